What follows belongs to an exercise in optimizing a design on an open flow for small area and a short achievable clock period; a production flow would make more cautious choices.
At most, simulation tests tie the RTL to the original design; equivalence was not proved.
The runs stand in the order in which they began. Some may have run side by side, so a run need not build on the results above it, and the first need not be the original design.
Some runs may be left out. An edit can pass the tests and still lose a function that they never use.
The RTL of run 1 was laid out without a check of its function.
Power and IR drop assume default switching activity.

[design/flow/design.v]
module APB_master (
    input PCLK,
    input PRESETn,
    input [31:0] paddr,
    input psel1,
    input [3:0] pstrb,
    input Transfer,
    input pwrite,
    input [31:0] pwdata,
    output reg [31:0] hi,
    output reg [31:0] lo,
    output reg [31:0] nhi,
    output reg [31:0] nlo,
    output reg wv,              
    output reg nwv,             
    output rd_en,               
    output reg [31:0] wd        
    );
    reg s_setup, s_access, s_hung;
    wire s_idle = ~(s_setup | s_access | s_hung);
    always @(posedge PCLK or negedge PRESETn) begin
        if (!PRESETn) begin
            s_setup  <= 1'b0;
            s_access <= 1'b0;
            s_hung   <= 1'b0;
        end else begin
            s_setup  <= (s_idle | s_access) & Transfer;
            s_access <= s_setup & psel1;
            s_hung   <= s_hung | (s_setup & ~psel1);
        end
    end
    wire in_range = ~|paddr[31:10];
    wire [31:0] dhi = {31'd0, in_range} << paddr[9:5];
    wire [31:0] dlo = 32'd1 << paddr[4:0];
    reg wr;
    always @(posedge PCLK) begin
        if (s_setup) begin
            hi  <= dhi;
            lo  <= dlo;
            nhi <= ~dhi;
            nlo <= ~dlo;
            wr  <= pwrite;
        end
    end
    function [31:0] encode(input [31:0] d, input [3:0] s);
        case (s)
            4'b0001: encode = {{24{d[7]}}, d[7:0]};
            4'b0010: encode = {{16{d[15]}}, d[15:8], 8'h00};
            4'b0011: encode = {{16{d[15]}}, d[15:0]};
            4'b0100: encode = {{16{d[23]}}, d[23:16], 8'h00};
            4'b0101: encode = {{8{d[23]}}, d[23:16], 8'h00, d[7:0]};
            4'b0110: encode = {{8{d[23]}}, d[23:8], 8'h00};
            4'b0111: encode = {{8{d[23]}}, d[23:0]};
            4'b1000: encode = {d[31:24], 24'h000000};
            4'b1001: encode = {d[31:24], 16'h0000, d[7:0]};
            4'b1010: encode = {d[30:23], 8'h00, d[15:8], 8'h00};
            4'b1011: encode = {d[30:23], 8'h00, d[15:0]};
            4'b1100: encode = {d[31:16], 16'h0000};
            4'b1101: encode = {d[31:16], 8'h00, d[7:0]};
            4'b1110: encode = {d[31:8], 8'h00};
            4'b1111: encode = d;
            default: encode = 32'h00000000;
        endcase
    endfunction
    always @(posedge PCLK) begin
        if (s_setup)
            wd <= pwdata;
        else if (s_access)
            wd <= encode(wd, pstrb);
    end
    always @(posedge PCLK) begin
        wv  <= s_access & wr;
        nwv <= ~(s_access & wr);
    end
    assign rd_en = s_access & ~wr & (pstrb == 4'b0000);
endmodule
module APB_Slave (
    input PCLK,
    input PRESETn,
    input [31:0] hi,
    input [31:0] lo,
    input [31:0] nhi,
    input [31:0] nlo,
    input wv,
    input nwv,
    input rd_en,
    input [31:0] wd,
    output reg [31:0] PRDATA
    );
    wire [32*1024-1:0] q;
    genvar i;
    generate
        for (i = 0; i < 1024; i = i + 1) begin : w
            wire we   = wv & hi[i/32] & lo[i%32];
            wire keep = nwv | nhi[i/32] | nlo[i%32];
            reg [31:0] d;
            always @(posedge PCLK)
                d <= (d & {32{keep}}) | (wd & {32{we}});
            assign q[i*32 +: 32] = d & {32{hi[i/32] & lo[i%32]}};
        end
    endgenerate
    wire [32*2047-1:0] t;
    assign t[32*1023 +: 32*1024] = q;
    generate
        for (i = 1022; i >= 0; i = i - 1) begin : o
            assign t[32*i +: 32] = t[32*(2*i+1) +: 32] | t[32*(2*i+2) +: 32];
        end
    endgenerate
    wire [31:0] rd = t[31:0];
    always @(posedge PCLK or negedge PRESETn) begin
        if (!PRESETn)
            PRDATA <= 32'h00000000;
        else if (rd_en)
            PRDATA <= rd;
    end
endmodule
module APB_top #(
        parameter ADDR_WIDTH = 32,
        parameter DATA_WIDTH = 32
    ) (
    input PCLK,
    input PRESETn,
    input [ADDR_WIDTH-1:0] paddr,
    input psel1,
    input [(DATA_WIDTH/8)-1:0] pstrb,
    input Transfer,
    input pwrite,
    input [DATA_WIDTH-1:0] pwdata,
    output [31:0] PRDATA
    );
    wire [31:0] hi, lo, nhi, nlo;
    wire        wv, nwv;
    wire        rd_en;
    wire [31:0] wd;
    APB_master Master (
        .PCLK(PCLK), .PRESETn(PRESETn),
        .paddr(paddr), .psel1(psel1), .pstrb(pstrb), .Transfer(Transfer),
        .pwrite(pwrite), .pwdata(pwdata),
        .hi(hi), .lo(lo), .nhi(nhi), .nlo(nlo), .wv(wv), .nwv(nwv),
        .rd_en(rd_en), .wd(wd)
    );
    APB_Slave Slave (
        .PCLK(PCLK), .PRESETn(PRESETn),
        .hi(hi), .lo(lo), .nhi(nhi), .nlo(nlo), .wv(wv), .nwv(nwv),
        .rd_en(rd_en), .wd(wd),
        .PRDATA(PRDATA)
    );
endmodule
[design/flow/run.sh]
#!/bin/bash
# synth_recipe.tcl (not shown) runs the flow's synth.tcl, then flattens the netlist and writes it again
# the make line also repeats each setting of config.mk as NAME=value (left out here)
make -C /OpenROAD-flow-scripts/flow DESIGN_CONFIG=/design/flow/config.mk WORK_HOME=/design/flow/orfs CLKGATE_MAP_FILE= SYNTH_SCRIPT=/design/flow/synth_recipe.tcl finish
[design/flow/config.mk]
export PLATFORM = sky130hd
export DESIGN_NAME = APB_top
export DESIGN_NICKNAME = APB_top
export VERILOG_FILES = /design/flow/design.v
export SDC_FILE = /design/flow/constraint.sdc
export NUM_CORES = 8
export LEC_CHECK = 0
export CAP_MARGIN = 35
export CORE_MARGIN = 2
export CORE_UTILIZATION = 40
export SETUP_SLACK_MARGIN = 0.7
export SLEW_MARGIN = 35
export SYNTH_MEMORY_MAX_BITS = 65536
[design/flow/constraint.sdc]
create_clock -name core_clock -period 7.0 [get_ports {PCLK}]
set_input_delay 1.4000 -clock core_clock [delete_from_list [all_inputs] [get_ports {PCLK}]]
set_output_delay 1.4000 -clock core_clock [all_outputs]
set_load 0.01 [all_outputs]
==> out/qor.csv, run 1 <==
stage;metric;value;unit
run_status;Failed at;5_1_grt;
run_status;status;did not finish;
clock_network;deepest level of the CTS H-tree;8;
placement;PortBufs;104;
run_status;Run Error;[ERROR GRT-0116] Global routing finished with congestion. Check the congestion regions in the DRC Viewer.;
logic_synthesis;Post-synth top cells;a22o_1 (34932), dfxtp_1 (32770), clkbuf_1 (15623), a22oi_1 (8123), nand3_1 (5522);
placement;RePlAce Congestion;1.531;
logic_synthesis;#FFs+latches synth;32966;
placement;HPWL Detailed;14630000;um
die;Rows;641;
die;Die H;1751;um
clock_network;CTS sink count;32966;
die;Die W;1751;um
global_route;Congestion Overflow GR;667282;
placement;placement-stage cell area;1391000;sq um
global_route;largest net degree at the start of global routing;158;
clock_network;Max clock buf depth;6;
logic_synthesis;mean post-synth cell area;10.77;sq um
logic_synthesis;Synth top area share;53.75;%
global_route;GRT Util Overall;128.2;%
logic_synthesis;Yosys Warn Count;2;
global_route;first-pass GRT wire length;25040000;um
global_route;number of global-route vias before repair;1612828;
placement;DP Worst Slack;-330.2;ps
logic_synthesis;sequential area share after synthesis;54.22;%
logic_synthesis;top cells by area, synth;dfxtp_1 (54%), a22o_1 (25%), a22oi_1 (5.0%);
logic_synthesis;syn_nets;113372;
logic_synthesis;number of library cell types mapped by synthesis;76;
logic_synthesis;Cells after Synth;113299;
logic_synthesis;Post-synth EDFFs;161;
logic_synthesis;most instantiated library cell after synthesis;a22o_1;
logic_synthesis;mapped cell area;1220000;sq um
clock_network;Clock Tree Root;clkbuf_16;
logic_synthesis;leading area contributor after synthesis;dfxtp_1;
die;# IOs;105;
clock_network;CTS Buf Count;3514;
die;Starting Density;40.09;%
logic_synthesis;Most used DFF post-synth;dfxtp_1;
logic_synthesis;Async SR Flop Fraction;0.1062;%
==> per-stage QoR <==
step,hold WS (ps),cells
after floorplan,428.7,113299
after global placement,448.2,149264
after detailed placement,447.1,151135
after CTS,54.87,157660
==> layer usage <==
layer	track usage, %	overflow
met1	122.1	175586
met4	119.3	65880
met5	108.7	8189
met2	150.4	327512
met3	116.8	90115
==> repair_timing <==
| action | in CTS |
|---|---|
| endpoints found under the setup margin | 28 |
| gates resized for setup | 180 |
| cloned | 2 |
| pin swaps | 79 |
| hold buffers | 4 |
| buffers inserted | 76 |
| endpoints found under the hold margin | 22 |
==> power by group through the flow <==
stage	Clock (W)	Combinational, W	Sequential [W]
after CTS	0.197	0.160	0.266
after detailed placement	0	0.159	0.269
after global placement	0	0.154	0.270
after floorplan	0	0.0619	0.253
==> worst max-delay path by stage <==
stage	startpoint	to	slack, ps	depth (start not counted)
after floorplan	Master.s_setup	Master.wd[14]	2960	5
after global placement	Master.hi[9]	Slave.PRDATA[3]	-6890	11
after detailed placement	Master.hi[7]	Slave.PRDATA[6]	-330	17
after CTS	Master.hi[23]	Slave.PRDATA[6]	560	16
==> cell families after synthesis <==
family / synth area share, %
AO/OA/AOI/OAI: 33.18
buffers and inverters: 5.464
flip-flops: 54.22
AND/OR/NAND/NOR: 7.131
==> inputs of run 2 (changes only) <==
==> design/flow/design.v (replaced) <==
module APB_master (
    input PCLK,
    input PRESETn,
    input psel1,
    input [3:0] pstrb,
    input Transfer,
    input pwrite,
    input [31:0] pwdata,
    output ld,                  
    output reg wv,              
    output rd_en,               
    output reg [31:0] wd        
    );
    reg s_setup, s_access, s_hung;
    wire s_idle = ~(s_setup | s_access | s_hung);
    always @(posedge PCLK or negedge PRESETn) begin
        if (!PRESETn) begin
            s_setup  <= 1'b0;
            s_access <= 1'b0;
            s_hung   <= 1'b0;
        end else begin
            s_setup  <= (s_idle | s_access) & Transfer;
            s_access <= s_setup & psel1;
            s_hung   <= s_hung | (s_setup & ~psel1);
        end
    end
    assign ld = s_setup;
    reg wr;
    always @(posedge PCLK)
        if (s_setup)
            wr <= pwrite;
    function [31:0] encode(input [31:0] d, input [3:0] s);
        case (s)
            4'b0001: encode = {{24{d[7]}}, d[7:0]};
            4'b0010: encode = {{16{d[15]}}, d[15:8], 8'h00};
            4'b0011: encode = {{16{d[15]}}, d[15:0]};
            4'b0100: encode = {{16{d[23]}}, d[23:16], 8'h00};
            4'b0101: encode = {{8{d[23]}}, d[23:16], 8'h00, d[7:0]};
            4'b0110: encode = {{8{d[23]}}, d[23:8], 8'h00};
            4'b0111: encode = {{8{d[23]}}, d[23:0]};
            4'b1000: encode = {d[31:24], 24'h000000};
            4'b1001: encode = {d[31:24], 16'h0000, d[7:0]};
            4'b1010: encode = {d[30:23], 8'h00, d[15:8], 8'h00};
            4'b1011: encode = {d[30:23], 8'h00, d[15:0]};
            4'b1100: encode = {d[31:16], 16'h0000};
            4'b1101: encode = {d[31:16], 8'h00, d[7:0]};
            4'b1110: encode = {d[31:8], 8'h00};
            4'b1111: encode = d;
            default: encode = 32'h00000000;
        endcase
    endfunction
    always @(posedge PCLK) begin
        if (s_setup)
            wd <= pwdata;
        else if (s_access)
            wd <= encode(wd, pstrb);
    end
    always @(posedge PCLK)
        wv <= s_access & wr;
    assign rd_en = s_access & ~wr & (pstrb == 4'b0000);
endmodule
module APB_Slave (
    input PCLK,
    input PRESETn,
    input [31:0] paddr,
    input ld,                   
    input wv,                   
    input rd_en,                
    input [31:0] wd,
    output reg [31:0] PRDATA
    );
    wire in_range = ~|paddr[31:10];
    wire [8*32-1:0] qrd;
    genvar j;
    generate
        for (j = 0; j < 8; j = j + 1) begin : q
            APB_memquad quad (
                .PCLK(PCLK), .ld(ld),
                .sel_in(in_range & (paddr[9:7] == j)), .a_in(paddr[6:0]),
                .wv(wv), .wd(wd), .rd(qrd[32*j +: 32])
            );
        end
    endgenerate
    wire [31:0] n0, n1, n2, n3, p0, p1, rd_n;
    APB_nor2 o0 (.a(qrd[0 +: 32]),   .b(qrd[32 +: 32]),  .y(n0));
    APB_nor2 o1 (.a(qrd[64 +: 32]),  .b(qrd[96 +: 32]),  .y(n1));
    APB_nor2 o2 (.a(qrd[128 +: 32]), .b(qrd[160 +: 32]), .y(n2));
    APB_nor2 o3 (.a(qrd[192 +: 32]), .b(qrd[224 +: 32]), .y(n3));
    APB_nand2 a0 (.a(n0), .b(n1), .y(p0));
    APB_nand2 a1 (.a(n2), .b(n3), .y(p1));
    APB_nor2 o4 (.a(p0), .b(p1), .y(rd_n));
    always @(posedge PCLK or negedge PRESETn) begin
        if (!PRESETn)
            PRDATA <= 32'h00000000;
        else if (rd_en)
            PRDATA <= ~rd_n;
    end
endmodule
module APB_memquad (
    input PCLK,
    input ld,
    input sel_in,
    input [6:0] a_in,
    input wv,
    input [31:0] wd,
    output [31:0] rd
    );
    wire [4*32-1:0] grd;
    genvar j;
    generate
        for (j = 0; j < 4; j = j + 1) begin : g
            APB_memgroup grp (
                .PCLK(PCLK), .ld(ld),
                .sel_in(sel_in & (a_in[6:5] == j)), .a_in(a_in[4:0]),
                .wv(wv), .wd(wd), .rd(grd[32*j +: 32])
            );
        end
    endgenerate
    wire [31:0] n0, n1;
    APB_nor2 o0 (.a(grd[0 +: 32]),  .b(grd[32 +: 32]), .y(n0));
    APB_nor2 o1 (.a(grd[64 +: 32]), .b(grd[96 +: 32]), .y(n1));
    APB_nand2 a0 (.a(n0), .b(n1), .y(rd));
endmodule
module APB_memgroup (
    input PCLK,
    input ld,
    input sel_in,
    input [4:0] a_in,
    input wv,
    input [31:0] wd,
    output [31:0] rd
    );
    reg [3:0] h;
    reg [7:0] l;
    always @(posedge PCLK)
        if (ld) begin
            h <= {3'd0, sel_in} << a_in[4:3];
            l <= 8'd1 << a_in[2:0];
        end
    wire [31:0] s;
    wire [31:0] we;
    wire [32*32-1:0] q;
    genvar k;
    generate
        for (k = 0; k < 32; k = k + 1) begin : w
            assign s[k]  = h[k/8] & l[k%8];
            assign we[k] = s[k] & wv;
            APB_memword word (.PCLK(PCLK), .we(we[k]), .keep(~we[k]), .wd(wd),
                              .q(q[32*k +: 32]));
        end
    endgenerate
    wire [4*32-1:0] r8;
    generate
        for (k = 0; k < 4; k = k + 1) begin : m
            APB_rdmux8 mux (.s(s[8*k +: 8]), .q(q[256*k +: 256]), .rd(r8[32*k +: 32]));
        end
    endgenerate
    wire [31:0] n0, n1;
    APB_nor2 o0 (.a(r8[0 +: 32]),  .b(r8[32 +: 32]), .y(n0));
    APB_nor2 o1 (.a(r8[64 +: 32]), .b(r8[96 +: 32]), .y(n1));
    APB_nand2 a0 (.a(n0), .b(n1), .y(rd));
endmodule
module APB_rdmux8 (
    input [7:0] s,
    input [8*32-1:0] q,
    output [31:0] rd
    );
    assign rd = (q[0 +: 32]   & {32{s[0]}}) | (q[32 +: 32]  & {32{s[1]}}) |
                (q[64 +: 32]  & {32{s[2]}}) | (q[96 +: 32]  & {32{s[3]}}) |
                (q[128 +: 32] & {32{s[4]}}) | (q[160 +: 32] & {32{s[5]}}) |
                (q[192 +: 32] & {32{s[6]}}) | (q[224 +: 32] & {32{s[7]}});
endmodule
module APB_memword (
    input PCLK,
    input we,
    input keep,
    input [31:0] wd,
    output reg [31:0] q
    );
    always @(posedge PCLK)
        q <= (q & {32{keep}}) | (wd & {32{we}});
endmodule
module APB_nor2 (
    input [31:0] a,
    input [31:0] b,
    output [31:0] y
    );
    assign y = ~(a | b);
endmodule
module APB_nand2 (
    input [31:0] a,
    input [31:0] b,
    output [31:0] y
    );
    assign y = ~(a & b);
endmodule
module APB_top #(
        parameter ADDR_WIDTH = 32,
        parameter DATA_WIDTH = 32
    ) (
    input PCLK,
    input PRESETn,
    input [ADDR_WIDTH-1:0] paddr,
    input psel1,
    input [(DATA_WIDTH/8)-1:0] pstrb,
    input Transfer,
    input pwrite,
    input [DATA_WIDTH-1:0] pwdata,
    output [31:0] PRDATA
    );
    wire        ld;
    wire        wv;
    wire        rd_en;
    wire [31:0] wd;
    APB_master Master (
        .PCLK(PCLK), .PRESETn(PRESETn),
        .psel1(psel1), .pstrb(pstrb), .Transfer(Transfer),
        .pwrite(pwrite), .pwdata(pwdata),
        .ld(ld), .wv(wv), .rd_en(rd_en), .wd(wd)
    );
    APB_Slave Slave (
        .PCLK(PCLK), .PRESETn(PRESETn),
        .paddr(paddr), .ld(ld), .wv(wv), .rd_en(rd_en), .wd(wd),
        .PRDATA(PRDATA)
    );
endmodule
==> design/flow/config.mk (replaced) <==
export PLATFORM = sky130hd
export DESIGN_NAME = APB_top
export DESIGN_NICKNAME = APB_top
export VERILOG_FILES = /design/flow/design.v
export SDC_FILE = /design/flow/constraint.sdc
export NUM_CORES = 8
export LEC_CHECK = 0
export CAP_MARGIN = 20
export CORE_MARGIN = 2
export CORE_UTILIZATION = 55
export CTS_CLUSTER_DIAMETER = 60
export CTS_CLUSTER_SIZE = 20
export PLACE_DENSITY = 0.65
export SETUP_SLACK_MARGIN = 3.0
export SLEW_MARGIN = 20
export SYNTH_HIERARCHICAL = 1
export SYNTH_MEMORY_MAX_BITS = 65536
==> out/qor.csv, run 2 <==
stage;metric;value;unit;change
worst_setup_path;Critical path origin;Slave.q[1].quad.g[3].grp.h[3];;
sta;Fin Setup TNS;0;ps;
pwr;Pwr Density;387.6;nW/um^2;
logic_synthesis;Cells after Synth;104185;;was 113299
die;Die W;1505;um;was 1751 um
finish;most common cell after layout, fill and taps aside;dfxtp_1;;
global_route;initial antenna violation count;186;;
worst_setup_path;startpoint class of the critical path;flop;;
logic_synthesis;mean post-synth cell area;11.90;sq um;was 10.77 sq um
drt;antenna viol nets, final;0;;
global_route;Congestion Overflow GR;0;;
finish;top flop regs;Slave.q.quad.g.grp.w.word.q (32768), Slave.q.quad.g.grp.l (256), Slave.q.quad.g.grp.h (128);;
sta;Rel. slew slack;3.205;%;
logic_synthesis;top cells by area, synth;dfxtp_1 (53%), a22o_1 (22%), a22oi_1 (9.9%);;was dfxtp_1 (54%), a22o_1 (25%), a22oi_1 (5.0%)
die;Die H;1505;um;was 1751 um
logic_synthesis;Post-Synth XOR/XNOR Area;0.0007065;%;was 0%
placement;RePlAce Congestion;0.8822;;was 1.531
worst_setup_path;crit end category;flop;;
sta;Slew @ Worst Pin;1452;ps;
worst_setup_path;Critical Path RT;8540;ps;
logic_synthesis;Synth top area share;52.92;%;was 53.75%
drt;Vias/cell;7.312;;
clock_network;CTS sink count;33221;;was 32966
sta;endpoints failing setup;0;;
pwr;Peak VDD IR;0.0003264;V;
finish;ratio of cells with drive above 1 in the final layout;10.96;%;
worst_setup_path;RR Startpoint;Slave.q[1].quad.g[3].grp.h[3];;
logic_synthesis;most instantiated library cell after synthesis;dfxtp_1;;was a22o_1
finish;final std cells w/o fill;131389;;
placement;# placed instances;127139;;was 151135
logic_synthesis;mux contribution to synthesized area;0.02503;%;was 0%
finish;register area;669500;sq um;
clock_network;Max clock buf depth;6;;unchanged
global_route;number of global-route vias before repair;911028;;
die;Starting Density;55.11;%;was 40.09%
logic_synthesis;Post-synth EDFFs;417;;was 161
global_route;first-pass GRT wire length;6472000;um;
logic_synthesis;main combinational cell family by area after synthesis;compound AO/OA/AOI/OAI gates;;unchanged
run_status;status;no timing/DRC/antenna violations;;was did not finish
worst_setup_path;CP Data Arrival Time;5790;ps;
clock_network;CTS Buf Count;2224;;was 3514
logic_synthesis;Yosys Warn Count;10;;was 2
logic_synthesis;Most used DFF post-synth;dfxtp_1;;unchanged
sta;minimum clock period;4244;ps;
logic_synthesis;syn_nets;104258;;was 113372
finish;max FFs per register;32768;;
logic_synthesis;#FFs+latches synth;33221;;was 32966
worst_setup_path;kind of critical path;flop to flop;;
worst_setup_path;worst reg2reg path endpoint;Slave.PRDATA[9];;
drt;drc violations;0;;
drt;initial DRC count;121902;;
run;# Max-Cap Violations;0;;
clock_network;clk slew on worst S/H paths;80;ps;
logic_synthesis;number of library cell types mapped by synthesis;48;;was 76
finish;Reg with most FFs;Slave.q.quad.g.grp.w.word.q;;
finish;Nets;99979;;
finish;Multi-input gate area;482500;sq um;
clock_network;clk latency of the worst-skew pair;1690;ps;
clock_network;CTS tree;done;;
placement;PortBufs;104;;unchanged
placement;HPWL Detailed;2583000;um;was 14630000 um
finish;most frequent cells in the layout;dfxtp_1 (32768), a22o_1 (30721), a22oi_1 (16376);;
placement;placement-stage cell area;1212000;sq um;was 1391000 sq um
worst_setup_path;CP max FO;32;;
die;core region area;2250000;sq um;
worst_setup_path;Reg2Reg Depth;13;;
pwr;Leak;488.2;nW;
global_route;GRT Util Overall;37.40;%;
finish;Finished Cell Area;1293000;sq um;
finish;Area Growth Syn to Fin;4.300;%;
logic_synthesis;sequential area share after synthesis;54.00;%;was 54.22%
logic_synthesis;post-synthesis compound-gate area fraction;33.30;%;was 33.18%
drt;routed len/inst;34.34;um;
die;total die area;2266000;sq um;
finish;Layout fillers;187910;;
sta;RSZ-0062 raised after global routing;yes;;
drt;drt first pass iters;8;;
die;Rows;551;;was 641
placement;DP Worst Slack;895.6;ps;was -330.2 ps
global_route;largest net degree at the start of global routing;150;;
logic_synthesis;post-synthesis adder-cell area fraction;0;%;unchanged
worst_hold_path;Hold Path Class;input pin to flop;;
drt;Post-Route WL;4512000;um;
sta;clk_skew;82.53;ps;
die;# IOs;105;;unchanged
sta;FMAX;235.6;MHz;
clock_network;Clock Tree Root;clkbuf_16;;unchanged
sta;Max Slew Vio Count;0;;
drt;via count;960728;;
logic_synthesis;mapped cell area;1240000;sq um;was 1220000 sq um
worst_setup_path;flop-to-flop setup slack;2760;ps;
worst_setup_path;Worst setup endpoint;Slave.PRDATA[9];;
logic_synthesis;Async SR Flop Fraction;0.1054;%;was 0.1062%
sta;Final Hold Fails;0;;
logic_synthesis;leading area contributor after synthesis;dfxtp_1;;unchanged
sta;final period utilization;60.63;%;
clock_network;deepest level of the CTS H-tree;8;;unchanged
logic_synthesis;simple-gate share of the synthesized area;5.045;%;was 7.131%
logic_synthesis;Post-synth top cells;dfxtp_1 (32769), a22o_1 (30721), a22oi_1 (16384), buf_6 (7043), nand4_1 (4097);;was a22o_1 (34932), dfxtp_1 (32770), clkbuf_1 (15623), a22oi_1 (8123), nand3_1 (5522)
sta;final worst slack;2756;ps;
## run 2: cell types whose count changed after synthesis, moves of 780 or more
cell      previous run  this run
clkbuf_1         15623         7
a22oi_1           8123     16384
buf_6                8      7043
nand3_1           5522      1026
a22o_1           34932     30721
nor2_1             293      2724
a22o_2               0      2048
nand4_1           2552      4097
buf_2              912      2434
a221oi_1          1504         0
and3_1            2590      1089
or3_1             1056         1
o22ai_1            854         0
nand2_1            605      1385
## run 2: how the worst min path moves through the flow
| stage | depth (start not counted) | from | slack (ps) | to |
|---|---|---|---|---|
| 2_1_floorplan | 1 | Master.s_hung | 430 | Master.s_hung |
| 3_3_place_gp | 1 | Master.s_hung | 450 | Master.s_hung |
| 3_5_place_dp | 1 | Master.wr | 460 | Master.wv |
| 4_1_cts | 2 | Transfer | 210 | Master.s_setup |
| 5_1_grt | 2 | Transfer | 300 | Master.s_setup |
| 6_report | 2 | Transfer | 300 | Master.s_setup |
## run 2: report_power, final
group | internal [W] | leakage, nW | switching, W | total [W]
sequential | 0.231 | 273 | 0.0226 | 0.253
combinational | 0.0468 | 179 | 0.0613 | 0.108
clock | 0.0683 | 35.5 | 0.0714 | 0.140
## run 2: layout make-up
class | count | area share [%]
tap | 29862 | 2.890
sequential | 33221 | 51.78
multi-input combinational | 60961 | 37.32
inverter | 35 | 0.01016
timing repair buffer | 3463 | 2.335
clock buffer | 2658 | 4.675
antenna | 161 | 0.03116
clock inverter | 1028 | 0.9681
## run 2: cell families after synthesis
logic type,Yosys count
mux,31
compound gates,49191
xor+xnor,1
flops,33221
buf+inv,10003
simple gates,11738
## run 2: worst max-delay path: stages (launching register included)
cell and delay, ps:
edfxtp_1 360, buf_4 190, and2_1 160, buf_4 250, a22oi_1 250, nand4_1 290
nor2_2 370, nand2_1 220, nor2_1 580, nand2_2 450, nor2_4 550, nand2_1 190
nor2_1 120, mux2i_1 70
## run 2: modules after synthesis (local to each module, per instance), a selection
module        cells inside  copies in the design
APB_master             155                     1
APB_rdmux8             184                   128
APB_memquad              4                     8
APB_memgroup           143                    32
APB_nor2                32                    85
APB_Slave              126                     1
APB_nand2               32                    42
## run 2: per-layer routing
metal | wire length (um) | vias up | track usage (%) | part of all wire [%]
li1 | - | 407878 | - | -
met1 | 1795000 | 486381 | 49.66 | 40
met2 | 1881000 | 56421 | 54.23 | 42
met3 | 511800 | 9940 | 9.730 | 11
met4 | 324100 | 108 | 23.60 | 7.2
met5 | 720 | - | 0.002085 | 0.016
## run 2: what timing repair did
item                                    4_1_cts  5_1_grt
pin swaps                                    96      124
hold buffers                                  1        0
endpoints found under the setup margin       58       51
endpoints found under the hold margin        19        0
gates resized for setup                    1160      295
buffers inserted                            173      227
## run 2: stage by stage
step	power (W)	util (%)	hold slack (ps)
global placement	0.3549	53.86	447.4
CTS	0.4963	57.34	205.5
finish	0.5012	57.48	302.6
detailed placement	0.3580	53.89	455.8
global route	0.5161	57.47	304.2
floorplan	0.3163	-	428.7
==> inputs of run 3 (changes only) <==
--- a/design/flow/config.mk
+++ b/design/flow/config.mk
@@ -8,8 +8,8 @@
 export CAP_MARGIN = 20
 export CORE_MARGIN = 2
-export CORE_UTILIZATION = 55
+export CORE_UTILIZATION = 65
 export CTS_CLUSTER_DIAMETER = 60
 export CTS_CLUSTER_SIZE = 20
-export PLACE_DENSITY = 0.65
+export PLACE_DENSITY = 0.72
 export SETUP_SLACK_MARGIN = 3.0
 export SLEW_MARGIN = 20
==> out/qor.csv, run 3 <==
stage;metric;value;unit;change
drt;drc violations;0;;unchanged
worst_hold_path;worst hold path cell count;2;;unchanged
worst_setup_path;worst reg2reg path endpoint;Slave.PRDATA[0];;was Slave.PRDATA[9]
finish;Nets;99914;;was 99979
sta;Rel. slew slack;3.994;%;was 3.205%
logic_synthesis;top cells by area, synth;dfxtp_1 (53%), a22o_1 (22%), a22oi_1 (9.9%);;unchanged
placement;RePlAce Congestion;0.9103;;was 0.8822
pwr;Leak;488.9;nW;was 488.2 nW
finish;Reg with most FFs;Slave.q.quad.g.grp.w.word.q;;unchanged
sta;minimum clock period;4260;ps;was 4244 ps
clock_network;Clock Tree Root;clkbuf_16;;unchanged
global_route;first-pass GRT wire length;6308000;um;was 6472000 um
pwr;Peak VDD IR;0.0003265;V;was 0.0003264 V
logic_synthesis;Async SR Flop Fraction;0.1054;%;unchanged
worst_setup_path;startpoint class of the critical path;flop;;unchanged
logic_synthesis;Post-synth EDFFs;417;;unchanged
worst_setup_path;kind of critical path;flop to flop;;unchanged
clock_network;Max clock buf depth;6;;unchanged
worst_hold_path;Hold Path Class;input pin to flop;;unchanged
run;# Max-Cap Violations;0;;unchanged
finish;max FFs per register;32768;;unchanged
finish;top flop regs;Slave.q.quad.g.grp.w.word.q (32768), Slave.q.quad.g.grp.l (256), Slave.q.quad.g.grp.h (128);;unchanged
worst_hold_path;Worst Hold End;Master.s_setup;;unchanged
finish;most frequent cells in the layout;dfxtp_1 (32768), a22o_1 (30721), a22oi_1 (16381);;was dfxtp_1 (32768), a22o_1 (30721), a22oi_1 (16376)
sta;Fin Setup TNS;0;ps;unchanged
logic_synthesis;Post-synth top cells;dfxtp_1 (32769), a22o_1 (30721), a22oi_1 (16384), buf_6 (7043), nand4_1 (4097);;unchanged
global_route;initial antenna violation count;185;;was 186
worst_setup_path;flop-to-flop setup slack;2740;ps;was 2760 ps
die;core region area;1904000;sq um;was 2250000 sq um
run_status;Fail Reasons;antenna violations;;
logic_synthesis;sequential area share after synthesis;54.00;%;unchanged
finish;Layout fillers;143625;;was 187910
logic_synthesis;syn_nets;104258;;unchanged
sta;final period utilization;60.85;%;was 60.63%
logic_synthesis;#FFs+latches synth;33221;;unchanged
clock_network;deepest level of the CTS H-tree;8;;unchanged
drt;via count;967813;;was 960728
logic_synthesis;Yosys Warn Count;10;;unchanged
sta;Slew @ Worst Pin;1440;ps;was 1452 ps
die;# IOs;105;;unchanged
finish;final core utilization;67.72;%;was 57.48%
global_route;Congestion Overflow GR;0;;unchanged
worst_setup_path;WP buf/inv;1;;was 2
die;Rows;507;;was 551
finish;register area;669500;sq um;about the same
die;total die area;1918000;sq um;was 2266000 sq um
drt;Post-Route WL;4375000;um;was 4512000 um
global_route;GRT met2 Usage;61.00;%;was 54.23%
clock_network;CTS tree;done;;unchanged
logic_synthesis;Most used DFF post-synth;dfxtp_1;;unchanged
worst_setup_path;RR Startpoint;Slave.q[4].quad.g[3].grp.l[6];;was Slave.q[1].quad.g[3].grp.h[3]
placement;DP Worst Slack;1126;ps;was 895.6 ps
sta;Final Hold Fails;0;;unchanged
worst_setup_path;CP max FO;32;;unchanged
finish;Multi-input gate area;481700;sq um;was 482500 sq um
placement;# placed instances;122706;;was 127139
worst_setup_path;delay-heaviest family, CP;simple AND/OR/NAND/NOR gates;;unchanged
sta;RSZ-0062 raised after global routing;yes;;unchanged
worst_setup_path;Reg2Reg Depth;12;;was 13
global_route;GRT Util Overall;43.00;%;was 37.40%
pwr;Pwr Density;391.4;nW/um^2;was 387.6 nW/um^2
die;Die H;1385;um;was 1505 um
logic_synthesis;mapped cell area;1240000;sq um;unchanged
logic_synthesis;leading area contributor after synthesis;dfxtp_1;;unchanged
logic_synthesis;mean post-synth cell area;11.90;sq um;unchanged
finish;ratio of cells with drive above 1 in the final layout;10.75;%;was 10.96%
sta;Max Slew Vio Count;0;;unchanged
worst_setup_path;slowest CP cell;edfxtp_1;;was nor2_1
worst_setup_path;crit end category;flop;;unchanged
placement;HPWL Detailed;2493000;um;was 2583000 um
global_route;GR peak layer;met2;;unchanged
die;Die W;1385;um;was 1505 um
sta;endpoints failing setup;0;;unchanged
logic_synthesis;most instantiated library cell after synthesis;dfxtp_1;;unchanged
worst_setup_path;critical-path cell list;and2_1 -> buf_4 -> a22oi_1 -> nand4_1 -> nor2_1 -> nand2_1 -> nor2_1 -> nand2_1 -> nor2_1 -> nand2_1 -> nor2_1 -> mux2i_1;;was buf_4 -> and2_1 -> buf_4 -> a22oi_1 -> nand4_1 -> nor2_2 -> nand2_1 -> nor2_1 -> nand2_2 -> nor2_4 -> nand2_1 -> nor2_1 -> mux2i_1
sta;clk_skew;61.22;ps;was 82.53 ps
sta;final worst slack;2740;ps;was 2756 ps
sta;FMAX;234.8;MHz;was 235.6 MHz
drt;drt first pass iters;7;;was 8
run_status;status;finished with violations;;was no timing/DRC/antenna violations
die;Starting Density;65.12;%;was 55.11%
drt;initial DRC count;134132;;was 121902
finish;final std cells w/o fill;127175;;was 131389
worst_setup_path;Critical Path RT;8380;ps;was 8540 ps
drt;antenna viol nets, final;1;;was 0
clock_network;CTS Buf Count;2262;;was 2224
clock_network;CTS sink count;33221;;unchanged
clock_network;clk latency of the worst-skew pair;1500;ps;was 1690 ps
worst_setup_path;Most Frequent Cell on Critical Path;nor2_1;;
drt;routed len/inst;34.40;um;was 34.34 um
placement;PortBufs;104;;unchanged
global_route;number of global-route vias before repair;917954;;was 911028
drt;Vias/cell;7.610;;was 7.312
logic_synthesis;number of library cell types mapped by synthesis;48;;unchanged
global_route;met3 Use GR;12.21;%;was 9.730%
worst_setup_path;Crit path largest cell delay;610;ps;was 580 ps
clock_network;clk slew on worst S/H paths;80;ps;about the same
finish;Area Growth Syn to Fin;3.988;%;was 4.300%
global_route;met1 usage;55.84;%;was 49.66%
logic_synthesis;Cells after Synth;104185;;unchanged
finish;most common cell after layout, fill and taps aside;dfxtp_1;;unchanged
global_route;largest net degree at the start of global routing;159;;was 150
logic_synthesis;Synth top area share;52.92;%;unchanged
worst_setup_path;CP Data Arrival Time;5640;ps;was 5790 ps
worst_hold_path;Hold Crit Start;Transfer;;unchanged
## run 3: changes by cell type in the layout (fill, tap and decap cells not counted), moves of 31 or more
cell       change
clkbuf_8      +58
buf_4         -97
clkinv_2      +57
clkinv_8      -52
nor2_1        +57
clkbuf_16     +78
and2_2        -76
clkbuf_1      +56
inv_16        -31
bufinv_16     +61
inv_6         -45
and2_1        +71
diode_2      +125
nor2_4        -47
## run 3: power by group
group,internal (W),switching [W]
Clock,0.0728,0.0703
Combinational,0.0466,0.0611
Sequential,0.231,0.0230
Total,0.350,0.154
## run 3: kinds of logic after synthesis
family,count (synthesis),share of synthesized area [%]
flip-flops,33221,54.00
AO/OA/AOI/OAI,49191,33.30
XOR/XNOR,1,0.0007066
buffers and inverters,10003,7.633
AND/OR/NAND/NOR,11738,5.045
multiplexers,31,0.02503
## run 3: what timing repair did
item | 4_1_cts | 5_1_grt
pin swaps | 46 | 89
resized for setup | 975 | 312
buffers inserted | 142 | 177
hold buffers | 1 | 0
setup endpoints to repair | 64 | 32
hold endpoints to repair | 3 | 0
cloned | 0 | 0
## run 3: how the worst max path moves through the flow
stage                                  start          endpoint  slack (ps)  depth (start not counted)
3_3_place_gp   Slave.q[7].quad.g[0].grp.h[0]   Slave.PRDATA[8]         940                         12
3_5_place_dp   Slave.q[7].quad.g[0].grp.h[0]  Slave.PRDATA[13]        1130                         12
4_1_cts        Slave.q[0].quad.g[0].grp.l[2]  Slave.PRDATA[13]        2800                         13
6_report       Slave.q[4].quad.g[3].grp.l[6]   Slave.PRDATA[0]        2740                         12
2_1_floorplan                  Master.wd[15]     Master.wd[30]      -11630                          3
5_1_grt        Slave.q[5].quad.g[0].grp.h[1]  Slave.PRDATA[28]        2960                         13
## run 3: final cells by class
class	count	area share, %
inverters	35	0.01019
repair buffers	3360	2.276
diodes	286	0.05552
clock inverters	1010	0.9697
clock buffers	2852	4.922
multi-input cells	60961	37.37
flip-flops and latches	33221	51.93
well taps	25450	2.470
## run 3: metrics by stage
stage	hold WS, ps	total power [W]	area, sq um
5_1_grt	455.0	0.5182	1289000
6_report	446.8	0.5045	1289000
3_3_place_gp	442.0	0.3534	1206000
2_1_floorplan	428.7	0.3163	1240000
3_5_place_dp	467.0	0.3569	1206000
4_1_cts	365.6	0.4980	1286000
## run 3: per-layer routing
metal	wire length [um]	vias to the layer above
li1	-	407888
met1	1656000	483723
met2	1796000	64363
met3	551800	11737
met4	370200	102
met5	799	-
## run 3: Yosys stat by module, one instance, submodules excluded, a selection
module        copies in the design  cells inside  flip-flops and latches
APB_nor2                        85            32                       0
APB_rdmux8                     128           184                       0
APB_nand2                       42            32                       0
APB_Slave                        1           126                      32
APB_memword                   1024            70                      32
APB_master                       1           155                      37
APB_memquad                      8             4                       0
APB_memgroup                    32           143                      12
==> inputs of run 4 (changes only) <==
--- a/design/flow/design.v
+++ b/design/flow/design.v
@@ -8,5 +8,5 @@
     input [31:0] pwdata,
     output ld,                  
-    output reg wv,              
+    output wc,                  
     output rd_en,               
     output reg [31:0] wd        
@@ -56,6 +56,5 @@
             wd <= encode(wd, pstrb);
     end
-    always @(posedge PCLK)
-        wv <= s_access & wr;
+    assign wc = s_access & wr;
     assign rd_en = s_access & ~wr & (pstrb == 4'b0000);
 endmodule
@@ -65,5 +64,5 @@
     input [31:0] paddr,
     input ld,                   
-    input wv,                   
+    input wc,                   
     input rd_en,                
     input [31:0] wd,
@@ -78,5 +77,5 @@
                 .PCLK(PCLK), .ld(ld),
                 .sel_in(in_range & (paddr[9:7] == j)), .a_in(paddr[6:0]),
-                .wv(wv), .wd(wd), .rd(qrd[32*j +: 32])
+                .wc(wc), .wd(wd), .rd(qrd[32*j +: 32])
             );
         end
@@ -102,5 +101,5 @@
     input sel_in,
     input [6:0] a_in,
-    input wv,
+    input wc,
     input [31:0] wd,
     output [31:0] rd
@@ -113,5 +112,5 @@
                 .PCLK(PCLK), .ld(ld),
                 .sel_in(sel_in & (a_in[6:5] == j)), .a_in(a_in[4:0]),
-                .wv(wv), .wd(wd), .rd(grd[32*j +: 32])
+                .wc(wc), .wd(wd), .rd(grd[32*j +: 32])
             );
         end
@@ -127,8 +126,11 @@
     input sel_in,
     input [4:0] a_in,
-    input wv,
+    input wc,                   
     input [31:0] wd,
     output [31:0] rd
     );
+    reg wv;
+    always @(posedge PCLK)
+        wv <= wc;
     reg [3:0] h;
     reg [7:0] l;
@@ -210,5 +212,5 @@
     );
     wire        ld;
-    wire        wv;
+    wire        wc;
     wire        rd_en;
     wire [31:0] wd;
@@ -217,9 +219,9 @@
         .psel1(psel1), .pstrb(pstrb), .Transfer(Transfer),
         .pwrite(pwrite), .pwdata(pwdata),
-        .ld(ld), .wv(wv), .rd_en(rd_en), .wd(wd)
+        .ld(ld), .wc(wc), .rd_en(rd_en), .wd(wd)
     );
     APB_Slave Slave (
         .PCLK(PCLK), .PRESETn(PRESETn),
-        .paddr(paddr), .ld(ld), .wv(wv), .rd_en(rd_en), .wd(wd),
+        .paddr(paddr), .ld(ld), .wc(wc), .rd_en(rd_en), .wd(wd),
         .PRDATA(PRDATA)
     );
--- a/design/flow/config.mk
+++ b/design/flow/config.mk
@@ -8,9 +8,9 @@
 export CAP_MARGIN = 20
 export CORE_MARGIN = 2
-export CORE_UTILIZATION = 65
-export CTS_CLUSTER_DIAMETER = 60
-export CTS_CLUSTER_SIZE = 20
-export PLACE_DENSITY = 0.72
-export SETUP_SLACK_MARGIN = 3.0
+export CORE_UTILIZATION = 55
+export CTS_CLUSTER_DIAMETER = 80
+export CTS_CLUSTER_SIZE = 25
+export PLACE_DENSITY = 0.65
+export SETUP_SLACK_MARGIN = 3.5
 export SLEW_MARGIN = 20
 export SYNTH_HIERARCHICAL = 1
==> out/qor.csv, run 4 <==
stage;metric;value;unit;change
run_status;status;finished with violations;;unchanged
run_status;Fail Reasons;max-slew violations;;was antenna violations
logic_synthesis;mapped cell area;1240000;sq um;about the same
logic_synthesis;Synth top area share;52.94;%;was 52.92%
finish;ratio of cells with drive above 1 in the final layout;11.59;%;was 10.75%
drt;antenna viol nets, final;0;;was 1
logic_synthesis;leading area contributor after synthesis;dfxtp_1;;unchanged
clock_network;clk slew on worst S/H paths;100;ps;was 80 ps
sta;final period utilization;57.33;%;was 60.85%
die;Starting Density;55.14;%;was 65.12%
finish;most frequent cells in the layout;dfxtp_1 (32770), a22o_1 (30721), a22oi_1 (16148);;was dfxtp_1 (32768), a22o_1 (30721), a22oi_1 (16381)
logic_synthesis;mean post-synth cell area;11.90;sq um;about the same
logic_synthesis;#FFs+latches synth;33252;;was 33221
drt;initial DRC count;124879;;was 134132
placement;PortBufs;104;;unchanged
worst_setup_path;startpoint class of the critical path;flop;;unchanged
sta;RSZ-0062 raised after global routing;yes;;unchanged
clock_network;Clock Tree Root;clkbuf_16;;unchanged
die;# IOs;105;;unchanged
drt;drc violations;0;;unchanged
worst_setup_path;CP max FO;32;;unchanged
drt;Post-Route WL;4531000;um;was 4375000 um
placement;HPWL Detailed;2558000;um;was 2493000 um
sta;endpoints failing setup;0;;unchanged
die;Die W;1506;um;was 1385 um
die;Rows;551;;was 507
logic_synthesis;Cells after Synth;104216;;was 104185
clock_network;CTS sink count;33252;;was 33221
pwr;Leak;484.4;nW;was 488.9 nW
global_route;number of global-route vias before repair;908897;;was 917954
logic_synthesis;Yosys Warn Count;10;;unchanged
finish;most common cell after layout, fill and taps aside;dfxtp_1;;unchanged
drt;Vias/cell;7.332;;was 7.610
sta;Rel. slew slack;-1.106;%;was 3.994%
global_route;largest net degree at the start of global routing;137;;was 159
clock_network;Max clock buf depth;6;;unchanged
sta;Fin Setup TNS;0;ps;unchanged
finish;Area Growth Syn to Fin;3.854;%;was 3.988%
pwr;Peak VDD IR;0.0002547;V;was 0.0003265 V
sta;Slew @ Worst Pin;1517;ps;was 1440 ps
pwr;Pwr Density;371.8;nW/um^2;was 391.4 nW/um^2
sta;FMAX;249.2;MHz;was 234.8 MHz
finish;max FFs per register;32768;;unchanged
worst_hold_path;Hold Path Class;input pin to asynchronous set/reset pin;;was input pin to flop
placement;placement-stage cell area;1213000;sq um;was 1206000 sq um
sta;minimum clock period;4013;ps;was 4260 ps
logic_synthesis;Most used DFF post-synth;dfxtp_1;;unchanged
global_route;initial antenna violation count;148;;was 185
global_route;GRT Util Overall;37.39;%;was 43.00%
worst_setup_path;Critical Path RT;8490;ps;was 8380 ps
global_route;Congestion Overflow GR;0;;unchanged
clock_network;CTS Buf Count;1619;;was 2262
finish;Nets;100443;;was 99914
clock_network;CTS tree;done;;unchanged
global_route;first-pass GRT wire length;6469000;um;was 6308000 um
clock_network;deepest level of the CTS H-tree;7;;was 8
sta;clk_skew;76.71;ps;was 61.22 ps
logic_synthesis;Post-synth EDFFs;417;;unchanged
die;total die area;2267000;sq um;was 1918000 sq um
die;core region area;2250000;sq um;was 1904000 sq um
logic_synthesis;sequential area share after synthesis;54.02;%;was 54.00%
logic_synthesis;most instantiated library cell after synthesis;dfxtp_1;;unchanged
finish;Reg with most FFs;Slave.q.quad.g.grp.w.word.q;;unchanged
logic_synthesis;Async SR Flop Fraction;0.1053;%;was 0.1054%
logic_synthesis;Post-synth top cells;dfxtp_1 (32800), a22o_1 (30721), a22oi_1 (16384), buf_6 (7043), nand4_1 (4097);;was dfxtp_1 (32769), a22o_1 (30721), a22oi_1 (16384), buf_6 (7043), nand4_1 (4097)
die;Die H;1506;um;was 1385 um
run;# Max-Cap Violations;0;;unchanged
finish;Layout fillers;188061;;was 143625
sta;Final Hold Fails;0;;unchanged
worst_setup_path;crit end category;flop;;unchanged
finish;top flop regs;Slave.q.quad.g.grp.w.word.q (32768), Slave.q.quad.g.grp.l (256), Slave.q.quad.g.grp.h (128);;unchanged
drt;via count;962201;;was 967813
logic_synthesis;top cells by area, synth;dfxtp_1 (53%), a22o_1 (22%), a22oi_1 (9.9%);;unchanged
logic_synthesis;syn_nets;104289;;was 104258
drt;drt first pass iters;13;;was 7
logic_synthesis;number of library cell types mapped by synthesis;48;;unchanged
placement;RePlAce Congestion;0.8816;;was 0.9103
worst_setup_path;CP Data Arrival Time;5510;ps;was 5640 ps
drt;routed len/inst;34.53;um;was 34.40 um
worst_setup_path;kind of critical path;flop to flop;;unchanged
sta;Max Slew Vio Count;1;;was 0
finish;Finished Cell Area;1288000;sq um;was 1289000 sq um
clock_network;clk latency of the worst-skew pair;1640;ps;was 1500 ps
run 4: changes by cell type after synthesis, sizes merged:
cell   delta
dfxtp    +31
run 4: cell families (layout without fill, tap and decap cells):
logic type	count (synthesis)	in the layout	share of synthesized area [%]
AO/OA/AOI/OAI	49191	49191	33.28
multiplexers	31	31	0.02502
AND/OR/NAND/NOR	11738	11747	5.043
other	0	233	0
buffers and inverters	10003	6922	7.629
XOR/XNOR	1	1	0.0007063
flip-flops	33252	33252	54.02
run 4: power by group:
group	internal, W	switching (W)
registers	0.231	0.0226
clock network	0.0472	0.0651
logic	0.0490	0.0642
run 4: repair_timing:
action | in CTS | in global routing
cloned | 14 | 69
hold buffers | 1 | 0
hold endpoints to repair | 4 | 0
buffers inserted | 818 | 342
pin swaps | 557 | 798
setup endpoints to repair | 64 | 64
resized for setup | 2751 | 1472
run 4: per-stage QoR:
| step | setup WS, ps | utilization (%) | hold slack (ps) | power, W | cells |
|---|---|---|---|---|---|
| 6_report | 2987 | 57.26 | 230.2 | 0.4790 | 131239 |
| 5_1_grt | 3026 | 57.24 | 181.3 | 0.4935 | 131070 |
| 4_1_cts | 2993 | 56.82 | 114.5 | 0.4720 | 130595 |
| 3_5_place_dp | 1087 | 53.94 | 451.4 | 0.3582 | 127367 |
| 3_3_place_gp | 830.7 | 53.92 | 441.4 | 0.3550 | 127352 |
| 2_1_floorplan | -11630 | - | 428.7 | 0.3165 | 104216 |
run 4: cell type report:
type                    instances  area [sq um]  share of cell area (%)
repair buffers               4492         42080                   3.267
clock buffers                1830         42480                   3.298
flip-flops and latches      33252        670100                   52.02
clock inverters               565          7005                  0.5438
inverters                      35         131.4                 0.01020
multi-input cells           60970        488400                   37.91
well taps                   29862         37360                   2.901
diodes                        233         583.1                 0.04526
run 4: worst paths after layout:
kind                                               startpoint          endpoint  slack (ps)  depth (start not counted)
worst max-delay path            Slave.q[4].quad.g[2].grp.l[7]  Slave.PRDATA[17]        2990                         13
worst min-delay path                                  PRESETn     Master.s_hung         230                          2
worst max register to register  Slave.q[4].quad.g[2].grp.l[7]  Slave.PRDATA[17]        2990                         13
worst min register to register                  Master.s_hung     Master.s_hung         480                          1
max in group asynchronous                             PRESETn  Slave.PRDATA[29]        5450                          3
min in group core_clock                              Transfer    Master.s_setup         310                          2
run 4: critical path, stage by stage (launching register included):
cell and delay (ps):
edfxtp_1 470, buf_4 190, and2_1 130, buf_4 280, a22oi_1 250, nand4_1 220, nor2_2 280, nand2_2 210
nor2_4 320, nand2_4 290, nor2_4 630, nand2_8 210, nor2_1 180, mux2i_1 80
run 4: metal layers:
layer  up-vias  share of wire (%)  routed length (um)  GRT usage, %
met5         -              0.017                 775             0
met4        86                6.5              295900         21.47
met3      9418                 12              527500         9.463
met2     57300                 42             1895000         54.34
met1    487439                 40             1812000         50.54
li1     407958                  -                   -             -
run 4: modules after synthesis (local to each module, per instance), a selection:
module	area (sq um)	times used
APB_nor2	120.1	85
APB_Slave	1425	1
APB_memword	991.0	1024
APB_memgroup	1190	32
APB_memquad	37.54	8
APB_rdmux8	1319	128
APB_master	1760	1
APB_nand2	120.1	42
==> inputs of run 5 (changes only) <==
--- a/design/flow/config.mk
+++ b/design/flow/config.mk
@@ -6,5 +6,5 @@
 export NUM_CORES = 8
 export LEC_CHECK = 0
-export CAP_MARGIN = 20
+export CAP_MARGIN = 35
 export CORE_MARGIN = 2
 export CORE_UTILIZATION = 55
@@ -13,5 +13,5 @@
 export PLACE_DENSITY = 0.65
 export SETUP_SLACK_MARGIN = 3.5
-export SLEW_MARGIN = 20
+export SLEW_MARGIN = 35
 export SYNTH_HIERARCHICAL = 1
 export SYNTH_MEMORY_MAX_BITS = 65536
==> out/qor.csv, run 5 <==
stage;metric;value;unit;change
worst_setup_path;startpoint class of the critical path;flop;;unchanged
placement;placement-stage cell area;1215000;sq um;was 1213000 sq um
logic_synthesis;main combinational cell family by area after synthesis;compound AO/OA/AOI/OAI gates;;unchanged
worst_hold_path;Hold Path Class;input pin to asynchronous set/reset pin;;unchanged
clock_network;clk latency of the worst-skew pair;1710;ps;was 1640 ps
worst_setup_path;critical-path cell list;buf_4 -> and2_4 -> buf_4 -> a22oi_1 -> nand4_1 -> nor2_1 -> nand2_2 -> nor2_2 -> nand2_1 -> nor2_4 -> nand2_2 -> nor2_1 -> mux2i_1;;was buf_4 -> and2_1 -> buf_4 -> a22oi_1 -> nand4_1 -> nor2_2 -> nand2_2 -> nor2_4 -> nand2_4 -> nor2_4 -> nand2_8 -> nor2_1 -> mux2i_1
logic_synthesis;simple-gate share of the synthesized area;5.043;%;unchanged
finish;final std cells w/o fill;131348;;was 131239
clock_network;Clock Tree Root;clkbuf_16;;unchanged
drt;antenna viol nets, final;0;;unchanged
die;Rows;551;;unchanged
logic_synthesis;number of library cell types mapped by synthesis;48;;unchanged
global_route;initial antenna violation count;145;;was 148
die;Die H;1506;um;unchanged
finish;Finished Cell Area;1293000;sq um;was 1288000 sq um
clock_network;deepest level of the CTS H-tree;7;;unchanged
die;Die W;1506;um;unchanged
sta;Fin Setup TNS;0;ps;unchanged
worst_setup_path;CP max FO;17;;was 32
worst_setup_path;Reg2Reg Depth;13;;unchanged
logic_synthesis;Post-synth top cells;dfxtp_1 (32800), a22o_1 (30721), a22oi_1 (16384), buf_6 (7043), nand4_1 (4097);;unchanged
logic_synthesis;Synth top area share;52.94;%;unchanged
logic_synthesis;post-synthesis adder-cell area fraction;0;%;unchanged
worst_setup_path;flop-to-flop setup slack;3020;ps;was 2990 ps
sta;endpoints failing setup;0;;unchanged
logic_synthesis;sequential area share after synthesis;54.02;%;unchanged
drt;Vias/cell;7.325;;was 7.332
worst_setup_path;kind of critical path;flop to flop;;unchanged
logic_synthesis;Most used DFF post-synth;dfxtp_1;;unchanged
sta;Slew @ Worst Pin;1386;ps;was 1517 ps
worst_setup_path;CP Data Arrival Time;5490;ps;was 5510 ps
sta;FMAX;251.5;MHz;was 249.2 MHz
logic_synthesis;most instantiated library cell after synthesis;dfxtp_1;;unchanged
clock_network;CTS tree;done;;unchanged
worst_setup_path;number of cells on the critical path;13;;unchanged
logic_synthesis;#FFs+latches synth;33252;;unchanged
finish;Area Growth Syn to Fin;4.208;%;was 3.854%
placement;PortBufs;104;;unchanged
clock_network;Max clock buf depth;6;;unchanged
worst_setup_path;Critical path origin;Slave.q[5].quad.g[0].grp.h[1];;was Slave.q[4].quad.g[2].grp.l[7]
worst_setup_path;Crit path largest cell delay;500;ps;was 630 ps
finish;most common cell after layout, fill and taps aside;dfxtp_1;;unchanged
drt;via count;962077;;was 962201
sta;RSZ-0062 raised after global routing;yes;;unchanged
worst_setup_path;RR Startpoint;Slave.q[5].quad.g[0].grp.h[1];;was Slave.q[4].quad.g[2].grp.l[7]
logic_synthesis;mapped cell area;1240000;sq um;unchanged
drt;drc violations;0;;unchanged
finish;max FFs per register;32768;;unchanged
global_route;Congestion Overflow GR;0;;unchanged
worst_setup_path;Worst setup endpoint;Slave.PRDATA[6];;was Slave.PRDATA[17]
pwr;Peak VDD IR;0.0002620;V;was 0.0002547 V
sta;clk_skew;101.2;ps;was 76.71 ps
clock_network;clk slew on worst S/H paths;100;ps;about the same
finish;Layout fillers;187577;;was 188061
global_route;number of global-route vias before repair;909800;;was 908897
logic_synthesis;Async SR Flop Fraction;0.1053;%;unchanged
die;Starting Density;55.14;%;unchanged
placement;HPWL Detailed;2567000;um;was 2558000 um
die;# IOs;105;;unchanged
logic_synthesis;post-synthesis compound-gate area fraction;33.28;%;unchanged
finish;Nets;100613;;was 100443
logic_synthesis;Post-Synth XOR/XNOR Area;0.0007061;%;unchanged
worst_setup_path;WP buf/inv;2;;unchanged
worst_setup_path;delay-heaviest family, CP;simple AND/OR/NAND/NOR gates;;unchanged
logic_synthesis;Post-synth EDFFs;417;;unchanged
logic_synthesis;Cells after Synth;104216;;unchanged
sta;Rel. slew slack;7.613;%;was -1.106%
pwr;Pwr Density;371.3;nW/um^2;was 371.8 nW/um^2
worst_setup_path;crit end category;flop;;unchanged
finish;Reg with most FFs;Slave.q.quad.g.grp.w.word.q;;unchanged
clock_network;CTS sink count;33252;;unchanged
finish;ratio of cells with drive above 1 in the final layout;11.82;%;was 11.59%
logic_synthesis;Yosys Warn Count;10;;unchanged
die;total die area;2267000;sq um;unchanged
sta;minimum clock period;3976;ps;was 4013 ps
global_route;GRT Util Overall;37.43;%;was 37.39%
finish;most frequent cells in the layout;dfxtp_1 (32770), a22o_1 (30721), a22oi_1 (16118);;was dfxtp_1 (32770), a22o_1 (30721), a22oi_1 (16148)
drt;initial DRC count;126210;;was 124879
run;# Max-Cap Violations;0;;unchanged
global_route;largest net degree at the start of global routing;137;;unchanged
worst_setup_path;Critical Path RT;8520;ps;was 8490 ps
sta;Final Hold Fails;0;;unchanged
sta;Max Slew Vio Count;0;;was 1
logic_synthesis;top cells by area, synth;dfxtp_1 (53%), a22o_1 (22%), a22oi_1 (9.9%);;unchanged
clock_network;CTS Buf Count;1621;;was 1619
placement;# placed instances;127424;;was 127367
pwr;Leak;486.2;nW;was 484.4 nW
worst_setup_path;worst reg2reg path endpoint;Slave.PRDATA[6];;was Slave.PRDATA[17]
placement;RePlAce Congestion;0.8816;;unchanged
drt;drt first pass iters;9;;was 13
logic_synthesis;syn_nets;104289;;unchanged
logic_synthesis;leading area contributor after synthesis;dfxtp_1;;unchanged
logic_synthesis;mux contribution to synthesized area;0.02502;%;unchanged
sta;final period utilization;56.80;%;was 57.33%
run_status;status;no timing/DRC/antenna violations;;was finished with violations
drt;Post-Route WL;4537000;um;was 4531000 um
die;core region area;2250000;sq um;unchanged
logic_synthesis;mean post-synth cell area;11.90;sq um;unchanged
worst_setup_path;slowest CP cell;nor2_4;;unchanged
finish;top flop regs;Slave.q.quad.g.grp.w.word.q (32768), Slave.q.quad.g.grp.l (256), Slave.q.quad.g.grp.h (128);;unchanged
pwr;Tot Pwr;0.4800;W;was 0.4790 W
drt;routed len/inst;34.54;um;was 34.53 um
global_route;first-pass GRT wire length;6470000;um;was 6469000 um
-- run 5: cell counts after synthesis --
Identical to the previous run, type by type.
-- run 5: power breakdown --
group          internal (W)  total [W]  switching, W
sequential            0.231      0.254        0.0226
combinational        0.0492      0.114        0.0644
clock                0.0475      0.113        0.0654
total                 0.328      0.480         0.152
-- run 5: worst min-delay path by stage --
stage / to / depth (start not counted) / slack (ps)
after floorplan: Master.s_hung / 1 / 430
after detailed placement: Master.s_hung / 1 / 450
after global placement: Master.s_hung / 1 / 440
after global routing: Master.s_hung / 2 / 210
after CTS: Master.s_hung / 2 / 120
final: Master.s_hung / 2 / 240
-- run 5: kinds of logic (layout without fill, tap and decap cells) --
group / after synthesis / after routing
compound gates: 49191 / 49191
flops: 33252 / 33252
simple gates: 11738 / 11748
buf+inv: 10003 / 7113
mux: 31 / 31
xor+xnor: 1 / 1
other cells: 0 / 150
-- run 5: Yosys stat by module (local to each module, per instance), excerpt --
module,cells inside,area [sq um],flip-flops and latches,copies in the design
APB_master,154,1760,36,1
APB_nand2,32,120.1,0,42
APB_rdmux8,184,1319,0,128
APB_memword,70,991.0,32,1024
APB_memquad,4,37.54,0,8
APB_nor2,32,120.1,0,85
APB_memgroup,144,1190,13,32
APB_Slave,126,1425,32,1
-- run 5: timing repair --
item | 4_1_cts | 5_1_grt
setup buffers | 890 | 350
endpoints found under the setup margin | 64 | 64
pin swaps | 638 | 820
gates resized for setup | 2874 | 1346
cloned | 26 | 57
hold endpoints to repair | 4 | 0
hold buffers | 1 | 0
-- run 5: area by class of cell --
| class | count | area [sq um] | share of cell area, % |
|---|---|---|---|
| repair buffers | 4659 | 44980 | 3.480 |
| flip-flops and latches | 33252 | 670100 | 51.85 |
| multi-input cells | 60971 | 489500 | 37.87 |
| clock buffers | 1855 | 42840 | 3.314 |
| well taps | 29862 | 37360 | 2.891 |
| clock inverters | 564 | 7238 | 0.5600 |
| diodes | 150 | 375.4 | 0.02904 |
| inverters | 35 | 131.4 | 0.01016 |
-- run 5: worst reg2reg max path: stages (launching register included) --
cell	delay, ps
edfxtp_1	480
buf_4	200
and2_4	240
buf_4	260
a22oi_1	210
nand4_1	100
nor2_1	380
nand2_2	330
nor2_2	310
nand2_1	260
nor2_4	500
nand2_2	280
nor2_1	200
mux2i_1	90
-- run 5: through the flow --
stage / utilization (%) / hold slack [ps] / worst slack [ps]
after floorplan: - / 428.7 / -11630
after global placement: 53.92 / 441.4 / 830.7
after detailed placement: 54.03 / 449.7 / 1293
after CTS: 57.00 / 121.2 / 2987
after global routing: 57.45 / 206.8 / 3036
final: 57.46 / 235.8 / 3024
-- run 5: metal layers --
layer / wire length (um) / up-vias / part of all wire (%) / GRT usage (%)
li1: - / 408336 / - / -
met1: 1809000 / 487328 / 40 / 50.15
met2: 1900000 / 56909 / 42 / 54.36
met3: 531000 / 9404 / 12 / 10.07
met4: 295800 / 100 / 6.5 / 21.71
met5: 659 / - / 0.015 / 0
==> inputs of run 6 (changes only) <==
--- a/design/flow/design.v
+++ b/design/flow/design.v
@@ -168,8 +168,24 @@
     output [31:0] rd
     );
-    assign rd = (q[0 +: 32]   & {32{s[0]}}) | (q[32 +: 32]  & {32{s[1]}}) |
-                (q[64 +: 32]  & {32{s[2]}}) | (q[96 +: 32]  & {32{s[3]}}) |
-                (q[128 +: 32] & {32{s[4]}}) | (q[160 +: 32] & {32{s[5]}}) |
-                (q[192 +: 32] & {32{s[6]}}) | (q[224 +: 32] & {32{s[7]}});
+    wire [31:0] t0, t1, t2;
+    APB_andor3 m0 (.s(s[2:0]), .q(q[0 +: 96]),  .y_n(t0));
+    APB_andor3 m1 (.s(s[5:3]), .q(q[96 +: 96]), .y_n(t1));
+    APB_andor2 m2 (.s(s[7:6]), .q(q[192 +: 64]), .y_n(t2));
+    assign rd = ~(t0 & t1 & t2);
+endmodule
+module APB_andor3 (
+    input [2:0] s,
+    input [3*32-1:0] q,
+    output [31:0] y_n
+    );
+    assign y_n = ~((q[0 +: 32] & {32{s[0]}}) | (q[32 +: 32] & {32{s[1]}}) |
+                   (q[64 +: 32] & {32{s[2]}}));
+endmodule
+module APB_andor2 (
+    input [1:0] s,
+    input [2*32-1:0] q,
+    output [31:0] y_n
+    );
+    assign y_n = ~((q[0 +: 32] & {32{s[0]}}) | (q[32 +: 32] & {32{s[1]}}));
 endmodule
 module APB_memword (
==> out/qor.csv, run 6 <==
stage;metric;value;unit;change
logic_synthesis;Post-Synth XOR/XNOR Area;0.0007108;%;was 0.0007061%
placement;# placed instances;122899;;was 127424
run_status;status;finished with violations;;was no timing/DRC/antenna violations
sta;minimum clock period;4213;ps;was 3976 ps
logic_synthesis;#FFs+latches synth;33252;;unchanged
die;Starting Density;55.04;%;was 55.14%
worst_setup_path;Crit path largest cell delay;1000;ps;was 500 ps
placement;DP Worst Slack;900.9;ps;was 1293 ps
logic_synthesis;Post-synth top cells;dfxtp_1 (32800), a22o_1 (30721), buf_6 (8195), a222oi_1 (8192), nand3_1 (5122);;was dfxtp_1 (32800), a22o_1 (30721), a22oi_1 (16384), buf_6 (7043), nand4_1 (4097)
worst_setup_path;startpoint class of the critical path;flop;;unchanged
drt;antenna viol nets, final;1;;was 0
logic_synthesis;Async SR Flop Fraction;0.1053;%;unchanged
logic_synthesis;sequential area share after synthesis;54.38;%;was 54.02%
die;total die area;2252000;sq um;was 2267000 sq um
worst_setup_path;CP max FO;11;;was 17
die;Rows;550;;was 551
finish;final std cells w/o fill;126766;;was 131348
logic_synthesis;mapped cell area;1232000;sq um;was 1240000 sq um
clock_network;CTS tree;done;;unchanged
finish;most common cell after layout, fill and taps aside;dfxtp_1;;unchanged
run_status;Fail Reasons;antenna violations;;
pwr;Cell Int Power;0.3274;W;was 0.3276 W
die;# IOs;105;;unchanged
global_route;initial antenna violation count;144;;was 145
sta;final worst slack;2787;ps;was 3024 ps
worst_setup_path;slowest CP cell;a222oi_1;;was nor2_4
pwr;sequential share of power;52.6;%;was 52.8%
global_route;first-pass GRT wire length;6391000;um;was 6470000 um
pwr;clock share of power;23.0;%;was 23.5%
placement;HPWL Detailed;2613000;um;was 2567000 um
sta;Max Slew Vio Count;0;;unchanged
worst_setup_path;crit end category;flop;;unchanged
global_route;Congestion Overflow GR;0;;unchanged
finish;Reg with most FFs;Slave.q.quad.g.grp.w.word.q;;unchanged
logic_synthesis;Synth top area share;53.29;%;was 52.94%
logic_synthesis;top cells by area, synth;dfxtp_1 (53%), a22o_1 (22%), buf_6 (7.5%);;was dfxtp_1 (53%), a22o_1 (22%), a22oi_1 (9.9%)
logic_synthesis;Post-synth EDFFs;417;;unchanged
clock_network;Clock Tree Root;clkbuf_16;;unchanged
sta;FMAX;237.4;MHz;was 251.5 MHz
placement;PortBufs;104;;unchanged
pwr;Tot Pwr;0.4822;W;was 0.4800 W
logic_synthesis;most instantiated library cell after synthesis;dfxtp_1;;unchanged
pwr;Leak;491.1;nW;was 486.2 nW
pwr;Sw Share;32.10;%;was 31.75%
logic_synthesis;mean post-synth cell area;12.31;sq um;was 11.90 sq um
clock_network;Max clock buf depth;6;;unchanged
worst_setup_path;Critical Path RT;8480;ps;was 8520 ps
worst_setup_path;critical-path cell list;buf_4 -> and2_4 -> buf_12 -> a222oi_1 -> nand3_1 -> nor2_2 -> nand2_2 -> nor2_4 -> nand2_4 -> nor2_4 -> buf_6 -> nand2_8 -> nor2_4 -> mux2i_1;;was buf_4 -> and2_4 -> buf_4 -> a22oi_1 -> nand4_1 -> nor2_1 -> nand2_2 -> nor2_2 -> nand2_1 -> nor2_4 -> nand2_2 -> nor2_1 -> mux2i_1
drt;initial DRC count;159171;;was 126210
worst_setup_path;CP Data Arrival Time;5690;ps;was 5490 ps
drt;Vias/cell;7.473;;was 7.325
global_route;number of global-route vias before repair;885577;;was 909800
die;Die H;1501;um;was 1506 um
drt;via count;947289;;was 962077
finish;Area Growth Syn to Fin;3.712;%;was 4.208%
pwr;Pwr Density;377.3;nW/um^2;was 371.3 nW/um^2
finish;ratio of cells with drive above 1 in the final layout;12.97;%;was 11.82%
logic_synthesis;mux contribution to synthesized area;0.02518;%;was 0.02502%
finish;top flop regs;Slave.q.quad.g.grp.w.word.q (32768), Slave.q.quad.g.grp.l (256), Slave.q.quad.g.grp.h (128);;unchanged
pwr;Combinational Power Share;24.4;%;was 23.7%
worst_setup_path;Most Frequent Cell on Critical Path;nor2_4;;
clock_network;deepest level of the CTS H-tree;7;;unchanged
global_route;largest net degree at the start of global routing;128;;was 137
placement;RePlAce Congestion;0.9077;;was 0.8816
logic_synthesis;main combinational cell family by area after synthesis;compound AO/OA/AOI/OAI gates;;unchanged
run;# Max-Cap Violations;0;;unchanged
logic_synthesis;syn_nets;100193;;was 104289
sta;endpoints failing setup;0;;unchanged
finish;most frequent cells in the layout;dfxtp_1 (32768), a22o_1 (30721), a222oi_1 (8192);;was dfxtp_1 (32770), a22o_1 (30721), a22oi_1 (16118)
sta;Rel. slew slack;14.70;%;was 7.613%
die;core region area;2239000;sq um;was 2250000 sq um
pwr;net switching power;0.1548;W;was 0.1524 W
sta;Slew @ Worst Pin;1280;ps;was 1386 ps
clock_network;CTS sink count;33252;;unchanged
drt;routed len/inst;35.29;um;was 34.54 um
drt;drc violations;0;;unchanged
finish;max FFs per register;32768;;unchanged
logic_synthesis;post-synthesis adder-cell area fraction;0;%;unchanged
finish;Nets;96118;;was 100613
logic_synthesis;number of library cell types mapped by synthesis;49;;was 48
sta;RSZ-0062 raised after global routing;yes;;unchanged
worst_hold_path;Hold Path Class;input pin to flop;;was input pin to asynchronous set/reset pin
logic_synthesis;simple-gate share of the synthesized area;4.660;%;was 5.043%
logic_synthesis;Most used DFF post-synth;dfxtp_1;;unchanged
global_route;GRT Util Overall;37.20;%;was 37.43%
clock_network;CTS Buf Count;1598;;was 1621
sta;Fin Setup TNS;0;ps;unchanged
sta;Final Hold Fails;0;;unchanged
sta;clk_skew;109.9;ps;was 101.2 ps
die;Die W;1501;um;was 1506 um
worst_setup_path;kind of critical path;flop to flop;;unchanged
sta;final period utilization;60.19;%;was 56.80%
pwr;Peak VDD IR;0.0002704;V;was 0.0002620 V
drt;Post-Route WL;4474000;um;was 4537000 um
clock_network;clk slew on worst S/H paths;100;ps;about the same
logic_synthesis;leading area contributor after synthesis;dfxtp_1;;unchanged
drt;drt first pass iters;14;;was 9
logic_synthesis;Cells after Synth;100120;;was 104216
logic_synthesis;post-synthesis compound-gate area fraction;32.67;%;was 33.28%
logic_synthesis;Yosys Warn Count;10;;unchanged
clock_network;clk latency of the worst-skew pair;1670;ps;was 1710 ps
run 6: cell types whose count changed after synthesis, sizes merged:
cell / change
nand4: -4096
a222oi: +8192
nand3: +4096
a22oi: -12288
run 6: per-stage QoR:
stage               instance area [sq um]  util, %  hold WS (ps)
floorplan                         1232000        -         428.7
global placement                  1196000    53.45         441.5
detailed placement                1201000    53.63         449.4
CTS                               1270000    56.73         145.7
global route                      1278000    57.07         263.9
finish                            1278000    57.09         251.6
run 6: worst max-delay path, delay by kind of cell, from the launching register on:
| family | cells | cell delay (ps) |
|---|---|---|
| buffers and inverters | 3 | 510 |
| AOI/OAI and AO/OA | 1 | 1000 |
| muxes | 1 | 80 |
| and+or+nand+nor | 9 | 1990 |
| DFF | 1 | 450 |
run 6: power by group through the flow:
stage / combinational, W / clock (W) / sequential (W)
2_1_floorplan: 0.0629 / 0 / 0.254
3_3_place_gp: 0.103 / 0 / 0.256
3_5_place_dp: 0.105 / 0 / 0.257
4_1_cts: 0.112 / 0.111 / 0.253
5_1_grt: 0.121 / 0.118 / 0.258
6_report: 0.118 / 0.111 / 0.254
run 6: Yosys stat by module (local to each module, per instance), excerpt:
module / flops+latches / cells inside
APB_andor3: 0 / 41
APB_memword: 32 / 70
APB_nand2: 0 / 32
APB_andor2: 0 / 38
APB_memquad: 0 / 4
APB_nor2: 0 / 32
APB_master: 36 / 154
APB_rdmux8: 0 / 32
APB_memgroup: 13 / 144
APB_Slave: 32 / 126
run 6: final timing paths:
check / start / endpoint / slack (ps) / cells past startpoint
worst max register to register: Slave.q[0].quad.g[3].grp.l[3] / Slave.PRDATA[25] / 2790 / 14
worst min register to register: Master.s_hung / Master.s_hung / 470 / 1
max in group asynchronous: PRESETn / Slave.PRDATA[29] / 5290 / 3
worst min-delay path: Transfer / Master.s_setup / 250 / 2
worst max-delay path: Slave.q[0].quad.g[3].grp.l[3] / Slave.PRDATA[25] / 2790 / 14
min in group asynchronous: PRESETn / Master.s_setup / 280 / 2
run 6: logic make-up (layout without fill, tap and decap cells):
| group | Yosys count | count (layout) |
|---|---|---|
| compound gates | 45095 | 45095 |
| flops | 33252 | 33252 |
| simple gates | 11738 | 11750 |
| buf+inv | 10003 | 6664 |
| mux | 31 | 31 |
| xor+xnor | 1 | 1 |
| other cells | 0 | 165 |
run 6: per-layer routing:
layer | vias up | GRT usage (%) | share of wire, %
li1 | 399245 | - | -
met1 | 478547 | 50.96 | 40
met2 | 60571 | 52.63 | 41
met3 | 8830 | 10.57 | 13
met4 | 96 | 20.85 | 6.4
met5 | - | 0.09008 | 0.014
run 6: repair_timing:
action,in CTS,in global routing
endpoints found under the hold margin,5,0
gates cloned,42,24
pin swaps,1110,713
gates resized for setup,3581,790
setup endpoints to repair,144,66
hold buffers,1,0
buffers inserted,996,189
run 6: area by class of cell:
class / instances / area, sq um
Multi-Input combinational cell: 56877 / 477900
Inverter: 35 / 131.4
Antenna cell: 165 / 412.9
Clock inverter: 529 / 6599
Sequential cell: 33252 / 670200
Tap cell: 29808 / 37300
Fill cell: 184677 / 960700
Timing Repair Buffer: 4281 / 43430
Clock buffer: 1819 / 41940
==> inputs of run 7 (changes only) <==
--- a/design/flow/design.v
+++ b/design/flow/design.v
@@ -168,24 +168,8 @@
     output [31:0] rd
     );
-    wire [31:0] t0, t1, t2;
-    APB_andor3 m0 (.s(s[2:0]), .q(q[0 +: 96]),  .y_n(t0));
-    APB_andor3 m1 (.s(s[5:3]), .q(q[96 +: 96]), .y_n(t1));
-    APB_andor2 m2 (.s(s[7:6]), .q(q[192 +: 64]), .y_n(t2));
-    assign rd = ~(t0 & t1 & t2);
-endmodule
-module APB_andor3 (
-    input [2:0] s,
-    input [3*32-1:0] q,
-    output [31:0] y_n
-    );
-    assign y_n = ~((q[0 +: 32] & {32{s[0]}}) | (q[32 +: 32] & {32{s[1]}}) |
-                   (q[64 +: 32] & {32{s[2]}}));
-endmodule
-module APB_andor2 (
-    input [1:0] s,
-    input [2*32-1:0] q,
-    output [31:0] y_n
-    );
-    assign y_n = ~((q[0 +: 32] & {32{s[0]}}) | (q[32 +: 32] & {32{s[1]}}));
+    assign rd = (q[0 +: 32]   & {32{s[0]}}) | (q[32 +: 32]  & {32{s[1]}}) |
+                (q[64 +: 32]  & {32{s[2]}}) | (q[96 +: 32]  & {32{s[3]}}) |
+                (q[128 +: 32] & {32{s[4]}}) | (q[160 +: 32] & {32{s[5]}}) |
+                (q[192 +: 32] & {32{s[6]}}) | (q[224 +: 32] & {32{s[7]}});
 endmodule
 module APB_memword (
--- a/design/flow/config.mk
+++ b/design/flow/config.mk
@@ -12,5 +12,5 @@
 export CTS_CLUSTER_SIZE = 25
 export PLACE_DENSITY = 0.65
-export SETUP_SLACK_MARGIN = 3.5
+export SETUP_SLACK_MARGIN = 3.2
 export SLEW_MARGIN = 35
 export SYNTH_HIERARCHICAL = 1
==> out/qor.csv, run 7 <==
stage;metric;value;unit;change
die;Starting Density;55.14;%;was 55.04%
sta;Final Hold Fails;0;;unchanged
clock_network;Max clock buf depth;6;;unchanged
finish;Reg with most FFs;Slave.q.quad.g.grp.w.word.q;;unchanged
logic_synthesis;mapped cell area;1240000;sq um;was 1232000 sq um
logic_synthesis;number of library cell types mapped by synthesis;48;;was 49
finish;max FFs per register;32768;;unchanged
die;Rows;551;;was 550
pwr;clock share of power;23.7;%;was 23.0%
logic_synthesis;simple-gate share of the synthesized area;5.043;%;was 4.660%
global_route;Congestion Overflow GR;0;;unchanged
sta;Slew @ Worst Pin;1377;ps;was 1280 ps
finish;ratio of cells with drive above 1 in the final layout;10.42;%;was 12.97%
logic_synthesis;Synth top area share;52.94;%;was 53.29%
pwr;Sw Share;31.55;%;was 32.10%
run_status;status;finished with violations;;unchanged
global_route;largest net degree at the start of global routing;137;;was 128
logic_synthesis;#FFs+latches synth;33252;;unchanged
sta;clk_skew;99.62;ps;was 109.9 ps
pwr;Cell Int Power;0.3259;W;was 0.3274 W
clock_network;CTS Buf Count;1621;;was 1598
die;Die H;1506;um;was 1501 um
pwr;sequential share of power;53.2;%;was 52.6%
sta;Fin Setup TNS;0;ps;unchanged
die;core region area;2250000;sq um;was 2239000 sq um
sta;FMAX;253.5;MHz;was 237.4 MHz
global_route;GRT Util Overall;37.22;%;was 37.20%
run_status;Fail Reasons;antenna violations;;unchanged
drt;drt first pass iters;9;;was 14
clock_network;clk latency of the worst-skew pair;1700;ps;was 1670 ps
pwr;Combinational Power Share;23.1;%;was 24.4%
sta;minimum clock period;3945;ps;was 4213 ps
logic_synthesis;main combinational cell family by area after synthesis;compound AO/OA/AOI/OAI gates;;unchanged
clock_network;CTS sink count;33252;;unchanged
finish;top flop regs;Slave.q.quad.g.grp.w.word.q (32768), Slave.q.quad.g.grp.l (256), Slave.q.quad.g.grp.h (128);;unchanged
logic_synthesis;Async SR Flop Fraction;0.1053;%;unchanged
drt;Vias/cell;7.315;;was 7.473
logic_synthesis;most instantiated library cell after synthesis;dfxtp_1;;unchanged
finish;most frequent cells in the layout;dfxtp_1 (32770), a22o_1 (30721), a22oi_1 (16361);;was dfxtp_1 (32768), a22o_1 (30721), a222oi_1 (8192)
worst_hold_path;Hold Path Class;input pin to asynchronous set/reset pin;;was input pin to flop
logic_synthesis;post-synthesis adder-cell area fraction;0;%;unchanged
die;Die W;1506;um;was 1501 um
global_route;initial antenna violation count;160;;was 144
pwr;Peak VDD IR;0.0002599;V;was 0.0002704 V
logic_synthesis;Post-synth EDFFs;417;;unchanged
logic_synthesis;Most used DFF post-synth;dfxtp_1;;unchanged
sta;final period utilization;56.36;%;was 60.19%
finish;Finished Cell Area;1279000;sq um;was 1278000 sq um
finish;Nets;100021;;was 96118
worst_setup_path;Critical Path RT;8480;ps;about the same
drt;initial DRC count;123611;;was 159171
sta;endpoints failing setup;0;;unchanged
drt;via count;956884;;was 947289
drt;metal2 WL;1878000;um;was 1839000 um
pwr;net switching power;0.1502;W;was 0.1548 W
clock_network;CTS tree;done;;unchanged
drt;antenna viol nets, final;3;;was 1
drt;drc violations;0;;unchanged
placement;RePlAce Congestion;0.8816;;was 0.9077
logic_synthesis;post-synthesis compound-gate area fraction;33.28;%;was 32.67%
placement;placement-stage cell area;1215000;sq um;was 1201000 sq um
finish;Layout fillers;189017;;was 184677
die;# IOs;105;;unchanged
sta;RSZ-0062 raised after global routing;yes;;unchanged
worst_setup_path;CP Data Arrival Time;5430;ps;was 5690 ps
logic_synthesis;Cells after Synth;104216;;was 100120
logic_synthesis;sequential area share after synthesis;54.02;%;was 54.38%
sta;Rel. slew slack;8.197;%;was 14.70%
logic_synthesis;top cells by area, synth;dfxtp_1 (53%), a22o_1 (22%), a22oi_1 (9.9%);;was dfxtp_1 (53%), a22o_1 (22%), buf_6 (7.5%)
drt;M1 wire length;1800000;um;was 1770000 um
drt;metal3 WL;523100;um;was 578300 um
logic_synthesis;Post-Synth XOR/XNOR Area;0.0007061;%;was 0.0007108%
logic_synthesis;leading area contributor after synthesis;dfxtp_1;;unchanged
die;total die area;2267000;sq um;was 2252000 sq um
worst_setup_path;CP max FO;32;;was 11
placement;HPWL Detailed;2567000;um;was 2613000 um
global_route;number of global-route vias before repair;904585;;was 885577
pwr;Pwr Density;372.3;nW/um^2;was 377.3 nW/um^2
pwr;Leak;481.0;nW;was 491.1 nW
worst_setup_path;startpoint class of the critical path;flop;;unchanged
worst_setup_path;kind of critical path;flop to flop;;unchanged
drt;routed len/inst;34.36;um;was 35.29 um
logic_synthesis;Post-synth top cells;dfxtp_1 (32800), a22o_1 (30721), a22oi_1 (16384), buf_6 (7043), nand4_1 (4097);;was dfxtp_1 (32800), a22o_1 (30721), buf_6 (8195), a222oi_1 (8192), nand3_1 (5122)
drt;Post-Route WL;4495000;um;was 4474000 um
logic_synthesis;Yosys Warn Count;10;;unchanged
finish;Area Growth Syn to Fin;3.113;%;was 3.712%
global_route;first-pass GRT wire length;6434000;um;was 6391000 um
clock_network;deepest level of the CTS H-tree;7;;unchanged
logic_synthesis;mux contribution to synthesized area;0.02502;%;was 0.02518%
clock_network;Clock Tree Root;clkbuf_16;;unchanged
worst_setup_path;crit end category;flop;;unchanged
finish;most common cell after layout, fill and taps aside;dfxtp_1;;unchanged
drt;DR top layer;met5;;unchanged
logic_synthesis;mean post-synth cell area;11.90;sq um;was 12.31 sq um
sta;Max Slew Vio Count;0;;unchanged
clock_network;clk slew on worst S/H paths;110;ps;was 100 ps
logic_synthesis;syn_nets;104289;;was 100193
placement;PortBufs;104;;unchanged
sta;Worst Hold Margin;245.7;ps;was 251.6 ps
run;# Max-Cap Violations;0;;unchanged
## run 7: cell count changes in the layout (fill, tap and decap cells not counted), moves of 296 or more
cell,change
a222oi_1,-8192
nor2_4,-328
a22oi_1,+12298
nor2_1,+366
nand3_2,-512
nand2_1,+296
and2_1,+450
nand4_1,+4096
nand3_1,-3513
## run 7: final timing paths
path	end	start	slack, ps	depth (start not counted)
hold reg to reg	Master.s_hung	Master.s_hung	470	1
setup reg to reg	Slave.PRDATA[9]	Slave.q[1].quad.g[3].grp.h[3]	3060	12
max in group asynchronous	Slave.PRDATA[29]	PRESETn	5460	3
hold / removal	Master.s_hung	PRESETn	250	2
min in group core_clock	Slave.q[0].quad.g[3].grp.h[2]	paddr[3]	320	2
setup / recovery	Slave.PRDATA[9]	Slave.q[1].quad.g[3].grp.h[3]	3060	12
## run 7: Yosys stat by module, one instance, submodules excluded, excerpt
module / flops+latches / copies in the design / area [sq um] / cells inside
APB_Slave: 32 / 1 / 1425 / 126
APB_rdmux8: 0 / 128 / 1319 / 184
APB_memword: 32 / 1024 / 991.0 / 70
APB_nand2: 0 / 42 / 120.1 / 32
APB_master: 36 / 1 / 1760 / 154
APB_memgroup: 13 / 32 / 1190 / 144
APB_nor2: 0 / 85 / 120.1 / 32
APB_memquad: 0 / 8 / 37.54 / 4
## run 7: routing by layer
metal  vias to the layer above  global-route usage [%]
li1                     407157                       -
met3                      9044                   10.08
met1                    484801                   49.89
met4                        90                   21.65
met5                         -                       0
met2                     55792                   53.94
## run 7: repair_timing
item	in CTS	in global routing
buffers inserted	360	366
endpoints found under the hold margin	4	0
endpoints found under the setup margin	64	49
hold buffers	1	0
resized for setup	1469	575
pin swaps	191	318
cloned	0	2
## run 7: critical path: stages (launching register included)
cell	delay, ps
edfxtp_1	570
and2_1	230
buf_4	300
a22oi_1	320
nand4_1	130
nor2_1	450
nand2_1	270
nor2_2	410
nand2_1	160
nor2_4	340
nand2_2	290
nor2_1	160
mux2i_1	100
## run 7: cell type report
type / count / area (sq um) / area share [%]
Clock inverter: 564 / 7238 / 0.5659
Tap cell: 29862 / 37360 / 2.921
Inverter: 35 / 131.4 / 0.01027
Antenna cell: 209 / 523.0 / 0.04089
Timing Repair Buffer: 4075 / 36570 / 2.860
Clock buffer: 1855 / 42840 / 3.350
Sequential cell: 33252 / 670100 / 52.40
Multi-Input combinational cell: 60963 / 484200 / 37.85
## run 7: power by group through the flow
| stage | logic, W | clock network [W] | registers [W] |
|---|---|---|---|
| after CTS | 0.105 | 0.113 | 0.253 |
| after global placement | 0.0995 | 0 | 0.256 |
| after floorplan | 0.0618 | 0 | 0.255 |
| final | 0.110 | 0.113 | 0.254 |
| after global routing | 0.113 | 0.119 | 0.258 |
| after detailed placement | 0.102 | 0 | 0.257 |
## run 7: kinds of logic (layout without fill, tap and decap cells)
| kind of cell | count (synthesis) | in the layout |
|---|---|---|
| multiplexers | 31 | 31 |
| XOR/XNOR | 1 | 1 |
| other | 0 | 209 |
| flip-flops | 33252 | 33252 |
| AND/OR/NAND/NOR | 11738 | 11740 |
| buffers and inverters | 10003 | 6529 |
| AO/OA/AOI/OAI | 49191 | 49191 |
## run 7: metrics by stage
| stage | worst slack [ps] | cells | power (W) | utilization, % |
|---|---|---|---|---|
| floorplan | -11630 | 104216 | 0.3165 | - |
| CTS | 2987 | 130204 | 0.4703 | 56.57 |
| global route | 3043 | 130682 | 0.4908 | 56.84 |
| global placement | 830.7 | 127352 | 0.3550 | 53.92 |
| detailed placement | 1293 | 127424 | 0.3583 | 54.03 |
| finish | 3055 | 130815 | 0.4762 | 56.85 |
==> inputs of run 8 (changes only) <==
--- a/design/flow/config.mk
+++ b/design/flow/config.mk
@@ -8,9 +8,9 @@
 export CAP_MARGIN = 35
 export CORE_MARGIN = 2
-export CORE_UTILIZATION = 55
+export CORE_UTILIZATION = 60
 export CTS_CLUSTER_DIAMETER = 80
 export CTS_CLUSTER_SIZE = 25
-export PLACE_DENSITY = 0.65
-export SETUP_SLACK_MARGIN = 3.2
+export PLACE_DENSITY = 0.68
+export SETUP_SLACK_MARGIN = 3.5
 export SLEW_MARGIN = 35
 export SYNTH_HIERARCHICAL = 1
==> out/qor.csv, run 8 <==
stage;metric;value;unit;change
pwr;Combinational Power Share;24.3;%;was 23.1%
pwr;Tot Pwr;0.4779;W;was 0.4762 W
finish;most common cell after layout, fill and taps aside;dfxtp_1;;unchanged
sta;endpoints failing setup;0;;unchanged
die;Starting Density;60.10;%;was 55.14%
finish;final std cells w/o fill;128850;;was 130815
logic_synthesis;Most used DFF post-synth;dfxtp_1;;unchanged
clock_network;CTS Buf Count;1575;;was 1621
pwr;clock share of power;22.7;%;was 23.7%
pwr;net switching power;0.1533;W;was 0.1502 W
finish;Layout fillers;165860;;was 189017
logic_synthesis;Post-synth top cells;dfxtp_1 (32800), a22o_1 (30721), a22oi_1 (16384), buf_6 (7043), nand4_1 (4097);;unchanged
global_route;first-pass GRT wire length;6417000;um;was 6434000 um
die;# IOs;105;;unchanged
logic_synthesis;Synth top area share;52.94;%;unchanged
sta;Max Slew Vio Count;0;;unchanged
worst_setup_path;startpoint class of the critical path;flop;;unchanged
placement;HPWL Detailed;2565000;um;was 2567000 um
logic_synthesis;mapped cell area;1240000;sq um;unchanged
drt;initial DRC count;128295;;was 123611
sta;FMAX;249.2;MHz;was 253.5 MHz
die;Die H;1442;um;was 1506 um
drt;drt first pass iters;8;;was 9
sta;clk_skew;74.15;ps;was 99.62 ps
logic_synthesis;Async SR Flop Fraction;0.1053;%;unchanged
global_route;Congestion Overflow GR;0;;unchanged
drt;Vias/cell;7.470;;was 7.315
logic_synthesis;Yosys Warn Count;10;;unchanged
clock_network;CTS sink count;33252;;unchanged
finish;Nets;100583;;was 100021
global_route;largest net degree at the start of global routing;135;;was 137
sta;Worst Hold Margin;348.9;ps;was 245.7 ps
die;Die W;1442;um;was 1506 um
sta;final period utilization;57.33;%;was 56.36%
logic_synthesis;most instantiated library cell after synthesis;dfxtp_1;;unchanged
placement;PortBufs;104;;unchanged
worst_setup_path;Critical Path RT;8490;ps;was 8480 ps
clock_network;Clock Tree Root;clkbuf_16;;unchanged
clock_network;deepest level of the CTS H-tree;7;;unchanged
run;# Max-Cap Violations;0;;unchanged
finish;top flop regs;Slave.q.quad.g.grp.w.word.q (32768), Slave.q.quad.g.grp.l (256), Slave.q.quad.g.grp.h (128);;unchanged
pwr;Peak VDD IR;0.0003440;V;was 0.0002599 V
drt;antenna viol nets, final;0;;was 3
clock_network;clk latency of the worst-skew pair;1650;ps;was 1700 ps
logic_synthesis;Post-synth EDFFs;417;;unchanged
sta;minimum clock period;4013;ps;was 3945 ps
placement;RePlAce Congestion;0.9005;;was 0.8816
worst_setup_path;CP max FO;32;;unchanged
drt;via count;962553;;was 956884
die;Rows;528;;was 551
sta;Fin Setup TNS;0;ps;unchanged
sta;Rel. slew slack;15.69;%;was 8.197%
pwr;Pwr Density;372.3;nW/um^2;about the same
die;total die area;2079000;sq um;was 2267000 sq um
finish;max FFs per register;32768;;unchanged
pwr;sequential share of power;53.1;%;was 53.2%
logic_synthesis;leading area contributor after synthesis;dfxtp_1;;unchanged
finish;most frequent cells in the layout;dfxtp_1 (32769), a22o_1 (30721), a22oi_1 (16140);;was dfxtp_1 (32770), a22o_1 (30721), a22oi_1 (16361)
clock_network;CTS tree;done;;unchanged
clock_network;Max clock buf depth;6;;unchanged
worst_hold_path;Hold Path Class;input pin to flop;;was input pin to asynchronous set/reset pin
finish;Reg with most FFs;Slave.q.quad.g.grp.w.word.q;;unchanged
worst_setup_path;crit end category;flop;;unchanged
sta;Final Hold Fails;0;;unchanged
pwr;Cell Int Power;0.3246;W;was 0.3259 W
drt;routed len/inst;34.78;um;was 34.36 um
finish;ratio of cells with drive above 1 in the final layout;11.44;%;was 10.42%
sta;RSZ-0062 raised after global routing;yes;;unchanged
die;core region area;2064000;sq um;was 2250000 sq um
logic_synthesis;#FFs+latches synth;33252;;unchanged
logic_synthesis;top cells by area, synth;dfxtp_1 (53%), a22o_1 (22%), a22oi_1 (9.9%);;unchanged
drt;drc violations;0;;unchanged
worst_setup_path;CP Data Arrival Time;5500;ps;was 5430 ps
logic_synthesis;Cells after Synth;104216;;unchanged
placement;placement-stage cell area;1213000;sq um;was 1215000 sq um
logic_synthesis;sequential area share after synthesis;54.02;%;unchanged
logic_synthesis;syn_nets;104289;;unchanged
pwr;Sw Share;32.07;%;was 31.55%
global_route;initial antenna violation count;139;;was 160
logic_synthesis;mean post-synth cell area;11.90;sq um;unchanged
global_route;GRT Util Overall;40.59;%;was 37.22%
finish;Multi-input gate area;488600;sq um;was 484200 sq um
drt;Post-Route WL;4481000;um;was 4495000 um
pwr;Leak;484.9;nW;was 481.0 nW
finish;register area;670200;sq um;was 670100 sq um
run_status;status;no timing/DRC/antenna violations;;was finished with violations
placement;# placed instances;125303;;was 127424
sta;Slew @ Worst Pin;1265;ps;was 1377 ps
global_route;number of global-route vias before repair;909749;;was 904585
finish;Finished Cell Area;1284000;sq um;was 1279000 sq um
clock_network;clk slew on worst S/H paths;110;ps;about the same
finish;Area Growth Syn to Fin;3.488;%;was 3.113%
logic_synthesis;number of library cell types mapped by synthesis;48;;unchanged
worst_setup_path;kind of critical path;flop to flop;;unchanged
## run 8: cell type report
type | instances | share of cell area (%)
repair buffers | 4683 | 3.377
clock buffers | 1823 | 3.241
well taps | 27560 | 2.686
multi-input cells | 60963 | 38.06
diodes | 142 | 0.02768
inverters | 35 | 0.01023
clock inverters | 392 | 0.3829
flip-flops and latches | 33252 | 52.21
## run 8: Yosys stat by module (local to each module, per instance), a selection
module | area, sq um | times used | flip-flops and latches | cells
APB_master | 1760 | 1 | 36 | 154
APB_nand2 | 120.1 | 42 | 0 | 32
APB_memword | 991.0 | 1024 | 32 | 70
APB_memquad | 37.54 | 8 | 0 | 4
APB_Slave | 1425 | 1 | 32 | 126
APB_rdmux8 | 1319 | 128 | 0 | 184
APB_nor2 | 120.1 | 85 | 0 | 32
APB_memgroup | 1190 | 32 | 13 | 144
## run 8: path summary, 6_finish.rpt
kind	startpoint	to	slack [ps]	depth (start not counted)
max	Slave.q[4].quad.g[1].grp.h[2]	Slave.PRDATA[29]	2990	12
min reg2reg	Master.s_hung	Master.s_hung	470	1
min in group asynchronous	PRESETn	Master.s_setup	390	2
max reg2reg	Slave.q[4].quad.g[1].grp.h[2]	Slave.PRDATA[29]	2990	12
max in group asynchronous	PRESETn	Slave.PRDATA[23]	5100	3
min	paddr[2]	Slave.q[6].quad.g[3].grp.l[0]	350	2
## run 8: power by group through the flow
stage / Sequential, W / Clock, W / Combinational [W]
floorplan: 0.255 / 0 / 0.0618
global placement: 0.256 / 0 / 0.102
detailed placement: 0.257 / 0 / 0.104
CTS: 0.253 / 0.108 / 0.110
global route: 0.258 / 0.115 / 0.119
finish: 0.254 / 0.108 / 0.116
## run 8: logic make-up (layout without fill, tap and decap cells)
| logic type | after synthesis | count (layout) | synth area share, % |
|---|---|---|---|
| AND/OR/NAND/NOR | 11738 | 11740 | 5.043 |
| flip-flops | 33252 | 33252 | 54.02 |
| AO/OA/AOI/OAI | 49191 | 49191 | 33.28 |
| buffers and inverters | 10003 | 6933 | 7.629 |
| other | 0 | 142 | 0 |
| multiplexers | 31 | 31 | 0.02502 |
| XOR/XNOR | 1 | 1 | 0.0007063 |
## run 8: timing repair
action	in CTS	in global routing
pin swaps	781	776
resized for setup	2923	1152
endpoints found under the setup margin	64	66
hold buffers	1	0
hold endpoints to repair	4	0
buffers inserted	838	275
cloned	20	39
## run 8: routing by layer
| metal | global-route usage [%] | up-vias | routed length [um] |
|---|---|---|---|
| met5 | 0.2917 | - | 896 |
| met4 | 27.06 | 88 | 340500 |
| met3 | 11.33 | 10132 | 548000 |
| met2 | 58.10 | 58740 | 1852000 |
| met1 | 53.51 | 485710 | 1739000 |
| li1 | - | 407883 | - |
## run 8: through the flow
stage	util [%]	worst slack (ps)
after global routing	62.19	3046
after detailed placement	58.76	1104
final	62.20	2987
after global placement	58.68	876.9
after CTS	61.79	2974
after floorplan	-	-11630
## run 8: worst max-delay path: stages (launching register included)
cell      delay (ps)
edfxtp_1         550
and2_2           260
buf_4            280
a22oi_1          280
nand4_1          330
nor2_4           350
nand2_1          140
nor2_4           750
nand2_1          190
nor2_2           240
nand2_8          170
nor2_1           140
a21oi_1           80
==> inputs of run 9 (changes only) <==
==> design/flow/config.mk (replaced) <==
export PLATFORM = sky130hd
export DESIGN_NAME = APB_top
export DESIGN_NICKNAME = APB_top
export VERILOG_FILES = /design/flow/design.v
export SDC_FILE = /design/flow/constraint.sdc
export NUM_CORES = 8
export LEC_CHECK = 0
export CAP_MARGIN = 28
export CORE_MARGIN = 2
export CORE_UTILIZATION = 55
export CTS_CLUSTER_DIAMETER = 80
export CTS_CLUSTER_SIZE = 25
export PLACE_DENSITY = 0.65
export SETUP_SLACK_MARGIN = 3.3
export SLEW_MARGIN = 28
export SYNTH_HIERARCHICAL = 1
export SYNTH_MEMORY_MAX_BITS = 65536
==> out/qor.csv, run 9 <==
stage;metric;value;unit;change
run_status;status;no timing/DRC/antenna violations;;unchanged
placement;# placed instances;127381;;was 125303
drt;Post-Route WL;4502000;um;was 4481000 um
die;Rows;551;;was 528
logic_synthesis;number of library cell types mapped by synthesis;48;;unchanged
clock_network;Max clock buf depth;6;;unchanged
finish;final std cells w/o fill;130919;;was 128850
logic_synthesis;syn_nets;104289;;unchanged
clock_network;CTS sink count;33252;;unchanged
worst_setup_path;Critical Path RT;8480;ps;was 8490 ps
clock_network;clk slew on worst S/H paths;100;ps;was 110 ps
sta;Rel. slew slack;10.46;%;was 15.69%
sta;endpoints failing setup;0;;unchanged
global_route;GR peak layer;met2;;unchanged
finish;max FFs per register;32768;;unchanged
global_route;first-pass GRT wire length;6439000;um;was 6417000 um
placement;RePlAce Congestion;0.8816;;was 0.9005
placement;DP Worst Slack;1303;ps;was 1104 ps
worst_setup_path;critical-path cell list;buf_1 -> and2_1 -> buf_4 -> a22oi_1 -> nand4_1 -> nor2_2 -> nand2_1 -> nor2_4 -> nand2_2 -> nor2_4 -> nand2_1 -> nor2_1 -> mux2i_1;;was and2_2 -> buf_4 -> a22oi_1 -> nand4_1 -> nor2_4 -> nand2_1 -> nor2_4 -> nand2_1 -> nor2_2 -> nand2_8 -> nor2_1 -> a21oi_1
logic_synthesis;Post-synth top cells;dfxtp_1 (32800), a22o_1 (30721), a22oi_1 (16384), buf_6 (7043), nand4_1 (4097);;unchanged
sta;Max Slew Vio Count;0;;unchanged
clock_network;CTS tree;done;;unchanged
die;Die W;1506;um;was 1442 um
worst_setup_path;startpoint class of the critical path;flop;;unchanged
drt;routed len/inst;34.39;um;was 34.78 um
pwr;Pwr Density;372.6;nW/um^2;was 372.3 nW/um^2
worst_setup_path;CP max FO;32;;unchanged
logic_synthesis;most instantiated library cell after synthesis;dfxtp_1;;unchanged
global_route;Congestion Overflow GR;0;;unchanged
global_route;number of global-route vias before repair;904821;;was 909749
finish;Nets;100175;;was 100583
run;# Max-Cap Violations;0;;unchanged
logic_synthesis;Yosys Warn Count;10;;unchanged
finish;Finished Cell Area;1281000;sq um;was 1284000 sq um
die;Starting Density;55.14;%;was 60.10%
placement;placement-stage cell area;1214000;sq um;was 1213000 sq um
sta;Fin Setup TNS;0;ps;unchanged
logic_synthesis;top cells by area, synth;dfxtp_1 (53%), a22o_1 (22%), a22oi_1 (9.9%);;unchanged
finish;most frequent cells in the layout;dfxtp_1 (32770), a22o_1 (30721), a22oi_1 (16300);;was dfxtp_1 (32769), a22o_1 (30721), a22oi_1 (16140)
clock_network;clk latency of the worst-skew pair;1690;ps;was 1650 ps
sta;Slew @ Worst Pin;1343;ps;was 1265 ps
die;# IOs;105;;unchanged
sta;clk_skew;101.6;ps;was 74.15 ps
drt;via count;957118;;was 962553
finish;top flop regs;Slave.q.quad.g.grp.w.word.q (32768), Slave.q.quad.g.grp.l (256), Slave.q.quad.g.grp.h (128);;unchanged
sta;RSZ-0062 raised after global routing;yes;;unchanged
global_route;GRT met2 Usage;53.98;%;was 58.10%
logic_synthesis;Cells after Synth;104216;;unchanged
finish;Area Growth Syn to Fin;3.267;%;was 3.488%
drt;antenna viol nets, final;0;;unchanged
logic_synthesis;mean post-synth cell area;11.90;sq um;unchanged
global_route;met1 usage;49.99;%;was 53.51%
worst_hold_path;Hold Path Class;input pin to asynchronous set/reset pin;;was input pin to flop
finish;ratio of cells with drive above 1 in the final layout;10.83;%;was 11.44%
worst_setup_path;CP Data Arrival Time;5400;ps;was 5500 ps
logic_synthesis;sequential area share after synthesis;54.02;%;unchanged
logic_synthesis;Most used DFF post-synth;dfxtp_1;;unchanged
pwr;Peak VDD IR;0.0003030;V;was 0.0003440 V
sta;minimum clock period;3918;ps;was 4013 ps
placement;HPWL Detailed;2560000;um;was 2565000 um
die;total die area;2267000;sq um;was 2079000 sq um
logic_synthesis;#FFs+latches synth;33252;;unchanged
die;core region area;2250000;sq um;was 2064000 sq um
global_route;GRT Util Overall;37.24;%;was 40.59%
die;Die H;1506;um;was 1442 um
worst_setup_path;crit end category;flop;;unchanged
logic_synthesis;mapped cell area;1240000;sq um;unchanged
finish;most common cell after layout, fill and taps aside;dfxtp_1;;unchanged
clock_network;Clock Tree Root;clkbuf_16;;unchanged
global_route;initial antenna violation count;152;;was 139
drt;Vias/cell;7.311;;was 7.470
logic_synthesis;Post-synth EDFFs;417;;unchanged
finish;Reg with most FFs;Slave.q.quad.g.grp.w.word.q;;unchanged
logic_synthesis;Async SR Flop Fraction;0.1053;%;unchanged
drt;drc violations;0;;unchanged
placement;PortBufs;104;;unchanged
global_route;met3 Use GR;9.977;%;was 11.33%
logic_synthesis;Synth top area share;52.94;%;unchanged
drt;drt first pass iters;7;;was 8
logic_synthesis;leading area contributor after synthesis;dfxtp_1;;unchanged
sta;final period utilization;55.97;%;was 57.33%
pwr;Leak;482.0;nW;was 484.9 nW
sta;Final Hold Fails;0;;unchanged
global_route;largest net degree at the start of global routing;137;;was 135
worst_setup_path;Crit path largest cell delay;500;ps;was 750 ps
clock_network;deepest level of the CTS H-tree;7;;unchanged
drt;initial DRC count;124225;;was 128295
sta;final worst slack;3082;ps;was 2987 ps
worst_setup_path;slowest CP cell;nor2_4;;unchanged
clock_network;CTS Buf Count;1620;;was 1575
worst_setup_path;kind of critical path;flop to flop;;unchanged
sta;FMAX;255.2;MHz;was 249.2 MHz
-- run 9: cell counts after synthesis --
No cell type changed its count.
-- run 9: routing by layer --
layer	vias to the layer above	wire length (um)
met5	-	607
met4	88	297300
met3	9191	521100
met2	55800	1878000
met1	484724	1805000
li1	407315	-
-- run 9: where the power goes --
part	leakage (nW)	switching (W)	internal [W]	total (W)
Combinational	184	0.0630	0.0480	0.111
Sequential	273	0.0225	0.231	0.253
Clock	24.4	0.0653	0.0475	0.113
Total	482	0.151	0.326	0.477
-- run 9: metrics by stage --
| step | power, W | utilization [%] | hold WS (ps) |
|---|---|---|---|
| after CTS | 0.4711 | 56.59 | 125.8 |
| after detailed placement | 0.3582 | 53.95 | 449.7 |
| after global placement | 0.3550 | 53.92 | 441.4 |
| after global routing | 0.4919 | 56.93 | 195.3 |
| after floorplan | 0.3165 | - | 428.7 |
| final | 0.4772 | 56.94 | 249.0 |
-- run 9: cell type report --
type,count,area (sq um)
clock inverters,571,7350
diodes,163,407.9
flip-flops and latches,33252,670100
inverters,35,131.4
repair buffers,4228,37580
multi-input cells,60965,485300
clock buffers,1843,42660
well taps,29862,37360
fillers,188741,968700
-- run 9: path summary, 6_finish.rpt --
| kind | from | slack, ps | cells past startpoint | end |
|---|---|---|---|---|
| min in group core_clock | paddr[3] | 300 | 2 | Slave.q[0].quad.g[2].grp.h[2] |
| worst min register to register | Master.s_hung | 470 | 1 | Master.s_hung |
| worst max register to register | Slave.q[0].quad.g[0].grp.h[0] | 3080 | 13 | Slave.PRDATA[20] |
| worst min-delay path | PRESETn | 250 | 2 | Master.s_hung |
| worst max-delay path | Slave.q[0].quad.g[0].grp.h[0] | 3080 | 13 | Slave.PRDATA[20] |
| max in group asynchronous | PRESETn | 5440 | 3 | Slave.PRDATA[29] |
-- run 9: critical path: cells and delay by family, from the launching register on --
kind	cells	cell delay (ps)
and+or+nand+nor	9	2520
buffers and inverters	2	430
DFF	1	410
AOI/OAI and AO/OA	1	240
muxes	1	80
-- run 9: what timing repair did --
item	4_1_cts	5_1_grt
setup buffers	498	423
gates resized for setup	1819	958
pin swaps	299	478
hold endpoints to repair	4	0
endpoints found under the setup margin	64	59
cloned	0	17
hold buffers	1	0
-- run 9: modules after synthesis, one instance, submodules excluded, a selection --
module / flops+latches / cell area, sq um
APB_master: 36 / 1760
APB_Slave: 32 / 1425
APB_rdmux8: 0 / 1319
APB_nand2: 0 / 120.1
APB_nor2: 0 / 120.1
APB_memquad: 0 / 37.54
-- run 9: cells by family after synthesis --
logic type,Yosys count,synth area share (%)
compound gates,49191,33.28
flops,33252,54.02
simple gates,11738,5.043
buf+inv,10003,7.629
mux,31,0.02502
xor+xnor,1,0.0007063
==> inputs of run 10 (changes only) <==
--- a/design/flow/config.mk
+++ b/design/flow/config.mk
@@ -6,5 +6,5 @@
 export NUM_CORES = 8
 export LEC_CHECK = 0
-export CAP_MARGIN = 28
+export CAP_MARGIN = 35
 export CORE_MARGIN = 2
 export CORE_UTILIZATION = 55
@@ -13,5 +13,5 @@
 export PLACE_DENSITY = 0.65
 export SETUP_SLACK_MARGIN = 3.3
-export SLEW_MARGIN = 28
+export SLEW_MARGIN = 35
 export SYNTH_HIERARCHICAL = 1
 export SYNTH_MEMORY_MAX_BITS = 65536
==> out/qor.csv, run 10 <==
stage;metric;value;unit;change
logic_synthesis;sequential area share after synthesis;54.02;%;unchanged
worst_setup_path;number of cells on the critical path;1;;was 13
worst_setup_path;WP buf/inv;1;;was 2
finish;Area Growth Syn to Fin;3.398;%;was 3.267%
logic_synthesis;mapped cell area;1240000;sq um;unchanged
pwr;Combinational Power Share;23.3;%;about the same
drt;routed len/inst;34.38;um;was 34.39 um
logic_synthesis;Async SR Flop Fraction;0.1053;%;unchanged
die;Die H;1506;um;unchanged
global_route;initial antenna violation count;153;;was 152
global_route;number of global-route vias before repair;905911;;was 904821
global_route;first-pass GRT wire length;6443000;um;was 6439000 um
sta;Fin Setup TNS;0;ps;unchanged
worst_setup_path;Worst setup endpoint;PRDATA[29];;was Slave.PRDATA[20]
pwr;clock share of power;23.6;%;about the same
drt;initial DRC count;124328;;was 124225
worst_setup_path;kind of critical path;flop to output pin;;was flop to flop
die;Starting Density;55.14;%;unchanged
logic_synthesis;syn_nets;104289;;unchanged
logic_synthesis;leading area contributor after synthesis;dfxtp_1;;unchanged
pwr;Peak VDD IR;0.0002656;V;was 0.0003030 V
worst_setup_path;critical-path cell list;buf_12;;was buf_1 -> and2_1 -> buf_4 -> a22oi_1 -> nand4_1 -> nor2_2 -> nand2_1 -> nor2_4 -> nand2_2 -> nor2_4 -> nand2_1 -> nor2_1 -> mux2i_1
clock_network;Max clock buf depth;6;;unchanged
worst_setup_path;CP max FO;2;;was 32
clock_network;deepest level of the CTS H-tree;7;;unchanged
finish;most frequent cells in the layout;dfxtp_1 (32770), a22o_1 (30721), a22oi_1 (16325);;was dfxtp_1 (32770), a22o_1 (30721), a22oi_1 (16300)
logic_synthesis;Yosys Warn Count;10;;unchanged
run_status;status;no timing/DRC/antenna violations;;unchanged
placement;HPWL Detailed;2567000;um;was 2560000 um
sta;Rel. slew slack;9.415;%;was 10.46%
sta;endpoints failing setup;0;;unchanged
pwr;Leak;482.4;nW;was 482.0 nW
finish;final core utilization;57.01;%;was 56.94%
worst_setup_path;crit end category;output pin;;was flop
placement;RePlAce Congestion;0.8816;;unchanged
placement;PortBufs;104;;unchanged
sta;clk_skew;101.6;ps;about the same
worst_setup_path;RR Startpoint;Slave.q[4].quad.g[3].grp.h[2];;was Slave.q[0].quad.g[0].grp.h[0]
die;# IOs;105;;unchanged
run;# Max-Cap Violations;0;;unchanged
global_route;GRT Util Overall;37.27;%;was 37.24%
logic_synthesis;number of library cell types mapped by synthesis;48;;unchanged
clock_network;CTS sink count;33252;;unchanged
worst_setup_path;CP Data Arrival Time;2530;ps;was 5400 ps
finish;final std cells w/o fill;130998;;was 130919
worst_setup_path;worst reg2reg path endpoint;Slave.PRDATA[21];;was Slave.PRDATA[20]
finish;ratio of cells with drive above 1 in the final layout;10.83;%;about the same
die;total die area;2267000;sq um;unchanged
die;Die W;1506;um;unchanged
logic_synthesis;Post-synth top cells;dfxtp_1 (32800), a22o_1 (30721), a22oi_1 (16384), buf_6 (7043), nand4_1 (4097);;unchanged
logic_synthesis;mean post-synth cell area;11.90;sq um;unchanged
sta;minimum clock period;3933;ps;was 3918 ps
drt;antenna viol nets, final;0;;unchanged
worst_setup_path;flop-to-flop setup slack;3110;ps;was 3080 ps
drt;Vias/cell;7.319;;was 7.311
global_route;largest net degree at the start of global routing;137;;unchanged
sta;RSZ-0062 raised after global routing;yes;;unchanged
worst_setup_path;Reg2Reg Depth;13;;unchanged
placement;# placed instances;127424;;was 127381
finish;Layout fillers;188694;;was 188741
pwr;net switching power;0.1509;W;was 0.1508 W
logic_synthesis;Post-synth EDFFs;417;;unchanged
finish;Nets;100193;;was 100175
logic_synthesis;top cells by area, synth;dfxtp_1 (53%), a22o_1 (22%), a22oi_1 (9.9%);;unchanged
pwr;Pwr Density;372.2;nW/um^2;was 372.6 nW/um^2
clock_network;CTS Buf Count;1621;;was 1620
sta;final period utilization;56.19;%;was 55.97%
finish;max FFs per register;32768;;unchanged
finish;most common cell after layout, fill and taps aside;dfxtp_1;;unchanged
global_route;Congestion Overflow GR;0;;unchanged
worst_hold_path;Hold Path Class;input pin to asynchronous set/reset pin;;unchanged
finish;Reg with most FFs;Slave.q.quad.g.grp.w.word.q;;unchanged
sta;Slew @ Worst Pin;1359;ps;was 1343 ps
die;core region area;2250000;sq um;unchanged
finish;top flop regs;Slave.q.quad.g.grp.w.word.q (32768), Slave.q.quad.g.grp.l (256), Slave.q.quad.g.grp.h (128);;unchanged
drt;via count;958742;;was 957118
clock_network;clk latency of the worst-skew pair;1710;ps;was 1690 ps
worst_setup_path;slowest CP cell;dfrtp_4;;was nor2_4
worst_setup_path;Critical Path RT;5600;ps;was 8480 ps
logic_synthesis;most instantiated library cell after synthesis;dfxtp_1;;unchanged
sta;Worst Hold Margin;226.1;ps;was 249.0 ps
worst_setup_path;Critical path origin;Slave.PRDATA[29];;was Slave.q[0].quad.g[0].grp.h[0]
clock_network;Clock Tree Root;clkbuf_16;;unchanged
worst_setup_path;delay-heaviest family, CP;flip-flops;;was simple AND/OR/NAND/NOR gates
pwr;sequential share of power;53.1;%;about the same
drt;drt first pass iters;7;;unchanged
clock_network;clk slew on worst S/H paths;100;ps;about the same
logic_synthesis;#FFs+latches synth;33252;;unchanged
worst_setup_path;Crit path largest cell delay;620;ps;was 500 ps
drt;drc violations;0;;unchanged
sta;Max Slew Vio Count;0;;unchanged
logic_synthesis;Synth top area share;52.94;%;unchanged
pwr;Sw Share;31.61;%;was 31.60%
pwr;Tot Pwr;0.4773;W;was 0.4772 W
die;Rows;551;;unchanged
logic_synthesis;Cells after Synth;104216;;unchanged
clock_network;CTS tree;done;;unchanged
sta;FMAX;254.2;MHz;was 255.2 MHz
worst_setup_path;startpoint class of the critical path;flop;;unchanged
logic_synthesis;Most used DFF post-synth;dfxtp_1;;unchanged
sta;Final Hold Fails;0;;unchanged
drt;Post-Route WL;4504000;um;was 4502000 um
pwr;Cell Int Power;0.3264;W;about the same
[run 10: cell counts after synthesis]
No cell type changed its count.
[run 10: modules after synthesis (local to each module, per instance), a selection]
module / flops+latches / times used / cells
APB_Slave: 32 / 1 / 126
APB_master: 36 / 1 / 154
APB_memgroup: 13 / 32 / 144
APB_memquad: 0 / 8 / 4
APB_memword: 32 / 1024 / 70
APB_nand2: 0 / 42 / 32
APB_nor2: 0 / 85 / 32
APB_rdmux8: 0 / 128 / 184
[run 10: kinds of logic (layout without fill, tap and decap cells)]
family,count (synthesis),in the layout,synth area share (%)
flops,33252,33252,54.02
simple gates,11738,11743,5.043
buf+inv,10003,6698,7.629
xor+xnor,1,1,0.0007063
mux,31,31,0.02502
compound gates,49191,49191,33.28
other cells,0,220,0
[run 10: area by class of cell]
type / count / area [sq um] / share of cell area [%]
flip-flops and latches: 33252 / 670100 / 52.25
well taps: 29862 / 37360 / 2.913
multi-input cells: 60966 / 485600 / 37.87
diodes: 220 / 550.5 / 0.04293
inverters: 35 / 131.4 / 0.01024
repair buffers: 4244 / 38600 / 3.010
clock inverters: 564 / 7238 / 0.5644
clock buffers: 1855 / 42840 / 3.340
[run 10: repair_timing]
item	in CTS	in global routing
setup endpoints to repair	64	60
buffers inserted	592	295
hold endpoints to repair	4	0
resized for setup	1784	864
cloned	2	10
hold buffers	1	0
pin swaps	301	453
[run 10: worst min-delay path by stage]
stage	from	slack, ps	cells past startpoint	end
CTS	PRESETn	120	2	Master.s_hung
detailed placement	Master.s_hung	450	1	Master.s_hung
finish	PRESETn	230	2	Master.s_hung
global route	PRESETn	210	2	Master.s_hung
global placement	Master.s_hung	440	1	Master.s_hung
floorplan	Master.s_hung	430	1	Master.s_hung
[run 10: metal layers]
metal	share of wire, %	vias up	wire [um]	GRT usage [%]
li1	-	407575	-	-
met1	40	485826	1803000	49.97
met2	42	56005	1884000	54.11
met3	12	9252	524900	10.05
met4	6.5	84	291200	21.49
met5	0.012	-	539	0
[run 10: through the flow]
stage	setup WS [ps]	instance area, sq um
3_5_place_dp	1293	1215000
5_1_grt	3051	1282000
6_report	3067	1283000
3_3_place_gp	830.7	1213000
4_1_cts	2987	1275000
2_1_floorplan	-11630	1240000
[run 10: power by group through the flow]
stage                     clock network, W  logic (W)  registers, W
final                                0.113      0.111         0.253
after global routing                 0.119      0.115         0.258
after CTS                            0.113      0.106         0.253
after detailed placement                 0      0.102         0.257
after global placement                   0     0.0995         0.256
after floorplan                          0     0.0618         0.255
==> inputs of run 11 (changes only) <==
--- a/design/flow/config.mk
+++ b/design/flow/config.mk
@@ -6,5 +6,5 @@
 export NUM_CORES = 8
 export LEC_CHECK = 0
-export CAP_MARGIN = 35
+export CAP_MARGIN = 25
 export CORE_MARGIN = 2
 export CORE_UTILIZATION = 55
@@ -13,5 +13,5 @@
 export PLACE_DENSITY = 0.65
 export SETUP_SLACK_MARGIN = 3.3
-export SLEW_MARGIN = 35
+export SLEW_MARGIN = 25
 export SYNTH_HIERARCHICAL = 1
 export SYNTH_MEMORY_MAX_BITS = 65536
==> out/qor.csv, run 11 <==
stage;metric;value;unit;change
die;Die H;1506;um;unchanged
sta;final period utilization;56.83;%;was 56.19%
sta;RSZ-0062 raised after global routing;yes;;unchanged
logic_synthesis;most instantiated library cell after synthesis;dfxtp_1;;unchanged
finish;Multi-input gate area;484800;sq um;was 485600 sq um
drt;Post-Route WL;4498000;um;was 4504000 um
drt;initial DRC count;121668;;was 124328
placement;placement-stage cell area;1213000;sq um;was 1215000 sq um
drt;drt first pass iters;9;;was 7
global_route;initial antenna violation count;147;;was 153
finish;most common cell after layout, fill and taps aside;dfxtp_1;;unchanged
pwr;Leak;480.8;nW;was 482.4 nW
clock_network;Clock Tree Root;clkbuf_16;;unchanged
run;# Max-Cap Violations;0;;unchanged
placement;# placed instances;127373;;was 127424
finish;Finished Cell Area;1279000;sq um;was 1283000 sq um
worst_setup_path;flop-to-flop setup slack;3020;ps;was 3110 ps
clock_network;clk slew on worst S/H paths;110;ps;was 100 ps
sta;Final Hold Fails;0;;unchanged
worst_setup_path;Critical Path RT;8530;ps;was 5600 ps
global_route;number of global-route vias before repair;905068;;was 905911
pwr;Cell Int Power;0.3260;W;was 0.3264 W
placement;HPWL Detailed;2559000;um;was 2567000 um
drt;antenna viol nets, final;0;;unchanged
clock_network;clk latency of the worst-skew pair;1690;ps;was 1710 ps
sta;Max Slew Vio Count;0;;unchanged
placement;RePlAce Congestion;0.8816;;unchanged
global_route;GR peak layer;met2;;unchanged
global_route;met1 usage;49.96;%;was 49.97%
worst_setup_path;CP Data Arrival Time;5510;ps;was 2530 ps
pwr;Pwr Density;373.0;nW/um^2;was 372.2 nW/um^2
clock_network;Max clock buf depth;6;;unchanged
worst_setup_path;startpoint class of the critical path;flop;;unchanged
sta;final worst slack;3022;ps;was 3067 ps
logic_synthesis;syn_nets;104289;;unchanged
logic_synthesis;Cells after Synth;104216;;unchanged
worst_setup_path;kind of critical path;flop to flop;;was flop to output pin
logic_synthesis;mean post-synth cell area;11.90;sq um;unchanged
sta;FMAX;251.4;MHz;was 254.2 MHz
die;total die area;2267000;sq um;unchanged
finish;Nets;100044;;was 100193
logic_synthesis;mapped cell area;1240000;sq um;unchanged
pwr;Sw Share;31.66;%;was 31.61%
run_status;status;no timing/DRC/antenna violations;;unchanged
worst_setup_path;Reg2Reg Depth;13;;unchanged
worst_setup_path;worst reg2reg path endpoint;Slave.PRDATA[6];;was Slave.PRDATA[21]
finish;top flop regs;Slave.q.quad.g.grp.w.word.q (32768), Slave.q.quad.g.grp.l (256), Slave.q.quad.g.grp.h (128);;unchanged
pwr;clock share of power;23.7;%;was 23.6%
logic_synthesis;Post-synth EDFFs;417;;unchanged
finish;most frequent cells in the layout;dfxtp_1 (32770), a22o_1 (30721), a22oi_1 (16314);;was dfxtp_1 (32770), a22o_1 (30721), a22oi_1 (16325)
finish;Reg with most FFs;Slave.q.quad.g.grp.w.word.q;;unchanged
logic_synthesis;#FFs+latches synth;33252;;unchanged
worst_hold_path;Hold Path Class;input pin to asynchronous set/reset pin;;unchanged
logic_synthesis;Post-synth top cells;dfxtp_1 (32800), a22o_1 (30721), a22oi_1 (16384), buf_6 (7043), nand4_1 (4097);;unchanged
logic_synthesis;top cells by area, synth;dfxtp_1 (53%), a22o_1 (22%), a22oi_1 (9.9%);;unchanged
pwr;net switching power;0.1510;W;was 0.1509 W
logic_synthesis;Most used DFF post-synth;dfxtp_1;;unchanged
pwr;sequential share of power;53.1;%;about the same
sta;endpoints failing setup;0;;unchanged
global_route;met3 Use GR;10.01;%;was 10.05%
pwr;Peak VDD IR;0.0002734;V;was 0.0002656 V
sta;clk_skew;97.90;ps;was 101.6 ps
drt;via count;956716;;was 958742
finish;Layout fillers;189415;;was 188694
finish;ratio of cells with drive above 1 in the final layout;10.65;%;was 10.83%
clock_network;CTS Buf Count;1625;;was 1621
finish;Area Growth Syn to Fin;3.081;%;was 3.398%
pwr;Combinational Power Share;23.2;%;was 23.3%
worst_setup_path;RR Startpoint;Slave.q[0].quad.g[3].grp.h[3];;was Slave.q[4].quad.g[3].grp.h[2]
finish;final std cells w/o fill;130830;;was 130998
logic_synthesis;leading area contributor after synthesis;dfxtp_1;;unchanged
clock_network;deepest level of the CTS H-tree;7;;unchanged
clock_network;CTS sink count;33252;;unchanged
die;Die W;1506;um;unchanged
logic_synthesis;Synth top area share;52.94;%;unchanged
worst_setup_path;CP max FO;32;;was 2
finish;max FFs per register;32768;;unchanged
global_route;first-pass GRT wire length;6439000;um;was 6443000 um
drt;drc violations;0;;unchanged
die;core region area;2250000;sq um;unchanged
drt;Vias/cell;7.313;;was 7.319
logic_synthesis;number of library cell types mapped by synthesis;48;;unchanged
sta;Rel. slew slack;6.033;%;was 9.415%
die;# IOs;105;;unchanged
die;Rows;551;;unchanged
global_route;GRT Util Overall;37.23;%;was 37.27%
global_route;Congestion Overflow GR;0;;unchanged
logic_synthesis;sequential area share after synthesis;54.02;%;unchanged
worst_setup_path;crit end category;flop;;was output pin
drt;routed len/inst;34.38;um;about the same
clock_network;CTS tree;done;;unchanged
global_route;GRT met2 Usage;54.01;%;was 54.11%
placement;DP Worst Slack;1296;ps;was 1293 ps
logic_synthesis;Async SR Flop Fraction;0.1053;%;unchanged
placement;PortBufs;104;;unchanged
sta;Slew @ Worst Pin;1410;ps;was 1359 ps
finish;register area;670100;sq um;about the same
logic_synthesis;Yosys Warn Count;10;;unchanged
sta;Fin Setup TNS;0;ps;unchanged
die;Starting Density;55.14;%;unchanged
global_route;largest net degree at the start of global routing;137;;unchanged
sta;minimum clock period;3978;ps;was 3933 ps
## run 11: how the worst max path moves through the flow
stage                                   from         endpoint  slack (ps)
6_report       Slave.q[0].quad.g[3].grp.h[3]  Slave.PRDATA[6]        3020
5_1_grt                     Slave.PRDATA[29]       PRDATA[29]        3040
4_1_cts                     Slave.PRDATA[29]       PRDATA[29]        2990
3_5_place_dp   Slave.q[4].quad.g[0].grp.h[2]  Slave.PRDATA[6]        1300
3_3_place_gp   Slave.q[4].quad.g[0].grp.h[2]  Slave.PRDATA[7]         830
2_1_floorplan                  Master.wd[15]    Master.wd[30]      -11630
## run 11: cells by family after synthesis
logic type | synth area share [%]
AOI/OAI and AO/OA | 33.28
xor gates and xnor gates | 0.0007063
buffers and inverters | 7.629
DFF | 54.02
muxes | 0.02502
and+or+nand+nor | 5.043
## run 11: metal layers
layer / wire length (um) / vias to the layer above
li1: - / 407085
met4: 295200 / 104
met2: 1877000 / 55527
met1: 1800000 / 484802
met5: 686 / -
met3: 525200 / 9198
## run 11: modules after synthesis (local to each module, per instance), a selection
module        times used  cell area, sq um  flops+latches  cells
APB_rdmux8           128              1319              0    184
APB_memgroup          32              1190             13    144
APB_memword         1024             991.0             32     70
APB_memquad            8             37.54              0      4
APB_nor2              85             120.1              0     32
APB_Slave              1              1425             32    126
APB_master             1              1760             36    154
APB_nand2             42             120.1              0     32
## run 11: layout make-up
type / count / share of cell area (%)
clock inverter: 598 / 0.5853
sequential: 33252 / 52.41
inverter: 35 / 0.01028
timing repair buffer: 4096 / 2.794
multi-input combinational: 60961 / 37.91
tap: 29862 / 2.922
clock buffer: 1839 / 3.327
antenna: 187 / 0.03660
## run 11: power by group through the flow
stage               Sequential (W)  Combinational, W  Clock [W]
floorplan                    0.255            0.0618          0
global placement             0.256            0.0995          0
detailed placement           0.257             0.102          0
CTS                          0.253             0.105      0.113
global route                 0.258             0.114      0.119
finish                       0.253             0.111      0.113
## run 11: through the flow
step                power (W)  utilization (%)  hold WS [ps]
floorplan              0.3165                -         428.7
global placement       0.3550            53.92         441.4
detailed placement     0.3582            53.94         449.7
CTS                    0.4708            56.56         86.11
global route           0.4916            56.82         162.6
finish                 0.4769            56.84         211.2
## run 11: what timing repair did
action | in CTS | in global routing
gates resized for setup | 1757 | 831
endpoints found under the hold margin | 4 | 0
cloned | 0 | 3
setup endpoints to repair | 64 | 63
pin swaps | 274 | 424
setup buffers | 471 | 353
hold buffers | 1 | 0
## run 11: critical path, stage by stage (launching register included)
cell and delay [ps]:
edfxtp_1 410, clkdlybuf4s18_2 290, and2_1 190, buf_6 210
a22oi_1 190, nand4_1 320, nor2_1 380, nand2_1 340
nor2_2 390, nand2_2 280, nor2_4 450, nand2_1 140
nor2_1 140, mux2i_1 90
==> inputs of run 12 (changes only) <==
--- a/design/flow/config.mk
+++ b/design/flow/config.mk
@@ -6,5 +6,5 @@
 export NUM_CORES = 8
 export LEC_CHECK = 0
-export CAP_MARGIN = 25
+export CAP_MARGIN = 35
 export CORE_MARGIN = 2
 export CORE_UTILIZATION = 55
@@ -12,6 +12,6 @@
 export CTS_CLUSTER_SIZE = 25
 export PLACE_DENSITY = 0.65
-export SETUP_SLACK_MARGIN = 3.3
-export SLEW_MARGIN = 25
+export SETUP_SLACK_MARGIN = 3.1
+export SLEW_MARGIN = 35
 export SYNTH_HIERARCHICAL = 1
 export SYNTH_MEMORY_MAX_BITS = 65536
==> out/qor.csv, run 12 <==
stage;metric;value;unit;change
logic_synthesis;top cells by area, synth;dfxtp_1 (53%), a22o_1 (22%), a22oi_1 (9.9%);;unchanged
pwr;Peak VDD IR;0.0002623;V;was 0.0002734 V
logic_synthesis;Most used DFF post-synth;dfxtp_1;;unchanged
clock_network;CTS sink count;33252;;unchanged
finish;final std cells w/o fill;130579;;was 130830
drt;initial DRC count;121647;;was 121668
drt;antenna viol nets, final;1;;was 0
placement;# placed instances;127424;;was 127373
clock_network;clk slew on worst S/H paths;110;ps;about the same
finish;most common cell after layout, fill and taps aside;dfxtp_1;;unchanged
drt;drt first pass iters;9;;unchanged
logic_synthesis;most instantiated library cell after synthesis;dfxtp_1;;unchanged
finish;Finished Cell Area;1276000;sq um;was 1279000 sq um
worst_setup_path;flop-to-flop setup slack;2900;ps;was 3020 ps
die;# IOs;105;;unchanged
drt;metal3 WL;522200;um;was 525200 um
die;Starting Density;55.14;%;unchanged
worst_setup_path;worst reg2reg path endpoint;Slave.PRDATA[19];;was Slave.PRDATA[6]
worst_setup_path;Reg2Reg Depth;12;;was 13
die;Rows;551;;unchanged
clock_network;deepest level of the CTS H-tree;7;;unchanged
sta;Fin Setup TNS;0;ps;unchanged
sta;RSZ-0062 raised after global routing;yes;;unchanged
sta;minimum clock period;4096;ps;was 3978 ps
pwr;Pwr Density;372.4;nW/um^2;was 373.0 nW/um^2
logic_synthesis;Cells after Synth;104216;;unchanged
finish;ratio of cells with drive above 1 in the final layout;10.07;%;was 10.65%
sta;Final Hold Fails;0;;unchanged
worst_setup_path;critical-path cell list;and2_1 -> buf_4 -> a22oi_1 -> nand4_1 -> nor2_2 -> nand2_1 -> nor2_2 -> nand2_2 -> nor2_4 -> nand2_2 -> nor2_1 -> mux2i_1;;was clkdlybuf4s18_2 -> and2_1 -> buf_6 -> a22oi_1 -> nand4_1 -> nor2_1 -> nand2_1 -> nor2_2 -> nand2_2 -> nor2_4 -> nand2_1 -> nor2_1 -> mux2i_1
sta;Rel. slew slack;15.73;%;was 6.033%
finish;top flop regs;Slave.q.quad.g.grp.w.word.q (32768), Slave.q.quad.g.grp.l (256), Slave.q.quad.g.grp.h (128);;unchanged
drt;drc violations;0;;unchanged
finish;most frequent cells in the layout;dfxtp_1 (32770), a22o_1 (30721), a22oi_1 (16372);;was dfxtp_1 (32770), a22o_1 (30721), a22oi_1 (16314)
run_status;Fail Reasons;antenna violations;;
die;total die area;2267000;sq um;unchanged
worst_setup_path;CP max FO;32;;unchanged
pwr;Leak;479.7;nW;was 480.8 nW
logic_synthesis;post-synthesis compound-gate area fraction;33.28;%;unchanged
drt;via count;955492;;was 956716
logic_synthesis;Async SR Flop Fraction;0.1053;%;unchanged
logic_synthesis;syn_nets;104289;;unchanged
worst_setup_path;startpoint class of the critical path;flop;;unchanged
drt;DR top layer;met5;;unchanged
die;Die W;1506;um;unchanged
finish;Area Growth Syn to Fin;2.868;%;was 3.081%
global_route;Congestion Overflow GR;0;;unchanged
finish;max FFs per register;32768;;unchanged
run_status;status;finished with violations;;was no timing/DRC/antenna violations
worst_setup_path;Crit path largest cell delay;530;ps;was 450 ps
worst_setup_path;WP buf/inv;1;;was 2
global_route;initial antenna violation count;161;;was 147
finish;Reg with most FFs;Slave.q.quad.g.grp.w.word.q;;unchanged
sta;clk_skew;101.3;ps;was 97.90 ps
worst_setup_path;kind of critical path;flop to flop;;unchanged
sta;Max Slew Vio Count;0;;unchanged
sta;final period utilization;58.52;%;was 56.83%
logic_synthesis;Synth top area share;52.94;%;unchanged
worst_setup_path;Critical Path RT;8460;ps;was 8530 ps
logic_synthesis;simple-gate share of the synthesized area;5.043;%;unchanged
placement;PortBufs;104;;unchanged
worst_setup_path;RR Startpoint;Slave.q[0].quad.g[3].grp.h[3];;unchanged
logic_synthesis;Post-synth EDFFs;417;;unchanged
drt;routed len/inst;34.38;um;about the same
logic_synthesis;number of library cell types mapped by synthesis;48;;unchanged
logic_synthesis;#FFs+latches synth;33252;;unchanged
worst_setup_path;crit end category;flop;;unchanged
logic_synthesis;mean post-synth cell area;11.90;sq um;unchanged
drt;M1 wire length;1797000;um;was 1800000 um
placement;placement-stage cell area;1215000;sq um;was 1213000 sq um
sta;Worst Hold Margin;242.7;ps;was 211.2 ps
placement;HPWL Detailed;2567000;um;was 2559000 um
global_route;largest net degree at the start of global routing;137;;unchanged
logic_synthesis;Post-Synth XOR/XNOR Area;0.0007061;%;unchanged
global_route;first-pass GRT wire length;6427000;um;was 6439000 um
die;Die H;1506;um;unchanged
worst_hold_path;Hold Path Class;input pin to asynchronous set/reset pin;;unchanged
worst_setup_path;CP Data Arrival Time;5560;ps;was 5510 ps
logic_synthesis;Yosys Warn Count;10;;unchanged
drt;Post-Route WL;4490000;um;was 4498000 um
logic_synthesis;main combinational cell family by area after synthesis;compound AO/OA/AOI/OAI gates;;unchanged
drt;Vias/cell;7.317;;was 7.313
sta;FMAX;244.1;MHz;was 251.4 MHz
logic_synthesis;Post-synth top cells;dfxtp_1 (32800), a22o_1 (30721), a22oi_1 (16384), buf_6 (7043), nand4_1 (4097);;unchanged
clock_network;Clock Tree Root;clkbuf_16;;unchanged
die;core region area;2250000;sq um;unchanged
pwr;Tot Pwr;0.4751;W;was 0.4769 W
sta;Slew @ Worst Pin;1264;ps;was 1410 ps
clock_network;clk latency of the worst-skew pair;1700;ps;was 1690 ps
logic_synthesis;sequential area share after synthesis;54.02;%;unchanged
logic_synthesis;mux contribution to synthesized area;0.02502;%;unchanged
global_route;number of global-route vias before repair;903301;;was 905068
global_route;GRT Util Overall;37.18;%;was 37.23%
worst_setup_path;delay-heaviest family, CP;simple AND/OR/NAND/NOR gates;;unchanged
finish;Nets;99835;;was 100044
clock_network;CTS tree;done;;unchanged
clock_network;CTS Buf Count;1621;;was 1625
run;# Max-Cap Violations;0;;unchanged
worst_setup_path;slowest CP cell;nor2_4;;unchanged
logic_synthesis;leading area contributor after synthesis;dfxtp_1;;unchanged
drt;metal2 WL;1872000;um;was 1877000 um
logic_synthesis;post-synthesis adder-cell area fraction;0;%;unchanged
placement;RePlAce Congestion;0.8816;;unchanged
sta;endpoints failing setup;0;;unchanged
clock_network;Max clock buf depth;6;;unchanged
logic_synthesis;mapped cell area;1240000;sq um;unchanged
run 12: cell counts after synthesis:
No cell type changed its count.
run 12: logic make-up (layout without fill, tap and decap cells):
kind of cell,Yosys count,after routing
flip-flops,33252,33252
AND/OR/NAND/NOR,11738,11740
AO/OA/AOI/OAI,49191,49191
buffers and inverters,10003,6343
XOR/XNOR,1,1
multiplexers,31,31
other,0,159
run 12: report_power, final:
group / switching [W] / internal [W] / total, W
clock: 0.0652 / 0.0475 / 0.113
sequential: 0.0227 / 0.231 / 0.254
combinational: 0.0617 / 0.0471 / 0.109
total: 0.150 / 0.326 / 0.475
run 12: how the worst max path moves through the flow:
stage / start / to / slack, ps / cells after the start
3_3_place_gp: Slave.q[4].quad.g[0].grp.h[2] / Slave.PRDATA[7] / 830 / 12
2_1_floorplan: Master.wd[15] / Master.wd[30] / -11630 / 3
6_report: Slave.q[0].quad.g[3].grp.h[3] / Slave.PRDATA[19] / 2900 / 12
3_5_place_dp: Slave.q[4].quad.g[0].grp.h[2] / Slave.PRDATA[6] / 1290 / 12
5_1_grt: Slave.PRDATA[31] / PRDATA[31] / 3050 / 1
4_1_cts: Slave.q[3].quad.g[1].grp.h[1] / Slave.PRDATA[6] / 2960 / 12
run 12: what timing repair did:
| item | CTS | global route |
|---|---|---|
| hold endpoints to repair | 4 | 0 |
| hold buffers | 1 | 0 |
| setup endpoints to repair | 63 | 34 |
| pin swaps | 123 | 229 |
| buffers inserted | 224 | 314 |
| gates cloned | 0 | 2 |
| resized for setup | 1172 | 435 |
run 12: modules after synthesis (local to each module, per instance), excerpt:
module | flip-flops and latches | copies in the design
APB_rdmux8 | 0 | 128
APB_memgroup | 13 | 32
APB_master | 36 | 1
APB_memquad | 0 | 8
APB_memword | 32 | 1024
APB_nand2 | 0 | 42
APB_Slave | 32 | 1
APB_nor2 | 0 | 85
run 12: area by class of cell:
class	count	area (sq um)
diodes	159	397.9
clock buffers	1855	42840
clock inverters	564	7238
fillers	189347	973600
inverters	35	131.4
multi-input cells	60963	482900
flip-flops and latches	33252	670100
well taps	29862	37360
repair buffers	3889	34890
run 12: per-stage QoR:
stage / worst slack, ps / util [%]
2_1_floorplan: -11630 / -
3_3_place_gp: 830.7 / 53.92
3_5_place_dp: 1293 / 54.03
4_1_cts: 2959 / 56.48
5_1_grt: 3049 / 56.71
6_report: 2904 / 56.72
run 12: layer usage:
layer	up-vias	track usage [%]
li1	406723	-
met1	483457	49.84
met2	55978	53.94
met3	9250	10.05
met4	84	21.53
met5	-	0
==> inputs of run 13 (changes only) <==
--- a/design/flow/config.mk
+++ b/design/flow/config.mk
@@ -12,5 +12,5 @@
 export CTS_CLUSTER_SIZE = 25
 export PLACE_DENSITY = 0.65
-export SETUP_SLACK_MARGIN = 3.1
+export SETUP_SLACK_MARGIN = 3.4
 export SLEW_MARGIN = 35
 export SYNTH_HIERARCHICAL = 1
==> out/qor.csv, run 13 <==
stage;metric;value;unit;change
run_status;status;no timing/DRC/antenna violations;;was finished with violations
die;Die W;1506;um;unchanged
logic_synthesis;mean post-synth cell area;11.90;sq um;unchanged
placement;placement-stage cell area;1215000;sq um;unchanged
worst_setup_path;kind of critical path;flop to flop;;unchanged
die;Rows;551;;unchanged
pwr;Peak VDD IR;0.0002632;V;was 0.0002623 V
drt;antenna viol nets, final;0;;was 1
pwr;sequential share of power;53.0;%;was 53.4%
logic_synthesis;number of library cell types mapped by synthesis;48;;unchanged
pwr;Cell Int Power;0.3270;W;was 0.3255 W
clock_network;Clock Tree Root;clkbuf_16;;unchanged
worst_setup_path;slowest CP cell;edfxtp_1;;was nor2_4
logic_synthesis;main combinational cell family by area after synthesis;compound AO/OA/AOI/OAI gates;;unchanged
clock_network;clk slew on worst S/H paths;100;ps;was 110 ps
global_route;GRT Util Overall;37.33;%;was 37.18%
finish;ratio of cells with drive above 1 in the final layout;11.31;%;was 10.07%
logic_synthesis;Post-synth top cells;dfxtp_1 (32800), a22o_1 (30721), a22oi_1 (16384), buf_6 (7043), nand4_1 (4097);;unchanged
pwr;Combinational Power Share;23.5;%;was 22.9%
sta;endpoints failing setup;0;;unchanged
global_route;GRT met2 Usage;54.15;%;was 53.94%
placement;RePlAce Congestion;0.8816;;unchanged
worst_setup_path;CP Data Arrival Time;5520;ps;was 5560 ps
drt;routed len/inst;34.46;um;was 34.38 um
logic_synthesis;post-synthesis adder-cell area fraction;0;%;unchanged
logic_synthesis;most instantiated library cell after synthesis;dfxtp_1;;unchanged
finish;most common cell after layout, fill and taps aside;dfxtp_1;;unchanged
finish;Finished Cell Area;1287000;sq um;was 1276000 sq um
finish;top flop regs;Slave.q.quad.g.grp.w.word.q (32768), Slave.q.quad.g.grp.l (256), Slave.q.quad.g.grp.h (128);;unchanged
worst_setup_path;Critical path origin;Slave.q[0].quad.g[2].grp.h[1];;was Slave.q[0].quad.g[3].grp.h[3]
logic_synthesis;Async SR Flop Fraction;0.1053;%;unchanged
global_route;first-pass GRT wire length;6455000;um;was 6427000 um
logic_synthesis;mux contribution to synthesized area;0.02502;%;unchanged
worst_setup_path;startpoint class of the critical path;flop;;unchanged
logic_synthesis;simple-gate share of the synthesized area;5.043;%;unchanged
finish;most frequent cells in the layout;dfxtp_1 (32770), a22o_1 (30721), a22oi_1 (16237);;was dfxtp_1 (32770), a22o_1 (30721), a22oi_1 (16372)
logic_synthesis;Yosys Warn Count;10;;unchanged
clock_network;CTS sink count;33252;;unchanged
finish;Area Growth Syn to Fin;3.792;%;was 2.868%
logic_synthesis;sequential area share after synthesis;54.02;%;unchanged
worst_setup_path;Most Frequent Cell on Critical Path;nor2_4;;
global_route;initial antenna violation count;143;;was 161
global_route;number of global-route vias before repair;907606;;was 903301
worst_setup_path;RR Startpoint;Slave.q[0].quad.g[2].grp.h[1];;was Slave.q[0].quad.g[3].grp.h[3]
drt;via count;960835;;was 955492
drt;Vias/cell;7.325;;was 7.317
worst_setup_path;Crit path largest cell delay;580;ps;was 530 ps
drt;drt first pass iters;9;;unchanged
sta;Slew @ Worst Pin;1266;ps;was 1264 ps
worst_hold_path;Hold Path Class;input pin to asynchronous set/reset pin;;unchanged
pwr;Leak;484.3;nW;was 479.7 nW
worst_setup_path;worst reg2reg path endpoint;Slave.PRDATA[16];;was Slave.PRDATA[19]
logic_synthesis;Post-Synth XOR/XNOR Area;0.0007061;%;unchanged
worst_setup_path;Reg2Reg Depth;12;;unchanged
sta;FMAX;249.2;MHz;was 244.1 MHz
global_route;met3 Use GR;10.08;%;was 10.05%
placement;PortBufs;104;;unchanged
die;Die H;1506;um;unchanged
clock_network;Max clock buf depth;6;;unchanged
worst_setup_path;crit end category;flop;;unchanged
placement;HPWL Detailed;2567000;um;unchanged
global_route;met1 usage;50.05;%;was 49.84%
clock_network;CTS tree;done;;unchanged
logic_synthesis;top cells by area, synth;dfxtp_1 (53%), a22o_1 (22%), a22oi_1 (9.9%);;unchanged
die;Starting Density;55.14;%;unchanged
pwr;Pwr Density;371.8;nW/um^2;was 372.4 nW/um^2
finish;Reg with most FFs;Slave.q.quad.g.grp.w.word.q;;unchanged
logic_synthesis;Cells after Synth;104216;;unchanged
worst_setup_path;Worst setup endpoint;Slave.PRDATA[16];;was Slave.PRDATA[19]
finish;Nets;100390;;was 99835
logic_synthesis;#FFs+latches synth;33252;;unchanged
clock_network;clk latency of the worst-skew pair;1700;ps;about the same
run;# Max-Cap Violations;0;;unchanged
sta;Max Slew Vio Count;0;;unchanged
sta;minimum clock period;4012;ps;was 4096 ps
finish;Layout fillers;188058;;was 189347
logic_synthesis;Most used DFF post-synth;dfxtp_1;;unchanged
die;total die area;2267000;sq um;unchanged
worst_setup_path;delay-heaviest family, CP;simple AND/OR/NAND/NOR gates;;unchanged
global_route;GR peak layer;met2;;unchanged
logic_synthesis;post-synthesis compound-gate area fraction;33.28;%;unchanged
worst_setup_path;CP max FO;19;;was 32
clock_network;CTS Buf Count;1621;;unchanged
global_route;Congestion Overflow GR;0;;unchanged
sta;RSZ-0062 raised after global routing;yes;;unchanged
die;core region area;2250000;sq um;unchanged
drt;initial DRC count;124120;;was 121647
sta;Fin Setup TNS;0;ps;unchanged
sta;Rel. slew slack;15.62;%;was 15.73%
logic_synthesis;leading area contributor after synthesis;dfxtp_1;;unchanged
sta;final period utilization;57.32;%;was 58.52%
sta;Final Hold Fails;0;;unchanged
drt;drc violations;0;;unchanged
worst_setup_path;Critical Path RT;8510;ps;was 8460 ps
die;# IOs;105;;unchanged
worst_setup_path;flop-to-flop setup slack;2990;ps;was 2900 ps
logic_synthesis;syn_nets;104289;;unchanged
drt;Post-Route WL;4520000;um;was 4490000 um
pwr;net switching power;0.1517;W;was 0.1496 W
pwr;Sw Share;31.68;%;was 31.48%
worst_setup_path;critical-path cell list;and2_2 -> buf_4 -> a22oi_1 -> nand4_1 -> nor2_4 -> nand2_1 -> nor2_4 -> nand2_2 -> nor2_4 -> nand2_1 -> nor2_1 -> mux2i_1;;was and2_1 -> buf_4 -> a22oi_1 -> nand4_1 -> nor2_2 -> nand2_1 -> nor2_2 -> nand2_2 -> nor2_4 -> nand2_2 -> nor2_1 -> mux2i_1
worst_setup_path;WP buf/inv;1;;unchanged
logic_synthesis;Synth top area share;52.94;%;unchanged
pwr;clock share of power;23.6;%;was 23.7%
logic_synthesis;Post-synth EDFFs;417;;unchanged
sta;clk_skew;101.5;ps;was 101.3 ps
finish;max FFs per register;32768;;unchanged
logic_synthesis;mapped cell area;1240000;sq um;unchanged
clock_network;deepest level of the CTS H-tree;7;;unchanged
global_route;largest net degree at the start of global routing;137;;unchanged
worst_setup_path;number of cells on the critical path;12;;unchanged
## run 13: cell counts after synthesis
Identical to the previous run, type by type.
## run 13: worst min-delay path by stage
stage                                to  cells after the start  slack (ps)
after floorplan           Master.s_hung                      1         430
after global placement    Master.s_hung                      1         440
after detailed placement  Master.s_hung                      1         450
final                     Master.s_hung                      2         230
after global routing      Master.s_hung                      2         210
after CTS                 Master.s_hung                      2         120
## run 13: logic make-up (layout without fill, tap and decap cells)
group | count (synthesis) | in the layout
simple gates | 11738 | 11745
compound gates | 49191 | 49191
flops | 33252 | 33252
buf+inv | 10003 | 6893
xor+xnor | 1 | 1
mux | 31 | 31
other cells | 0 | 197
## run 13: final cells by class
type                       instances  area [sq um]  share of cell area [%]
tap                            29862         37360                   2.902
antenna                          197         493.0                 0.03829
multi-input combinational      60968        487500                   37.87
sequential                     33252        670100                   52.05
clock buffer                    1855         42840                   3.328
clock inverter                   564          7238                  0.5622
inverter                          35         131.4                 0.01020
timing repair buffer            4439         41650                   3.235
## run 13: through the flow
step	total power, W	hold WS [ps]	worst slack, ps	cells	util, %
2_1_floorplan	0.3165	428.7	-11630	104216	-
3_3_place_gp	0.3550	441.4	830.7	127352	53.92
3_5_place_dp	0.3583	449.7	1293	127424	54.03
4_1_cts	0.4721	121.2	2987	130608	56.84
5_1_grt	0.4932	205.0	3051	131041	57.21
6_report	0.4786	227.9	2988	131172	57.23
## run 13: power groups by stage
stage / Clock, W / Combinational, W / Sequential [W]
3_3_place_gp: 0 / 0.0995 / 0.256
3_5_place_dp: 0 / 0.102 / 0.257
5_1_grt: 0.119 / 0.116 / 0.258
4_1_cts: 0.113 / 0.107 / 0.253
6_report: 0.113 / 0.112 / 0.253
2_1_floorplan: 0 / 0.0618 / 0.255
## run 13: modules after synthesis, one instance, submodules excluded, excerpt
module        times used  cells  cell area [sq um]
APB_memquad            8      4              37.54
APB_nor2              85     32              120.1
APB_memword         1024     70              991.0
APB_rdmux8           128    184               1319
APB_nand2             42     32              120.1
APB_Slave              1    126               1425
APB_memgroup          32    144               1190
## run 13: repair_timing
action	CTS	global route
cloned	8	43
setup buffers	756	292
hold endpoints to repair	4	0
resized for setup	2280	1137
pin swaps	451	603
setup endpoints to repair	64	64
hold buffers	1	0
## run 13: per-layer routing
metal / up-vias / part of all wire [%]
li1: 407950 / -
met1: 486519 / 40
met2: 56793 / 42
met3: 9487 / 12
met4: 86 / 6.5
met5: - / 0.015
## run 13: worst register-to-register path: stages (launching register included)
cell,delay [ps]
edfxtp_1,580
and2_2,430
buf_4,310
a22oi_1,230
nand4_1,430
nor2_4,300
nand2_1,150
nor2_4,250
nand2_2,250
nor2_4,580
nand2_1,150
nor2_1,120
mux2i_1,90
==> inputs of run 14 (changes only) <==
--- a/design/flow/config.mk
+++ b/design/flow/config.mk
@@ -11,6 +11,6 @@
 export CTS_CLUSTER_DIAMETER = 80
 export CTS_CLUSTER_SIZE = 25
-export PLACE_DENSITY = 0.65
-export SETUP_SLACK_MARGIN = 3.4
+export PLACE_DENSITY = 0.62
+export SETUP_SLACK_MARGIN = 3.3
 export SLEW_MARGIN = 35
 export SYNTH_HIERARCHICAL = 1
==> out/qor.csv, run 14 <==
stage;metric;value;unit;change
worst_setup_path;Critical path origin;Slave.q[5].quad.g[0].grp.h[0];;was Slave.q[0].quad.g[2].grp.h[1]
worst_setup_path;kind of critical path;flop to flop;;unchanged
global_route;first-pass GRT wire length;6547000;um;was 6455000 um
worst_setup_path;crit end category;flop;;unchanged
logic_synthesis;Most used DFF post-synth;dfxtp_1;;unchanged
sta;minimum clock period;4122;ps;was 4012 ps
logic_synthesis;leading area contributor after synthesis;dfxtp_1;;unchanged
finish;register area;670200;sq um;was 670100 sq um
drt;drc violations;0;;unchanged
drt;Post-Route WL;4590000;um;was 4520000 um
placement;HPWL Detailed;2634000;um;was 2567000 um
sta;Slew @ Worst Pin;1220;ps;was 1266 ps
pwr;Peak VDD IR;0.0002562;V;was 0.0002632 V
clock_network;CTS sink count;33252;;unchanged
finish;Area Growth Syn to Fin;3.506;%;was 3.792%
logic_synthesis;Async SR Flop Fraction;0.1053;%;unchanged
drt;via count;956439;;was 960835
finish;most frequent cells in the layout;dfxtp_1 (32768), a22o_1 (30721), a22oi_1 (16311);;was dfxtp_1 (32770), a22o_1 (30721), a22oi_1 (16237)
finish;most common cell after layout, fill and taps aside;dfxtp_1;;unchanged
logic_synthesis;sequential area share after synthesis;54.02;%;unchanged
finish;max FFs per register;32768;;unchanged
clock_network;clk slew on worst S/H paths;110;ps;was 100 ps
worst_setup_path;CP Data Arrival Time;5610;ps;was 5520 ps
pwr;Pwr Density;373.5;nW/um^2;was 371.8 nW/um^2
worst_setup_path;delay-heaviest family, CP;simple AND/OR/NAND/NOR gates;;unchanged
clock_network;Max clock buf depth;6;;unchanged
logic_synthesis;number of library cell types mapped by synthesis;48;;unchanged
pwr;Leak;483.8;nW;was 484.3 nW
global_route;largest net degree at the start of global routing;129;;was 137
placement;RePlAce Congestion;0.8909;;was 0.8816
sta;FMAX;242.6;MHz;was 249.2 MHz
sta;final period utilization;58.88;%;was 57.32%
worst_setup_path;slowest CP cell;nand2_2;;was edfxtp_1
global_route;initial antenna violation count;137;;was 143
finish;final core utilization;57.07;%;was 57.23%
logic_synthesis;Post-synth top cells;dfxtp_1 (32800), a22o_1 (30721), a22oi_1 (16384), buf_6 (7043), nand4_1 (4097);;unchanged
worst_setup_path;startpoint class of the critical path;flop;;unchanged
logic_synthesis;Cells after Synth;104216;;unchanged
sta;Final Hold Fails;0;;unchanged
worst_setup_path;Reg2Reg Depth;12;;unchanged
clock_network;CTS Buf Count;1641;;was 1621
run_status;status;no timing/DRC/antenna violations;;unchanged
worst_setup_path;worst reg2reg path endpoint;Slave.PRDATA[29];;was Slave.PRDATA[16]
die;Starting Density;55.14;%;unchanged
worst_setup_path;RR Startpoint;Slave.q[5].quad.g[0].grp.h[0];;was Slave.q[0].quad.g[2].grp.h[1]
global_route;GRT Util Overall;38.06;%;was 37.33%
clock_network;clk latency of the worst-skew pair;1670;ps;was 1700 ps
worst_setup_path;Most Frequent Cell on Critical Path;nor2_1;;was nor2_4
finish;Reg with most FFs;Slave.q.quad.g.grp.w.word.q;;unchanged
sta;endpoints failing setup;0;;unchanged
worst_setup_path;critical-path cell list;and2_1 -> buf_4 -> a22oi_1 -> nand4_1 -> nor2_1 -> nand2_1 -> nor2_1 -> nand2_2 -> nor2_1 -> nand2_1 -> nor2_1 -> a21oi_1;;was and2_2 -> buf_4 -> a22oi_1 -> nand4_1 -> nor2_4 -> nand2_1 -> nor2_4 -> nand2_2 -> nor2_4 -> nand2_1 -> nor2_1 -> mux2i_1
clock_network;deepest level of the CTS H-tree;7;;unchanged
placement;DP Worst Slack;922.5;ps;was 1293 ps
worst_setup_path;CP max FO;32;;was 19
worst_setup_path;WP buf/inv;1;;unchanged
finish;top flop regs;Slave.q.quad.g.grp.w.word.q (32768), Slave.q.quad.g.grp.l (256), Slave.q.quad.g.grp.h (128);;unchanged
placement;PortBufs;104;;unchanged
finish;Layout fillers;189331;;was 188058
sta;Max Slew Vio Count;0;;unchanged
sta;final worst slack;2878;ps;was 2988 ps
finish;ratio of cells with drive above 1 in the final layout;11.10;%;was 11.31%
logic_synthesis;Synth top area share;52.94;%;unchanged
sta;Fin Setup TNS;0;ps;unchanged
die;Die W;1506;um;unchanged
sta;clk_skew;113.9;ps;was 101.5 ps
drt;drt first pass iters;7;;was 9
logic_synthesis;mean post-synth cell area;11.90;sq um;unchanged
die;# IOs;105;;unchanged
drt;antenna viol nets, final;0;;unchanged
die;Die H;1506;um;unchanged
drt;Vias/cell;7.291;;was 7.325
drt;initial DRC count;122617;;was 124120
logic_synthesis;syn_nets;104289;;unchanged
worst_setup_path;Critical Path RT;8490;ps;was 8510 ps
finish;Nets;100363;;was 100390
drt;routed len/inst;34.99;um;was 34.46 um
global_route;number of global-route vias before repair;903104;;was 907606
run;# Max-Cap Violations;0;;unchanged
worst_setup_path;Worst setup endpoint;Slave.PRDATA[29];;was Slave.PRDATA[16]
clock_network;CTS tree;done;;unchanged
worst_setup_path;Crit path largest cell delay;540;ps;was 580 ps
sta;Rel. slew slack;18.66;%;was 15.62%
logic_synthesis;mapped cell area;1240000;sq um;unchanged
die;core region area;2250000;sq um;unchanged
worst_setup_path;number of cells on the critical path;12;;unchanged
logic_synthesis;Yosys Warn Count;10;;unchanged
logic_synthesis;Post-synth EDFFs;417;;unchanged
logic_synthesis;most instantiated library cell after synthesis;dfxtp_1;;unchanged
worst_hold_path;Hold Path Class;input pin to asynchronous set/reset pin;;unchanged
die;total die area;2267000;sq um;unchanged
sta;RSZ-0062 raised after global routing;yes;;unchanged
finish;Multi-input gate area;485400;sq um;was 487500 sq um
die;Rows;551;;unchanged
logic_synthesis;#FFs+latches synth;33252;;unchanged
clock_network;Clock Tree Root;clkbuf_16;;unchanged
worst_setup_path;flop-to-flop setup slack;2880;ps;was 2990 ps
logic_synthesis;top cells by area, synth;dfxtp_1 (53%), a22o_1 (22%), a22oi_1 (9.9%);;unchanged
global_route;Congestion Overflow GR;0;;unchanged
run 14: cell counts after synthesis:
Identical to the previous run, type by type.
run 14: cell families after synthesis:
logic type / Yosys count / share of synthesized area (%)
xor+xnor: 1 / 0.0007063
flops: 33252 / 54.02
mux: 31 / 0.02502
buf+inv: 10003 / 7.629
compound gates: 49191 / 33.28
simple gates: 11738 / 5.043
run 14: per-layer routing:
layer	wire length, um	track usage [%]
met1	1867000	51.48
met2	1920000	55.50
met3	480300	8.487
met4	321500	23.26
met5	447	0
run 14: per-module statistics from Yosys, one instance, submodules excluded, a selection:
module | flops+latches | cells inside | times used | cell area, sq um
APB_Slave | 32 | 126 | 1 | 1425
APB_master | 36 | 154 | 1 | 1760
APB_memquad | 0 | 4 | 8 | 37.54
APB_memword | 32 | 70 | 1024 | 991.0
APB_nand2 | 0 | 32 | 42 | 120.1
APB_nor2 | 0 | 32 | 85 | 120.1
APB_rdmux8 | 0 | 184 | 128 | 1319
run 14: worst min path at each step:
stage / to / slack [ps] / cells past startpoint / startpoint
finish: Master.s_access / 260 / 2 / PRESETn
global route: Master.s_access / 250 / 2 / PRESETn
floorplan: Master.s_hung / 430 / 1 / Master.s_hung
detailed placement: Master.s_hung / 450 / 1 / Master.s_hung
global placement: Master.s_hung / 440 / 1 / Master.s_hung
CTS: Slave.q[0].quad.g[3].grp.h[0] / 150 / 2 / paddr[3]
run 14: power by group:
| group | switching (W) | internal, W | leakage (nW) |
|---|---|---|---|
| clock | 0.0662 | 0.0480 | 24.7 |
| sequential | 0.0225 | 0.231 | 273 |
| combinational | 0.0639 | 0.0480 | 186 |
run 14: layout make-up:
cell class	instances	share of cell area [%]
flip-flops and latches	33252	52.20
repair buffers	4397	3.064
clock inverters	620	0.6014
diodes	175	0.03411
multi-input cells	60963	37.81
inverters	35	0.01023
well taps	29862	2.910
clock buffers	1870	3.368
run 14: through the flow:
| stage | total power [W] | instances | hold WS [ps] | cell area, sq um |
|---|---|---|---|---|
| floorplan | 0.3165 | 104216 | 428.7 | 1240000 |
| global placement | 0.3568 | 127502 | 439.1 | 1214000 |
| detailed placement | 0.3598 | 127564 | 450.5 | 1216000 |
| CTS | 0.4742 | 130657 | 149.7 | 1278000 |
| global route | 0.4941 | 131065 | 245.2 | 1284000 |
| finish | 0.4795 | 131174 | 259.6 | 1284000 |
run 14: worst register-to-register path, stage by stage (launching register included):
cell and delay, ps:
edfxtp_1 530, and2_1 230, buf_4 260, a22oi_1 400, nand4_1 240, nor2_1 410, nand2_1 360, nor2_1 450
nand2_2 550, nor2_1 250, nand2_1 90, nor2_1 130, a21oi_1 80
run 14: what timing repair did:
action | in CTS | in global routing
buffers inserted | 602 | 303
cloned | 0 | 9
endpoints found under the setup margin | 65 | 64
endpoints found under the hold margin | 11 | 0
gates resized for setup | 2024 | 674
hold buffers | 1 | 0
pin swaps | 305 | 392

-- what the ideal ports hide --
No port has a modelled driver above. Below, the same layouts with a new extraction and two added sets of constraints. Step 1 assumes that a clkbuf_16 drives the clock port and a buf_2 every other input. Step 2, shift: input delay + t, output delay - t, t = (earliest + latest rising clock arrival at the registers) / 2. This alone moves slack from input paths to output paths. a / b / c = ideal / step 1 / step 2; a / b = the first two.
run | t (ns) | setup slack, ns | worst setup path at the end | slew at the worst register clock pin (ns)
run 2 | 1.883 | 2.756 / 2.740 / 1.217 | input to register | 0.09 / 0.09
run 3 | 1.683 | 2.740 / 2.740 / 1.738 | input to register | 0.09 / 0.09
run 4 | 1.817 | 2.987 / 2.873 / 1.877 | input to register | 0.11 / 0.11
run 5 | 1.871 | 3.024 / 2.838 / 2.097 | input to register | 0.11 / 0.11
run 6 | 1.844 | 2.787 / 2.787 / 1.961 | input to register | 0.11 / 0.11
run 7 | 1.853 | 3.055 / 2.859 / 2.071 | input to register | 0.11 / 0.11
run 8 | 1.858 | 2.987 / 2.788 / 1.786 | input to register | 0.11 / 0.11
run 9 | 1.863 | 3.082 / 2.890 / 2.010 | input to register | 0.11 / 0.11
run 10 | 1.880 | 3.067 / 2.837 / 1.983 | input to register | 0.11 / 0.11
run 11 | 1.873 | 3.022 / 2.846 / 2.031 | input to register | 0.11 / 0.11
run 12 | 1.867 | 2.904 / 2.850 / 2.097 | input to register | 0.11 / 0.11
run 13 | 1.866 | 2.988 / 2.846 / 2.080 | input to register | 0.11 / 0.11
run 14 | 1.831 | 2.878 / 2.751 / 1.510 | input to register | 0.11 / 0.11
The setup slack of run 2, which loses most, moves by -0.016 ns with the drivers and by -1.539 ns with both steps.
